What follows belongs to an exercise in optimizing a design on an open flow for small area, a short achievable clock period and few clock cycles; a production flow would make more cautious choices.
Only simulation tests tie the RTL to the original design; equivalence was not proved.
Runs are listed by start time; runs that overlapped did not see each other's results, and the first one shown may already differ from the original design.
The series may have gaps, and a smaller design here may also do less where the tests do not look.

==> flow/design.v <==
`timescale 1ns / 1ps
module MUL_DIV(
	input clk,
	input reset,
	input [31:0] SrcA,
	input [31:0] SrcB,
	input [2:0] Mul_Div_ctr,
	input Start,
	input EI_HILO_ctr,			 
	input ExcReq_E,				 
	output reg Busy,
	output reg [31:0] HI,
	output reg [31:0] LO
	);
	reg [3:0] count; 
	reg [2:0] MD_ctr;
	wire [31:0] SrcA_Ext;
	wire [31:0] SrcB_Ext;
	reg [31:0] SrcA_reg;
	reg [31:0] SrcB_reg;
	assign SrcA_Ext = ((Mul_Div_ctr == 3'b100) || (Mul_Div_ctr == 3'b110))?  $signed(SrcA): 
							((Mul_Div_ctr == 3'b011) || (Mul_Div_ctr == 3'b101))?  $unsigned(SrcA):
																									$unsigned(SrcA);
	assign SrcB_Ext = ((Mul_Div_ctr == 3'b100) || (Mul_Div_ctr == 3'b110))?  $signed(SrcB): 
							((Mul_Div_ctr == 3'b011) || (Mul_Div_ctr == 3'b101))?  $unsigned(SrcB):
																									$unsigned(SrcB);
	always@(posedge clk)                                                                         
		begin
			if(reset)
				begin
					count <= 0;
					MD_ctr <= 0;
					SrcA_reg <= 0;
					SrcB_reg <= 0;
					Busy <= 0;
					HI <= 0;
					LO <= 0;
				end
			else
				begin
					if(MD_ctr == 3'b011)
						begin
							if(Busy)																								  
								begin
									count <= count + 1;
								end
							if(count == 4'b0011)
								begin
									{HI, LO} <= SrcA_reg * SrcB_reg;
									Busy <= 0;
									count <= 0;
									MD_ctr <= 3'b000;
								end
						end
					else if(MD_ctr == 3'b100)
						begin
							if(Busy)																								  
								begin
									count <= count + 1;
								end
							if(count == 4'b0011)
								begin
									{HI, LO} <= $signed(SrcA_reg) * $signed(SrcB_reg);
									Busy <= 0;
									count <= 0;
									MD_ctr <= 3'b000;
								end
						end
					else if(MD_ctr == 3'b101)
						begin
							if(Busy)
								begin
									count <= count + 1;
								end
							if(count == 4'b1000)
								begin
									if(SrcB_reg == 32'b0)
										begin
											HI <= SrcA_reg;
											LO <= 32'hffffffff;
										end
									else
										begin
											HI <= SrcA_reg % SrcB_reg;
											LO <= SrcA_reg / SrcB_reg;
										end
									Busy <= 0;
									count <= 0;
									MD_ctr <= 3'b000;
								end
						end
					else if(MD_ctr == 3'b110)
						begin
							if(Busy)
								begin
									count <= count + 1;
								end
							if(count == 4'b1000)
								begin
									if(SrcB_reg == 32'b0)
										begin
											HI <= SrcA_reg;
											LO <= 32'hffffffff;
										end
									else if((SrcA_reg == 32'h80000000) && (SrcB_reg == 32'hffffffff))
										begin
											HI <= 32'b0;
											LO <= 32'h80000000;
										end
									else
										begin
											HI <= $signed(SrcA_reg) % $signed(SrcB_reg);
											LO <= $signed(SrcA_reg) / $signed(SrcB_reg);
										end
									Busy <= 0;
									count <= 0;
									MD_ctr <= 3'b000;
								end
						end
					else if((Mul_Div_ctr == 3'b001) && (EI_HILO_ctr == 0) && (ExcReq_E == 0))  HI <= SrcA;  
					else if((Mul_Div_ctr == 3'b010) && (EI_HILO_ctr == 0) && (ExcReq_E == 0)) LO <= SrcA;
					else if((Start) && (EI_HILO_ctr == 0) && (ExcReq_E == 0))
						begin
							Busy <= 1'b1;
							MD_ctr <= Mul_Div_ctr;
							SrcA_reg <= SrcA_Ext;
							SrcB_reg <= SrcB_Ext;																			   
						end
				end
		end
endmodule
==> flow/run.sh <==
#!/bin/bash
# synth_recipe.tcl (not shown) runs the flow's synth.tcl, then flattens the netlist and writes it again
# the make line also repeats each setting of config.mk as NAME=value (left out here)
make -C /OpenROAD-flow-scripts/flow DESIGN_CONFIG=/design/flow/config.mk WORK_HOME=/design/flow/orfs CLKGATE_MAP_FILE= SYNTH_SCRIPT=/design/flow/synth_recipe.tcl finish
==> flow/config.mk <==
export PLATFORM = sky130hd
export DESIGN_NAME = MUL_DIV
export DESIGN_NICKNAME = MUL_DIV
export VERILOG_FILES = /design/flow/design.v
export SDC_FILE = /design/flow/constraint.sdc
export NUM_CORES = 4
export LEC_CHECK = 0
export CAP_MARGIN = 40
export CORE_MARGIN = 2
export CORE_UTILIZATION = 40
export SLEW_MARGIN = 30
==> flow/constraint.sdc <==
create_clock -name core_clock -period 100.0 [get_ports {clk}]
set_input_delay 20.0000 -clock core_clock [delete_from_list [all_inputs] [get_ports {clk}]]
set_output_delay 20.0000 -clock core_clock [all_outputs]
set_load 0.01 [all_outputs]
==> results.cfg, run 1 <==
[clocking]
cts_buffers = 25
cts-root-buf = clkbuf_16
clock_latency_ns = 0.58
cts_hold_buf = 0
h-tree-depth = 4
tritoncts = done
path_clk_slew_ns = 0.06
clockBufferDepth = 3
cts_sinks = 136

[yosys]
synth-edff-count = 0
synth_area_per_cell_um2 = 7.55
syn_nets = 18800
ys_warn_count = 1
ys_ff_latch = 136
yosys_most_used_dff = dfxtp_1
synth_async_sr_flop_share_pct = 0
synth_area_um2 = 119000
ys_seq_area_share_pct = 2.28
syn_inst = 15800
synth.distinct_cells = 103

[sta]
hold_violations = 0
rsz0062_at_grt = no
fin_skew_ns = 0.0463
finalSetupViolCount = 0
tns_ns = 0
maxSlewViolCount = 0
period_share_pct = 96.3
worst_pin_slew_ns = 1.17
relSlewSlack_pct = 20.7
fmaxAchievable_ghz = 0.0104
fin_crit_ns = 96.29

[routing]
drc_errors = 0
wl_met3_um = 66800
vias_per_cell = 6.25
firstDrtPassIters = 9
wl_met2_um = 243000
top_layer = met5
wl_um = 590000
ant_nets = 0
vias = 123000
wire_per_inst_um = 29.9
wl_met1_um = 225000
drt_iter0_drc = 14900

[cells_and_area]
multiInputGateArea_um2 = 108000
area_delta_synth_final_pct = 7.14
drive_gt1_share_pct = 6.19
mostFrequentLayoutCell = nand2_1
final_nets = 18800
regArea_um2 = 2810
nFillCells = 30600
mostFrequentLayoutCells = nand2_1 (2032), inv_1 (1772), fa_1 (1473)

[critical_path]
crit_fanout = 45
critPathArrivalTime_ns = 96.76
crit_path_end_kind = flip-flop
startpoint_type = flip-flop
crit_path_frequent_cell = ha_1
crit_required_ns = 100.47
cpPeakStageDelay_ns = 0.81
critPathKind = reg -> reg
crit_slowest_cell = a211oi_2

[job]
cap_violations = 0

[grt]
gr-usage-all-layers_pct = 38.2
grt_pass1_vias = 119000
antenna_found_initial = 62
grt_max_degree = 80
grt_overflow = 0
grt_pass1_wl_um = 842000

[floorplanning]
die-area_um2 = 303000
core-area_um2 = 297000
std_cell_rows = 200
io_pins = 137
start_util_pct = 40.2
die_x_um = 551
fp.dieH_um = 551

[placement]
routabilityCongestion = 1.10
hpwl_um = 470000
io_buffers = 136

[outcome]
status = complete, no violations

[worst_hold_path]
hp-class = reg -> reg
[Yosys cell counts, types with 150 or more instances]
library cell  number  area (µm²)
a21o_1           395        2970
a21oi_1         1118        5600
a31oi_1          172        1080
and2_1           181        1130
clkbuf_1         518        1940
fa_1            1474       29500
ha_1            1458       18200
inv_1           1786        6700
nand2_1         2034        7630
nand3_1          298        1490
nor2_1          1428        5360
nor3_1           318        1590
o21a_1           245        1840
o21ai_0          648        3240
or3_1            150         938
xnor2_1          598        5240
xor2_1           372        3260
[path summary, 6_finish.rpt]
kind | from | to | slack (ns) | depth (start not counted)
worst max register to register | SrcB_reg[0]$_SDFFE_PP0P_ | LO[21]$_SDFFE_PP0P_ | 3.71 | 347
worst max-delay path | SrcB_reg[0]$_SDFFE_PP0P_ | LO[21]$_SDFFE_PP0P_ | 3.71 | 347
worst min register to register | LO[23]$_SDFFE_PP0P_ | LO[23]$_SDFFE_PP0P_ | 0.45 | 2
worst min-delay path | LO[23]$_SDFFE_PP0P_ | LO[23]$_SDFFE_PP0P_ | 0.45 | 2
[per-layer routing]
layer  track usage (%)  vias up
li1                  -    54200
met1              47.7    60000
met2              56.6     7119
met3              10.3     1827
met4              27.7       52
met5             0.141        -
[worst max-delay path, delay by kind of cell, from the launching register on]
kind,cells,cell delay [ns]
AO/OA/AOI/OAI,171,46.59
AND/OR/NAND/NOR,108,27.88
adder cells (fa/ha/maj),32,10.41
buffers and inverters,30,8.45
multiplexers,4,1.36
XOR/XNOR,2,0.85
flip-flops,1,0.31
[logic make-up after synthesis]
group	synth area share (%)
AND/OR/NAND/NOR	20.0
AO/OA/AOI/OAI	21.2
adder cells (fa/ha/maj)	40.0
buffers and inverters	7.80
XOR/XNOR	7.11
multiplexers	1.55
flip-flops	2.28
[metrics by stage]
step	utilization (%)	hold slack [ns]	setup slack (ns)	instance area [µm²]	std cells
after floorplan	-	0.466	16.31	119000	15800
after detailed placement	42.7	0.444	3.50	127000	19600
after global routing	43.1	0.478	0.0177	128000	19700
final	43.1	0.450	3.71	128000	19700
after global placement	42.6	0.441	1.39	126000	19600
after CTS	43.0	0.451	2.97	128000	19700
[cell type report]
| class | instances | area share [%] |
|---|---|---|
| multi-input combinational | 13200 | 84.4 |
| inverter | 1805 | 5.30 |
| tap | 3939 | 3.85 |
| timing repair buffer | 568 | 3.66 |
| sequential | 136 | 2.19 |
| clock buffer | 29 | 0.516 |
| antenna | 23 | 0.0450 |
| clock inverter | 4 | 0.0156 |
[timing repair]
action,4_1_cts,5_1_grt
setup endpoints to repair,0,64
setup buffers,0,0
gates resized for setup,0,26
Testbench counts, summed over its fixed seeds: cycles 91,326.
Power of run 1 is left out: the tool's default activity adds up to more than one toggle a clock period on the data nets, which glitch-free logic cannot reach.
==> run 2, diff against run 1 <==
==> flow/design.v (replaced) <==
`timescale 1ns / 1ps
module MUL_DIV(
	input clk,
	input reset,
	input [31:0] SrcA,
	input [31:0] SrcB,
	input [2:0] Mul_Div_ctr,
	input Start,
	input EI_HILO_ctr,
	input ExcReq_E,
	output reg Busy,
	output reg [31:0] HI,
	output reg [31:0] LO
	);
	localparam MTHI = 3'b001, MTLO = 3'b010, MULT = 3'b100, DIVU = 3'b101, DIV = 3'b110;
	reg [31:0] M;        
	reg [4:0]  cnt;      
	reg        is_div;   
	reg        sgn;      
	reg        setup;    
	reg        fix;      
	reg        negq, negr;
	function [4:0] clz32;
		input [31:0] x;
		reg [15:0] y16; reg [7:0] y8; reg [3:0] y4; reg [1:0] y2;
		reg z16, z8, z4, z2, z1;
		begin
			z16 = ~|x[31:16];  y16 = z16 ? x[15:0]  : x[31:16];
			z8  = ~|y16[15:8]; y8  = z8  ? y16[7:0] : y16[15:8];
			z4  = ~|y8[7:4];   y4  = z4  ? y8[3:0]  : y8[7:4];
			z2  = ~|y4[3:2];   y2  = z2  ? y4[1:0]  : y4[3:2];
			z1  = ~y2[1];
			clz32 = {z16, z8, z4, z2, z1};
		end
	endfunction
	function [31:0] cneg;
		input [31:0] x;
		input n;
		integer i;
		reg c;
		begin
			c = 1'b0;
			for (i = 0; i < 32; i = i + 1) begin
				cneg[i] = x[i] ^ (n & c);
				c = c | x[i];
			end
		end
	endfunction
	wire take    = ~Busy & ~EI_HILO_ctr & ~ExcReq_E;
	wire cmd_sgn = (Mul_Div_ctr == MULT) | (Mul_Div_ctr == DIV);
	wire cmd_div = (Mul_Div_ctr == DIVU) | (Mul_Div_ctr == DIV);
	wire last    = (cnt == 5'd0);
	wire [39:0] mt;
	mul_step u_mul(.acc(HI), .hx(sgn & HI[31]), .m(M), .mx(sgn & M[31]),
	               .dig(LO[7:0]), .neg7(sgn & last), .t(mt));
	wire        sa  = sgn & HI[31];
	wire        sb  = sgn & M[31];
	wire [31:0] n1  = cneg(HI, setup ? sa : negr);
	wire [31:0] n2  = cneg(setup ? M : LO, setup ? sb : negq);
	wire [4:0]  za = clz32(n1);
	wire [4:0]  zb = clz32(n2);
	wire        bzero = ~|M;
	wire [5:0]  nd = {1'b0, zb} - {1'b0, za};    
	wire        qzero = nd[5];                   
	wire [31:0] dsh = M << cnt;
	wire [32:0] dt;
	wire [32:0] dc;
	assign dc[0] = 1'b1;
	genvar gi;
	generate for (gi = 0; gi < 32; gi = gi + 1) begin : g_sub
		assign dt[gi]   = HI[gi] ^ ~dsh[gi] ^ dc[gi];
		assign dc[gi+1] = (HI[gi] & ~dsh[gi]) | (HI[gi] & dc[gi]) | (~dsh[gi] & dc[gi]);
	end endgenerate
	wire        q = dc[32];                       
	always @(posedge clk) begin
		if (reset) begin
			Busy <= 1'b0;
			HI <= 32'b0;
			LO <= 32'b0;
		end else if (!Busy) begin
			if (take) begin
				if (Mul_Div_ctr == MTHI) HI <= SrcA;
				if (Mul_Div_ctr == MTLO) LO <= SrcA;
				if (Start) begin
					Busy   <= 1'b1;
					is_div <= cmd_div;
					sgn    <= cmd_sgn;
					setup  <= cmd_div;
					fix    <= 1'b0;
					cnt    <= 5'd3;
					M      <= SrcB;
					LO     <= SrcA;
					HI     <= cmd_div ? SrcA : 32'b0;
				end
			end
		end else if (!is_div) begin
			HI  <= mt[39:8];
			LO  <= {mt[7:0], LO[31:8]};
			cnt <= cnt - 5'd1;
			if (last) Busy <= 1'b0;
		end else if (setup) begin
			setup <= 1'b0;
			negq  <= sa ^ sb;
			negr  <= sa;
			if (bzero) begin
				LO   <= 32'hffffffff;
				Busy <= 1'b0;
			end else if (qzero) begin
				LO   <= 32'b0;
				Busy <= 1'b0;
			end else begin
				HI  <= n1;
				M   <= n2;
				LO  <= 32'b0;
				cnt <= nd[4:0];
			end
		end else if (fix) begin
			HI   <= n1;
			LO   <= n2;
			Busy <= 1'b0;
		end else begin
			if (q) HI <= dt[31:0];
			LO  <= {LO[30:0], q};
			cnt <= cnt - 5'd1;
			if (last) begin
				if (negq | negr) fix <= 1'b1;
				else Busy <= 1'b0;
			end
		end
	end
endmodule
module mul_step(
	input [31:0] acc, input hx,
	input [31:0] m, input mx,
	input [7:0] dig, input neg7,
	output [39:0] t);
	wire w1;
	wire w2;
	wire w3;
	wire w4;
	wire w5;
	wire w6;
	wire w7;
	wire w8;
	wire w9;
	wire w10;
	wire w11;
	wire w12;
	wire w13;
	wire w14;
	wire w15;
	wire w16;
	wire w17;
	wire w18;
	wire w19;
	wire w20;
	wire w21;
	wire w22;
	wire w23;
	wire w24;
	wire w25;
	wire w26;
	wire w27;
	wire w28;
	wire w29;
	wire w30;
	wire w31;
	wire w32;
	wire w33;
	wire w34;
	wire w35;
	wire w36;
	wire w37;
	wire w38;
	wire w39;
	wire w40;
	wire w41;
	wire w42;
	wire w43;
	wire w44;
	wire w45;
	wire w46;
	wire w47;
	wire w48;
	wire w49;
	wire w50;
	wire w51;
	wire w52;
	wire w53;
	wire w54;
	wire w55;
	wire w56;
	wire w57;
	wire w58;
	wire w59;
	wire w60;
	wire w61;
	wire w62;
	wire w63;
	wire w64;
	wire w65;
	wire w66;
	wire w67;
	wire w68;
	wire w69;
	wire w70;
	wire w71;
	wire w72;
	wire w73;
	wire w74;
	wire w75;
	wire w76;
	wire w77;
	wire w78;
	wire w79;
	wire w80;
	wire w81;
	wire w82;
	wire w83;
	wire w84;
	wire w85;
	wire w86;
	wire w87;
	wire w88;
	wire w89;
	wire w90;
	wire w91;
	wire w92;
	wire w93;
	wire w94;
	wire w95;
	wire w96;
	wire w97;
	wire w98;
	wire w99;
	wire w100;
	wire w101;
	wire w102;
	wire w103;
	wire w104;
	wire w105;
	wire w106;
	wire w107;
	wire w108;
	wire w109;
	wire w110;
	wire w111;
	wire w112;
	wire w113;
	wire w114;
	wire w115;
	wire w116;
	wire w117;
	wire w118;
	wire w119;
	wire w120;
	wire w121;
	wire w122;
	wire w123;
	wire w124;
	wire w125;
	wire w126;
	wire w127;
	wire w128;
	wire w129;
	wire w130;
	wire w131;
	wire w132;
	wire w133;
	wire w134;
	wire w135;
	wire w136;
	wire w137;
	wire w138;
	wire w139;
	wire w140;
	wire w141;
	wire w142;
	wire w143;
	wire w144;
	wire w145;
	wire w146;
	wire w147;
	wire w148;
	wire w149;
	wire w150;
	wire w151;
	wire w152;
	wire w153;
	wire w154;
	wire w155;
	wire w156;
	wire w157;
	wire w158;
	wire w159;
	wire w160;
	wire w161;
	wire w162;
	wire w163;
	wire w164;
	wire w165;
	wire w166;
	wire w167;
	wire w168;
	wire w169;
	wire w170;
	wire w171;
	wire w172;
	wire w173;
	wire w174;
	wire w175;
	wire w176;
	wire w177;
	wire w178;
	wire w179;
	wire w180;
	wire w181;
	wire w182;
	wire w183;
	wire w184;
	wire w185;
	wire w186;
	wire w187;
	wire w188;
	wire w189;
	wire w190;
	wire w191;
	wire w192;
	wire w193;
	wire w194;
	wire w195;
	wire w196;
	wire w197;
	wire w198;
	wire w199;
	wire w200;
	wire w201;
	wire w202;
	wire w203;
	wire w204;
	wire w205;
	wire w206;
	wire w207;
	wire w208;
	wire w209;
	wire w210;
	wire w211;
	wire w212;
	wire w213;
	wire w214;
	wire w215;
	wire w216;
	wire w217;
	wire w218;
	wire w219;
	wire w220;
	wire w221;
	wire w222;
	wire w223;
	wire w224;
	wire w225;
	wire w226;
	wire w227;
	wire w228;
	wire w229;
	wire w230;
	wire w231;
	wire w232;
	wire w233;
	wire w234;
	wire w235;
	wire w236;
	wire w237;
	wire w238;
	wire w239;
	wire w240;
	wire w241;
	wire w242;
	wire w243;
	wire w244;
	wire w245;
	wire w246;
	wire w247;
	wire w248;
	wire w249;
	wire w250;
	wire w251;
	wire w252;
	wire w253;
	wire w254;
	wire w255;
	wire w256;
	wire w257;
	wire w258;
	wire w259;
	wire w260;
	wire w261;
	wire w262;
	wire w263;
	wire w264;
	wire w265;
	wire w266;
	wire w267;
	wire w268;
	wire w269;
	wire w270;
	wire w271;
	wire w272;
	wire w273;
	wire w274;
	wire w275;
	wire w276;
	wire w277;
	wire w278;
	wire w279;
	wire w280;
	wire w281;
	wire w282;
	wire w283;
	wire w284;
	wire w285;
	wire w286;
	wire w287;
	wire w288;
	wire w289;
	wire w290;
	wire w291;
	wire w292;
	wire w293;
	wire w294;
	wire w295;
	wire w296;
	wire w297;
	wire w298;
	wire w299;
	wire w300;
	wire w301;
	wire w302;
	wire w303;
	wire w304;
	wire w305;
	wire w306;
	wire w307;
	wire w308;
	wire w309;
	wire w310;
	wire w311;
	wire w312;
	wire w313;
	wire w314;
	wire w315;
	wire w316;
	wire w317;
	wire w318;
	wire w319;
	wire w320;
	wire w321;
	wire w322;
	wire w323;
	wire w324;
	wire w325;
	wire w326;
	wire w327;
	wire w328;
	wire w329;
	wire w330;
	wire w331;
	wire w332;
	wire w333;
	wire w334;
	wire w335;
	wire w336;
	wire w337;
	wire w338;
	wire w339;
	wire w340;
	wire w341;
	wire w342;
	wire w343;
	wire w344;
	wire w345;
	wire w346;
	wire w347;
	wire w348;
	wire w349;
	wire w350;
	wire w351;
	wire w352;
	wire w353;
	wire w354;
	wire w355;
	wire w356;
	wire w357;
	wire w358;
	wire w359;
	wire w360;
	wire w361;
	wire w362;
	wire w363;
	wire w364;
	wire w365;
	wire w366;
	wire w367;
	wire w368;
	wire w369;
	wire w370;
	wire w371;
	wire w372;
	wire w373;
	wire w374;
	wire w375;
	wire w376;
	wire w377;
	wire w378;
	wire w379;
	wire w380;
	wire w381;
	wire w382;
	wire w383;
	wire w384;
	wire w385;
	wire w386;
	wire w387;
	wire w388;
	wire w389;
	wire w390;
	wire w391;
	wire w392;
	wire w393;
	wire w394;
	wire w395;
	wire w396;
	wire w397;
	wire w398;
	wire w399;
	wire w400;
	wire w401;
	wire w402;
	wire w403;
	wire w404;
	wire w405;
	wire w406;
	wire w407;
	wire w408;
	wire w409;
	wire w410;
	wire w411;
	wire w412;
	wire w413;
	wire w414;
	wire w415;
	wire w416;
	wire w417;
	wire w418;
	wire w419;
	wire w420;
	wire w421;
	wire w422;
	wire w423;
	wire w424;
	wire w425;
	wire w426;
	wire w427;
	wire w428;
	wire w429;
	wire w430;
	wire w431;
	wire w432;
	wire w433;
	wire w434;
	wire w435;
	wire w436;
	wire w437;
	wire w438;
	wire w439;
	wire w440;
	wire w441;
	wire w442;
	wire w443;
	wire w444;
	wire w445;
	wire w446;
	wire w447;
	wire w448;
	wire w449;
	wire w450;
	wire w451;
	wire w452;
	wire w453;
	wire w454;
	wire w455;
	wire w456;
	wire w457;
	wire w458;
	wire w459;
	wire w460;
	wire w461;
	wire w462;
	wire w463;
	wire w464;
	wire w465;
	wire w466;
	wire w467;
	wire w468;
	wire w469;
	wire w470;
	wire w471;
	wire w472;
	wire w473;
	wire w474;
	wire w475;
	wire w476;
	wire w477;
	wire w478;
	wire w479;
	wire w480;
	wire w481;
	wire w482;
	wire w483;
	wire w484;
	wire w485;
	wire w486;
	wire w487;
	wire w488;
	wire w489;
	wire w490;
	wire w491;
	wire w492;
	wire w493;
	wire w494;
	wire w495;
	wire w496;
	wire w497;
	wire w498;
	wire w499;
	wire w500;
	wire w501;
	wire w502;
	wire w503;
	wire w504;
	wire w505;
	wire w506;
	wire w507;
	wire w508;
	wire w509;
	wire w510;
	wire w511;
	wire w512;
	wire w513;
	wire w514;
	wire w515;
	wire w516;
	wire w517;
	wire w518;
	wire w519;
	wire w520;
	wire w521;
	wire w522;
	wire w523;
	wire w524;
	wire w525;
	wire w526;
	wire w527;
	wire w528;
	wire w529;
	wire w530;
	wire w531;
	wire w532;
	wire w533;
	wire w534;
	wire w535;
	wire w536;
	wire w537;
	wire w538;
	wire w539;
	wire w540;
	wire w541;
	wire w542;
	wire w543;
	wire w544;
	wire w545;
	wire w546;
	wire w547;
	wire w548;
	wire w549;
	wire w550;
	wire w551;
	wire w552;
	wire w553;
	wire w554;
	wire w555;
	wire w556;
	wire w557;
	wire w558;
	wire w559;
	wire w560;
	wire w561;
	wire w562;
	wire w563;
	wire w564;
	wire w565;
	wire w566;
	wire w567;
	wire w568;
	wire w569;
	wire w570;
	wire w571;
	wire w572;
	wire w573;
	wire w574;
	wire w575;
	wire w576;
	wire w577;
	wire w578;
	wire w579;
	wire w580;
	wire w581;
	wire w582;
	wire w583;
	wire w584;
	wire w585;
	wire w586;
	wire w587;
	wire w588;
	wire w589;
	wire w590;
	wire w591;
	wire w592;
	wire w593;
	wire w594;
	wire w595;
	wire w596;
	wire w597;
	wire w598;
	wire w599;
	wire w600;
	wire w601;
	wire w602;
	wire w603;
	wire w604;
	wire w605;
	wire w606;
	wire w607;
	wire w608;
	wire w609;
	wire w610;
	wire w611;
	wire w612;
	wire w613;
	wire w614;
	wire w615;
	wire w616;
	wire w617;
	wire w618;
	wire w619;
	wire w620;
	wire w621;
	wire w622;
	wire w623;
	wire w624;
	wire w625;
	wire w626;
	wire w627;
	wire w628;
	wire w629;
	wire w630;
	wire w631;
	wire w632;
	wire w633;
	wire w634;
	wire w635;
	wire w636;
	wire w637;
	wire w638;
	wire w639;
	wire w640;
	wire w641;
	wire w642;
	wire w643;
	wire w644;
	wire w645;
	wire w646;
	wire w647;
	wire w648;
	wire w649;
	wire w650;
	wire w651;
	wire w652;
	wire w653;
	wire w654;
	wire w655;
	wire w656;
	wire w657;
	wire w658;
	wire w659;
	wire w660;
	wire w661;
	wire w662;
	wire w663;
	wire w664;
	wire w665;
	wire w666;
	wire w667;
	wire w668;
	wire w669;
	wire w670;
	wire w671;
	wire w672;
	wire w673;
	wire w674;
	wire w675;
	wire w676;
	wire w677;
	wire w678;
	wire w679;
	wire w680;
	wire w681;
	wire w682;
	wire w683;
	wire w684;
	wire w685;
	wire w686;
	wire w687;
	wire w688;
	wire w689;
	wire w690;
	wire w691;
	wire w692;
	wire w693;
	wire w694;
	wire w695;
	wire w696;
	wire w697;
	wire w698;
	wire w699;
	wire w700;
	wire w701;
	wire w702;
	wire w703;
	wire w704;
	wire w705;
	wire w706;
	wire w707;
	wire w708;
	wire w709;
	wire w710;
	wire w711;
	wire w712;
	wire w713;
	wire w714;
	wire w715;
	wire w716;
	wire w717;
	wire w718;
	wire w719;
	wire w720;
	wire w721;
	wire w722;
	wire w723;
	wire w724;
	wire w725;
	wire w726;
	wire w727;
	wire w728;
	wire w729;
	wire w730;
	wire w731;
	wire w732;
	wire w733;
	wire w734;
	wire w735;
	wire w736;
	wire w737;
	wire w738;
	wire w739;
	wire w740;
	wire w741;
	wire w742;
	wire w743;
	wire w744;
	wire w745;
	wire w746;
	wire w747;
	wire w748;
	wire w749;
	wire w750;
	wire w751;
	wire w752;
	wire w753;
	wire w754;
	wire w755;
	wire w756;
	wire w757;
	wire w758;
	wire w759;
	wire w760;
	wire w761;
	wire w762;
	wire w763;
	wire w764;
	wire w765;
	wire w766;
	wire w767;
	wire w768;
	wire w769;
	wire w770;
	wire w771;
	wire w772;
	wire w773;
	wire w774;
	wire w775;
	wire w776;
	wire w777;
	wire w778;
	wire w779;
	wire w780;
	wire w781;
	wire w782;
	wire w783;
	wire w784;
	wire w785;
	wire w786;
	wire w787;
	wire w788;
	wire w789;
	wire w790;
	wire w791;
	wire w792;
	wire w793;
	wire w794;
	wire w795;
	assign w1 = (m[0] & dig[0]);
	assign w2 = (m[1] & dig[0]);
	assign w3 = (m[0] & dig[1]);
	assign w4 = (m[2] & dig[0]);
	assign w5 = (m[1] & dig[1]);
	assign w6 = (m[0] & dig[2]);
	assign w7 = (m[3] & dig[0]);
	assign w8 = (m[2] & dig[1]);
	assign w9 = (m[1] & dig[2]);
	assign w10 = (m[0] & dig[3]);
	assign w11 = (m[4] & dig[0]);
	assign w12 = (m[3] & dig[1]);
	assign w13 = (m[2] & dig[2]);
	assign w14 = (m[1] & dig[3]);
	assign w15 = (m[0] & dig[4]);
	assign w16 = (m[5] & dig[0]);
	assign w17 = (m[4] & dig[1]);
	assign w18 = (m[3] & dig[2]);
	assign w19 = (m[2] & dig[3]);
	assign w20 = (m[1] & dig[4]);
	assign w21 = (m[0] & dig[5]);
	assign w22 = (m[6] & dig[0]);
	assign w23 = (m[5] & dig[1]);
	assign w24 = (m[4] & dig[2]);
	assign w25 = (m[3] & dig[3]);
	assign w26 = (m[2] & dig[4]);
	assign w27 = (m[1] & dig[5]);
	assign w28 = (m[0] & dig[6]);
	assign w29 = (m[7] & dig[0]);
	assign w30 = (m[6] & dig[1]);
	assign w31 = (m[5] & dig[2]);
	assign w32 = (m[4] & dig[3]);
	assign w33 = (m[3] & dig[4]);
	assign w34 = (m[2] & dig[5]);
	assign w35 = (m[1] & dig[6]);
	assign w36 = ((m[0] & dig[7]) ^ neg7);
	assign w37 = neg7;
	assign w38 = (m[8] & dig[0]);
	assign w39 = (m[7] & dig[1]);
	assign w40 = (m[6] & dig[2]);
	assign w41 = (m[5] & dig[3]);
	assign w42 = (m[4] & dig[4]);
	assign w43 = (m[3] & dig[5]);
	assign w44 = (m[2] & dig[6]);
	assign w45 = ((m[1] & dig[7]) ^ neg7);
	assign w46 = (m[9] & dig[0]);
	assign w47 = (m[8] & dig[1]);
	assign w48 = (m[7] & dig[2]);
	assign w49 = (m[6] & dig[3]);
	assign w50 = (m[5] & dig[4]);
	assign w51 = (m[4] & dig[5]);
	assign w52 = (m[3] & dig[6]);
	assign w53 = ((m[2] & dig[7]) ^ neg7);
	assign w54 = (m[10] & dig[0]);
	assign w55 = (m[9] & dig[1]);
	assign w56 = (m[8] & dig[2]);
	assign w57 = (m[7] & dig[3]);
	assign w58 = (m[6] & dig[4]);
	assign w59 = (m[5] & dig[5]);
	assign w60 = (m[4] & dig[6]);
	assign w61 = ((m[3] & dig[7]) ^ neg7);
	assign w62 = (m[11] & dig[0]);
	assign w63 = (m[10] & dig[1]);
	assign w64 = (m[9] & dig[2]);
	assign w65 = (m[8] & dig[3]);
	assign w66 = (m[7] & dig[4]);
	assign w67 = (m[6] & dig[5]);
	assign w68 = (m[5] & dig[6]);
	assign w69 = ((m[4] & dig[7]) ^ neg7);
	assign w70 = (m[12] & dig[0]);
	assign w71 = (m[11] & dig[1]);
	assign w72 = (m[10] & dig[2]);
	assign w73 = (m[9] & dig[3]);
	assign w74 = (m[8] & dig[4]);
	assign w75 = (m[7] & dig[5]);
	assign w76 = (m[6] & dig[6]);
	assign w77 = ((m[5] & dig[7]) ^ neg7);
	assign w78 = (m[13] & dig[0]);
	assign w79 = (m[12] & dig[1]);
	assign w80 = (m[11] & dig[2]);
	assign w81 = (m[10] & dig[3]);
	assign w82 = (m[9] & dig[4]);
	assign w83 = (m[8] & dig[5]);
	assign w84 = (m[7] & dig[6]);
	assign w85 = ((m[6] & dig[7]) ^ neg7);
	assign w86 = (m[14] & dig[0]);
	assign w87 = (m[13] & dig[1]);
	assign w88 = (m[12] & dig[2]);
	assign w89 = (m[11] & dig[3]);
	assign w90 = (m[10] & dig[4]);
	assign w91 = (m[9] & dig[5]);
	assign w92 = (m[8] & dig[6]);
	assign w93 = ((m[7] & dig[7]) ^ neg7);
	assign w94 = (m[15] & dig[0]);
	assign w95 = (m[14] & dig[1]);
	assign w96 = (m[13] & dig[2]);
	assign w97 = (m[12] & dig[3]);
	assign w98 = (m[11] & dig[4]);
	assign w99 = (m[10] & dig[5]);
	assign w100 = (m[9] & dig[6]);
	assign w101 = ((m[8] & dig[7]) ^ neg7);
	assign w102 = (m[16] & dig[0]);
	assign w103 = (m[15] & dig[1]);
	assign w104 = (m[14] & dig[2]);
	assign w105 = (m[13] & dig[3]);
	assign w106 = (m[12] & dig[4]);
	assign w107 = (m[11] & dig[5]);
	assign w108 = (m[10] & dig[6]);
	assign w109 = ((m[9] & dig[7]) ^ neg7);
	assign w110 = (m[17] & dig[0]);
	assign w111 = (m[16] & dig[1]);
	assign w112 = (m[15] & dig[2]);
	assign w113 = (m[14] & dig[3]);
	assign w114 = (m[13] & dig[4]);
	assign w115 = (m[12] & dig[5]);
	assign w116 = (m[11] & dig[6]);
	assign w117 = ((m[10] & dig[7]) ^ neg7);
	assign w118 = (m[18] & dig[0]);
	assign w119 = (m[17] & dig[1]);
	assign w120 = (m[16] & dig[2]);
	assign w121 = (m[15] & dig[3]);
	assign w122 = (m[14] & dig[4]);
	assign w123 = (m[13] & dig[5]);
	assign w124 = (m[12] & dig[6]);
	assign w125 = ((m[11] & dig[7]) ^ neg7);
	assign w126 = (m[19] & dig[0]);
	assign w127 = (m[18] & dig[1]);
	assign w128 = (m[17] & dig[2]);
	assign w129 = (m[16] & dig[3]);
	assign w130 = (m[15] & dig[4]);
	assign w131 = (m[14] & dig[5]);
	assign w132 = (m[13] & dig[6]);
	assign w133 = ((m[12] & dig[7]) ^ neg7);
	assign w134 = (m[20] & dig[0]);
	assign w135 = (m[19] & dig[1]);
	assign w136 = (m[18] & dig[2]);
	assign w137 = (m[17] & dig[3]);
	assign w138 = (m[16] & dig[4]);
	assign w139 = (m[15] & dig[5]);
	assign w140 = (m[14] & dig[6]);
	assign w141 = ((m[13] & dig[7]) ^ neg7);
	assign w142 = (m[21] & dig[0]);
	assign w143 = (m[20] & dig[1]);
	assign w144 = (m[19] & dig[2]);
	assign w145 = (m[18] & dig[3]);
	assign w146 = (m[17] & dig[4]);
	assign w147 = (m[16] & dig[5]);
	assign w148 = (m[15] & dig[6]);
	assign w149 = ((m[14] & dig[7]) ^ neg7);
	assign w150 = (m[22] & dig[0]);
	assign w151 = (m[21] & dig[1]);
	assign w152 = (m[20] & dig[2]);
	assign w153 = (m[19] & dig[3]);
	assign w154 = (m[18] & dig[4]);
	assign w155 = (m[17] & dig[5]);
	assign w156 = (m[16] & dig[6]);
	assign w157 = ((m[15] & dig[7]) ^ neg7);
	assign w158 = (m[23] & dig[0]);
	assign w159 = (m[22] & dig[1]);
	assign w160 = (m[21] & dig[2]);
	assign w161 = (m[20] & dig[3]);
	assign w162 = (m[19] & dig[4]);
	assign w163 = (m[18] & dig[5]);
	assign w164 = (m[17] & dig[6]);
	assign w165 = ((m[16] & dig[7]) ^ neg7);
	assign w166 = (m[24] & dig[0]);
	assign w167 = (m[23] & dig[1]);
	assign w168 = (m[22] & dig[2]);
	assign w169 = (m[21] & dig[3]);
	assign w170 = (m[20] & dig[4]);
	assign w171 = (m[19] & dig[5]);
	assign w172 = (m[18] & dig[6]);
	assign w173 = ((m[17] & dig[7]) ^ neg7);
	assign w174 = (m[25] & dig[0]);
	assign w175 = (m[24] & dig[1]);
	assign w176 = (m[23] & dig[2]);
	assign w177 = (m[22] & dig[3]);
	assign w178 = (m[21] & dig[4]);
	assign w179 = (m[20] & dig[5]);
	assign w180 = (m[19] & dig[6]);
	assign w181 = ((m[18] & dig[7]) ^ neg7);
	assign w182 = (m[26] & dig[0]);
	assign w183 = (m[25] & dig[1]);
	assign w184 = (m[24] & dig[2]);
	assign w185 = (m[23] & dig[3]);
	assign w186 = (m[22] & dig[4]);
	assign w187 = (m[21] & dig[5]);
	assign w188 = (m[20] & dig[6]);
	assign w189 = ((m[19] & dig[7]) ^ neg7);
	assign w190 = (m[27] & dig[0]);
	assign w191 = (m[26] & dig[1]);
	assign w192 = (m[25] & dig[2]);
	assign w193 = (m[24] & dig[3]);
	assign w194 = (m[23] & dig[4]);
	assign w195 = (m[22] & dig[5]);
	assign w196 = (m[21] & dig[6]);
	assign w197 = ((m[20] & dig[7]) ^ neg7);
	assign w198 = (m[28] & dig[0]);
	assign w199 = (m[27] & dig[1]);
	assign w200 = (m[26] & dig[2]);
	assign w201 = (m[25] & dig[3]);
	assign w202 = (m[24] & dig[4]);
	assign w203 = (m[23] & dig[5]);
	assign w204 = (m[22] & dig[6]);
	assign w205 = ((m[21] & dig[7]) ^ neg7);
	assign w206 = (m[29] & dig[0]);
	assign w207 = (m[28] & dig[1]);
	assign w208 = (m[27] & dig[2]);
	assign w209 = (m[26] & dig[3]);
	assign w210 = (m[25] & dig[4]);
	assign w211 = (m[24] & dig[5]);
	assign w212 = (m[23] & dig[6]);
	assign w213 = ((m[22] & dig[7]) ^ neg7);
	assign w214 = (m[30] & dig[0]);
	assign w215 = (m[29] & dig[1]);
	assign w216 = (m[28] & dig[2]);
	assign w217 = (m[27] & dig[3]);
	assign w218 = (m[26] & dig[4]);
	assign w219 = (m[25] & dig[5]);
	assign w220 = (m[24] & dig[6]);
	assign w221 = ((m[23] & dig[7]) ^ neg7);
	assign w222 = (m[31] & dig[0]);
	assign w223 = (m[30] & dig[1]);
	assign w224 = (m[29] & dig[2]);
	assign w225 = (m[28] & dig[3]);
	assign w226 = (m[27] & dig[4]);
	assign w227 = (m[26] & dig[5]);
	assign w228 = (m[25] & dig[6]);
	assign w229 = ((m[24] & dig[7]) ^ neg7);
	assign w230 = ~hx;
	assign w231 = ~(mx & dig[0]);
	assign w232 = (m[31] & dig[1]);
	assign w233 = (m[30] & dig[2]);
	assign w234 = (m[29] & dig[3]);
	assign w235 = (m[28] & dig[4]);
	assign w236 = (m[27] & dig[5]);
	assign w237 = (m[26] & dig[6]);
	assign w238 = ((m[25] & dig[7]) ^ neg7);
	assign w239 = ~(mx & dig[1]);
	assign w240 = (m[31] & dig[2]);
	assign w241 = (m[30] & dig[3]);
	assign w242 = (m[29] & dig[4]);
	assign w243 = (m[28] & dig[5]);
	assign w244 = (m[27] & dig[6]);
	assign w245 = ((m[26] & dig[7]) ^ neg7);
	assign w246 = ~(mx & dig[2]);
	assign w247 = (m[31] & dig[3]);
	assign w248 = (m[30] & dig[4]);
	assign w249 = (m[29] & dig[5]);
	assign w250 = (m[28] & dig[6]);
	assign w251 = ((m[27] & dig[7]) ^ neg7);
	assign w252 = ~(mx & dig[3]);
	assign w253 = (m[31] & dig[4]);
	assign w254 = (m[30] & dig[5]);
	assign w255 = (m[29] & dig[6]);
	assign w256 = ((m[28] & dig[7]) ^ neg7);
	assign w257 = ~(mx & dig[4]);
	assign w258 = (m[31] & dig[5]);
	assign w259 = (m[30] & dig[6]);
	assign w260 = ((m[29] & dig[7]) ^ neg7);
	assign w261 = ~(mx & dig[5]);
	assign w262 = (m[31] & dig[6]);
	assign w263 = ((m[30] & dig[7]) ^ neg7);
	assign w264 = ~(mx & dig[6]);
	assign w265 = ((m[31] & dig[7]) ^ neg7);
	assign w266 = ((mx & dig[7]) ^ neg7);
	assign w267 = 1'b1;
	assign w268 = acc[1] ^ w2 ^ w3;
	assign w269 = (acc[1] & w2) | (acc[1] & w3) | (w2 & w3);
	assign w270 = acc[2] ^ w4 ^ w5;
	assign w271 = (acc[2] & w4) | (acc[2] & w5) | (w4 & w5);
	assign w272 = acc[3] ^ w7 ^ w8;
	assign w273 = (acc[3] & w7) | (acc[3] & w8) | (w7 & w8);
	assign w274 = acc[4] ^ w11 ^ w12;
	assign w275 = (acc[4] & w11) | (acc[4] & w12) | (w11 & w12);
	assign w276 = w13 ^ w14 ^ w15;
	assign w277 = (w13 & w14) | (w13 & w15) | (w14 & w15);
	assign w278 = acc[5] ^ w16 ^ w17;
	assign w279 = (acc[5] & w16) | (acc[5] & w17) | (w16 & w17);
	assign w280 = w18 ^ w19 ^ w20;
	assign w281 = (w18 & w19) | (w18 & w20) | (w19 & w20);
	assign w282 = acc[6] ^ w22 ^ w23;
	assign w283 = (acc[6] & w22) | (acc[6] & w23) | (w22 & w23);
	assign w284 = w24 ^ w25 ^ w26;
	assign w285 = (w24 & w25) | (w24 & w26) | (w25 & w26);
	assign w286 = acc[7] ^ w29 ^ w30;
	assign w287 = (acc[7] & w29) | (acc[7] & w30) | (w29 & w30);
	assign w288 = w31 ^ w32 ^ w33;
	assign w289 = (w31 & w32) | (w31 & w33) | (w32 & w33);
	assign w290 = w34 ^ w35 ^ w36;
	assign w291 = (w34 & w35) | (w34 & w36) | (w35 & w36);
	assign w292 = acc[8] ^ w38 ^ w39;
	assign w293 = (acc[8] & w38) | (acc[8] & w39) | (w38 & w39);
	assign w294 = w40 ^ w41 ^ w42;
	assign w295 = (w40 & w41) | (w40 & w42) | (w41 & w42);
	assign w296 = w43 ^ w44 ^ w45;
	assign w297 = (w43 & w44) | (w43 & w45) | (w44 & w45);
	assign w298 = acc[9] ^ w46 ^ w47;
	assign w299 = (acc[9] & w46) | (acc[9] & w47) | (w46 & w47);
	assign w300 = w48 ^ w49 ^ w50;
	assign w301 = (w48 & w49) | (w48 & w50) | (w49 & w50);
	assign w302 = w51 ^ w52 ^ w53;
	assign w303 = (w51 & w52) | (w51 & w53) | (w52 & w53);
	assign w304 = acc[10] ^ w54 ^ w55;
	assign w305 = (acc[10] & w54) | (acc[10] & w55) | (w54 & w55);
	assign w306 = w56 ^ w57 ^ w58;
	assign w307 = (w56 & w57) | (w56 & w58) | (w57 & w58);
	assign w308 = w59 ^ w60 ^ w61;
	assign w309 = (w59 & w60) | (w59 & w61) | (w60 & w61);
	assign w310 = acc[11] ^ w62 ^ w63;
	assign w311 = (acc[11] & w62) | (acc[11] & w63) | (w62 & w63);
	assign w312 = w64 ^ w65 ^ w66;
	assign w313 = (w64 & w65) | (w64 & w66) | (w65 & w66);
	assign w314 = w67 ^ w68 ^ w69;
	assign w315 = (w67 & w68) | (w67 & w69) | (w68 & w69);
	assign w316 = acc[12] ^ w70 ^ w71;
	assign w317 = (acc[12] & w70) | (acc[12] & w71) | (w70 & w71);
	assign w318 = w72 ^ w73 ^ w74;
	assign w319 = (w72 & w73) | (w72 & w74) | (w73 & w74);
	assign w320 = w75 ^ w76 ^ w77;
	assign w321 = (w75 & w76) | (w75 & w77) | (w76 & w77);
	assign w322 = acc[13] ^ w78 ^ w79;
	assign w323 = (acc[13] & w78) | (acc[13] & w79) | (w78 & w79);
	assign w324 = w80 ^ w81 ^ w82;
	assign w325 = (w80 & w81) | (w80 & w82) | (w81 & w82);
	assign w326 = w83 ^ w84 ^ w85;
	assign w327 = (w83 & w84) | (w83 & w85) | (w84 & w85);
	assign w328 = acc[14] ^ w86 ^ w87;
	assign w329 = (acc[14] & w86) | (acc[14] & w87) | (w86 & w87);
	assign w330 = w88 ^ w89 ^ w90;
	assign w331 = (w88 & w89) | (w88 & w90) | (w89 & w90);
	assign w332 = w91 ^ w92 ^ w93;
	assign w333 = (w91 & w92) | (w91 & w93) | (w92 & w93);
	assign w334 = acc[15] ^ w94 ^ w95;
	assign w335 = (acc[15] & w94) | (acc[15] & w95) | (w94 & w95);
	assign w336 = w96 ^ w97 ^ w98;
	assign w337 = (w96 & w97) | (w96 & w98) | (w97 & w98);
	assign w338 = w99 ^ w100 ^ w101;
	assign w339 = (w99 & w100) | (w99 & w101) | (w100 & w101);
	assign w340 = acc[16] ^ w102 ^ w103;
	assign w341 = (acc[16] & w102) | (acc[16] & w103) | (w102 & w103);
	assign w342 = w104 ^ w105 ^ w106;
	assign w343 = (w104 & w105) | (w104 & w106) | (w105 & w106);
	assign w344 = w107 ^ w108 ^ w109;
	assign w345 = (w107 & w108) | (w107 & w109) | (w108 & w109);
	assign w346 = acc[17] ^ w110 ^ w111;
	assign w347 = (acc[17] & w110) | (acc[17] & w111) | (w110 & w111);
	assign w348 = w112 ^ w113 ^ w114;
	assign w349 = (w112 & w113) | (w112 & w114) | (w113 & w114);
	assign w350 = w115 ^ w116 ^ w117;
	assign w351 = (w115 & w116) | (w115 & w117) | (w116 & w117);
	assign w352 = acc[18] ^ w118 ^ w119;
	assign w353 = (acc[18] & w118) | (acc[18] & w119) | (w118 & w119);
	assign w354 = w120 ^ w121 ^ w122;
	assign w355 = (w120 & w121) | (w120 & w122) | (w121 & w122);
	assign w356 = w123 ^ w124 ^ w125;
	assign w357 = (w123 & w124) | (w123 & w125) | (w124 & w125);
	assign w358 = acc[19] ^ w126 ^ w127;
	assign w359 = (acc[19] & w126) | (acc[19] & w127) | (w126 & w127);
	assign w360 = w128 ^ w129 ^ w130;
	assign w361 = (w128 & w129) | (w128 & w130) | (w129 & w130);
	assign w362 = w131 ^ w132 ^ w133;
	assign w363 = (w131 & w132) | (w131 & w133) | (w132 & w133);
	assign w364 = acc[20] ^ w134 ^ w135;
	assign w365 = (acc[20] & w134) | (acc[20] & w135) | (w134 & w135);
	assign w366 = w136 ^ w137 ^ w138;
	assign w367 = (w136 & w137) | (w136 & w138) | (w137 & w138);
	assign w368 = w139 ^ w140 ^ w141;
	assign w369 = (w139 & w140) | (w139 & w141) | (w140 & w141);
	assign w370 = acc[21] ^ w142 ^ w143;
	assign w371 = (acc[21] & w142) | (acc[21] & w143) | (w142 & w143);
	assign w372 = w144 ^ w145 ^ w146;
	assign w373 = (w144 & w145) | (w144 & w146) | (w145 & w146);
	assign w374 = w147 ^ w148 ^ w149;
	assign w375 = (w147 & w148) | (w147 & w149) | (w148 & w149);
	assign w376 = acc[22] ^ w150 ^ w151;
	assign w377 = (acc[22] & w150) | (acc[22] & w151) | (w150 & w151);
	assign w378 = w152 ^ w153 ^ w154;
	assign w379 = (w152 & w153) | (w152 & w154) | (w153 & w154);
	assign w380 = w155 ^ w156 ^ w157;
	assign w381 = (w155 & w156) | (w155 & w157) | (w156 & w157);
	assign w382 = acc[23] ^ w158 ^ w159;
	assign w383 = (acc[23] & w158) | (acc[23] & w159) | (w158 & w159);
	assign w384 = w160 ^ w161 ^ w162;
	assign w385 = (w160 & w161) | (w160 & w162) | (w161 & w162);
	assign w386 = w163 ^ w164 ^ w165;
	assign w387 = (w163 & w164) | (w163 & w165) | (w164 & w165);
	assign w388 = acc[24] ^ w166 ^ w167;
	assign w389 = (acc[24] & w166) | (acc[24] & w167) | (w166 & w167);
	assign w390 = w168 ^ w169 ^ w170;
	assign w391 = (w168 & w169) | (w168 & w170) | (w169 & w170);
	assign w392 = w171 ^ w172 ^ w173;
	assign w393 = (w171 & w172) | (w171 & w173) | (w172 & w173);
	assign w394 = acc[25] ^ w174 ^ w175;
	assign w395 = (acc[25] & w174) | (acc[25] & w175) | (w174 & w175);
	assign w396 = w176 ^ w177 ^ w178;
	assign w397 = (w176 & w177) | (w176 & w178) | (w177 & w178);
	assign w398 = w179 ^ w180 ^ w181;
	assign w399 = (w179 & w180) | (w179 & w181) | (w180 & w181);
	assign w400 = acc[26] ^ w182 ^ w183;
	assign w401 = (acc[26] & w182) | (acc[26] & w183) | (w182 & w183);
	assign w402 = w184 ^ w185 ^ w186;
	assign w403 = (w184 & w185) | (w184 & w186) | (w185 & w186);
	assign w404 = w187 ^ w188 ^ w189;
	assign w405 = (w187 & w188) | (w187 & w189) | (w188 & w189);
	assign w406 = acc[27] ^ w190 ^ w191;
	assign w407 = (acc[27] & w190) | (acc[27] & w191) | (w190 & w191);
	assign w408 = w192 ^ w193 ^ w194;
	assign w409 = (w192 & w193) | (w192 & w194) | (w193 & w194);
	assign w410 = w195 ^ w196 ^ w197;
	assign w411 = (w195 & w196) | (w195 & w197) | (w196 & w197);
	assign w412 = acc[28] ^ w198 ^ w199;
	assign w413 = (acc[28] & w198) | (acc[28] & w199) | (w198 & w199);
	assign w414 = w200 ^ w201 ^ w202;
	assign w415 = (w200 & w201) | (w200 & w202) | (w201 & w202);
	assign w416 = w203 ^ w204 ^ w205;
	assign w417 = (w203 & w204) | (w203 & w205) | (w204 & w205);
	assign w418 = acc[29] ^ w206 ^ w207;
	assign w419 = (acc[29] & w206) | (acc[29] & w207) | (w206 & w207);
	assign w420 = w208 ^ w209 ^ w210;
	assign w421 = (w208 & w209) | (w208 & w210) | (w209 & w210);
	assign w422 = w211 ^ w212 ^ w213;
	assign w423 = (w211 & w212) | (w211 & w213) | (w212 & w213);
	assign w424 = acc[30] ^ w214 ^ w215;
	assign w425 = (acc[30] & w214) | (acc[30] & w215) | (w214 & w215);
	assign w426 = w216 ^ w217 ^ w218;
	assign w427 = (w216 & w217) | (w216 & w218) | (w217 & w218);
	assign w428 = w219 ^ w220 ^ w221;
	assign w429 = (w219 & w220) | (w219 & w221) | (w220 & w221);
	assign w430 = acc[31] ^ w222 ^ w223;
	assign w431 = (acc[31] & w222) | (acc[31] & w223) | (w222 & w223);
	assign w432 = w224 ^ w225 ^ w226;
	assign w433 = (w224 & w225) | (w224 & w226) | (w225 & w226);
	assign w434 = w227 ^ w228 ^ w229;
	assign w435 = (w227 & w228) | (w227 & w229) | (w228 & w229);
	assign w436 = w230 ^ w231 ^ w232;
	assign w437 = (w230 & w231) | (w230 & w232) | (w231 & w232);
	assign w438 = w233 ^ w234 ^ w235;
	assign w439 = (w233 & w234) | (w233 & w235) | (w234 & w235);
	assign w440 = w236 ^ w237 ^ w238;
	assign w441 = (w236 & w237) | (w236 & w238) | (w237 & w238);
	assign w442 = w239 ^ w240 ^ w241;
	assign w443 = (w239 & w240) | (w239 & w241) | (w240 & w241);
	assign w444 = w242 ^ w243 ^ w244;
	assign w445 = (w242 & w243) | (w242 & w244) | (w243 & w244);
	assign w446 = w246 ^ w247 ^ w248;
	assign w447 = (w246 & w247) | (w246 & w248) | (w247 & w248);
	assign w448 = w249 ^ w250 ^ w251;
	assign w449 = (w249 & w250) | (w249 & w251) | (w250 & w251);
	assign w450 = w252 ^ w253 ^ w254;
	assign w451 = (w252 & w253) | (w252 & w254) | (w253 & w254);
	assign w452 = w257 ^ w258 ^ w259;
	assign w453 = (w257 & w258) | (w257 & w259) | (w258 & w259);
	assign w454 = w261 ^ w262 ^ w263;
	assign w455 = (w261 & w262) | (w261 & w263) | (w262 & w263);
	assign w456 = w269 ^ w270 ^ w6;
	assign w457 = (w269 & w270) | (w269 & w6) | (w270 & w6);
	assign w458 = w271 ^ w272 ^ w9;
	assign w459 = (w271 & w272) | (w271 & w9) | (w272 & w9);
	assign w460 = w273 ^ w274 ^ w276;
	assign w461 = (w273 & w274) | (w273 & w276) | (w274 & w276);
	assign w462 = w275 ^ w277 ^ w278;
	assign w463 = (w275 & w277) | (w275 & w278) | (w277 & w278);
	assign w464 = w279 ^ w281 ^ w282;
	assign w465 = (w279 & w281) | (w279 & w282) | (w281 & w282);
	assign w466 = w284 ^ w27 ^ w28;
	assign w467 = (w284 & w27) | (w284 & w28) | (w27 & w28);
	assign w468 = w283 ^ w285 ^ w286;
	assign w469 = (w283 & w285) | (w283 & w286) | (w285 & w286);
	assign w470 = w288 ^ w290 ^ w37;
	assign w471 = (w288 & w290) | (w288 & w37) | (w290 & w37);
	assign w472 = w287 ^ w289 ^ w291;
	assign w473 = (w287 & w289) | (w287 & w291) | (w289 & w291);
	assign w474 = w292 ^ w294 ^ w296;
	assign w475 = (w292 & w294) | (w292 & w296) | (w294 & w296);
	assign w476 = w293 ^ w295 ^ w297;
	assign w477 = (w293 & w295) | (w293 & w297) | (w295 & w297);
	assign w478 = w298 ^ w300 ^ w302;
	assign w479 = (w298 & w300) | (w298 & w302) | (w300 & w302);
	assign w480 = w299 ^ w301 ^ w303;
	assign w481 = (w299 & w301) | (w299 & w303) | (w301 & w303);
	assign w482 = w304 ^ w306 ^ w308;
	assign w483 = (w304 & w306) | (w304 & w308) | (w306 & w308);
	assign w484 = w305 ^ w307 ^ w309;
	assign w485 = (w305 & w307) | (w305 & w309) | (w307 & w309);
	assign w486 = w310 ^ w312 ^ w314;
	assign w487 = (w310 & w312) | (w310 & w314) | (w312 & w314);
	assign w488 = w311 ^ w313 ^ w315;
	assign w489 = (w311 & w313) | (w311 & w315) | (w313 & w315);
	assign w490 = w316 ^ w318 ^ w320;
	assign w491 = (w316 & w318) | (w316 & w320) | (w318 & w320);
	assign w492 = w317 ^ w319 ^ w321;
	assign w493 = (w317 & w319) | (w317 & w321) | (w319 & w321);
	assign w494 = w322 ^ w324 ^ w326;
	assign w495 = (w322 & w324) | (w322 & w326) | (w324 & w326);
	assign w496 = w323 ^ w325 ^ w327;
	assign w497 = (w323 & w325) | (w323 & w327) | (w325 & w327);
	assign w498 = w328 ^ w330 ^ w332;
	assign w499 = (w328 & w330) | (w328 & w332) | (w330 & w332);
	assign w500 = w329 ^ w331 ^ w333;
	assign w501 = (w329 & w331) | (w329 & w333) | (w331 & w333);
	assign w502 = w334 ^ w336 ^ w338;
	assign w503 = (w334 & w336) | (w334 & w338) | (w336 & w338);
	assign w504 = w335 ^ w337 ^ w339;
	assign w505 = (w335 & w337) | (w335 & w339) | (w337 & w339);
	assign w506 = w340 ^ w342 ^ w344;
	assign w507 = (w340 & w342) | (w340 & w344) | (w342 & w344);
	assign w508 = w341 ^ w343 ^ w345;
	assign w509 = (w341 & w343) | (w341 & w345) | (w343 & w345);
	assign w510 = w346 ^ w348 ^ w350;
	assign w511 = (w346 & w348) | (w346 & w350) | (w348 & w350);
	assign w512 = w347 ^ w349 ^ w351;
	assign w513 = (w347 & w349) | (w347 & w351) | (w349 & w351);
	assign w514 = w352 ^ w354 ^ w356;
	assign w515 = (w352 & w354) | (w352 & w356) | (w354 & w356);
	assign w516 = w353 ^ w355 ^ w357;
	assign w517 = (w353 & w355) | (w353 & w357) | (w355 & w357);
	assign w518 = w358 ^ w360 ^ w362;
	assign w519 = (w358 & w360) | (w358 & w362) | (w360 & w362);
	assign w520 = w359 ^ w361 ^ w363;
	assign w521 = (w359 & w361) | (w359 & w363) | (w361 & w363);
	assign w522 = w364 ^ w366 ^ w368;
	assign w523 = (w364 & w366) | (w364 & w368) | (w366 & w368);
	assign w524 = w365 ^ w367 ^ w369;
	assign w525 = (w365 & w367) | (w365 & w369) | (w367 & w369);
	assign w526 = w370 ^ w372 ^ w374;
	assign w527 = (w370 & w372) | (w370 & w374) | (w372 & w374);
	assign w528 = w371 ^ w373 ^ w375;
	assign w529 = (w371 & w373) | (w371 & w375) | (w373 & w375);
	assign w530 = w376 ^ w378 ^ w380;
	assign w531 = (w376 & w378) | (w376 & w380) | (w378 & w380);
	assign w532 = w377 ^ w379 ^ w381;
	assign w533 = (w377 & w379) | (w377 & w381) | (w379 & w381);
	assign w534 = w382 ^ w384 ^ w386;
	assign w535 = (w382 & w384) | (w382 & w386) | (w384 & w386);
	assign w536 = w383 ^ w385 ^ w387;
	assign w537 = (w383 & w385) | (w383 & w387) | (w385 & w387);
	assign w538 = w388 ^ w390 ^ w392;
	assign w539 = (w388 & w390) | (w388 & w392) | (w390 & w392);
	assign w540 = w389 ^ w391 ^ w393;
	assign w541 = (w389 & w391) | (w389 & w393) | (w391 & w393);
	assign w542 = w394 ^ w396 ^ w398;
	assign w543 = (w394 & w396) | (w394 & w398) | (w396 & w398);
	assign w544 = w395 ^ w397 ^ w399;
	assign w545 = (w395 & w397) | (w395 & w399) | (w397 & w399);
	assign w546 = w400 ^ w402 ^ w404;
	assign w547 = (w400 & w402) | (w400 & w404) | (w402 & w404);
	assign w548 = w401 ^ w403 ^ w405;
	assign w549 = (w401 & w403) | (w401 & w405) | (w403 & w405);
	assign w550 = w406 ^ w408 ^ w410;
	assign w551 = (w406 & w408) | (w406 & w410) | (w408 & w410);
	assign w552 = w407 ^ w409 ^ w411;
	assign w553 = (w407 & w409) | (w407 & w411) | (w409 & w411);
	assign w554 = w412 ^ w414 ^ w416;
	assign w555 = (w412 & w414) | (w412 & w416) | (w414 & w416);
	assign w556 = w413 ^ w415 ^ w417;
	assign w557 = (w413 & w415) | (w413 & w417) | (w415 & w417);
	assign w558 = w418 ^ w420 ^ w422;
	assign w559 = (w418 & w420) | (w418 & w422) | (w420 & w422);
	assign w560 = w419 ^ w421 ^ w423;
	assign w561 = (w419 & w421) | (w419 & w423) | (w421 & w423);
	assign w562 = w424 ^ w426 ^ w428;
	assign w563 = (w424 & w426) | (w424 & w428) | (w426 & w428);
	assign w564 = w425 ^ w427 ^ w429;
	assign w565 = (w425 & w427) | (w425 & w429) | (w427 & w429);
	assign w566 = w430 ^ w432 ^ w434;
	assign w567 = (w430 & w432) | (w430 & w434) | (w432 & w434);
	assign w568 = w431 ^ w433 ^ w435;
	assign w569 = (w431 & w433) | (w431 & w435) | (w433 & w435);
	assign w570 = w436 ^ w438 ^ w440;
	assign w571 = (w436 & w438) | (w436 & w440) | (w438 & w440);
	assign w572 = w437 ^ w439 ^ w441;
	assign w573 = (w437 & w439) | (w437 & w441) | (w439 & w441);
	assign w574 = w442 ^ w444 ^ w245;
	assign w575 = (w442 & w444) | (w442 & w245) | (w444 & w245);
	assign w576 = w443 ^ w445 ^ w446;
	assign w577 = (w443 & w445) | (w443 & w446) | (w445 & w446);
	assign w578 = w447 ^ w449 ^ w450;
	assign w579 = (w447 & w449) | (w447 & w450) | (w449 & w450);
	assign w580 = w451 ^ w452 ^ w260;
	assign w581 = (w451 & w452) | (w451 & w260) | (w452 & w260);
	assign w582 = w455 ^ w264 ^ w265;
	assign w583 = (w455 & w264) | (w455 & w265) | (w264 & w265);
	assign w584 = w457 ^ w458 ^ w10;
	assign w585 = (w457 & w458) | (w457 & w10) | (w458 & w10);
	assign w586 = w461 ^ w462 ^ w280;
	assign w587 = (w461 & w462) | (w461 & w280) | (w462 & w280);
	assign w588 = w463 ^ w464 ^ w466;
	assign w589 = (w463 & w464) | (w463 & w466) | (w464 & w466);
	assign w590 = w465 ^ w467 ^ w468;
	assign w591 = (w465 & w467) | (w465 & w468) | (w467 & w468);
	assign w592 = w469 ^ w471 ^ w472;
	assign w593 = (w469 & w471) | (w469 & w472) | (w471 & w472);
	assign w594 = w473 ^ w475 ^ w476;
	assign w595 = (w473 & w475) | (w473 & w476) | (w475 & w476);
	assign w596 = w477 ^ w479 ^ w480;
	assign w597 = (w477 & w479) | (w477 & w480) | (w479 & w480);
	assign w598 = w481 ^ w483 ^ w484;
	assign w599 = (w481 & w483) | (w481 & w484) | (w483 & w484);
	assign w600 = w485 ^ w487 ^ w488;
	assign w601 = (w485 & w487) | (w485 & w488) | (w487 & w488);
	assign w602 = w489 ^ w491 ^ w492;
	assign w603 = (w489 & w491) | (w489 & w492) | (w491 & w492);
	assign w604 = w493 ^ w495 ^ w496;
	assign w605 = (w493 & w495) | (w493 & w496) | (w495 & w496);
	assign w606 = w497 ^ w499 ^ w500;
	assign w607 = (w497 & w499) | (w497 & w500) | (w499 & w500);
	assign w608 = w501 ^ w503 ^ w504;
	assign w609 = (w501 & w503) | (w501 & w504) | (w503 & w504);
	assign w610 = w505 ^ w507 ^ w508;
	assign w611 = (w505 & w507) | (w505 & w508) | (w507 & w508);
	assign w612 = w509 ^ w511 ^ w512;
	assign w613 = (w509 & w511) | (w509 & w512) | (w511 & w512);
	assign w614 = w513 ^ w515 ^ w516;
	assign w615 = (w513 & w515) | (w513 & w516) | (w515 & w516);
	assign w616 = w517 ^ w519 ^ w520;
	assign w617 = (w517 & w519) | (w517 & w520) | (w519 & w520);
	assign w618 = w521 ^ w523 ^ w524;
	assign w619 = (w521 & w523) | (w521 & w524) | (w523 & w524);
	assign w620 = w525 ^ w527 ^ w528;
	assign w621 = (w525 & w527) | (w525 & w528) | (w527 & w528);
	assign w622 = w529 ^ w531 ^ w532;
	assign w623 = (w529 & w531) | (w529 & w532) | (w531 & w532);
	assign w624 = w533 ^ w535 ^ w536;
	assign w625 = (w533 & w535) | (w533 & w536) | (w535 & w536);
	assign w626 = w537 ^ w539 ^ w540;
	assign w627 = (w537 & w539) | (w537 & w540) | (w539 & w540);
	assign w628 = w541 ^ w543 ^ w544;
	assign w629 = (w541 & w543) | (w541 & w544) | (w543 & w544);
	assign w630 = w545 ^ w547 ^ w548;
	assign w631 = (w545 & w547) | (w545 & w548) | (w547 & w548);
	assign w632 = w549 ^ w551 ^ w552;
	assign w633 = (w549 & w551) | (w549 & w552) | (w551 & w552);
	assign w634 = w553 ^ w555 ^ w556;
	assign w635 = (w553 & w555) | (w553 & w556) | (w555 & w556);
	assign w636 = w557 ^ w559 ^ w560;
	assign w637 = (w557 & w559) | (w557 & w560) | (w559 & w560);
	assign w638 = w561 ^ w563 ^ w564;
	assign w639 = (w561 & w563) | (w561 & w564) | (w563 & w564);
	assign w640 = w565 ^ w567 ^ w568;
	assign w641 = (w565 & w567) | (w565 & w568) | (w567 & w568);
	assign w642 = w569 ^ w571 ^ w572;
	assign w643 = (w569 & w571) | (w569 & w572) | (w571 & w572);
	assign w644 = w573 ^ w575 ^ w576;
	assign w645 = (w573 & w575) | (w573 & w576) | (w575 & w576);
	assign w646 = w577 ^ w578 ^ w255;
	assign w647 = (w577 & w578) | (w577 & w255) | (w578 & w255);
	assign w648 = w581 ^ w453 ^ w454;
	assign w649 = (w581 & w453) | (w581 & w454) | (w453 & w454);
	assign w650 = w583 ^ w266 ^ w267;
	assign w651 = w585 ^ w459 ^ w460;
	assign w652 = (w585 & w459) | (w585 & w460) | (w459 & w460);
	assign w653 = w589 ^ w590 ^ w470;
	assign w654 = (w589 & w590) | (w589 & w470) | (w590 & w470);
	assign w655 = w591 ^ w592 ^ w474;
	assign w656 = (w591 & w592) | (w591 & w474) | (w592 & w474);
	assign w657 = w593 ^ w594 ^ w478;
	assign w658 = (w593 & w594) | (w593 & w478) | (w594 & w478);
	assign w659 = w595 ^ w596 ^ w482;
	assign w660 = (w595 & w596) | (w595 & w482) | (w596 & w482);
	assign w661 = w597 ^ w598 ^ w486;
	assign w662 = (w597 & w598) | (w597 & w486) | (w598 & w486);
	assign w663 = w599 ^ w600 ^ w490;
	assign w664 = (w599 & w600) | (w599 & w490) | (w600 & w490);
	assign w665 = w601 ^ w602 ^ w494;
	assign w666 = (w601 & w602) | (w601 & w494) | (w602 & w494);
	assign w667 = w603 ^ w604 ^ w498;
	assign w668 = (w603 & w604) | (w603 & w498) | (w604 & w498);
	assign w669 = w605 ^ w606 ^ w502;
	assign w670 = (w605 & w606) | (w605 & w502) | (w606 & w502);
	assign w671 = w607 ^ w608 ^ w506;
	assign w672 = (w607 & w608) | (w607 & w506) | (w608 & w506);
	assign w673 = w609 ^ w610 ^ w510;
	assign w674 = (w609 & w610) | (w609 & w510) | (w610 & w510);
	assign w675 = w611 ^ w612 ^ w514;
	assign w676 = (w611 & w612) | (w611 & w514) | (w612 & w514);
	assign w677 = w613 ^ w614 ^ w518;
	assign w678 = (w613 & w614) | (w613 & w518) | (w614 & w518);
	assign w679 = w615 ^ w616 ^ w522;
	assign w680 = (w615 & w616) | (w615 & w522) | (w616 & w522);
	assign w681 = w617 ^ w618 ^ w526;
	assign w682 = (w617 & w618) | (w617 & w526) | (w618 & w526);
	assign w683 = w619 ^ w620 ^ w530;
	assign w684 = (w619 & w620) | (w619 & w530) | (w620 & w530);
	assign w685 = w621 ^ w622 ^ w534;
	assign w686 = (w621 & w622) | (w621 & w534) | (w622 & w534);
	assign w687 = w623 ^ w624 ^ w538;
	assign w688 = (w623 & w624) | (w623 & w538) | (w624 & w538);
	assign w689 = w625 ^ w626 ^ w542;
	assign w690 = (w625 & w626) | (w625 & w542) | (w626 & w542);
	assign w691 = w627 ^ w628 ^ w546;
	assign w692 = (w627 & w628) | (w627 & w546) | (w628 & w546);
	assign w693 = w629 ^ w630 ^ w550;
	assign w694 = (w629 & w630) | (w629 & w550) | (w630 & w550);
	assign w695 = w631 ^ w632 ^ w554;
	assign w696 = (w631 & w632) | (w631 & w554) | (w632 & w554);
	assign w697 = w633 ^ w634 ^ w558;
	assign w698 = (w633 & w634) | (w633 & w558) | (w634 & w558);
	assign w699 = w635 ^ w636 ^ w562;
	assign w700 = (w635 & w636) | (w635 & w562) | (w636 & w562);
	assign w701 = w637 ^ w638 ^ w566;
	assign w702 = (w637 & w638) | (w637 & w566) | (w638 & w566);
	assign w703 = w639 ^ w640 ^ w570;
	assign w704 = (w639 & w640) | (w639 & w570) | (w640 & w570);
	assign w705 = w641 ^ w642 ^ w574;
	assign w706 = (w641 & w642) | (w641 & w574) | (w642 & w574);
	assign w707 = w643 ^ w644 ^ w448;
	assign w708 = (w643 & w644) | (w643 & w448) | (w644 & w448);
	assign w709 = w645 ^ w646 ^ w256;
	assign w710 = (w645 & w646) | (w645 & w256) | (w646 & w256);
	assign w711 = w647 ^ w579 ^ w580;
	assign w712 = (w647 & w579) | (w647 & w580) | (w579 & w580);
	assign w713 = w652 ^ w586 ^ w21;
	assign w714 = (w652 & w586) | (w652 & w21) | (w586 & w21);
	assign w715 = w714 ^ w587 ^ w588;
	assign w716 = (w714 & w587) | (w714 & w588) | (w587 & w588);
	assign w717 = acc[0] ^ w1;
	assign w718 = acc[0] & w1;
	assign w719 = w268 ^ w718;
	assign w720 = w268 & w718;
	assign w721 = w456 ^ w720;
	assign w722 = w456 & w720;
	assign w723 = w584 ^ w722;
	assign w724 = w584 & w722;
	assign w725 = w651 ^ w724;
	assign w726 = w651 & w724;
	assign w727 = w713 ^ w726;
	assign w728 = w713 & w726;
	assign w729 = w715 ^ w728;
	assign w730 = w715 & w728;
	assign w731 = w716 ^ w653 ^ w730;
	assign w732 = (w716 & w653) | (w716 & w730) | (w653 & w730);
	assign w733 = w654 ^ w655 ^ w732;
	assign w734 = (w654 & w655) | (w654 & w732) | (w655 & w732);
	assign w735 = w656 ^ w657 ^ w734;
	assign w736 = (w656 & w657) | (w656 & w734) | (w657 & w734);
	assign w737 = w658 ^ w659 ^ w736;
	assign w738 = (w658 & w659) | (w658 & w736) | (w659 & w736);
	assign w739 = w660 ^ w661 ^ w738;
	assign w740 = (w660 & w661) | (w660 & w738) | (w661 & w738);
	assign w741 = w662 ^ w663 ^ w740;
	assign w742 = (w662 & w663) | (w662 & w740) | (w663 & w740);
	assign w743 = w664 ^ w665 ^ w742;
	assign w744 = (w664 & w665) | (w664 & w742) | (w665 & w742);
	assign w745 = w666 ^ w667 ^ w744;
	assign w746 = (w666 & w667) | (w666 & w744) | (w667 & w744);
	assign w747 = w668 ^ w669 ^ w746;
	assign w748 = (w668 & w669) | (w668 & w746) | (w669 & w746);
	assign w749 = w670 ^ w671 ^ w748;
	assign w750 = (w670 & w671) | (w670 & w748) | (w671 & w748);
	assign w751 = w672 ^ w673 ^ w750;
	assign w752 = (w672 & w673) | (w672 & w750) | (w673 & w750);
	assign w753 = w674 ^ w675 ^ w752;
	assign w754 = (w674 & w675) | (w674 & w752) | (w675 & w752);
	assign w755 = w676 ^ w677 ^ w754;
	assign w756 = (w676 & w677) | (w676 & w754) | (w677 & w754);
	assign w757 = w678 ^ w679 ^ w756;
	assign w758 = (w678 & w679) | (w678 & w756) | (w679 & w756);
	assign w759 = w680 ^ w681 ^ w758;
	assign w760 = (w680 & w681) | (w680 & w758) | (w681 & w758);
	assign w761 = w682 ^ w683 ^ w760;
	assign w762 = (w682 & w683) | (w682 & w760) | (w683 & w760);
	assign w763 = w684 ^ w685 ^ w762;
	assign w764 = (w684 & w685) | (w684 & w762) | (w685 & w762);
	assign w765 = w686 ^ w687 ^ w764;
	assign w766 = (w686 & w687) | (w686 & w764) | (w687 & w764);
	assign w767 = w688 ^ w689 ^ w766;
	assign w768 = (w688 & w689) | (w688 & w766) | (w689 & w766);
	assign w769 = w690 ^ w691 ^ w768;
	assign w770 = (w690 & w691) | (w690 & w768) | (w691 & w768);
	assign w771 = w692 ^ w693 ^ w770;
	assign w772 = (w692 & w693) | (w692 & w770) | (w693 & w770);
	assign w773 = w694 ^ w695 ^ w772;
	assign w774 = (w694 & w695) | (w694 & w772) | (w695 & w772);
	assign w775 = w696 ^ w697 ^ w774;
	assign w776 = (w696 & w697) | (w696 & w774) | (w697 & w774);
	assign w777 = w698 ^ w699 ^ w776;
	assign w778 = (w698 & w699) | (w698 & w776) | (w699 & w776);
	assign w779 = w700 ^ w701 ^ w778;
	assign w780 = (w700 & w701) | (w700 & w778) | (w701 & w778);
	assign w781 = w702 ^ w703 ^ w780;
	assign w782 = (w702 & w703) | (w702 & w780) | (w703 & w780);
	assign w783 = w704 ^ w705 ^ w782;
	assign w784 = (w704 & w705) | (w704 & w782) | (w705 & w782);
	assign w785 = w706 ^ w707 ^ w784;
	assign w786 = (w706 & w707) | (w706 & w784) | (w707 & w784);
	assign w787 = w708 ^ w709 ^ w786;
	assign w788 = (w708 & w709) | (w708 & w786) | (w709 & w786);
	assign w789 = w710 ^ w711 ^ w788;
	assign w790 = (w710 & w711) | (w710 & w788) | (w711 & w788);
	assign w791 = w712 ^ w648 ^ w790;
	assign w792 = (w712 & w648) | (w712 & w790) | (w648 & w790);
	assign w793 = w649 ^ w582 ^ w792;
	assign w794 = (w649 & w582) | (w649 & w792) | (w582 & w792);
	assign w795 = w650 ^ w794;
	assign t[0] = w717;
	assign t[1] = w719;
	assign t[2] = w721;
	assign t[3] = w723;
	assign t[4] = w725;
	assign t[5] = w727;
	assign t[6] = w729;
	assign t[7] = w731;
	assign t[8] = w733;
	assign t[9] = w735;
	assign t[10] = w737;
	assign t[11] = w739;
	assign t[12] = w741;
	assign t[13] = w743;
	assign t[14] = w745;
	assign t[15] = w747;
	assign t[16] = w749;
	assign t[17] = w751;
	assign t[18] = w753;
	assign t[19] = w755;
	assign t[20] = w757;
	assign t[21] = w759;
	assign t[22] = w761;
	assign t[23] = w763;
	assign t[24] = w765;
	assign t[25] = w767;
	assign t[26] = w769;
	assign t[27] = w771;
	assign t[28] = w773;
	assign t[29] = w775;
	assign t[30] = w777;
	assign t[31] = w779;
	assign t[32] = w781;
	assign t[33] = w783;
	assign t[34] = w785;
	assign t[35] = w787;
	assign t[36] = w789;
	assign t[37] = w791;
	assign t[38] = w793;
	assign t[39] = w795;
endmodule
==> run 2 against run 1 <==
  * Non-clock buffer count shrank 364
  * Final cell count shrank 85%
  * Via count shrank 85%
  * Utilization grew 2.3 points
  * Synthesized cell count shrank 86%
  * Area after synthesis shrank 84%
  * Final area shrank 83%
  * Critical path type is now in -> reg
  * Critical endpoint is now HI[4]$_SDFFE_PP0P_
==> results.cfg, run 2 <==
[cells_and_area]
nFillCells = 4672
post-route-util_pct = 45.4
area_delta_synth_final_pct = 12.0
mostFrequentLayoutCells = fa_1 (288), nand2_1 (282), inv_1 (229)
drive_gt1_share_pct = 9.45
top_regs = HI (32), LO (32), M (32)
final_nets = 2666
mostFrequentLayoutCell = fa_1
final_area_um2 = 21700
diodes = 0

[routing]
drc_errors = 0
wl_um = 79700
firstDrtPassIters = 7
wire_per_inst_um = 27.4
vias_per_cell = 6.21
drt_iter0_drc = 2328
vias = 18100
ant_nets = 0

[placement]
routabilityCongestion = 1.01
io_buffers = 136
preCtsSetupSlack_ns = 77.43
placed_cell_area_um2 = 21400
hpwl_um = 60200

[critical_path]
crit_fanout = 62
crit_slowest_cell = clkdlybuf4s50_1
cpPeakStageDelay_ns = 0.53
startpoint_type = input port
crit_path_end_kind = flip-flop
crit_required_ns = 100.25
critPathArrivalTime_ns = 22.46
crit_path_cell_trace = clkdlybuf4s50_1, or3b_2, a21oi_1, a21boi_4, buf_4, o21ai_0, a22oi_1, nor2_1
critPathKind = in -> reg

[job]
cap_violations = 0

[yosys]
synth.distinct_cells = 105
ys_seq_area_share_pct = 13.4
synth_compound_area_share_pct = 16.1
synth_xor_area_share_pct = 4.55
netlist_top_cells_count = fa_1 (288), nand2_1 (283), inv_1 (229), nor2_1 (177), clkbuf_1 (150)
synth.area.mux_share_pct = 7.94
synth.top_cell.area_share_pct = 29.8
synth_area_um2 = 19400
synth-edff-count = 43
ys_ff_latch = 108
synth_async_sr_flop_share_pct = 0
synth_area_per_cell_um2 = 8.59
synth_top_family_by_area = adder cells
yosysMostFrequentCell = fa_1
synthSimpleGateAreaFrac_pct = 19.0
yosys.area.top_type = fa_1
yosys_most_used_dff = dfxtp_1
syn_nets = 2628
synthAdderAreaFrac_pct = 30.7
synth_area_leaders = fa_1 (30%), dfxtp_1 (6.7%), edfxtp_1 (6.7%)
ys_warn_count = 1
syn_inst = 2254

[clocking]
clockBufferDepth = 2
cts-root-buf = clkbuf_16
h-tree-depth = 3
path_clk_slew_ns = 0.08
clock_latency_ns = 0.40
cts_sinks = 108
cts_setup_buffers = 0
cts_resized = 0
cts_hold_buf = 0
tritoncts = done
cts_buffers = 9

[floorplanning]
start_util_pct = 40.6
die_x_um = 224
fp.dieH_um = 224
core-area_um2 = 47700
std_cell_rows = 80
die-area_um2 = 50200
io_pins = 137

[sta]
period_share_pct = 22.2
fmaxAchievable_ghz = 0.0450
worst_pin_slew_ns = 0.922
finalSetupViolCount = 0
rsz0062_at_grt = no
hold_violations = 0
fin_crit_ns = 22.22
fin_skew_ns = 0.0167
relSlewSlack_pct = 38.3
fin_ws_ns = 77.78
maxSlewViolCount = 0
tns_ns = 0

[grt]
antenna_found_initial = 1
grt_max_degree = 71
gr-usage-all-layers_pct = 31.8
grt_pass1_vias = 17600
grt_overflow = 0
grt_pass1_wl_um = 118000

[outcome]
status = complete, no violations

[worst_hold_path]
hp-class = reg -> reg
-- run 2: per-stage QoR --
step,std cells,hold slack [ns]
2_1_floorplan,2254,0.533
3_3_place_gp,2889,0.530
3_5_place_dp,2895,0.540
4_1_cts,2911,0.552
5_1_grt,2912,0.601
6_report,2912,0.554
-- run 2: cells by family after synthesis --
logic type | count (synthesis)
buffers and inverters | 413
muxes | 125
DFF | 108
adders and majority gates | 302
xor gates and xnor gates | 98
AOI/OAI and AO/OA | 456
and+or+nand+nor | 752
-- run 2: worst paths after layout --
path,from,end,slack [ns],cells past startpoint
setup / recovery,Mul_Div_ctr[0],HI[4]$_SDFFE_PP0P_,77.78,8
hold / removal,HI[10]$_SDFFE_PP0P_,HI[10]$_SDFFE_PP0P_,0.55,2
setup reg to reg,cnt[0]$_SDFFCE_PN1P_,HI[31]$_SDFFE_PP0P_,81.66,50
hold reg to reg,HI[10]$_SDFFE_PP0P_,HI[10]$_SDFFE_PP0P_,0.55,2
-- run 2: routing by layer --
metal,vias to the layer above,share of wire (%),GRT usage [%],routed length [µm]
met5,-,0.011,0,9
met4,2,4.5,13.5,3600
met3,199,12,7.52,9320
met2,1182,42,46.4,33600
met1,9038,42,45.0,33200
li1,7653,-,-,-
-- run 2: worst max-delay path: cells and delay by family --
| family | cells | cell delay (ns) |
|---|---|---|
| AOI/OAI and AO/OA | 4 | 0.89 |
| buffers and inverters | 2 | 1.04 |
| and+or+nand+nor | 2 | 0.51 |
-- run 2: area by class of cell --
cell class	instances	area [µm²]	share of cell area, %
Sequential cell	108	2590	12.0
Timing Repair Buffer	204	1950	8.99
Multi-Input combinational cell	1733	15200	70.0
Tap cell	615	769	3.55
Clock buffer	10	239	1.10
Inverter	236	887	4.09
Clock inverter	6	65.1	0.300
Testbench counts for the RTL of run 2, summed over its fixed seeds: cycles 79,156.
Power of run 2 is not shown: the default activity estimate is doubtful for this run.
==> run 3, diff against run 2 <==
==> flow/design.v (replaced) <==
`timescale 1ns / 1ps
module MUL_DIV(
	input clk,
	input reset,
	input [31:0] SrcA,
	input [31:0] SrcB,
	input [2:0] Mul_Div_ctr,
	input Start,
	input EI_HILO_ctr,
	input ExcReq_E,
	output reg Busy,
	output reg [31:0] HI,
	output reg [31:0] LO
	);
	reg [31:0] M;        
	reg [4:0]  cnt;      
	reg        is_div;   
	reg        sgn;      
	reg        first;    
	reg        fix;      
	reg        negq, negr;
	reg        bm1;      
	function [4:0] clz32;
		input [31:0] x;
		reg [15:0] y16; reg [7:0] y8; reg [3:0] y4; reg [1:0] y2;
		reg z16, z8, z4, z2, z1;
		begin
			z16 = ~|x[31:16];  y16 = z16 ? x[15:0]  : x[31:16];
			z8  = ~|y16[15:8]; y8  = z8  ? y16[7:0] : y16[15:8];
			z4  = ~|y8[7:4];   y4  = z4  ? y8[3:0]  : y8[7:4];
			z2  = ~|y4[3:2];   y2  = z2  ? y4[1:0]  : y4[3:2];
			z1  = ~y2[1];
			clz32 = {z16, z8, z4, z2, z1};
		end
	endfunction
	function [31:0] cneg;
		input [31:0] x;
		input n;
		integer i;
		reg c;
		begin
			c = 1'b0;
			for (i = 0; i < 32; i = i + 1) begin
				cneg[i] = x[i] ^ (n & c);
				c = c | x[i];
			end
		end
	endfunction
	wire ok    = ~EI_HILO_ctr & ~ExcReq_E;
	wire capHI = ~Busy & ok & (Start | Mul_Div_ctr[0]);    
	wire capLO = ~Busy & ok & (Start | Mul_Div_ctr[1]);    
	wire last  = (cnt == 5'd0);
	wire [39:0] mt;
	wire [31:0] acc = first ? 32'b0 : HI;
	mul_step u_mul(.acc(acc), .hx(acc[31]), .m(M), .mx(sgn & M[31]),
	               .b(LO[7:0]), .bm1(bm1), .ext(~sgn & last & LO[7]), .t(mt));
	wire        sa  = sgn & HI[31];
	wire        sb  = sgn & M[31];
	wire [31:0] n1  = cneg(HI, first ? sa : negr);
	wire [31:0] n2  = cneg(first ? M : LO, first ? sb : negq);
	wire [4:0]  za = clz32(n1);
	wire [4:0]  zb = clz32(n2);
	wire        bzero = ~|M;
	wire [5:0]  nd = {1'b0, zb} - {1'b0, za};    
	wire        qzero = nd[5];                   
	wire [32:0] d1 = {1'b0, M} << {cnt[3:0], 1'b1};
	wire [31:0] d2 = d1[32:1];
	wire [33:0] c1, c3;
	wire [32:0] c2;
	wire [32:0] s1;
	wire [31:0] s2, s3;
	assign c1[0] = 1'b1;
	assign c2[0] = 1'b1;
	assign c3[0] = 1'b1;
	genvar gi;
	generate for (gi = 0; gi < 33; gi = gi + 1) begin : g_s1
		wire a = (gi < 32) ? HI[gi] : 1'b0;
		wire b = ~d1[gi];
		assign s1[gi]   = a ^ b ^ c1[gi];
		assign c1[gi+1] = (a & b) | (a & c1[gi]) | (b & c1[gi]);
	end endgenerate
	generate for (gi = 0; gi < 32; gi = gi + 1) begin : g_s23
		wire b = ~d2[gi];
		assign s2[gi]   = HI[gi] ^ b ^ c2[gi];
		assign c2[gi+1] = (HI[gi] & b) | (HI[gi] & c2[gi]) | (b & c2[gi]);
		assign s3[gi]   = s1[gi] ^ b ^ c3[gi];
		assign c3[gi+1] = (s1[gi] & b) | (s1[gi] & c3[gi]) | (b & c3[gi]);
	end endgenerate
	wire        q1 = c1[33];
	wire        q2 = q1 ? c3[32] : c2[32];
	wire [31:0] r2 = q1 ? (q2 ? s3 : s1[31:0]) : (q2 ? s2 : HI);
	always @(posedge clk) begin
		if (!Busy) begin
			M      <= SrcB;
			is_div <= Mul_Div_ctr[2] & (Mul_Div_ctr[1] | Mul_Div_ctr[0]);
			sgn    <= Mul_Div_ctr[2] & ~Mul_Div_ctr[0];
			first  <= 1'b1;
			fix    <= 1'b0;
			cnt    <= 5'd3;
			bm1    <= 1'b0;
		end else if (!is_div) begin
			first  <= 1'b0;
			bm1    <= LO[7];
			cnt    <= cnt - 5'd1;
		end else if (first) begin
			first  <= 1'b0;
			negq   <= sa ^ sb;
			negr   <= sa;
			M      <= n2;
			cnt    <= {1'b0, nd[4:1]};
		end else if (!fix) begin
			cnt    <= cnt - 5'd1;
			if (last) fix <= 1'b1;
		end
	end
	always @(posedge clk) begin
		if (reset) begin
			Busy <= 1'b0;
		end else if (!Busy) begin
			Busy <= Start & ok;
		end else if (!is_div) begin
			if (last) Busy <= 1'b0;
		end else if (first) begin
			if (bzero | qzero) Busy <= 1'b0;
		end else if (fix | (last & ~(negq | negr))) begin
			Busy <= 1'b0;
		end
	end
	always @(posedge clk) begin
		if (reset) begin
			HI <= 32'b0;
		end else if (!Busy) begin
			if (capHI) HI <= SrcA;
		end else if (!is_div) begin
			HI <= mt[39:8];
		end else if (first) begin
			if (!(bzero | qzero)) HI <= n1;
		end else if (fix) begin
			HI <= n1;
		end else begin
			HI <= r2;
		end
	end
	always @(posedge clk) begin
		if (reset) begin
			LO <= 32'b0;
		end else if (!Busy) begin
			if (capLO) LO <= SrcA;
		end else if (!is_div) begin
			LO <= {mt[7:0], LO[31:8]};
		end else if (first) begin
			LO <= {32{bzero}};
		end else if (fix) begin
			LO <= n2;
		end else begin
			LO <= {LO[29:0], q1, q2};
		end
	end
endmodule
module mul_step(
	input [31:0] acc, input hx,
	input [31:0] m, input mx,
	input [7:0] b, input bm1, input ext,
	output [39:0] t);
	wire w1;
	wire w2;
	wire w3;
	wire w4;
	wire w5;
	wire w6;
	wire w7;
	wire w8;
	wire w9;
	wire w10;
	wire w11;
	wire w12;
	wire w13;
	wire w14;
	wire w15;
	wire w16;
	wire w17;
	wire w18;
	wire w19;
	wire w20;
	wire w21;
	wire w22;
	wire w23;
	wire w24;
	wire w25;
	wire w26;
	wire w27;
	wire w28;
	wire w29;
	wire w30;
	wire w31;
	wire w32;
	wire w33;
	wire w34;
	wire w35;
	wire w36;
	wire w37;
	wire w38;
	wire w39;
	wire w40;
	wire w41;
	wire w42;
	wire w43;
	wire w44;
	wire w45;
	wire w46;
	wire w47;
	wire w48;
	wire w49;
	wire w50;
	wire w51;
	wire w52;
	wire w53;
	wire w54;
	wire w55;
	wire w56;
	wire w57;
	wire w58;
	wire w59;
	wire w60;
	wire w61;
	wire w62;
	wire w63;
	wire w64;
	wire w65;
	wire w66;
	wire w67;
	wire w68;
	wire w69;
	wire w70;
	wire w71;
	wire w72;
	wire w73;
	wire w74;
	wire w75;
	wire w76;
	wire w77;
	wire w78;
	wire w79;
	wire w80;
	wire w81;
	wire w82;
	wire w83;
	wire w84;
	wire w85;
	wire w86;
	wire w87;
	wire w88;
	wire w89;
	wire w90;
	wire w91;
	wire w92;
	wire w93;
	wire w94;
	wire w95;
	wire w96;
	wire w97;
	wire w98;
	wire w99;
	wire w100;
	wire w101;
	wire w102;
	wire w103;
	wire w104;
	wire w105;
	wire w106;
	wire w107;
	wire w108;
	wire w109;
	wire w110;
	wire w111;
	wire w112;
	wire w113;
	wire w114;
	wire w115;
	wire w116;
	wire w117;
	wire w118;
	wire w119;
	wire w120;
	wire w121;
	wire w122;
	wire w123;
	wire w124;
	wire w125;
	wire w126;
	wire w127;
	wire w128;
	wire w129;
	wire w130;
	wire w131;
	wire w132;
	wire w133;
	wire w134;
	wire w135;
	wire w136;
	wire w137;
	wire w138;
	wire w139;
	wire w140;
	wire w141;
	wire w142;
	wire w143;
	wire w144;
	wire w145;
	wire w146;
	wire w147;
	wire w148;
	wire w149;
	wire w150;
	wire w151;
	wire w152;
	wire w153;
	wire w154;
	wire w155;
	wire w156;
	wire w157;
	wire w158;
	wire w159;
	wire w160;
	wire w161;
	wire w162;
	wire w163;
	wire w164;
	wire w165;
	wire w166;
	wire w167;
	wire w168;
	wire w169;
	wire w170;
	wire w171;
	wire w172;
	wire w173;
	wire w174;
	wire w175;
	wire w176;
	wire w177;
	wire w178;
	wire w179;
	wire w180;
	wire w181;
	wire w182;
	wire w183;
	wire w184;
	wire w185;
	wire w186;
	wire w187;
	wire w188;
	wire w189;
	wire w190;
	wire w191;
	wire w192;
	wire w193;
	wire w194;
	wire w195;
	wire w196;
	wire w197;
	wire w198;
	wire w199;
	wire w200;
	wire w201;
	wire w202;
	wire w203;
	wire w204;
	wire w205;
	wire w206;
	wire w207;
	wire w208;
	wire w209;
	wire w210;
	wire w211;
	wire w212;
	wire w213;
	wire w214;
	wire w215;
	wire w216;
	wire w217;
	wire w218;
	wire w219;
	wire w220;
	wire w221;
	wire w222;
	wire w223;
	wire w224;
	wire w225;
	wire w226;
	wire w227;
	wire w228;
	wire w229;
	wire w230;
	wire w231;
	wire w232;
	wire w233;
	wire w234;
	wire w235;
	wire w236;
	wire w237;
	wire w238;
	wire w239;
	wire w240;
	wire w241;
	wire w242;
	wire w243;
	wire w244;
	wire w245;
	wire w246;
	wire w247;
	wire w248;
	wire w249;
	wire w250;
	wire w251;
	wire w252;
	wire w253;
	wire w254;
	wire w255;
	wire w256;
	wire w257;
	wire w258;
	wire w259;
	wire w260;
	wire w261;
	wire w262;
	wire w263;
	wire w264;
	wire w265;
	wire w266;
	wire w267;
	wire w268;
	wire w269;
	wire w270;
	wire w271;
	wire w272;
	wire w273;
	wire w274;
	wire w275;
	wire w276;
	wire w277;
	wire w278;
	wire w279;
	wire w280;
	wire w281;
	wire w282;
	wire w283;
	wire w284;
	wire w285;
	wire w286;
	wire w287;
	wire w288;
	wire w289;
	wire w290;
	wire w291;
	wire w292;
	wire w293;
	wire w294;
	wire w295;
	wire w296;
	wire w297;
	wire w298;
	wire w299;
	wire w300;
	wire w301;
	wire w302;
	wire w303;
	wire w304;
	wire w305;
	wire w306;
	wire w307;
	wire w308;
	wire w309;
	wire w310;
	wire w311;
	wire w312;
	wire w313;
	wire w314;
	wire w315;
	wire w316;
	wire w317;
	wire w318;
	wire w319;
	wire w320;
	wire w321;
	wire w322;
	wire w323;
	wire w324;
	wire w325;
	wire w326;
	wire w327;
	wire w328;
	wire w329;
	wire w330;
	wire w331;
	wire w332;
	wire w333;
	wire w334;
	wire w335;
	wire w336;
	wire w337;
	wire w338;
	wire w339;
	wire w340;
	wire w341;
	wire w342;
	wire w343;
	wire w344;
	wire w345;
	wire w346;
	wire w347;
	wire w348;
	wire w349;
	wire w350;
	wire w351;
	wire w352;
	wire w353;
	wire w354;
	wire w355;
	wire w356;
	wire w357;
	wire w358;
	wire w359;
	wire w360;
	wire w361;
	wire w362;
	wire w363;
	wire w364;
	wire w365;
	wire w366;
	wire w367;
	wire w368;
	wire w369;
	wire w370;
	wire w371;
	wire w372;
	wire w373;
	wire w374;
	wire w375;
	wire w376;
	wire w377;
	wire w378;
	wire w379;
	wire w380;
	wire w381;
	wire w382;
	wire w383;
	wire w384;
	wire w385;
	wire w386;
	wire w387;
	wire w388;
	wire w389;
	wire w390;
	wire w391;
	wire w392;
	wire w393;
	wire w394;
	wire w395;
	wire w396;
	wire w397;
	wire w398;
	wire w399;
	wire w400;
	wire w401;
	wire w402;
	wire w403;
	wire w404;
	wire w405;
	wire w406;
	wire w407;
	wire w408;
	wire w409;
	wire w410;
	wire w411;
	wire w412;
	wire w413;
	wire w414;
	wire w415;
	wire w416;
	wire w417;
	wire w418;
	wire w419;
	wire w420;
	wire w421;
	wire w422;
	wire w423;
	wire w424;
	wire w425;
	wire w426;
	wire w427;
	wire w428;
	wire w429;
	wire w430;
	wire w431;
	wire w432;
	wire w433;
	wire w434;
	wire w435;
	wire w436;
	wire w437;
	wire w438;
	wire w439;
	wire w440;
	wire w441;
	wire w442;
	wire w443;
	wire w444;
	wire w445;
	wire w446;
	wire w447;
	wire w448;
	wire w449;
	wire w450;
	wire w451;
	wire w452;
	wire w453;
	wire w454;
	wire w455;
	wire w456;
	wire w457;
	wire w458;
	wire w459;
	wire w460;
	wire w461;
	wire w462;
	wire w463;
	wire w464;
	wire w465;
	wire w466;
	wire w467;
	wire w468;
	wire w469;
	wire w470;
	wire w471;
	wire w472;
	wire w473;
	wire w474;
	wire w475;
	wire w476;
	wire w477;
	wire w478;
	wire w479;
	wire w480;
	wire w481;
	wire w482;
	wire w483;
	wire w484;
	wire w485;
	wire w486;
	wire w487;
	wire w488;
	wire w489;
	wire w490;
	wire w491;
	wire w492;
	wire w493;
	wire w494;
	wire w495;
	wire w496;
	wire w497;
	wire w498;
	wire w499;
	wire w500;
	wire w501;
	wire w502;
	wire w503;
	wire w504;
	wire w505;
	wire w506;
	wire w507;
	wire w508;
	wire w509;
	wire w510;
	wire w511;
	wire w512;
	wire w513;
	wire w514;
	wire w515;
	wire w516;
	wire w517;
	wire w518;
	wire w519;
	wire w520;
	assign w1 = ~hx;
	assign w2 = b[0] ^ bm1;
	assign w3 = (b[1] & ~b[0] & ~bm1) | (~b[1] & b[0] & bm1);
	assign w4 = ((w2 & m[0])) ^ b[1];
	assign w5 = ((w2 & m[1]) | (w3 & m[0])) ^ b[1];
	assign w6 = ((w2 & m[2]) | (w3 & m[1])) ^ b[1];
	assign w7 = ((w2 & m[3]) | (w3 & m[2])) ^ b[1];
	assign w8 = ((w2 & m[4]) | (w3 & m[3])) ^ b[1];
	assign w9 = ((w2 & m[5]) | (w3 & m[4])) ^ b[1];
	assign w10 = ((w2 & m[6]) | (w3 & m[5])) ^ b[1];
	assign w11 = ((w2 & m[7]) | (w3 & m[6])) ^ b[1];
	assign w12 = ((w2 & m[8]) | (w3 & m[7])) ^ b[1];
	assign w13 = ((w2 & m[9]) | (w3 & m[8])) ^ b[1];
	assign w14 = ((w2 & m[10]) | (w3 & m[9])) ^ b[1];
	assign w15 = ((w2 & m[11]) | (w3 & m[10])) ^ b[1];
	assign w16 = ((w2 & m[12]) | (w3 & m[11])) ^ b[1];
	assign w17 = ((w2 & m[13]) | (w3 & m[12])) ^ b[1];
	assign w18 = ((w2 & m[14]) | (w3 & m[13])) ^ b[1];
	assign w19 = ((w2 & m[15]) | (w3 & m[14])) ^ b[1];
	assign w20 = ((w2 & m[16]) | (w3 & m[15])) ^ b[1];
	assign w21 = ((w2 & m[17]) | (w3 & m[16])) ^ b[1];
	assign w22 = ((w2 & m[18]) | (w3 & m[17])) ^ b[1];
	assign w23 = ((w2 & m[19]) | (w3 & m[18])) ^ b[1];
	assign w24 = ((w2 & m[20]) | (w3 & m[19])) ^ b[1];
	assign w25 = ((w2 & m[21]) | (w3 & m[20])) ^ b[1];
	assign w26 = ((w2 & m[22]) | (w3 & m[21])) ^ b[1];
	assign w27 = ((w2 & m[23]) | (w3 & m[22])) ^ b[1];
	assign w28 = ((w2 & m[24]) | (w3 & m[23])) ^ b[1];
	assign w29 = ((w2 & m[25]) | (w3 & m[24])) ^ b[1];
	assign w30 = ((w2 & m[26]) | (w3 & m[25])) ^ b[1];
	assign w31 = ((w2 & m[27]) | (w3 & m[26])) ^ b[1];
	assign w32 = ((w2 & m[28]) | (w3 & m[27])) ^ b[1];
	assign w33 = ((w2 & m[29]) | (w3 & m[28])) ^ b[1];
	assign w34 = ((w2 & m[30]) | (w3 & m[29])) ^ b[1];
	assign w35 = ((w2 & m[31]) | (w3 & m[30])) ^ b[1];
	assign w36 = ((w2 & mx) | (w3 & m[31])) ^ b[1];
	assign w37 = ~(((w2 & mx) | (w3 & mx)) ^ b[1]);
	assign w38 = b[2] ^ b[1];
	assign w39 = (b[3] & ~b[2] & ~b[1]) | (~b[3] & b[2] & b[1]);
	assign w40 = ((w38 & m[0])) ^ b[3];
	assign w41 = ((w38 & m[1]) | (w39 & m[0])) ^ b[3];
	assign w42 = ((w38 & m[2]) | (w39 & m[1])) ^ b[3];
	assign w43 = ((w38 & m[3]) | (w39 & m[2])) ^ b[3];
	assign w44 = ((w38 & m[4]) | (w39 & m[3])) ^ b[3];
	assign w45 = ((w38 & m[5]) | (w39 & m[4])) ^ b[3];
	assign w46 = ((w38 & m[6]) | (w39 & m[5])) ^ b[3];
	assign w47 = ((w38 & m[7]) | (w39 & m[6])) ^ b[3];
	assign w48 = ((w38 & m[8]) | (w39 & m[7])) ^ b[3];
	assign w49 = ((w38 & m[9]) | (w39 & m[8])) ^ b[3];
	assign w50 = ((w38 & m[10]) | (w39 & m[9])) ^ b[3];
	assign w51 = ((w38 & m[11]) | (w39 & m[10])) ^ b[3];
	assign w52 = ((w38 & m[12]) | (w39 & m[11])) ^ b[3];
	assign w53 = ((w38 & m[13]) | (w39 & m[12])) ^ b[3];
	assign w54 = ((w38 & m[14]) | (w39 & m[13])) ^ b[3];
	assign w55 = ((w38 & m[15]) | (w39 & m[14])) ^ b[3];
	assign w56 = ((w38 & m[16]) | (w39 & m[15])) ^ b[3];
	assign w57 = ((w38 & m[17]) | (w39 & m[16])) ^ b[3];
	assign w58 = ((w38 & m[18]) | (w39 & m[17])) ^ b[3];
	assign w59 = ((w38 & m[19]) | (w39 & m[18])) ^ b[3];
	assign w60 = ((w38 & m[20]) | (w39 & m[19])) ^ b[3];
	assign w61 = ((w38 & m[21]) | (w39 & m[20])) ^ b[3];
	assign w62 = ((w38 & m[22]) | (w39 & m[21])) ^ b[3];
	assign w63 = ((w38 & m[23]) | (w39 & m[22])) ^ b[3];
	assign w64 = ((w38 & m[24]) | (w39 & m[23])) ^ b[3];
	assign w65 = ((w38 & m[25]) | (w39 & m[24])) ^ b[3];
	assign w66 = ((w38 & m[26]) | (w39 & m[25])) ^ b[3];
	assign w67 = ((w38 & m[27]) | (w39 & m[26])) ^ b[3];
	assign w68 = ((w38 & m[28]) | (w39 & m[27])) ^ b[3];
	assign w69 = ((w38 & m[29]) | (w39 & m[28])) ^ b[3];
	assign w70 = ((w38 & m[30]) | (w39 & m[29])) ^ b[3];
	assign w71 = ((w38 & m[31]) | (w39 & m[30])) ^ b[3];
	assign w72 = ((w38 & mx) | (w39 & m[31])) ^ b[3];
	assign w73 = ~(((w38 & mx) | (w39 & mx)) ^ b[3]);
	assign w74 = b[4] ^ b[3];
	assign w75 = (b[5] & ~b[4] & ~b[3]) | (~b[5] & b[4] & b[3]);
	assign w76 = ((w74 & m[0])) ^ b[5];
	assign w77 = ((w74 & m[1]) | (w75 & m[0])) ^ b[5];
	assign w78 = ((w74 & m[2]) | (w75 & m[1])) ^ b[5];
	assign w79 = ((w74 & m[3]) | (w75 & m[2])) ^ b[5];
	assign w80 = ((w74 & m[4]) | (w75 & m[3])) ^ b[5];
	assign w81 = ((w74 & m[5]) | (w75 & m[4])) ^ b[5];
	assign w82 = ((w74 & m[6]) | (w75 & m[5])) ^ b[5];
	assign w83 = ((w74 & m[7]) | (w75 & m[6])) ^ b[5];
	assign w84 = ((w74 & m[8]) | (w75 & m[7])) ^ b[5];
	assign w85 = ((w74 & m[9]) | (w75 & m[8])) ^ b[5];
	assign w86 = ((w74 & m[10]) | (w75 & m[9])) ^ b[5];
	assign w87 = ((w74 & m[11]) | (w75 & m[10])) ^ b[5];
	assign w88 = ((w74 & m[12]) | (w75 & m[11])) ^ b[5];
	assign w89 = ((w74 & m[13]) | (w75 & m[12])) ^ b[5];
	assign w90 = ((w74 & m[14]) | (w75 & m[13])) ^ b[5];
	assign w91 = ((w74 & m[15]) | (w75 & m[14])) ^ b[5];
	assign w92 = ((w74 & m[16]) | (w75 & m[15])) ^ b[5];
	assign w93 = ((w74 & m[17]) | (w75 & m[16])) ^ b[5];
	assign w94 = ((w74 & m[18]) | (w75 & m[17])) ^ b[5];
	assign w95 = ((w74 & m[19]) | (w75 & m[18])) ^ b[5];
	assign w96 = ((w74 & m[20]) | (w75 & m[19])) ^ b[5];
	assign w97 = ((w74 & m[21]) | (w75 & m[20])) ^ b[5];
	assign w98 = ((w74 & m[22]) | (w75 & m[21])) ^ b[5];
	assign w99 = ((w74 & m[23]) | (w75 & m[22])) ^ b[5];
	assign w100 = ((w74 & m[24]) | (w75 & m[23])) ^ b[5];
	assign w101 = ((w74 & m[25]) | (w75 & m[24])) ^ b[5];
	assign w102 = ((w74 & m[26]) | (w75 & m[25])) ^ b[5];
	assign w103 = ((w74 & m[27]) | (w75 & m[26])) ^ b[5];
	assign w104 = ((w74 & m[28]) | (w75 & m[27])) ^ b[5];
	assign w105 = ((w74 & m[29]) | (w75 & m[28])) ^ b[5];
	assign w106 = ((w74 & m[30]) | (w75 & m[29])) ^ b[5];
	assign w107 = ((w74 & m[31]) | (w75 & m[30])) ^ b[5];
	assign w108 = ((w74 & mx) | (w75 & m[31])) ^ b[5];
	assign w109 = ~(((w74 & mx) | (w75 & mx)) ^ b[5]);
	assign w110 = b[6] ^ b[5];
	assign w111 = (b[7] & ~b[6] & ~b[5]) | (~b[7] & b[6] & b[5]);
	assign w112 = ((w110 & m[0])) ^ b[7];
	assign w113 = ((w110 & m[1]) | (w111 & m[0])) ^ b[7];
	assign w114 = ((w110 & m[2]) | (w111 & m[1])) ^ b[7];
	assign w115 = ((w110 & m[3]) | (w111 & m[2])) ^ b[7];
	assign w116 = ((w110 & m[4]) | (w111 & m[3])) ^ b[7];
	assign w117 = ((w110 & m[5]) | (w111 & m[4])) ^ b[7];
	assign w118 = ((w110 & m[6]) | (w111 & m[5])) ^ b[7];
	assign w119 = ((w110 & m[7]) | (w111 & m[6])) ^ b[7];
	assign w120 = ((w110 & m[8]) | (w111 & m[7])) ^ b[7];
	assign w121 = ((w110 & m[9]) | (w111 & m[8])) ^ b[7];
	assign w122 = ((w110 & m[10]) | (w111 & m[9])) ^ b[7];
	assign w123 = ((w110 & m[11]) | (w111 & m[10])) ^ b[7];
	assign w124 = ((w110 & m[12]) | (w111 & m[11])) ^ b[7];
	assign w125 = ((w110 & m[13]) | (w111 & m[12])) ^ b[7];
	assign w126 = ((w110 & m[14]) | (w111 & m[13])) ^ b[7];
	assign w127 = ((w110 & m[15]) | (w111 & m[14])) ^ b[7];
	assign w128 = ((w110 & m[16]) | (w111 & m[15])) ^ b[7];
	assign w129 = ((w110 & m[17]) | (w111 & m[16])) ^ b[7];
	assign w130 = ((w110 & m[18]) | (w111 & m[17])) ^ b[7];
	assign w131 = ((w110 & m[19]) | (w111 & m[18])) ^ b[7];
	assign w132 = ((w110 & m[20]) | (w111 & m[19])) ^ b[7];
	assign w133 = ((w110 & m[21]) | (w111 & m[20])) ^ b[7];
	assign w134 = ((w110 & m[22]) | (w111 & m[21])) ^ b[7];
	assign w135 = ((w110 & m[23]) | (w111 & m[22])) ^ b[7];
	assign w136 = ((w110 & m[24]) | (w111 & m[23])) ^ b[7];
	assign w137 = ((w110 & m[25]) | (w111 & m[24])) ^ b[7];
	assign w138 = ((w110 & m[26]) | (w111 & m[25])) ^ b[7];
	assign w139 = ((w110 & m[27]) | (w111 & m[26])) ^ b[7];
	assign w140 = ((w110 & m[28]) | (w111 & m[27])) ^ b[7];
	assign w141 = ((w110 & m[29]) | (w111 & m[28])) ^ b[7];
	assign w142 = ((w110 & m[30]) | (w111 & m[29])) ^ b[7];
	assign w143 = ((w110 & m[31]) | (w111 & m[30])) ^ b[7];
	assign w144 = ((w110 & mx) | (w111 & m[31])) ^ b[7];
	assign w145 = ((w110 & mx) | (w111 & mx)) ^ b[7];
	assign w146 = m[0] & ext;
	assign w147 = m[1] & ext;
	assign w148 = m[2] & ext;
	assign w149 = m[3] & ext;
	assign w150 = m[4] & ext;
	assign w151 = m[5] & ext;
	assign w152 = m[6] & ext;
	assign w153 = m[7] & ext;
	assign w154 = m[8] & ext;
	assign w155 = m[9] & ext;
	assign w156 = m[10] & ext;
	assign w157 = m[11] & ext;
	assign w158 = m[12] & ext;
	assign w159 = m[13] & ext;
	assign w160 = m[14] & ext;
	assign w161 = m[15] & ext;
	assign w162 = m[16] & ext;
	assign w163 = m[17] & ext;
	assign w164 = m[18] & ext;
	assign w165 = m[19] & ext;
	assign w166 = m[20] & ext;
	assign w167 = m[21] & ext;
	assign w168 = m[22] & ext;
	assign w169 = m[23] & ext;
	assign w170 = m[24] & ext;
	assign w171 = m[25] & ext;
	assign w172 = m[26] & ext;
	assign w173 = m[27] & ext;
	assign w174 = m[28] & ext;
	assign w175 = m[29] & ext;
	assign w176 = m[30] & ext;
	assign w177 = m[31] & ext;
	assign w178 = acc[0] ^ w4 ^ b[1];
	assign w179 = (acc[0] & w4) | (acc[0] & b[1]) | (w4 & b[1]);
	assign w180 = acc[2] ^ w6 ^ w40;
	assign w181 = (acc[2] & w6) | (acc[2] & w40) | (w6 & w40);
	assign w182 = acc[3] ^ w7 ^ w41;
	assign w183 = (acc[3] & w7) | (acc[3] & w41) | (w7 & w41);
	assign w184 = acc[4] ^ w8 ^ w42;
	assign w185 = (acc[4] & w8) | (acc[4] & w42) | (w8 & w42);
	assign w186 = acc[5] ^ w9 ^ w43;
	assign w187 = (acc[5] & w9) | (acc[5] & w43) | (w9 & w43);
	assign w188 = acc[6] ^ w10 ^ w44;
	assign w189 = (acc[6] & w10) | (acc[6] & w44) | (w10 & w44);
	assign w190 = w78 ^ w112 ^ b[7];
	assign w191 = (w78 & w112) | (w78 & b[7]) | (w112 & b[7]);
	assign w192 = acc[7] ^ w11 ^ w45;
	assign w193 = (acc[7] & w11) | (acc[7] & w45) | (w11 & w45);
	assign w194 = acc[8] ^ w12 ^ w46;
	assign w195 = (acc[8] & w12) | (acc[8] & w46) | (w12 & w46);
	assign w196 = w80 ^ w114 ^ w146;
	assign w197 = (w80 & w114) | (w80 & w146) | (w114 & w146);
	assign w198 = acc[9] ^ w13 ^ w47;
	assign w199 = (acc[9] & w13) | (acc[9] & w47) | (w13 & w47);
	assign w200 = w81 ^ w115 ^ w147;
	assign w201 = (w81 & w115) | (w81 & w147) | (w115 & w147);
	assign w202 = acc[10] ^ w14 ^ w48;
	assign w203 = (acc[10] & w14) | (acc[10] & w48) | (w14 & w48);
	assign w204 = w82 ^ w116 ^ w148;
	assign w205 = (w82 & w116) | (w82 & w148) | (w116 & w148);
	assign w206 = acc[11] ^ w15 ^ w49;
	assign w207 = (acc[11] & w15) | (acc[11] & w49) | (w15 & w49);
	assign w208 = w83 ^ w117 ^ w149;
	assign w209 = (w83 & w117) | (w83 & w149) | (w117 & w149);
	assign w210 = acc[12] ^ w16 ^ w50;
	assign w211 = (acc[12] & w16) | (acc[12] & w50) | (w16 & w50);
	assign w212 = w84 ^ w118 ^ w150;
	assign w213 = (w84 & w118) | (w84 & w150) | (w118 & w150);
	assign w214 = acc[13] ^ w17 ^ w51;
	assign w215 = (acc[13] & w17) | (acc[13] & w51) | (w17 & w51);
	assign w216 = w85 ^ w119 ^ w151;
	assign w217 = (w85 & w119) | (w85 & w151) | (w119 & w151);
	assign w218 = acc[14] ^ w18 ^ w52;
	assign w219 = (acc[14] & w18) | (acc[14] & w52) | (w18 & w52);
	assign w220 = w86 ^ w120 ^ w152;
	assign w221 = (w86 & w120) | (w86 & w152) | (w120 & w152);
	assign w222 = acc[15] ^ w19 ^ w53;
	assign w223 = (acc[15] & w19) | (acc[15] & w53) | (w19 & w53);
	assign w224 = w87 ^ w121 ^ w153;
	assign w225 = (w87 & w121) | (w87 & w153) | (w121 & w153);
	assign w226 = acc[16] ^ w20 ^ w54;
	assign w227 = (acc[16] & w20) | (acc[16] & w54) | (w20 & w54);
	assign w228 = w88 ^ w122 ^ w154;
	assign w229 = (w88 & w122) | (w88 & w154) | (w122 & w154);
	assign w230 = acc[17] ^ w21 ^ w55;
	assign w231 = (acc[17] & w21) | (acc[17] & w55) | (w21 & w55);
	assign w232 = w89 ^ w123 ^ w155;
	assign w233 = (w89 & w123) | (w89 & w155) | (w123 & w155);
	assign w234 = acc[18] ^ w22 ^ w56;
	assign w235 = (acc[18] & w22) | (acc[18] & w56) | (w22 & w56);
	assign w236 = w90 ^ w124 ^ w156;
	assign w237 = (w90 & w124) | (w90 & w156) | (w124 & w156);
	assign w238 = acc[19] ^ w23 ^ w57;
	assign w239 = (acc[19] & w23) | (acc[19] & w57) | (w23 & w57);
	assign w240 = w91 ^ w125 ^ w157;
	assign w241 = (w91 & w125) | (w91 & w157) | (w125 & w157);
	assign w242 = acc[20] ^ w24 ^ w58;
	assign w243 = (acc[20] & w24) | (acc[20] & w58) | (w24 & w58);
	assign w244 = w92 ^ w126 ^ w158;
	assign w245 = (w92 & w126) | (w92 & w158) | (w126 & w158);
	assign w246 = acc[21] ^ w25 ^ w59;
	assign w247 = (acc[21] & w25) | (acc[21] & w59) | (w25 & w59);
	assign w248 = w93 ^ w127 ^ w159;
	assign w249 = (w93 & w127) | (w93 & w159) | (w127 & w159);
	assign w250 = acc[22] ^ w26 ^ w60;
	assign w251 = (acc[22] & w26) | (acc[22] & w60) | (w26 & w60);
	assign w252 = w94 ^ w128 ^ w160;
	assign w253 = (w94 & w128) | (w94 & w160) | (w128 & w160);
	assign w254 = acc[23] ^ w27 ^ w61;
	assign w255 = (acc[23] & w27) | (acc[23] & w61) | (w27 & w61);
	assign w256 = w95 ^ w129 ^ w161;
	assign w257 = (w95 & w129) | (w95 & w161) | (w129 & w161);
	assign w258 = acc[24] ^ w28 ^ w62;
	assign w259 = (acc[24] & w28) | (acc[24] & w62) | (w28 & w62);
	assign w260 = w96 ^ w130 ^ w162;
	assign w261 = (w96 & w130) | (w96 & w162) | (w130 & w162);
	assign w262 = acc[25] ^ w29 ^ w63;
	assign w263 = (acc[25] & w29) | (acc[25] & w63) | (w29 & w63);
	assign w264 = w97 ^ w131 ^ w163;
	assign w265 = (w97 & w131) | (w97 & w163) | (w131 & w163);
	assign w266 = acc[26] ^ w30 ^ w64;
	assign w267 = (acc[26] & w30) | (acc[26] & w64) | (w30 & w64);
	assign w268 = w98 ^ w132 ^ w164;
	assign w269 = (w98 & w132) | (w98 & w164) | (w132 & w164);
	assign w270 = acc[27] ^ w31 ^ w65;
	assign w271 = (acc[27] & w31) | (acc[27] & w65) | (w31 & w65);
	assign w272 = w99 ^ w133 ^ w165;
	assign w273 = (w99 & w133) | (w99 & w165) | (w133 & w165);
	assign w274 = acc[28] ^ w32 ^ w66;
	assign w275 = (acc[28] & w32) | (acc[28] & w66) | (w32 & w66);
	assign w276 = w100 ^ w134 ^ w166;
	assign w277 = (w100 & w134) | (w100 & w166) | (w134 & w166);
	assign w278 = acc[29] ^ w33 ^ w67;
	assign w279 = (acc[29] & w33) | (acc[29] & w67) | (w33 & w67);
	assign w280 = w101 ^ w135 ^ w167;
	assign w281 = (w101 & w135) | (w101 & w167) | (w135 & w167);
	assign w282 = acc[30] ^ w34 ^ w68;
	assign w283 = (acc[30] & w34) | (acc[30] & w68) | (w34 & w68);
	assign w284 = w102 ^ w136 ^ w168;
	assign w285 = (w102 & w136) | (w102 & w168) | (w136 & w168);
	assign w286 = acc[31] ^ w35 ^ w69;
	assign w287 = (acc[31] & w35) | (acc[31] & w69) | (w35 & w69);
	assign w288 = w103 ^ w137 ^ w169;
	assign w289 = (w103 & w137) | (w103 & w169) | (w137 & w169);
	assign w290 = w1 ^ w36 ^ w70;
	assign w291 = (w1 & w36) | (w1 & w70) | (w36 & w70);
	assign w292 = w104 ^ w138 ^ w170;
	assign w293 = (w104 & w138) | (w104 & w170) | (w138 & w170);
	assign w294 = w37 ^ w71 ^ w105;
	assign w295 = (w37 & w71) | (w37 & w105) | (w71 & w105);
	assign w296 = w72 ^ w106 ^ w140;
	assign w297 = (w72 & w106) | (w72 & w140) | (w106 & w140);
	assign w298 = w73 ^ w107 ^ w141;
	assign w299 = (w73 & w107) | (w73 & w141) | (w107 & w141);
	assign w300 = w108 ^ w142 ^ w174;
	assign w301 = (w108 & w142) | (w108 & w174) | (w142 & w174);
	assign w302 = w109 ^ w143 ^ w175;
	assign w303 = (w109 & w143) | (w109 & w175) | (w143 & w175);
	assign w304 = w144 ^ w176 ^ 1'b1;
	assign w305 = (w144 & w176) | (w144 & 1'b1) | (w176 & 1'b1);
	assign w306 = w145 ^ w177 ^ 1'b1;
	assign w307 = w179 ^ acc[1] ^ w5;
	assign w308 = (w179 & acc[1]) | (w179 & w5) | (acc[1] & w5);
	assign w309 = w183 ^ w184 ^ w76;
	assign w310 = (w183 & w184) | (w183 & w76) | (w184 & w76);
	assign w311 = w185 ^ w186 ^ w77;
	assign w312 = (w185 & w186) | (w185 & w77) | (w186 & w77);
	assign w313 = w187 ^ w188 ^ w190;
	assign w314 = (w187 & w188) | (w187 & w190) | (w188 & w190);
	assign w315 = w189 ^ w191 ^ w192;
	assign w316 = (w189 & w191) | (w189 & w192) | (w191 & w192);
	assign w317 = w193 ^ w194 ^ w196;
	assign w318 = (w193 & w194) | (w193 & w196) | (w194 & w196);
	assign w319 = w195 ^ w197 ^ w198;
	assign w320 = (w195 & w197) | (w195 & w198) | (w197 & w198);
	assign w321 = w199 ^ w201 ^ w202;
	assign w322 = (w199 & w201) | (w199 & w202) | (w201 & w202);
	assign w323 = w203 ^ w205 ^ w206;
	assign w324 = (w203 & w205) | (w203 & w206) | (w205 & w206);
	assign w325 = w207 ^ w209 ^ w210;
	assign w326 = (w207 & w209) | (w207 & w210) | (w209 & w210);
	assign w327 = w211 ^ w213 ^ w214;
	assign w328 = (w211 & w213) | (w211 & w214) | (w213 & w214);
	assign w329 = w215 ^ w217 ^ w218;
	assign w330 = (w215 & w217) | (w215 & w218) | (w217 & w218);
	assign w331 = w219 ^ w221 ^ w222;
	assign w332 = (w219 & w221) | (w219 & w222) | (w221 & w222);
	assign w333 = w223 ^ w225 ^ w226;
	assign w334 = (w223 & w225) | (w223 & w226) | (w225 & w226);
	assign w335 = w227 ^ w229 ^ w230;
	assign w336 = (w227 & w229) | (w227 & w230) | (w229 & w230);
	assign w337 = w231 ^ w233 ^ w234;
	assign w338 = (w231 & w233) | (w231 & w234) | (w233 & w234);
	assign w339 = w235 ^ w237 ^ w238;
	assign w340 = (w235 & w237) | (w235 & w238) | (w237 & w238);
	assign w341 = w239 ^ w241 ^ w242;
	assign w342 = (w239 & w241) | (w239 & w242) | (w241 & w242);
	assign w343 = w243 ^ w245 ^ w246;
	assign w344 = (w243 & w245) | (w243 & w246) | (w245 & w246);
	assign w345 = w247 ^ w249 ^ w250;
	assign w346 = (w247 & w249) | (w247 & w250) | (w249 & w250);
	assign w347 = w251 ^ w253 ^ w254;
	assign w348 = (w251 & w253) | (w251 & w254) | (w253 & w254);
	assign w349 = w255 ^ w257 ^ w258;
	assign w350 = (w255 & w257) | (w255 & w258) | (w257 & w258);
	assign w351 = w259 ^ w261 ^ w262;
	assign w352 = (w259 & w261) | (w259 & w262) | (w261 & w262);
	assign w353 = w263 ^ w265 ^ w266;
	assign w354 = (w263 & w265) | (w263 & w266) | (w265 & w266);
	assign w355 = w267 ^ w269 ^ w270;
	assign w356 = (w267 & w269) | (w267 & w270) | (w269 & w270);
	assign w357 = w271 ^ w273 ^ w274;
	assign w358 = (w271 & w273) | (w271 & w274) | (w273 & w274);
	assign w359 = w275 ^ w277 ^ w278;
	assign w360 = (w275 & w277) | (w275 & w278) | (w277 & w278);
	assign w361 = w279 ^ w281 ^ w282;
	assign w362 = (w279 & w281) | (w279 & w282) | (w281 & w282);
	assign w363 = w283 ^ w285 ^ w286;
	assign w364 = (w283 & w285) | (w283 & w286) | (w285 & w286);
	assign w365 = w287 ^ w289 ^ w290;
	assign w366 = (w287 & w289) | (w287 & w290) | (w289 & w290);
	assign w367 = w291 ^ w293 ^ w294;
	assign w368 = (w291 & w293) | (w291 & w294) | (w293 & w294);
	assign w369 = w295 ^ w296 ^ w172;
	assign w370 = (w295 & w296) | (w295 & w172) | (w296 & w172);
	assign w371 = w297 ^ w298 ^ w173;
	assign w372 = (w297 & w298) | (w297 & w173) | (w298 & w173);
	assign w373 = w299 ^ w300 ^ 1'b1;
	assign w374 = (w299 & w300) | (w299 & 1'b1) | (w300 & 1'b1);
	assign w375 = w308 ^ w180 ^ b[3];
	assign w376 = (w308 & w180) | (w308 & b[3]) | (w180 & b[3]);
	assign w377 = w314 ^ w315 ^ w79;
	assign w378 = (w314 & w315) | (w314 & w79) | (w315 & w79);
	assign w379 = w318 ^ w319 ^ w200;
	assign w380 = (w318 & w319) | (w318 & w200) | (w319 & w200);
	assign w381 = w320 ^ w321 ^ w204;
	assign w382 = (w320 & w321) | (w320 & w204) | (w321 & w204);
	assign w383 = w322 ^ w323 ^ w208;
	assign w384 = (w322 & w323) | (w322 & w208) | (w323 & w208);
	assign w385 = w324 ^ w325 ^ w212;
	assign w386 = (w324 & w325) | (w324 & w212) | (w325 & w212);
	assign w387 = w326 ^ w327 ^ w216;
	assign w388 = (w326 & w327) | (w326 & w216) | (w327 & w216);
	assign w389 = w328 ^ w329 ^ w220;
	assign w390 = (w328 & w329) | (w328 & w220) | (w329 & w220);
	assign w391 = w330 ^ w331 ^ w224;
	assign w392 = (w330 & w331) | (w330 & w224) | (w331 & w224);
	assign w393 = w332 ^ w333 ^ w228;
	assign w394 = (w332 & w333) | (w332 & w228) | (w333 & w228);
	assign w395 = w334 ^ w335 ^ w232;
	assign w396 = (w334 & w335) | (w334 & w232) | (w335 & w232);
	assign w397 = w336 ^ w337 ^ w236;
	assign w398 = (w336 & w337) | (w336 & w236) | (w337 & w236);
	assign w399 = w338 ^ w339 ^ w240;
	assign w400 = (w338 & w339) | (w338 & w240) | (w339 & w240);
	assign w401 = w340 ^ w341 ^ w244;
	assign w402 = (w340 & w341) | (w340 & w244) | (w341 & w244);
	assign w403 = w342 ^ w343 ^ w248;
	assign w404 = (w342 & w343) | (w342 & w248) | (w343 & w248);
	assign w405 = w344 ^ w345 ^ w252;
	assign w406 = (w344 & w345) | (w344 & w252) | (w345 & w252);
	assign w407 = w346 ^ w347 ^ w256;
	assign w408 = (w346 & w347) | (w346 & w256) | (w347 & w256);
	assign w409 = w348 ^ w349 ^ w260;
	assign w410 = (w348 & w349) | (w348 & w260) | (w349 & w260);
	assign w411 = w350 ^ w351 ^ w264;
	assign w412 = (w350 & w351) | (w350 & w264) | (w351 & w264);
	assign w413 = w352 ^ w353 ^ w268;
	assign w414 = (w352 & w353) | (w352 & w268) | (w353 & w268);
	assign w415 = w354 ^ w355 ^ w272;
	assign w416 = (w354 & w355) | (w354 & w272) | (w355 & w272);
	assign w417 = w356 ^ w357 ^ w276;
	assign w418 = (w356 & w357) | (w356 & w276) | (w357 & w276);
	assign w419 = w358 ^ w359 ^ w280;
	assign w420 = (w358 & w359) | (w358 & w280) | (w359 & w280);
	assign w421 = w360 ^ w361 ^ w284;
	assign w422 = (w360 & w361) | (w360 & w284) | (w361 & w284);
	assign w423 = w362 ^ w363 ^ w288;
	assign w424 = (w362 & w363) | (w362 & w288) | (w363 & w288);
	assign w425 = w364 ^ w365 ^ w292;
	assign w426 = (w364 & w365) | (w364 & w292) | (w365 & w292);
	assign w427 = w366 ^ w367 ^ w139;
	assign w428 = (w366 & w367) | (w366 & w139) | (w367 & w139);
	assign w429 = w368 ^ w369 ^ 1'b1;
	assign w430 = (w368 & w369) | (w368 & 1'b1) | (w369 & 1'b1);
	assign w431 = w374 ^ w301 ^ w302;
	assign w432 = (w374 & w301) | (w374 & w302) | (w301 & w302);
	assign w433 = w376 ^ w181 ^ w182;
	assign w434 = (w376 & w181) | (w376 & w182) | (w181 & w182);
	assign w435 = w378 ^ w316 ^ w317;
	assign w436 = (w378 & w316) | (w378 & w317) | (w316 & w317);
	assign w437 = w424 ^ w425 ^ 1'b1;
	assign w438 = (w424 & w425) | (w424 & 1'b1) | (w425 & 1'b1);
	assign w439 = w426 ^ w427 ^ w171;
	assign w440 = (w426 & w427) | (w426 & w171) | (w427 & w171);
	assign w441 = w430 ^ w370 ^ w371;
	assign w442 = (w430 & w370) | (w430 & w371) | (w370 & w371);
	assign w443 = w432 ^ w303 ^ w304;
	assign w444 = (w432 & w303) | (w432 & w304) | (w303 & w304);
	assign w445 = w434 ^ w309 ^ b[5];
	assign w446 = (w434 & w309) | (w434 & b[5]) | (w309 & b[5]);
	assign w447 = w440 ^ w428 ^ w429;
	assign w448 = (w440 & w428) | (w440 & w429) | (w428 & w429);
	assign w449 = w442 ^ w372 ^ w373;
	assign w450 = (w442 & w372) | (w442 & w373) | (w372 & w373);
	assign w451 = w444 ^ w305 ^ w306;
	assign w452 = w446 ^ w310 ^ w311;
	assign w453 = (w446 & w310) | (w446 & w311) | (w310 & w311);
	assign w454 = w453 ^ w312 ^ w313;
	assign w455 = (w453 & w312) | (w453 & w313) | (w312 & w313);
	assign w456 = w455 ^ w377 ^ w113;
	assign w457 = (w455 & w377) | (w455 & w113) | (w377 & w113);
	assign w458 = w457 ^ w435;
	assign w459 = w457 & w435;
	assign w460 = w436 ^ w379 ^ w459;
	assign w461 = (w436 & w379) | (w436 & w459) | (w379 & w459);
	assign w462 = w380 ^ w381 ^ w461;
	assign w463 = (w380 & w381) | (w380 & w461) | (w381 & w461);
	assign w464 = w382 ^ w383 ^ w463;
	assign w465 = (w382 & w383) | (w382 & w463) | (w383 & w463);
	assign w466 = w384 ^ w385 ^ w465;
	assign w467 = (w384 & w385) | (w384 & w465) | (w385 & w465);
	assign w468 = w386 ^ w387 ^ w467;
	assign w469 = (w386 & w387) | (w386 & w467) | (w387 & w467);
	assign w470 = w388 ^ w389 ^ w469;
	assign w471 = (w388 & w389) | (w388 & w469) | (w389 & w469);
	assign w472 = w390 ^ w391 ^ w471;
	assign w473 = (w390 & w391) | (w390 & w471) | (w391 & w471);
	assign w474 = w392 ^ w393 ^ w473;
	assign w475 = (w392 & w393) | (w392 & w473) | (w393 & w473);
	assign w476 = w394 ^ w395 ^ w475;
	assign w477 = (w394 & w395) | (w394 & w475) | (w395 & w475);
	assign w478 = w396 ^ w397 ^ w477;
	assign w479 = (w396 & w397) | (w396 & w477) | (w397 & w477);
	assign w480 = w398 ^ w399 ^ w479;
	assign w481 = (w398 & w399) | (w398 & w479) | (w399 & w479);
	assign w482 = w400 ^ w401 ^ w481;
	assign w483 = (w400 & w401) | (w400 & w481) | (w401 & w481);
	assign w484 = w402 ^ w403 ^ w483;
	assign w485 = (w402 & w403) | (w402 & w483) | (w403 & w483);
	assign w486 = w404 ^ w405 ^ w485;
	assign w487 = (w404 & w405) | (w404 & w485) | (w405 & w485);
	assign w488 = w406 ^ w407 ^ w487;
	assign w489 = (w406 & w407) | (w406 & w487) | (w407 & w487);
	assign w490 = w408 ^ w409 ^ w489;
	assign w491 = (w408 & w409) | (w408 & w489) | (w409 & w489);
	assign w492 = w410 ^ w411 ^ w491;
	assign w493 = (w410 & w411) | (w410 & w491) | (w411 & w491);
	assign w494 = w412 ^ w413 ^ w493;
	assign w495 = (w412 & w413) | (w412 & w493) | (w413 & w493);
	assign w496 = w414 ^ w415 ^ w495;
	assign w497 = (w414 & w415) | (w414 & w495) | (w415 & w495);
	assign w498 = w416 ^ w417 ^ w497;
	assign w499 = (w416 & w417) | (w416 & w497) | (w417 & w497);
	assign w500 = w418 ^ w419 ^ w499;
	assign w501 = (w418 & w419) | (w418 & w499) | (w419 & w499);
	assign w502 = w420 ^ w421 ^ w501;
	assign w503 = (w420 & w421) | (w420 & w501) | (w421 & w501);
	assign w504 = w422 ^ w423 ^ w503;
	assign w505 = (w422 & w423) | (w422 & w503) | (w423 & w503);
	assign w506 = w437 ^ w505;
	assign w507 = w437 & w505;
	assign w508 = w438 ^ w439 ^ w507;
	assign w509 = (w438 & w439) | (w438 & w507) | (w439 & w507);
	assign w510 = w447 ^ w509;
	assign w511 = w447 & w509;
	assign w512 = w448 ^ w441 ^ w511;
	assign w513 = (w448 & w441) | (w448 & w511) | (w441 & w511);
	assign w514 = w449 ^ w513;
	assign w515 = w449 & w513;
	assign w516 = w450 ^ w431 ^ w515;
	assign w517 = (w450 & w431) | (w450 & w515) | (w431 & w515);
	assign w518 = w443 ^ w517;
	assign w519 = w443 & w517;
	assign w520 = w451 ^ w519;
	assign t[0] = w178;
	assign t[1] = w307;
	assign t[2] = w375;
	assign t[3] = w433;
	assign t[4] = w445;
	assign t[5] = w452;
	assign t[6] = w454;
	assign t[7] = w456;
	assign t[8] = w458;
	assign t[9] = w460;
	assign t[10] = w462;
	assign t[11] = w464;
	assign t[12] = w466;
	assign t[13] = w468;
	assign t[14] = w470;
	assign t[15] = w472;
	assign t[16] = w474;
	assign t[17] = w476;
	assign t[18] = w478;
	assign t[19] = w480;
	assign t[20] = w482;
	assign t[21] = w484;
	assign t[22] = w486;
	assign t[23] = w488;
	assign t[24] = w490;
	assign t[25] = w492;
	assign t[26] = w494;
	assign t[27] = w496;
	assign t[28] = w498;
	assign t[29] = w500;
	assign t[30] = w502;
	assign t[31] = w504;
	assign t[32] = w506;
	assign t[33] = w508;
	assign t[34] = w510;
	assign t[35] = w512;
	assign t[36] = w514;
	assign t[37] = w516;
	assign t[38] = w518;
	assign t[39] = w520;
endmodule
--- a/flow/config.mk
+++ b/flow/config.mk
@@ -6,4 +6,5 @@
 export NUM_CORES = 4
 export LEC_CHECK = 0
+export ABC_AREA = 1
 export CAP_MARGIN = 40
 export CORE_MARGIN = 2
==> run 3 against run 2 <==
  * Still clean
  * Synthesized cell count up 22%
  * Die area up 2.3%
  * Global-route usage up 2.2 points
  * Final area up 0.34%
  * Maximum frequency up 0.94%
  * Sequential share of layout area down 0.26 points
  * Worst hold slack worse by 0.082 ns
  * Non-clock buffer count down 19
  * Via count up 11%
  * Flip-flop and latch count up 1
  * Critical path depth up 1
  * Utilization down 0.97 points
  * Largest cell class unchanged
  * Highest routed layer unchanged
==> results.cfg, run 3 <==
[sta]
fin_skew_ns = 0.0190
hold_violations = 0
maxSlewViolCount = 0
worst_pin_slew_ns = 0.854
period_share_pct = 22.0
tns_ns = 0
fin_crit_ns = 22.01
rsz0062_at_grt = no
relSlewSlack_pct = 42.9
finalSetupViolCount = 0
fmaxAchievable_ghz = 0.0454

[yosys]
synth.area.mux_share_pct = 0.354
ys_seq_area_share_pct = 12.8
netlist_top_cells_count = nand2_1 (574), inv_1 (327), fa_1 (252), nor2_1 (218), o21ai_0 (202)
syn_nets = 3080
synth_area_per_cell_um2 = 7.24
ys_warn_count = 1
synth-edff-count = 36
ys_ff_latch = 109
synthAdderAreaFrac_pct = 26.5
synth_top_family_by_area = adder cells
synth.top_cell.area_share_pct = 25.5
syn_inst = 2739
synth_async_sr_flop_share_pct = 0
synthSimpleGateAreaFrac_pct = 23.0
yosys.area.top_type = fa_1
synth_area_um2 = 19800
synth_xor_area_share_pct = 7.64
synth.distinct_cells = 58
yosys_most_used_dff = dfxtp_1
yosysMostFrequentCell = nand2_1
synth_area_leaders = fa_1 (25%), nand2_1 (11%), xor2_1 (7.5%)
synth_compound_area_share_pct = 17.8

[floorplanning]
core-area_um2 = 49000
io_pins = 137
start_util_pct = 40.5
die-area_um2 = 51300
std_cell_rows = 81
die_x_um = 227
fp.dieH_um = 227

[cells_and_area]
multiInputGateArea_um2 = 15000
drive_gt1_share_pct = 6.77
top_regs = HI (32), LO (32), M (32)
mostFrequentLayoutCell = nand2_1
final_area_um2 = 21800
area_delta_synth_final_pct = 9.84
final_nets = 3067
mostFrequentLayoutCells = nand2_1 (573), inv_1 (326), fa_1 (252)
nFillCells = 5041
regArea_um2 = 2550

[critical_path]
startpoint_type = input port
crit_path_end_kind = flip-flop
crit_required_ns = 100.28
crit_fanout = 62
critPathKind = in -> reg
critPathArrivalTime_ns = 22.29

[grt]
met3_usage_pct = 7.32
grt_max_degree = 68
use_met1_pct = 44.1
grt_pass1_wl_um = 127000
busiest_layer = met2
grtUsageMet2_pct = 53.1
grt_pass1_vias = 19600
gr-usage-all-layers_pct = 34.0
antenna_found_initial = 6
grt_overflow = 0

[placement]
routabilityCongestion = 0.983
io_buffers = 136
placed_cell_area_um2 = 21400
hpwl_um = 68700

[clocking]
cts_buffers = 9
path_clk_slew_ns = 0.09
cts-root-buf = clkbuf_16
h-tree-depth = 3
tritoncts = done
clock_latency_ns = 0.39
cts_sinks = 109
cts_resized = 0
cts_hold_buf = 0
clockBufferDepth = 2
cts_setup_buffers = 0

[routing]
firstDrtPassIters = 7
drt_iter0_drc = 2607
ant_nets = 0
vias_per_cell = 5.90
vias = 20000
wire_per_inst_um = 25.5
drc_errors = 0
wl_um = 86500

[outcome]
status = complete, no violations

[job]
cap_violations = 0

[worst_hold_path]
hp-class = reg -> reg
run 3: worst max-delay path: stages:
cell and delay [ns]:
clkdlybuf4s50_1 0.39, or2_2 0.34, o21ai_0 0.35, o21ai_0 0.18, inv_2 0.07, buf_4 0.61
nand3_2 0.14, nand2_1 0.09, nor2_1 0.05
run 3: cell type report:
| class | count | area share (%) |
|---|---|---|
| Multi-Input combinational cell | 2062 | 68.8 |
| Sequential cell | 109 | 11.7 |
| Timing Repair Buffer | 185 | 8.00 |
| Inverter | 359 | 6.21 |
| Tap cell | 664 | 3.82 |
| Clock buffer | 14 | 1.31 |
| Clock inverter | 2 | 0.178 |
| Antenna cell | 2 | 0.0230 |
run 3: final timing paths:
path | depth (start not counted) | slack, ns | to | from
min reg2reg | 2 | 0.47 | cnt[4]$_SDFFE_PN0P_ | cnt[4]$_SDFFE_PN0P_
min | 2 | 0.47 | cnt[4]$_SDFFE_PN0P_ | cnt[4]$_SDFFE_PN0P_
max reg2reg | 57 | 82.83 | HI[31]$_SDFFE_PP0P_ | LO[1]$_SDFFE_PP0P_
max | 9 | 77.99 | HI[9]$_SDFFE_PP0P_ | ExcReq_E
run 3: routing by layer:
metal / share of wire (%) / wire length, µm
met3: 10 / 8860
met1: 39 / 33700
met4: 6.2 / 5360
met2: 45 / 38500
met5: 0.069 / 60
run 3: cells by family (layout without fill, tap and decap cells):
| group | count (synthesis) | in the layout |
|---|---|---|
| simple gates | 1012 | 1012 |
| compound gates | 601 | 601 |
| buf+inv | 568 | 560 |
| fa+ha+maj | 269 | 269 |
| xor+xnor | 173 | 173 |
| flops | 109 | 109 |
| mux | 7 | 7 |
| other cells | 0 | 2 |
run 3: stage by stage:
step | util, % | instances | hold WS (ns) | setup slack [ns]
floorplan | - | 2739 | 0.443 | 78.72
global placement | 43.7 | 3378 | 0.453 | 77.62
detailed placement | 43.8 | 3379 | 0.459 | 77.61
CTS | 44.5 | 3395 | 0.472 | 78.01
global route | 44.5 | 3395 | 0.507 | 77.83
finish | 44.5 | 3397 | 0.472 | 77.99
Testbench counts for the RTL of run 3, summed over its fixed seeds: cycles 67,513.
Power of run 3 is not shown: the default activity estimate is doubtful for this run.
==> run 4, diff against run 3 <==
--- a/flow/config.mk
+++ b/flow/config.mk
@@ -7,6 +7,6 @@
 export LEC_CHECK = 0
 export ABC_AREA = 1
-export CAP_MARGIN = 40
+export CAP_MARGIN = 10
 export CORE_MARGIN = 2
-export CORE_UTILIZATION = 40
-export SLEW_MARGIN = 30
+export CORE_UTILIZATION = 60
+export SLEW_MARGIN = 10
==> run 4 against run 3 <==
  * Still clean on timing, DRC and antenna
  * Sequential share of layout area increased by 0.18 points
  * Final cell count decreased by 6.5%
  * Setup slack improved by 0.053 ns
==> results.cfg, run 4 <==
[cells_and_area]
final_nets = 3062
mostFrequentLayoutCell = nand2_1
top_regs = HI (32), LO (32), M (32)
mostFrequentLayoutCells = nand2_1 (574), inv_1 (326), fa_1 (252)
area_delta_synth_final_pct = 8.17
nFillCells = 2987
regArea_um2 = 2550
multiInputGateArea_um2 = 15000
drive_gt1_share_pct = 6.49

[critical_path]
r2r_end = HI[31]$_SDFFE_PP0P_
critPathKind = in -> reg
cpPeakStageDelay_ns = 0.62
startpoint_type = input port
crit_path_cell_trace = clkdlybuf4s50_1, or2_2, o21ai_0, o21ai_0, inv_2, buf_4, nand3_2, nand2_1, nor2_1
critPathArrivalTime_ns = 22.23
worstReg2RegStart = LO[1]$_SDFFE_PP0P_
crit_path_frequent_cell = o21ai_0
crit_fanout = 62
crit_path_end_kind = flip-flop
crit_slowest_cell = buf_4
crit_required_ns = 100.27
reg2regPathDepth = 57
r2r_slack_ns = 81.54

[yosys]
netlist_top_cells_count = nand2_1 (574), inv_1 (327), fa_1 (252), nor2_1 (218), o21ai_0 (202)
ys_warn_count = 1
synth_area_per_cell_um2 = 7.24
synth.top_cell.area_share_pct = 25.5
synth.distinct_cells = 58
syn_nets = 3080
synth_async_sr_flop_share_pct = 0
yosys.area.top_type = fa_1
syn_inst = 2739
yosys_most_used_dff = dfxtp_1
synth_area_leaders = fa_1 (25%), nand2_1 (11%), xor2_1 (7.5%)
ys_seq_area_share_pct = 12.8
yosysMostFrequentCell = nand2_1
synth-edff-count = 36
ys_ff_latch = 109
synth_area_um2 = 19800

[floorplanning]
fp.dieH_um = 186
io_pins = 137
die_x_um = 186
start_util_pct = 60.9
core-area_um2 = 32500
std_cell_rows = 66
die-area_um2 = 34500

[worst_hold_path]
hp-class = reg -> reg
holdPathStages = 2
min_from = cnt[4]$_SDFFE_PN0P_
min_to = cnt[4]$_SDFFE_PN0P_

[routing]
vias_per_cell = 6.59
wire_per_inst_um = 25.9
vias = 20900
drc_errors = 0
ant_nets = 0
wl_um = 82200
firstDrtPassIters = 7
drt_iter0_drc = 3220

[sta]
finalSetupViolCount = 0
period_share_pct = 22.0
hold_violations = 0
tns_ns = 0
fin_crit_ns = 21.96
worst_pin_slew_ns = 1.09
maxSlewViolCount = 0
rsz0062_at_grt = no
relSlewSlack_pct = 27.1
fmaxAchievable_ghz = 0.0455
fin_skew_ns = 0.0252

[clocking]
cts_setup_buffers = 0
cts_hold_buf = 0
cts_resized = 0
cts_buffers = 9
h-tree-depth = 3
path_clk_slew_ns = 0.09
clock_latency_ns = 0.39
cts_sinks = 109
tritoncts = done
cts-root-buf = clkbuf_16
clockBufferDepth = 2

[job]
cap_violations = 0

[grt]
gr-usage-all-layers_pct = 48.1
grt_overflow = 0
antenna_found_initial = 9
grt_pass1_wl_um = 122000
grt_max_degree = 83
grt_pass1_vias = 19900

[outcome]
status = complete, no violations

[placement]
io_buffers = 136
routabilityCongestion = 1.05
hpwl_um = 62900
## run 4: metrics by stage
step / std cells / utilization [%] / instance area (µm²) / hold WS [ns] / setup slack [ns]
after floorplan: 2739 / - / 19800 / 0.443 / 78.72
after global placement: 3152 / 64.9 / 21100 / 0.454 / 77.80
after detailed placement: 3152 / 64.9 / 21100 / 0.467 / 77.74
after CTS: 3168 / 65.8 / 21400 / 0.480 / 78.13
after global routing: 3168 / 65.8 / 21400 / 0.523 / 77.97
final: 3177 / 65.9 / 21400 / 0.481 / 78.04
## run 4: layout make-up
type,count,share of cell area [%]
multi-input combinational,2062,69.8
sequential,109,11.9
timing repair buffer,180,7.89
inverter,359,6.30
tap,442,2.58
clock buffer,12,1.20
clock inverter,4,0.245
antenna,9,0.105
## run 4: routing by layer
metal  share of wire [%]  global-route usage [%]  vias up  wire length, µm
met5               0.062                       0        -               51
met4                 8.1                    32.2        6             6680
met3                  15                    17.3      423            12100
met2                  42                    69.5     1718            34300
met1                  35                    60.3     9917            29000
li1                    -                       -     8884                -
## run 4: worst max-delay path: cells and delay by family
kind            cells  cell delay, ns
buf+inv             3            1.08
simple gates        4            0.62
compound gates      2            0.45
## run 4: cell families (layout without fill, tap and decap cells)
group	Yosys count	in the layout	synth area share, %
AOI/OAI and AO/OA	601	601	17.8
and+or+nand+nor	1012	1012	23.0
adders and majority gates	269	269	26.5
DFF	109	109	12.8
buffers and inverters	568	555	11.9
muxes	7	7	0.354
other	0	9	0
xor gates and xnor gates	173	173	7.64
## run 4: how the worst max path moves through the flow
stage                  start                  end  slack, ns
global route        ExcReq_E   HI[1]$_SDFFE_PP0P_      77.97
finish              ExcReq_E   HI[7]$_SDFFE_PP0P_      78.04
CTS                 ExcReq_E  HI[18]$_SDFFE_PP0P_      78.13
global placement    ExcReq_E  HI[31]$_SDFFE_PP0P_      77.80
detailed placement  ExcReq_E   HI[1]$_SDFFE_PP0P_      77.74
floorplan           ExcReq_E   LO[6]$_SDFFE_PP0P_      78.72
Power of run 4 is not shown: the default activity estimate is doubtful for this run.
==> run 5, diff against run 4 <==
==> flow/flow/run.sh (new file) <==
#!/bin/bash
# Own layout flow: the standard flow (standard.sh) unchanged, except that the
# ports are buffered with sky130_fd_sc_hd__buf_1 instead of ORFS's default choice
# (clkdlybuf4s50_1). make's full output goes to synth.log and layout.log here;
# each ORFS step's log is in orfs/logs/.
set -euo pipefail
bash standard.sh synth > synth.log 2>&1
bash standard.sh "BUFFER_PORTS_ARGS=-buffer_cell sky130_fd_sc_hd__buf_1" finish > layout.log 2>&1
==> flow/standard.sh (new file) <==
#!/bin/bash
# synth_recipe.tcl (not shown) runs the flow's synth.tcl, then flattens the netlist and writes it again
# the make line also repeats each setting of config.mk as NAME=value (left out here)
make -C /OpenROAD-flow-scripts/flow DESIGN_CONFIG=/design/flow/config.mk WORK_HOME=/design/flow/orfs CLKGATE_MAP_FILE= SYNTH_SCRIPT=/design/flow/synth_recipe.tcl "${@:-finish}"
--- a/flow/config.mk
+++ b/flow/config.mk
@@ -7,6 +7,6 @@
 export LEC_CHECK = 0
 export ABC_AREA = 1
-export CAP_MARGIN = 10
+export CAP_MARGIN = 40
 export CORE_MARGIN = 2
-export CORE_UTILIZATION = 60
-export SLEW_MARGIN = 10
+export CORE_UTILIZATION = 40
+export SLEW_MARGIN = 30
removed: flow/run.sh
==> run 5 against run 4 <==
  * Non-clock buffer count is 7 higher
  * Die area rose by 49%
  * Worst hold slack lost 0.015 ns
  * Final area fell by 2.5%
  * Routed wire length up 4.8%
  * First-iteration DRC count is 11% lower
  * Register-to-register slack improved by 1.2 ns
  * Final cell count increased by 7.0%
  * Critical path depth did not move
  * Setup slack gained 0.22 ns
  * Clock-buffer cell count shrank 2
  * Synthesized cell count unchanged
  * Critical endpoint is now HI[1]$_SDFFE_PP0P_
==> results.cfg, run 5 <==
[clocking]
clock_latency_ns = 0.40
cts_buffers = 9
clockBufferDepth = 2
cts_sinks = 109
h-tree-depth = 3
cts_resized = 0
tritoncts = done
path_clk_slew_ns = 0.08
cts_setup_buffers = 0
cts_hold_buf = 0
cts-root-buf = clkbuf_16

[job]
cap_violations = 0

[sta]
rsz0062_at_grt = no
fin_ws_ns = 78.27
period_share_pct = 21.7
fmaxAchievable_ghz = 0.0460
relSlewSlack_pct = 43.9
tns_ns = 0
hold_violations = 0
finalSetupViolCount = 0
fin_crit_ns = 21.73
whs_ns = 0.467
worst_pin_slew_ns = 0.841
fin_skew_ns = 0.0174
maxSlewViolCount = 0

[cells_and_area]
mostFrequentLayoutCell = nand2_1
drive_gt1_share_pct = 6.84
top_regs = HI (32), LO (32), M (32)
final_nets = 3069
layout.cells.non_filler = 3398
nFillCells = 5136
area_delta_synth_final_pct = 5.49
mostFrequentLayoutCells = nand2_1 (574), inv_1 (326), fa_1 (252)

[routing]
wire_per_inst_um = 25.3
vias = 20000
vias_per_cell = 5.89
drt_iter0_drc = 2861
wl_um = 86100
ant_nets = 0
drc_errors = 0
firstDrtPassIters = 6

[worst_hold_path]
holdPathStages = 2
hp-class = reg -> reg

[critical_path]
reg2regPathDepth = 57
critPathKind = in -> reg
crit_required_ns = 100.28
crit_fanout = 62
critPathArrivalTime_ns = 22.02
startpoint_type = input port
crit_path_end_kind = flip-flop
r2r_slack_ns = 82.77

[floorplanning]
std_cell_rows = 81
io_pins = 137
die-area_um2 = 51300
die_x_um = 227
start_util_pct = 40.5
fp.dieH_um = 227
core-area_um2 = 49000

[placement]
preCtsSetupSlack_ns = 77.90
hpwl_um = 67800
io_buffers = 136
placed_cells = 3381
routabilityCongestion = 0.971

[yosys]
synth_area_leaders = fa_1 (25%), nand2_1 (11%), xor2_1 (7.5%)
yosys_most_used_dff = dfxtp_1
netlist_top_cells_count = nand2_1 (574), inv_1 (327), fa_1 (252), nor2_1 (218), o21ai_0 (202)
synth-edff-count = 36
yosys.area.top_type = fa_1
ys_ff_latch = 109
synth_async_sr_flop_share_pct = 0
yosysMostFrequentCell = nand2_1
synth.top_cell.area_share_pct = 25.5
syn_inst = 2739
synth.distinct_cells = 58
synth_area_um2 = 19800
syn_nets = 3080
ys_warn_count = 1
ys_seq_area_share_pct = 12.8
synth_area_per_cell_um2 = 7.24

[grt]
gr-usage-all-layers_pct = 33.7
grt_pass1_wl_um = 127000
antenna_found_initial = 6
grt_overflow = 0
grt_max_degree = 67
grt_pass1_vias = 19500

[outcome]
status = complete, no violations
==> run 5: changes by cell type in the layout (fill, tap and decap cells not counted), moves of 2 or more <==
cell	delta
buf_1	+136
inv_8	+2
clkdlybuf4s50_1	-136
inv_6	-2
buf_4	+4
diode_2	-8
==> run 5: area by class of cell <==
| cell class | instances | area (µm²) | area share (%) |
|---|---|---|---|
| inverter | 359 | 1350 | 6.46 |
| antenna | 1 | 2.50 | 0.0120 |
| clock buffer | 10 | 229 | 1.10 |
| multi-input combinational | 2062 | 15000 | 71.6 |
| clock inverter | 6 | 71.3 | 0.341 |
| tap | 664 | 831 | 3.97 |
| sequential | 109 | 2550 | 12.2 |
| timing repair buffer | 187 | 911 | 4.36 |
==> run 5: worst max-delay path, stage by stage <==
cell     delay (ns)
buf_1          0.07
or2_2          0.33
o21ai_0        0.39
o21ai_0        0.20
inv_2          0.07
buf_4          0.62
nand3_1        0.15
nand2_1        0.09
nor2_1         0.05
==> run 5: final timing paths <==
| check | start | to |
|---|---|---|
| hold reg to reg | cnt[4]$_SDFFE_PN0P_ | cnt[4]$_SDFFE_PN0P_ |
| setup reg to reg | LO[1]$_SDFFE_PP0P_ | HI[31]$_SDFFE_PP0P_ |
| hold / removal | cnt[4]$_SDFFE_PN0P_ | cnt[4]$_SDFFE_PN0P_ |
| setup / recovery | ExcReq_E | HI[1]$_SDFFE_PP0P_ |
==> run 5: cell families (layout without fill, tap and decap cells) <==
kind of cell	count (synthesis)	after routing	share of synthesized area (%)
XOR/XNOR	173	173	7.64
other	0	1	0
flip-flops	109	109	12.8
AND/OR/NAND/NOR	1012	1012	23.0
multiplexers	7	7	0.354
adder cells (fa/ha/maj)	269	269	26.5
AO/OA/AOI/OAI	601	601	17.8
buffers and inverters	568	562	11.9
==> run 5: per-stage QoR <==
| stage | instance area, µm² | util (%) |
|---|---|---|
| 3_5_place_dp | 20600 | 42.1 |
| 2_1_floorplan | 19800 | - |
| 3_3_place_gp | 20600 | 42.0 |
| 5_1_grt | 20900 | 42.7 |
| 4_1_cts | 20900 | 42.7 |
| 6_report | 20900 | 42.7 |
==> run 5: metal layers <==
layer	share of wire [%]	GRT usage (%)	vias to the layer above	routed length, µm
li1	-	-	8889	-
met5	0.037	0	-	32
met4	6.3	18.1	4	5400
met3	9.8	7.24	243	8460
met1	39	43.7	9768	33700
met2	45	52.6	1107	38400
Power of run 5 is not shown: the default activity estimate is doubtful for this run.
==> run 6, diff against run 5 <==
==> flow/flow/run.sh (replaced) <==
#!/bin/bash
# Own layout flow: the standard flow (standard.sh) with two changes:
#  - synthesis uses flow/synth.tcl: synth_recipe.tcl with Yosys's synth -noabc
#    (same registers, names and cell types as the standard synthesis);
#  - the ports are buffered with sky130_fd_sc_hd__buf_1 instead of ORFS's
#    default choice (clkdlybuf4s50_1).
# make's full output goes to synth.log and layout.log here; each ORFS step's
# log is in orfs/logs/.
set -euo pipefail
here=$(pwd)
bash standard.sh "SYNTH_SCRIPT=$here/flow/synth.tcl" synth > synth.log 2>&1
bash standard.sh "SYNTH_SCRIPT=$here/flow/synth.tcl" "BUFFER_PORTS_ARGS=-buffer_cell sky130_fd_sc_hd__buf_1" finish > layout.log 2>&1
==> flow/flow/synth.tcl (new file) <==
# The standard flow's synthesis script (synth_recipe.tcl) with one change: Yosys's generic
# synth runs without its quick ABC pass (-noabc), so the full adders written in
# the RTL reach extract_fa as written; ORFS's own ABC mapping follows as usual.
proc synth {args} { yosys synth -nofsm -noshare -noabc {*}$args }
source $::env(SCRIPTS_DIR)/synth.tcl
# left out here: clear keep_hierarchy, flatten, clean up, hide names made inside functions, write 1_2_yosys.v
==> run 6 against run 5 <==
  * Global-route usage down 0.93 points
  * Via count is 4.1% lower
  * Critical path depth up 1
  * Still clean on timing, DRC and antenna
  * First-iteration DRC count shrank 6.8%
  * Die area down 4.6%
  * Final area is 4.2% lower
  * Highest routed layer unchanged
  * Register-to-register slack worse by 1.9 ns
  * Utilization rose by 0.30 points
  * Critical path type unchanged
==> results.cfg, run 6 <==
[routing]
wire_per_inst_um = 26.1
firstDrtPassIters = 7
vias = 19200
vias_per_cell = 6.12
ant_nets = 0
drc_errors = 0
drt_iter0_drc = 2666
wl_um = 81700

[yosys]
synth.top_cell.area_share_pct = 26.9
syn_inst = 2531
netlist_top_cells_count = nand2_1 (549), o21ai_0 (268), fa_1 (254), nor2_1 (212), inv_1 (191)
synth_area_per_cell_um2 = 7.46
synth.distinct_cells = 55
synth_area_leaders = fa_1 (27%), nand2_1 (11%), xor2_1 (8.2%)
ys_warn_count = 1
yosysMostFrequentCell = nand2_1
syn_nets = 2878
yosys.area.top_type = fa_1
ys_seq_area_share_pct = 13.5
yosys_most_used_dff = dfxtp_1
synth_async_sr_flop_share_pct = 0
synth_area_um2 = 18900
ys_ff_latch = 109
synth-edff-count = 36

[floorplanning]
die-area_um2 = 49000
core-area_um2 = 46600
die_x_um = 221
start_util_pct = 40.6
std_cell_rows = 79
io_pins = 137
fp.dieH_um = 221

[critical_path]
crit_slowest_cell = buf_4
critPathKind = in -> reg
startpoint_type = input port
crit_required_ns = 100.28
critPathArrivalTime_ns = 21.87
crit_path_cell_trace = buf_1, or2_2, o21ai_0, inv_1, nor2_1, o21ai_0, clkinv_1, buf_4, o21ai_0, a41oi_1
crit_path_end_kind = flip-flop
cpPeakStageDelay_ns = 0.44
crit_path_frequent_cell = o21ai_0
crit_fanout = 59

[cells_and_area]
top_regs = HI (32), LO (32), M (32)
area_delta_synth_final_pct = 6.01
diodes = 0
nFillCells = 4797
final_nets = 2870
mostFrequentLayoutCells = nand2_1 (549), o21ai_0 (268), fa_1 (254)
layout.cells.non_filler = 3135
regArea_um2 = 2550
multiInputGateArea_um2 = 14700
drive_gt1_share_pct = 6.53
mostFrequentLayoutCell = nand2_1

[grt]
grt_max_degree = 92
grt_pass1_wl_um = 121000
grt_pass1_vias = 18600
antenna_found_initial = 3
gr-usage-all-layers_pct = 32.8
grt_overflow = 0

[job]
cap_violations = 0

[sta]
relSlewSlack_pct = 32.9
whs_ns = 0.467
hold_violations = 0
rsz0062_at_grt = no
worst_pin_slew_ns = 0.996
maxSlewViolCount = 0
period_share_pct = 21.6
fmaxAchievable_ghz = 0.0463
tns_ns = 0
finalSetupViolCount = 0
fin_skew_ns = 0.0148
fin_crit_ns = 21.59

[clocking]
cts_hold_buf = 0
cts-root-buf = clkbuf_16
path_clk_slew_ns = 0.09
clock_latency_ns = 0.38
clockBufferDepth = 2
cts_resized = 0
cts_setup_buffers = 0
cts_sinks = 109
tritoncts = done
h-tree-depth = 3
cts_buffers = 9

[placement]
routabilityCongestion = 1.02
io_buffers = 136
hpwl_um = 64000
placed_cells = 3115

[worst_hold_path]
hp-class = reg -> reg

[outcome]
status = complete, no violations
-- run 6: area by class of cell --
class	instances	area share (%)
repair buffers	190	4.74
clock inverters	7	0.412
inverters	214	4.01
well taps	607	3.79
multi-input cells	1999	73.2
flip-flops and latches	109	12.7
clock buffers	9	1.12
-- run 6: per-stage QoR --
| step | cell area, µm² | utilization, % | worst slack [ns] |
|---|---|---|---|
| global route | 20000 | 43.0 | 78.18 |
| finish | 20000 | 43.0 | 78.41 |
| floorplan | 18900 | - | 78.37 |
| detailed placement | 19700 | 42.2 | 78.09 |
| CTS | 20000 | 42.9 | 78.45 |
| global placement | 19600 | 42.2 | 78.10 |
-- run 6: final timing paths --
check / cells after the start / to / startpoint / slack (ns)
max: 10 / HI[7]$_SDFFE_PP0P_ / EI_HILO_ctr / 78.41
min: 2 / cnt[4]$_SDFFE_PN0P_ / cnt[4]$_SDFFE_PN0P_ / 0.47
max reg2reg: 48 / HI[31]$_SDFFE_PP0P_ / LO[3]$_SDFFE_PP0P_ / 80.88
min reg2reg: 2 / cnt[4]$_SDFFE_PN0P_ / cnt[4]$_SDFFE_PN0P_ / 0.47
-- run 6: layer usage --
layer / up-vias / GRT usage, % / routed length (µm)
met4: 4 / 16.1 / 4630
met5: - / 0 / 22
met3: 186 / 9.12 / 10200
met1: 9388 / 44.2 / 32300
met2: 1241 / 48.3 / 34700
li1: 8379 / - / -
-- run 6: worst max-delay path, delay by kind of cell --
family	cells	cell delay, ns
buf+inv	4	0.70
compound gates	4	0.70
simple gates	2	0.44
-- run 6: cells by family after synthesis --
family	after synthesis	synth area share [%]
simple gates	918	21.0
compound gates	622	19.4
buf+inv	423	9.19
fa+ha+maj	275	28.3
xor+xnor	178	8.29
flops	109	13.5
mux	6	0.318
Power of run 6 is not shown: the default activity estimate is doubtful for this run.

separate check: timing with driven ports:
In the flow no input, the clock included, has a driving cell. The finished layouts below were timed again as built, in two steps. Step 1 (the two cells are an assumption about what drives the block):
set clk [get_ports {clk}]
set_driving_cell -lib_cell sky130_fd_sc_hd__clkbuf_16 $clk
set_driving_cell -lib_cell sky130_fd_sc_hd__buf_2 [delete_from_list [all_inputs] $clk]
Step 2 times the ports against the registers' clock, not the clock port: input delays grow and output delays shrink by t, the midpoint of the rising clock arrivals with the driver on. Three values: ideal ports, drivers, drivers and shift; two values: the first two.
run	shift t [ns]	setup WS [ns]	clock arrival spread, ns	worst register clock-pin slew, ns
run 1	0.627	3.706 / 3.706 / 3.706	0.047 / 0.047	0.09 / 0.09
run 2	0.440	77.783 / 77.806 / 77.367	0.016 / 0.017	0.09 / 0.09
run 3	0.438	77.990 / 78.022 / 77.584	0.019 / 0.019	0.09 / 0.09
run 4	0.428	78.042 / 78.065 / 77.637	0.025 / 0.025	0.10 / 0.10
run 5	0.449	78.267 / 78.300 / 77.851	0.017 / 0.018	0.09 / 0.09
run 6	0.416	78.412 / 78.437 / 78.021	0.014 / 0.015	0.09 / 0.09
After both steps every run listed still meets setup and hold.
